From an optimization exercise on the open Yosys and OpenROAD flow, aimed at small area and few clock cycles; shortcuts taken in it are not production practice.
At most, simulation tests tie the RTL to the original design; equivalence was not proved.
Order is by start time. A run may have started before the one above it ended, and the first run may already hold edits.
Some runs may be left out. An edit can pass the tests and still lose a function that they never use.
Only the layout flow was run in runs 3 and 4; the RTL was not checked for function there.

===== design/flow/run.sh =====
#!/bin/bash
# synth_recipe.tcl (not shown) runs the flow's synth.tcl, then flattens the netlist and writes it again
# the make line also repeats each setting of config.mk as NAME=value (left out here)
make -C /OpenROAD-flow-scripts/flow DESIGN_CONFIG=/design/flow/config.mk WORK_HOME=/design/flow/orfs CLKGATE_MAP_FILE= SYNTH_SCRIPT=/design/flow/synth_recipe.tcl finish

===== design/flow/config.mk =====
export PLATFORM = sky130hd
export DESIGN_NAME = gazmusino_top
export DESIGN_NICKNAME = gazmusino_top
export VERILOG_FILES = /design/flow/design.v
export SDC_FILE = /design/flow/constraint.sdc
export NUM_CORES = 4
export LEC_CHECK = 0
export CAP_MARGIN = 20
export CORE_MARGIN = 2
export CORE_UTILIZATION = 40
export SLEW_MARGIN = 20

===== design/flow/constraint.sdc =====
create_clock -name core_clock -period 18.0 [get_ports {clk}]
set_input_delay 3.6000 -clock core_clock [delete_from_list [all_inputs] [get_ports {clk}]]
set_output_delay 3.6000 -clock core_clock [all_outputs]
set_load 0.01 [all_outputs]

===== design/flow/design.v =====
localparam int NUM_MMIO = 1;
localparam int CORE_RF_NUM_READ = 3;
typedef logic[31:0] rv32_word;
typedef rv32_word [1:0] rv64_word;
typedef logic [4:0] rv_reg_id_t;
typedef logic [11:0] rv_csr_id_t;
typedef logic [6:0] opcode_t;
typedef struct packed {
    logic [6:0] funct7;      
    rv_reg_id_t rs2;         
    rv_reg_id_t rs1;         
    logic [2:0] funct3;      
    rv_reg_id_t rd;          
    opcode_t opcode;         
} rv_instr_t;
typedef struct packed {
    rv_reg_id_t rs3;
    logic [1:0] fmt;
    rv_reg_id_t rs2;
    rv_reg_id_t rs1;
    logic [2:0] rm;
    rv_reg_id_t rd;
    opcode_t opcode;
} rv_r4_instr_t;
localparam logic [31:0] RV_NOP = 32'h33;
typedef enum logic [6:0] {
    OPCODE_LUI = 7'b0110111,
    OPCODE_AUIPC = 7'b0010111,
    OPCODE_JAL = 7'b1101111,
    OPCODE_JALR = 7'b1100111,
    OPCODE_BRANCH = 7'b1100011,
    OPCODE_LOAD = 7'b0000011,
    OPCODE_STORE = 7'b0100011,
    OPCODE_INTEGER_IMM = 7'b0010011,
    OPCODE_INTEGER_REG = 7'b0110011,
    OPCODE_ZICSR = 7'b1110011,
    OPCODE_BARRIER = 7'b0001111,
    OPCODE_CUSTOM_0 = 7'b0001011,
    OPCODE_CUSTOM_1 = 7'b0101011,
    OPCODE_CUSTOM_2 = 7'b1011011,
    OPCODE_CUSTOM_3 = 7'b1111011
} valid_opcodes_t;
typedef enum logic [2:0] {
    INSTR_R_TYPE,
    INSTR_I_TYPE,
    INSTR_S_TYPE,
    INSTR_B_TYPE,
    INSTR_U_TYPE,
    INSTR_J_TYPE
} instr_type_t;
typedef enum logic [3:0] {
    ALU_OP_ADD  = 4'b0000,
    ALU_OP_SLL  = 4'b0001,
    ALU_OP_SLT  = 4'b0010,
    ALU_OP_SLTU = 4'b0011,
    ALU_OP_XOR  = 4'b0100,
    ALU_OP_SRL  = 4'b0101,
    ALU_OP_OR   = 4'b0110,
    ALU_OP_AND  = 4'b0111,
    ALU_OP_SUB  = 4'b1000,
    ALU_OP_SRA  = 4'b1101
} int_alu_op_t;
typedef enum logic [1:0] {
    MUL_OP_MUL    = 2'b00,
    MUL_OP_MULH   = 2'b01,
    MUL_OP_MULHSU = 2'b10,
    MUL_OP_MULHU  = 2'b11
} mul_op_t;
typedef enum logic [1:0] {
    CSR_NOP = 2'b00,
    CSR_RW = 2'b01,
    CSR_RS = 2'b10,
    CSR_RC = 2'b11
} zicsr_op_t;
typedef enum logic [3:0] {
    OP_BEQ = 4'b0000,
    OP_BNE = 4'b0001,
    OP_BLT = 4'b0100,
    OP_BGE = 4'b0101,
    OP_BLTU = 4'b0110,
    OP_BGEU = 4'b0111,
    OP_J = 4'b1000,
    OP_NOP = 4'b1111
} branch_op_t;
typedef enum logic [3:0] {
    MEM_LB = 4'b0000,
    MEM_LH = 4'b0001,
    MEM_LW = 4'b0010,
    MEM_LBU = 4'b0100,
    MEM_LHU = 4'b0101,
    MEM_SB = 4'b1000,
    MEM_SH = 4'b1001,
    MEM_SW = 4'b1010,
    MEM_NOP = 4'b1111
} mem_op_t;
typedef enum logic [2:0] {
    ALU_IN_ZERO,
    ALU_IN_REG_1,
    ALU_IN_REG_2,
    ALU_IN_PC,
    ALU_IN_IMM
} int_alu_xbar_t;
typedef enum logic [2:0] {
    WB_PC4,
    WB_INT_ALU,
    WB_MEM_DATA,
    WB_STORE,
    WB_MUL_UNIT,
    WB_CSR,
    WB_FXMADD
} wb_result_t;
typedef enum logic [2:0] {
    NO_BYPASS,
    BYPASS_EXEC_BUFF,
    BYPASS_MEM_BUFF
} bypass_t;
typedef struct packed {
    int_alu_op_t op;
    int_alu_xbar_t [1:0] xbar;
} int_alu_instr_t;
typedef struct packed {
    logic invalid;
    logic is_bubble;
    instr_type_t t;
    bypass_t [CORE_RF_NUM_READ - 1:0] bypass_rs;
    branch_op_t branch_op;
    int_alu_instr_t int_alu_instr;
    mem_op_t mem_op;
    wb_result_t wb_result_src;
    logic register_wb;
    logic csr_wb;
} rv_control_t;
localparam logic [36:0] NOP_CTRL =
    {1'b0, 1'b0, INSTR_R_TYPE, {CORE_RF_NUM_READ{NO_BYPASS}}, OP_NOP,
     ALU_OP_ADD, ALU_IN_ZERO, ALU_IN_ZERO, MEM_NOP, WB_INT_ALU, 1'b0, 1'b0};
localparam logic [36:0] BUBBLE_CTRL =
    {1'b0, 1'b1, INSTR_R_TYPE, {CORE_RF_NUM_READ{NO_BYPASS}}, OP_NOP,
     ALU_OP_ADD, ALU_IN_ZERO, ALU_IN_ZERO, MEM_NOP, WB_INT_ALU, 1'b0, 1'b0};
typedef struct packed {
    logic write;
    rv_reg_id_t id;
    rv32_word data;
} register_write_request_t;
typedef struct packed {
    rv_csr_id_t id;
    rv32_word value;
    logic write;
} csr_write_request_t;
typedef struct packed {
    rv32_word pc;
    logic generate_nop;
} fetch_decode_buffer_t;
typedef struct packed {
    rv_instr_t instr;
    rv32_word pc;
    rv_control_t control;
    rv32_word[CORE_RF_NUM_READ - 1:0] reg_data;
} decode_exec_buffer_t;
typedef struct packed {
    rv_instr_t instr;
    rv32_word pc;
    rv_control_t control;
    rv32_word [1:0] data_result;
} exec_mem_buffer_t;
typedef exec_mem_buffer_t mem_wb_buffer_t;
typedef struct packed {
    rv32_word addr;
    rv32_word data;
    mem_op_t op;
} memory_request_t;
/*verilator lint_off UNUSEDSIGNAL*/
module rv32_immediate_gen
(
    input instr_type_t instr_type,
    input rv32_word instruction,
    output rv32_word immediate
);
function automatic [31:0] decode_i_imm(input [31:0] instr);
    reg [31:0] imm;
    imm[31:11] = {21{instr[31]}};
    imm[10:0] = instr[30:20];
    decode_i_imm = imm;
endfunction
function automatic [31:0] decode_s_imm(input [31:0] instr);
    reg [31:0] imm;
    imm[31:11] = {21{instr[31]}};
    imm[10:5] = instr[30:25];
    imm[4:0] = instr[11:7];
    decode_s_imm = imm;
endfunction
function automatic [31:0] decode_b_imm(input [31:0] instr);
    reg [31:0] imm;
    imm[31:12] = {20{instr[31]}};
    imm[11] = instr[7];
    imm[10:5] = instr[30:25];
    imm[4:1] = instr[11:8];
    imm[0] = 0;
    decode_b_imm = imm;
endfunction
function automatic [31:0] decode_u_imm(input [31:0] instr);
    reg [31:0] imm;
    imm[31:12] = instr[31:12];
    imm[11:0] = 12'b0;
    decode_u_imm = imm;
endfunction
function automatic [31:0] decode_j_imm(input [31:0] instr);
    reg [31:0] imm;
    imm[31:20] = {12{instr[31]}};
    imm[19:12] = instr[19:12];
    imm[11] = instr[20];
    imm[10:1] = instr[30:21];
    imm[0] = 0;
    decode_j_imm = imm;
endfunction
always_comb begin
    case (instr_type)
        INSTR_I_TYPE: immediate = decode_i_imm(instruction);
        INSTR_S_TYPE: immediate = decode_s_imm(instruction);
        INSTR_B_TYPE: immediate = decode_b_imm(instruction);
        INSTR_U_TYPE: immediate = decode_u_imm(instruction);
        INSTR_J_TYPE: immediate = decode_j_imm(instruction);
        default: immediate = 0;
    endcase
end
endmodule
module rv32_int_alu
(
    input rv32_word op1, op2,
    input int_alu_op_t opsel,
    output rv32_word result
);
always_comb begin
    case (opsel)
        ALU_OP_ADD: begin
            result = op1 + op2;
        end
        ALU_OP_SLL: begin
            result = op1 << op2[4:0];
        end
        ALU_OP_SLT: begin
            result = {31'b0, $signed(op1) < $signed(op2)};
        end
        ALU_OP_SLTU: begin
            result = {31'b0, op1 < op2};
        end
        ALU_OP_XOR: begin
            result = op1 ^ op2;
        end
        ALU_OP_SRL: begin
            result = op1 >> op2[4:0];
        end
        ALU_OP_OR: begin
            result = op1 | op2;
        end
        ALU_OP_AND: begin
            result = op1 & op2;
        end
        ALU_OP_SRA: begin
            result = $signed(op1) >>> op2[4:0];
        end
        ALU_OP_SUB: begin
            result = $signed(op1) - $signed(op2);
        end
        default: result = 0;
    endcase
end
endmodule
module rv32_branch_unit
(
    input rv32_word op1, op2,
    input branch_op_t branch_op,
    output logic do_branch
);
logic eq, lt, ltu;
always_comb begin
    eq = (op1 == op2);
    lt = ($signed(op1) < $signed(op2));
    ltu = (op1 < op2);
end
always_comb begin
    case (branch_op)
        OP_BEQ: do_branch = eq;
        OP_BNE: do_branch = ~eq;
        OP_BLT: do_branch = lt;
        OP_BGE: do_branch = ~lt;
        OP_BLTU: do_branch = ltu;
        OP_BGEU: do_branch = ~ltu;
        OP_J: do_branch = 1;
        default: do_branch = 0;
    endcase
end
endmodule
/*verilator lint_off UNUSEDSIGNAL*/
module rv32_mul_unit
(
    input rv32_word op1, op2,
    input mul_op_t opsel,
    output rv32_word result
);
logic[63:0] smul, umul;
logic[32:0] sumul_op1, sumul_op2;
logic[65:0] sumul;
always_comb begin
    smul = $signed(op1) * $signed(op2);
    umul = op1 * op2;
    sumul_op1[31:0] = op1;
    sumul_op1[32] = op1[31];
    sumul_op2[31:0] = op2;
    sumul_op2[32] = 0;
    sumul = $signed(sumul_op1) * $signed(sumul_op2);
    case(opsel)
        MUL_OP_MUL: result = smul[31:0];
        MUL_OP_MULH: result = smul[63:32];
        MUL_OP_MULHSU: result = sumul[63:32];
        MUL_OP_MULHU: result = umul[63:32];
    endcase
end
endmodule
module rv32_zicsr_unit
(
    input rv32_word csr, operand,
    input zicsr_op_t opsel,
    output rv32_word reg_result,
    output rv32_word csr_result
);
always_comb begin
    reg_result = csr;
    case (opsel)
        CSR_RW: begin
            csr_result = operand;
        end
        CSR_RS: begin 
            csr_result = csr | operand;
        end
        CSR_RC: begin
            csr_result = csr & (~operand);
        end
        default: csr_result = csr; 
    endcase
end
endmodule
module rv32_fxmadd_unit
(
    input  rv32_word mul_op_1, mul_op_2, add_op,
    input logic[2:0] low_bits_selected_scale,
    input logic[1:0] high_bit_selected_scale,
    output rv32_word result 
);
logic[31:0] res_mul, res_mul_shifted;
logic[4:0] shift_value;
always_comb begin
    shift_value = {high_bit_selected_scale, low_bits_selected_scale};
    res_mul = $signed(mul_op_1) * $signed(mul_op_2);
    res_mul_shifted = $signed(res_mul) >>> shift_value;
    result = $signed(res_mul_shifted) + $signed(add_op);
end
endmodule
/*verilator lint_off UNUSEDSIGNAL*/
module rv32_load_fix
(
    input mem_op_t op,
    input rv32_word addr,
    output rv32_word fixed_load,
    input rv32_word raw_load
);
always_comb begin
    case (op)
        MEM_LW: begin
            fixed_load = raw_load;
        end
        MEM_LB: begin
            case(addr[1:0])
                0: fixed_load[7:0] = raw_load[7:0];
                1: fixed_load[7:0] = raw_load[15:8];
                2: fixed_load[7:0] = raw_load[23:16];
                3: fixed_load[7:0] = raw_load[31:24];
                default: fixed_load[7:0] = 0;
            endcase
            fixed_load[31:8] = {24{fixed_load[7]}};
        end
        MEM_LH: begin
            case(addr[1:0])
                0: fixed_load[15:0] = raw_load[15:0];
                2: fixed_load[15:0] = raw_load[31:16];
                default: fixed_load[15:0] = 0;
            endcase
            fixed_load[31:16] = {16{fixed_load[15]}};
        end
        MEM_LBU: begin
            case(addr[1:0])
                0: fixed_load[7:0] = raw_load[7:0];
                1: fixed_load[7:0] = raw_load[15:8];
                2: fixed_load[7:0] = raw_load[23:16];
                3: fixed_load[7:0] = raw_load[31:24];
                default: fixed_load[7:0] = 0;
            endcase
            fixed_load[31:8] = 0;
        end
        MEM_LHU: begin
            case(addr[1:0])
                0: fixed_load[15:0] = raw_load[15:0];
                2: fixed_load[15:0] = raw_load[31:16];
                default: fixed_load[15:0] = 0;
            endcase
            fixed_load[31:16] = 0;
        end
        default: begin
            fixed_load = 0;
        end
    endcase
end
endmodule
/*verilator lint_off UNUSEDSIGNAL*/
module rv32_decoder
(
    input rv_instr_t instr,
    output rv_control_t control,
    output logic [CORE_RF_NUM_READ-1:0] use_rs
);
logic is_srai;
always_comb begin
    is_srai = 0;
    control = NOP_CTRL;
    for (int idx = 0; idx < CORE_RF_NUM_READ; idx = idx + 1) begin
        use_rs[idx] = 0;  
    end
    case(instr.opcode)
        OPCODE_LUI: begin
            control.t = INSTR_U_TYPE;
            control.int_alu_instr.xbar[1] = ALU_IN_IMM;
            control.register_wb = 1;
        end
        OPCODE_AUIPC: begin
            control.t = INSTR_U_TYPE;
            control.int_alu_instr.xbar[0] = ALU_IN_PC;
            control.int_alu_instr.xbar[1] = ALU_IN_IMM;
            control.register_wb = 1;
        end
        OPCODE_JAL: begin
            control.t = INSTR_J_TYPE;
            control.branch_op = OP_J;
            control.int_alu_instr.xbar[0] = ALU_IN_PC;
            control.int_alu_instr.xbar[1] = ALU_IN_IMM;
            control.register_wb = 1;
            control.wb_result_src = WB_PC4;
        end
        OPCODE_JALR: begin
            control.t = INSTR_I_TYPE;
            control.branch_op = OP_J;
            control.int_alu_instr.xbar[0] = ALU_IN_REG_1;
            control.int_alu_instr.xbar[1] = ALU_IN_IMM;
            control.register_wb = 1;
            control.wb_result_src = WB_PC4;
            use_rs[0] = 1;
        end
        OPCODE_BRANCH: begin
            control.t = INSTR_B_TYPE;
            control.branch_op = branch_op_t'({1'b0, instr.funct3});
            control.int_alu_instr.xbar[0] = ALU_IN_PC;
            control.int_alu_instr.xbar[1] = ALU_IN_IMM;
            use_rs[0] = 1;
            use_rs[1] = 1;
        end
        OPCODE_INTEGER_IMM: begin
            if (instr.funct3 == 3'b101 && instr.funct7[5]) is_srai = 1;
            else is_srai = 0;
            control.t = INSTR_I_TYPE;
            control.int_alu_instr.op = int_alu_op_t'({is_srai, instr.funct3});
            control.int_alu_instr.xbar[0] = ALU_IN_REG_1;
            control.int_alu_instr.xbar[1] = ALU_IN_IMM;
            control.register_wb = 1;
            use_rs[0] = 1;
        end
        OPCODE_INTEGER_REG: begin
            control.t = INSTR_R_TYPE;
            control.register_wb = 1;
            use_rs[0] = 1;
            use_rs[1] = 1;
            case (instr.funct7)
                7'b0000001: begin  
                    control.wb_result_src = WB_MUL_UNIT;
                end
                default: begin  
                    control.int_alu_instr.op = int_alu_op_t'({instr.funct7[5], instr.funct3});
                    control.int_alu_instr.xbar[0] = ALU_IN_REG_1;
                    control.int_alu_instr.xbar[1] = ALU_IN_REG_2;
                end
            endcase
        end
        OPCODE_STORE: begin
            control.t = INSTR_S_TYPE;
            control.int_alu_instr.xbar[0] = ALU_IN_REG_1;
            control.int_alu_instr.xbar[1] = ALU_IN_IMM;
            control.mem_op = mem_op_t'({1'b1, instr.funct3});
            control.wb_result_src = WB_STORE;
            use_rs[0] = 1;
            use_rs[1] = 1;
        end
        OPCODE_LOAD: begin
            control.t = INSTR_I_TYPE;
            control.int_alu_instr.xbar[0] = ALU_IN_REG_1;
            control.int_alu_instr.xbar[1] = ALU_IN_IMM;
            control.mem_op = mem_op_t'({1'b0, instr.funct3});
            control.wb_result_src = WB_MEM_DATA;
            control.register_wb = 1;
            use_rs[0] = 1;
        end
        OPCODE_ZICSR: begin
            control.register_wb = 1;
            control.csr_wb = 1;
            control.wb_result_src = WB_CSR;
            use_rs[0] = 1;
        end
        OPCODE_CUSTOM_0: begin
            control.wb_result_src = WB_FXMADD;
            control.register_wb = 1;
            use_rs[0] = 1;
            use_rs[1] = 1;
            use_rs[2] = 1;
        end
        OPCODE_CUSTOM_1: begin
            control.invalid = 1;
        end
        OPCODE_CUSTOM_2: begin
            control.invalid = 1;
        end
        default: begin
            control.invalid = 1;
        end
    endcase
    if (instr.rd == 0) control.register_wb = 0;
end
endmodule
/*verilator lint_off UNUSEDSIGNAL*/
module rv32_hazzard_detection_unit
(
    input logic [CORE_RF_NUM_READ-1:0] use_rs,
    input rv_instr_t current_instr,
    input rv_control_t current_control,
    input decode_exec_buffer_t decode_exec_buff,
    input exec_mem_buffer_t exec_mem_buff,
    output logic stall,
    output bypass_t [CORE_RF_NUM_READ - 1:0] bypass_rs
);
logic [CORE_RF_NUM_READ-1:0] stall_vec;
rv_r4_instr_t r4_instr;
rv_reg_id_t rs;
always_comb begin
    stall_vec = '0;
    r4_instr = current_instr;
    rs = '0;
    for(int idx = 0; idx < CORE_RF_NUM_READ; idx = idx + 1) begin
        bypass_rs[idx] = NO_BYPASS;
        if (idx == 0) rs = current_instr.rs1;
        else if (idx == 1) rs = current_instr.rs2;
        else if (idx == 2) rs = r4_instr.rs3;
        else rs = current_instr.rd;
        if(rs == exec_mem_buff.instr.rd && exec_mem_buff.control.register_wb)
            bypass_rs[idx] = BYPASS_MEM_BUFF;
        if (rs == decode_exec_buff.instr.rd &&
            decode_exec_buff.control.register_wb) begin
            bypass_rs[idx] = BYPASS_EXEC_BUFF;
            if (decode_exec_buff.control.wb_result_src == WB_MEM_DATA)
                stall_vec[idx] = 1;
        end
        if (!use_rs[idx]) begin
            bypass_rs[idx] = NO_BYPASS;
            stall_vec[idx] = 0;
        end
    end
    stall = |stall_vec;
    if (current_control.wb_result_src == WB_CSR) begin
        stall = stall | (decode_exec_buff.control.wb_result_src == WB_CSR);
        stall = stall | (exec_mem_buff.control.wb_result_src == WB_CSR);
    end
end
endmodule
module rv32_register_file
#(
    parameter int NUM_READ_PORTS = 4
) (
    input logic clk,
    input rv_reg_id_t [NUM_READ_PORTS - 1:0] rs,
    output rv32_word [NUM_READ_PORTS - 1:0] o,
    input register_write_request_t write_request
);
rv32_word register_file [32];
always_ff @(posedge clk) begin
    if (write_request.write) begin
        register_file[write_request.id] <= write_request.data;
    end
end
always_comb begin
    for(int idx = 0; idx < NUM_READ_PORTS; idx = idx + 1) begin
        if (rs[idx] == 0) o[idx] = 0;
        else if (write_request.write && write_request.id == rs[idx]) o[idx] = write_request.data;
        else o[idx] = register_file[rs[idx]];
    end
end
endmodule
module rv32_csr
(
    input logic clk, resetn,
    input rv_csr_id_t read_id,
    output rv32_word read_value,
    input csr_write_request_t write_request
);
localparam logic [11:0] CSR_MSCRATCH = 12'h340;
rv32_word mscratch;
always_comb begin
    read_value = 0;
    if (read_id == CSR_MSCRATCH) read_value = mscratch;
end
always_ff @(posedge clk) begin
    if (resetn && write_request.write && write_request.id == CSR_MSCRATCH) begin
        mscratch <= write_request.value;
    end
end
endmodule
/*verilator lint_off UNUSEDSIGNAL*/
module rv32_fetch_stage
(
    input logic clk, resetn,
    input logic set_nop,
    input logic stop,
    input rv32_word set_nop_pc,
    input rv32_word pc,
    output logic stall,
    output fetch_decode_buffer_t fetch_decode_buff,
    output memory_request_t instr_request,
    input logic request_done
);
fetch_decode_buffer_t internal_data;
always_comb begin
    if (stop) instr_request.op = MEM_NOP;
    else instr_request.op = MEM_LW;
    instr_request.addr = pc;
    instr_request.data = 0;
    stall = ~request_done;
end
always_ff @(posedge clk) begin
    if (!resetn) begin
        fetch_decode_buff.pc <= 0;
        fetch_decode_buff.generate_nop <= 1;
    end
    else if (set_nop) begin
        fetch_decode_buff.pc <= set_nop_pc;
        fetch_decode_buff.generate_nop <= 1;
    end
    else if (!stop) begin
        if (request_done) begin
            fetch_decode_buff.pc <= pc;
            fetch_decode_buff.generate_nop <= 0;
        end
    end
end
endmodule
/*verilator lint_off UNUSEDSIGNAL*/
module rv32_decode_stage
(
    input logic clk, resetn,
    input logic set_nop, stop,
    input rv32_word set_nop_pc,
    input fetch_decode_buffer_t fetch_decode_buff,
    output decode_exec_buffer_t decode_exec_buff,
    output logic stall,
    input rv_instr_t instr,
    input rv32_word [CORE_RF_NUM_READ - 1:0] reg_data,
    input rv32_word csr_data,
    input exec_mem_buffer_t exec_mem_buff
);
decode_exec_buffer_t internal_data;
decode_exec_buffer_t output_internal_data;
rv_instr_t internal_instr;
always_comb begin
    if (fetch_decode_buff.generate_nop) internal_instr = RV_NOP;
    else internal_instr = instr;
end
logic [CORE_RF_NUM_READ-1:0] decoder_use_rs;
rv_control_t decoder_output;
rv32_decoder decoder(
    .instr(internal_instr),
    .use_rs(decoder_use_rs),
    .control(decoder_output)
);
logic [CORE_RF_NUM_READ-1:0] use_rs;
rv_control_t control_signals;
always_comb begin
    use_rs = decoder_use_rs;
    control_signals = decoder_output;
end
bypass_t [CORE_RF_NUM_READ - 1:0] bypass_rs;
logic hazzard_stall;
rv32_hazzard_detection_unit hazzard_detection(
    .use_rs(use_rs),
    .current_instr(internal_instr),
    .current_control(control_signals),
    .decode_exec_buff(decode_exec_buff),
    .exec_mem_buff(exec_mem_buff),
    .stall(hazzard_stall),
    .bypass_rs(bypass_rs)
);
always_comb begin
    internal_data.pc = fetch_decode_buff.pc;
    internal_data.instr = internal_instr;
    internal_data.reg_data = reg_data;
    internal_data.control = control_signals;
    internal_data.control.bypass_rs = bypass_rs;
    stall = hazzard_stall;
    if (internal_data.control.wb_result_src == WB_CSR) begin
        internal_data.reg_data[2] = csr_data;
    end
    if (fetch_decode_buff.generate_nop) begin
        internal_data.control = BUBBLE_CTRL;
    end
    output_internal_data = internal_data;
    if (stall | set_nop) begin
        output_internal_data.instr = RV_NOP;
        output_internal_data.control = BUBBLE_CTRL;
        if (set_nop) output_internal_data.pc = set_nop_pc;
    end
end
always_ff @(posedge clk) begin
    if (!resetn) begin
        decode_exec_buff.instr <= RV_NOP;
        decode_exec_buff.control <= BUBBLE_CTRL;
        decode_exec_buff.pc <= 0;
    end
    else if (!stop) begin
        decode_exec_buff <= output_internal_data;
    end
end
endmodule
/*verilator lint_off UNUSEDSIGNAL*/
module rv32_exec_stage
(
    input logic clk, resetn,
    input decode_exec_buffer_t decode_exec_buff,
    output exec_mem_buffer_t exec_mem_buff,
    input logic stop,
    output logic do_jump,
    output rv32_word jump_addr,
    input rv32_word wb_bypass
);
exec_mem_buffer_t internal_data;
rv32_word [CORE_RF_NUM_READ-1:0] reg_data;
always_comb begin
    for(int idx = 0; idx < CORE_RF_NUM_READ; idx = idx + 1) begin
        case (decode_exec_buff.control.bypass_rs[idx])
            BYPASS_EXEC_BUFF: reg_data[idx] = exec_mem_buff.data_result[0];
            BYPASS_MEM_BUFF: reg_data[idx] = wb_bypass;
            default: reg_data[idx] = decode_exec_buff.reg_data[idx];
        endcase
    end
end
rv32_word immediate;
rv32_immediate_gen immediate_gen(
    .instr_type(decode_exec_buff.control.t),
    .instruction(decode_exec_buff.instr),
    .immediate(immediate)
);
zicsr_op_t zicsr_unit_op;
rv32_word zicsr_operand_data, zicsr_reg_result, zicsr_csr_result;
always_comb begin
    zicsr_unit_op = zicsr_op_t'(decode_exec_buff.instr.funct3[1:0]);
    if (decode_exec_buff.instr.funct3[2] == 0) zicsr_operand_data = reg_data[0];
    else begin
        zicsr_operand_data[4:0] = decode_exec_buff.instr.rs1;
        zicsr_operand_data[31:5] = 0;
    end
end
rv32_zicsr_unit zicsr_unit (
    .csr(reg_data[2]), .operand(zicsr_operand_data),
    .opsel(zicsr_unit_op),
    .reg_result(zicsr_reg_result), .csr_result(zicsr_csr_result)
);
rv32_word [1:0] alu_op;
always_comb begin
    for(int idx = 0; idx < 2; idx = idx + 1) begin
        case (decode_exec_buff.control.int_alu_instr.xbar[idx])
            ALU_IN_REG_1: alu_op[idx] = reg_data[0];
            ALU_IN_REG_2: alu_op[idx] = reg_data[1];
            ALU_IN_PC: alu_op[idx] = decode_exec_buff.pc;
            ALU_IN_IMM: alu_op[idx] = immediate;
            default: alu_op[idx] = 0;
        endcase
    end
end
rv32_word int_alu_result;
rv32_int_alu int_alu (
    .op1(alu_op[0]), .op2(alu_op[1]),
    .opsel(decode_exec_buff.control.int_alu_instr.op),
    .result(int_alu_result)
);
logic branch_unit_out;
rv32_branch_unit branch_unit (
    .op1(reg_data[0]), .op2(reg_data[1]),
    .branch_op(decode_exec_buff.control.branch_op),
    .do_branch(branch_unit_out)
);
mul_op_t mul_unit_op;
rv32_word mul_unit_result;
always_comb begin 
    mul_unit_op = mul_op_t'(decode_exec_buff.instr.funct3[1:0]);
end
rv32_mul_unit mul_unit (
    .op1(reg_data[0]), .op2(reg_data[1]),
    .opsel(mul_unit_op),
    .result(mul_unit_result)
);
rv_r4_instr_t instr_r4;
assign instr_r4 = decode_exec_buff.instr;
rv32_word fxmadd_result;
rv32_fxmadd_unit fxmadd (
    .mul_op_1(reg_data[0]),
    .mul_op_2(reg_data[1]),
    .add_op(reg_data[2]),
    .low_bits_selected_scale(instr_r4.rm),
    .high_bit_selected_scale(instr_r4.fmt),
    .result(fxmadd_result)
);
always_comb begin
    internal_data.instr = decode_exec_buff.instr;
    internal_data.pc = decode_exec_buff.pc;
    jump_addr = int_alu_result;
    do_jump = branch_unit_out;
    begin
        internal_data.control = decode_exec_buff.control;
        internal_data.data_result[1] = int_alu_result;
        case(decode_exec_buff.control.wb_result_src)
            WB_PC4: internal_data.data_result[0] = decode_exec_buff.pc + 4;
            WB_INT_ALU: internal_data.data_result[0] = int_alu_result;
            WB_STORE: internal_data.data_result[0] = reg_data[1];
            WB_MUL_UNIT: internal_data.data_result[0] = mul_unit_result;
            WB_CSR: begin 
                internal_data.data_result[0] = zicsr_reg_result;
                internal_data.data_result[1] = zicsr_csr_result;
            end
            WB_FXMADD: internal_data.data_result[0] = fxmadd_result;
            default: internal_data.data_result[0] = 0;
        endcase
    end
end
always_ff @(posedge clk) begin
    if (!resetn) begin
        exec_mem_buff.instr <= RV_NOP;
        exec_mem_buff.pc <= 0;
        exec_mem_buff.control <= BUBBLE_CTRL;
    end
    else if (!stop) exec_mem_buff <= internal_data;
end
endmodule
/*verilator lint_off UNUSEDSIGNAL*/
module rv32_mem_stage
(
    input logic clk, resetn,
    input exec_mem_buffer_t exec_mem_buff,
    output mem_wb_buffer_t mem_wb_buff,
    output logic stall,
    output memory_request_t data_request,
    input logic request_done,
    output csr_write_request_t csr_write_request,
    output logic instr_retired
);
mem_wb_buffer_t internal_data;
always_comb begin 
    csr_write_request.id = exec_mem_buff.instr[31:20];
    csr_write_request.value = exec_mem_buff.data_result[1];
    csr_write_request.write = exec_mem_buff.control.csr_wb;
end
always_comb begin
    data_request.addr = exec_mem_buff.data_result[1];
    data_request.op = exec_mem_buff.control.mem_op;
    data_request.data = exec_mem_buff.data_result[0];
end
always_comb begin
    internal_data = exec_mem_buff;
    if (exec_mem_buff.control.mem_op == MEM_NOP) stall = 0;
    else stall = ~request_done;
    instr_retired = ~(internal_data.control.is_bubble | stall);
end
always_ff @(posedge clk) begin
    if(!resetn) begin
        mem_wb_buff.instr <= RV_NOP;
        mem_wb_buff.control <= BUBBLE_CTRL;
        mem_wb_buff.pc <= 0;
    end
    else if (!stall) mem_wb_buff <= internal_data;
    else begin 
        mem_wb_buff.control.is_bubble <= 1;
    end
end
endmodule
/*verilator lint_off UNUSEDSIGNAL*/
module rv32_wb_stage
(
    input mem_wb_buffer_t mem_wb_buff,
    input rv32_word mem_data,
    output register_write_request_t rf_write_request
);
rv32_word fixed_load;
rv32_load_fix load_fix(
    .op(mem_wb_buff.control.mem_op),
    .addr(mem_wb_buff.data_result[1]),
    .raw_load(mem_data),
    .fixed_load(fixed_load)
);
always_comb begin
    rf_write_request.write = mem_wb_buff.control.register_wb;
    rf_write_request.id = mem_wb_buff.instr.rd;
    case (mem_wb_buff.control.wb_result_src)
        WB_MEM_DATA: rf_write_request.data = fixed_load;
        default: rf_write_request.data = mem_wb_buff.data_result[0];
    endcase
end
endmodule
/*verilator lint_off UNUSEDSIGNAL*/
module rv32_core
(
    input logic clk, resetn,
    output memory_request_t instr_request,
    input logic instr_request_done,
    input rv_instr_t instr,
    output memory_request_t data_request,
    input logic data_request_done,
    input rv32_word data
);
fetch_decode_buffer_t fetch_decode_buff;
decode_exec_buffer_t decode_exec_buff;
exec_mem_buffer_t exec_mem_buff;
mem_wb_buffer_t mem_wb_buff;
rv32_word wb_bypass;
logic dec_stall;
logic mem_stall;
logic exec_jump;
logic jump_set_nop;
rv32_word exec_jump_addr, jump_nop_pc;
rv32_word pc; 
rv32_word next_pc;
always_comb begin
    jump_set_nop = 0;
    jump_nop_pc = decode_exec_buff.pc;
    next_pc = pc + 4;
    if(exec_jump) begin
        next_pc = exec_jump_addr;
        jump_set_nop = 1;
    end
    else if (dec_stall | mem_stall) next_pc = pc;
end
always_ff @(posedge clk) begin
    if (!resetn) pc <= 0;
    else pc <= next_pc;
end
rv_reg_id_t [CORE_RF_NUM_READ - 1:0] rs;
rv32_word [CORE_RF_NUM_READ - 1:0] reg_data;
rv_r4_instr_t r4_instr;
always_comb begin
    r4_instr = instr;  
    rs[0] = r4_instr.rs1;
    rs[1] = r4_instr.rs2;
    rs[2] = r4_instr.rs3;
end
register_write_request_t rf_write_request;
rv32_register_file #(.NUM_READ_PORTS(CORE_RF_NUM_READ)) rf(
    .clk(clk),
    .rs(rs), .o(reg_data),
    .write_request(rf_write_request)
);
rv32_word csr_read_data;
rv_csr_id_t csr_read_id;
csr_write_request_t csr_write_request;
logic instr_retired;
always_comb begin 
    csr_read_id = instr[31:20];
end
rv32_csr csr_file(
    .clk(clk), .resetn(resetn),
    .read_id(csr_read_id), .read_value(csr_read_data),
    .write_request(csr_write_request)
);
logic fetch_stall;
rv32_fetch_stage fetch_stage(
    .clk(clk), .resetn(resetn),
    .pc(pc),
    .fetch_decode_buff(fetch_decode_buff),
    .stall(fetch_stall),
    .stop(dec_stall | mem_stall),
    .set_nop(jump_set_nop),
    .set_nop_pc(jump_nop_pc),
    .instr_request(instr_request),
    .request_done(instr_request_done)
);
rv32_decode_stage decode_stage(
    .clk(clk), .resetn(resetn),
    .fetch_decode_buff(fetch_decode_buff),
    .instr(instr),
    .decode_exec_buff(decode_exec_buff),
    .stall(dec_stall),
    .stop(mem_stall),
    .set_nop(jump_set_nop),
    .set_nop_pc(jump_nop_pc),
    .reg_data(reg_data),
    .csr_data(csr_read_data),
    .exec_mem_buff(exec_mem_buff)
);
rv32_exec_stage exec_stage(
    .clk(clk), .resetn(resetn),
    .decode_exec_buff(decode_exec_buff),
    .exec_mem_buff(exec_mem_buff),
    .stop(mem_stall),
    .do_jump(exec_jump),
    .jump_addr(exec_jump_addr),
    .wb_bypass(rf_write_request.data)
);
rv32_mem_stage mem_stage(
    .clk(clk), .resetn(resetn),
    .exec_mem_buff(exec_mem_buff),
    .mem_wb_buff(mem_wb_buff),
    .stall(mem_stall),
    .data_request(data_request),
    .request_done(data_request_done),
    .csr_write_request(csr_write_request),
    .instr_retired(instr_retired)
);
rv32_wb_stage wb_stage(
    .mem_wb_buff(mem_wb_buff),
    .mem_data(data),
    .rf_write_request(rf_write_request)
);
endmodule
module gazmusino_top
(
    input  logic        clk,
    input  logic        resetn,
    output logic [31:0] imem_addr,
    output logic        imem_req,
    input  logic [31:0] imem_rdata,
    output logic [31:0] dmem_addr,
    output logic [31:0] dmem_wdata,
    output logic [3:0]  dmem_op,
    input  logic        dmem_ready,
    input  logic [31:0] dmem_rdata
);
memory_request_t instr_request, data_request;
rv32_core core (
    .clk(clk), .resetn(resetn),
    .instr_request(instr_request),
    .instr_request_done(1'b1),
    .instr(imem_rdata),
    .data_request(data_request),
    .data_request_done(dmem_ready),
    .data(dmem_rdata)
);
assign imem_addr  = instr_request.addr;
assign imem_req   = (instr_request.op == MEM_LW);
assign dmem_addr  = data_request.addr;
assign dmem_wdata = data_request.data;
assign dmem_op    = data_request.op;
endmodule

==> results.json, run 1 <==
{
  "synth.area.top_cells": "fa_1 (27%), edfxtp_1 (22%), mux4_2 (11%)",
  "cap_violations": 0,
  "clkLatencyLatePin_ns": 0.86,
  "crit_arrival_ns": 17.97,
  "cts_root_buf": "clkbuf_16",
  "cp.required_ns": 18.53,
  "finClkSkew_ns": 0.0906,
  "synth_adder_area_share": 0.330,
  "dpl_cell_area_um2": 182000,
  "fin_hold_ws_ns": 0.451,
  "io_pins": 168,
  "fin_crit_sh": 0.969,
  "die_w_um": 658,
  "core_area_um2": 426000,
  "slew_viol_final": 0,
  "finalNetCount": 19400,
  "cts_inserted_buffers": 160,
  "end_kind": "flip-flop",
  "syn2layout_area_growth_pct": 9.68,
  "dieArea_um2": 432000,
  "synth_top_area_frac": 0.267,
  "fmax_mhz": 57.3,
  "post_cts_buffers": 0,
  "dp.cells": 21700,
  "firstDrtPassIters": 12,
  "antenna_found_initial": 46,
  "ys.flop_type": "edfxtp_1",
  "stdcell_count": 22100,
  "drc": 0,
  "postCtsHoldBufs": 0,
  "final-hold-violation-count": 0,
  "slowest_stage": "a222oi_1",
  "die_h_um": 658,
  "vias": 136000,
  "synth_top_family_by_area": "adder cells",
  "synthesis.nets": 19400,
  "wl_met2_mm": 339,
  "fp-row-count": 240,
  "rsz0062_at_grt": "false",
  "cp_max_fo": 11,
  "globalRouteOverflowTotal": 0,
  "synthMuxAreaShare": 0.136,
  "cts_tree": "yes",
  "ctsResizeCount": 0,
  "routedLengthMet1_mm": 281,
  "synth_top_cell_by_area": "fa_1",
  "cts_max_level": 4,
  "setup_tns_ns": 0,
  "netlist_instances": 16200,
  "wl_per_cell_um": 35.0,
  "drive_gt1_frac": 0.126,
  "min_path_type": "flip-flop to flip-flop",
  "yosysUniqueCellTypes": 107,
  "gp_congestion": 1.06,
  "viasPerCell": 6.17,
  "layout_min_cycle_time_ns": 17.44,
  "start_kind": "input pin",
  "setup_viol": 0,
  "synth_simple_gate_area_frac": 0.0873,
  "track_usage": 0.354,
  "clockBufferDepth": 4,
  "synth_edf_count": 1250,
  "grt_pass1_wl_mm": 1080,
  "yosysSeqAreaShare": 0.242,
  "port_buffers": 167,
  "synth-compound-area-share": 0.0990,
  "drt-total-wl_mm": 772,
  "design_area_um2": 187000,
  "hold_path_depth": 2,
  "top_layer": "met5",
  "status": "no timing/DRC/antenna violations",
  "worstMarginPinSlew_ns": 1.29,
  "critPathKind": "input pin to flip-flop",
  "synthesis.area_um2": 171000,
  "start_util": 0.401,
  "synth_area_per_cell_um2": 10.6,
  "slowest_delay_ns": 0.80,
  "dp_hpwl_mm": 601,
  "wl_met3_mm": 89.4,
  "async_flop_share": 0,
  "grt_pass1_vias": 137000,
  "r2r_setup_slack_ns": 2.70,
  "cts_sinks": 1441,
  "yosysWarnings": 17,
  "grt_max_degree": 132,
  "relSlewSlack": 0.143,
  "drtIter0Drc": 18900,
  "crit_top_cell": "fa_1",
  "rr_worst_depth": 50,
  "synth_xor_area_frac": 0.0151,
  "antenna_left": 0,
  "ys_seq_elements": 1441,
  "cts.reportedPaths.clkPinSlew_ns": 0.06
}
==> through the flow <==
step | setup WS, ns | util
after floorplan | 1.91 | -
after global placement | -0.103 | 0.427
after detailed placement | -0.103 | 0.427
after CTS | 0.659 | 0.439
after global routing | 0.142 | 0.439
final | 0.555 | 0.439
==> cells by family after synthesis <==
kind of cell,after synthesis
buffers and inverters,4023
and+or+nand+nor,3426
adders and majority gates,3133
AOI/OAI and AO/OA,2573
DFF,1441
muxes,1276
xor gates and xnor gates,294
==> registers in the layout (all words and copies together) (netlist names) <==
register                            count
core.csr_file.mscratch                 32
core.pc                                32
core.fetch_stage.fetch_decode_buff     33
core.decode_stage.decode_exec_buff    183
core.mem_stage.mem_wb_buff             47
core.rf.register_file                1024
core.exec_stage.exec_mem_buff          90
==> final timing paths <==
kind | startpoint | to
setup reg to reg | core.mem_stage.mem_wb_buff[32] | core.exec_stage.exec_mem_buff[30]
hold reg to reg | core.fetch_stage.fetch_decode_buff[12] | core.decode_stage.decode_exec_buff[144]
hold / removal | core.fetch_stage.fetch_decode_buff[12] | core.decode_stage.decode_exec_buff[144]
setup / recovery | dmem_rdata[31] | core.exec_stage.exec_mem_buff[30]
==> layout make-up <==
cell class	instances	area, um2
diodes	37	92.6
clock buffers	189	4240
clock inverters	96	993
fillers	40700	239000
inverters	3048	11500
multi-input cells	10700	115000
flip-flops and latches	1441	41400
well taps	5687	7120
repair buffers	858	7140
==> layout by cell type (no fill, tap or decap), types with 32 or more instances in the layout <==
cell and count:
ha_1 849, xnor2_1 195, edfxtp_1 1250, a21o_1 165, a22o_1 66, a31oi_1 117, and2_1 60, nand2_1 1340
nor2_4 41, nand3_1 163, fa_1 2280, o22ai_1 96, nor2_1 1211, nand4_1 93, dfxtp_1 184, o211ai_1 89
o2111ai_1 36, clkinv_1 54, a221o_1 41, o21a_1 49, nor2b_1 64, a211oi_1 175, nor3_1 105, or3_1 39
mux4_2 837, o21bai_1 38, and3_1 51, clkbuf_16 163, o21ai_0 417, buf_4 675, inv_1 3005, a221oi_1 59
mux2i_1 411, a21oi_1 706, a22oi_1 95, xor2_1 99, o221ai_1 32, clkdlybuf4s50_1 151, nand2b_1 61, diode_2 37
==> worst max-delay path, delay by kind of cell <==
| family | cells | cell delay, ns |
|---|---|---|
| muxes | 4 | 1.12 |
| adders and majority gates | 10 | 4.59 |
| buffers and inverters | 14 | 2.46 |
| and+or+nand+nor | 4 | 0.83 |
| xor gates and xnor gates | 1 | 0.16 |
| AOI/OAI and AO/OA | 19 | 5.16 |
==> Yosys cell counts, types with 41 or more instances <==
cell	instances
clkbuf_1	680
a21oi_1	730
and2_1	63
mux4_2	837
o21ai_0	428
a22oi_1	95
and3_1	52
a221oi_1	60
a221o_1	41
edfxtp_1	1250
o211ai_1	89
xor2_1	99
nand2_1	1342
a31oi_1	127
buf_4	73
o22ai_1	96
a22o_1	67
nor2_1	1254
fa_1	2280
nor2b_1	67
inv_1	3007
nor3_1	111
nand2b_1	61
nand3_1	166
buf_1	183
ha_1	853
a211oi_1	181
a21o_1	166
o21a_1	51
mux2i_1	414
nand4_1	93
xnor2_1	195
dfxtp_1	191
==> metal layers <==
layer,GRT usage,vias to the layer above
li1,-,54900
met1,0.451,70100
met5,0,-
met4,0.225,18
met3,0.0905,2063
met2,0.539,9073
Testbench counts, summed over its fixed seeds: cycles 52,013.
Power of run 1 is left out: the tool's default activity adds up to more than one toggle a clock period on the data nets, which glitch-free logic cannot reach.
==> inputs of run 2 (changes only) <==
==> design/flow/design.v (replaced) <==
module gazmusino_top
(
    input  logic        clk,
    input  logic        resetn,
    output logic [31:0] imem_addr,
    output logic        imem_req,
    input  logic [31:0] imem_rdata,
    output logic [31:0] dmem_addr,
    output logic [31:0] dmem_wdata,
    output logic [3:0]  dmem_op,
    input  logic        dmem_ready,
    input  logic [31:0] dmem_rdata
);
logic [31:0] pc_q;       
logic        fx_q;       
logic        w_en;       
logic [4:0]  w_rd;
logic        w_ld;       
logic [2:0]  w_f3;       
logic [31:0] w_res;      
logic [31:0] mscratch;
logic [31:0] rf [1:31];
logic [31:0] ins;
assign ins = imem_rdata;
logic [2:0] f3;
logic [4:0] rd, ra, rb;
assign f3 = ins[14:12];
assign rd = ins[11:7];
assign ra = ins[19:15];
assign rb = fx_q ? ins[31:27] : ins[24:20];
logic op_lui, op_auipc, op_jal, op_jalr, op_br, op_ld, op_st, op_imm, op_reg, op_sys, op_fx;
assign op_lui   = ins[6:0] == 7'b0110111;
assign op_auipc = ins[6:0] == 7'b0010111;
assign op_jal   = ins[6:0] == 7'b1101111;
assign op_jalr  = ins[6:0] == 7'b1100111;
assign op_br    = ins[6:0] == 7'b1100011;
assign op_ld    = ins[6:0] == 7'b0000011;
assign op_st    = ins[6:0] == 7'b0100011;
assign op_imm   = ins[6:0] == 7'b0010011;
assign op_reg   = ins[6:0] == 7'b0110011;
assign op_sys   = ins[6:0] == 7'b1110011;
assign op_fx    = ins[6:0] == 7'b0001011;
logic is_mul, is_alu;
assign is_mul = op_reg && ins[31:25] == 7'b0000001;
assign is_alu = op_imm || (op_reg && !is_mul);
logic [31:0] imm_i, imm_s, imm_b, imm_u, imm_j;
assign imm_i = {{21{ins[31]}}, ins[30:20]};
assign imm_s = {{21{ins[31]}}, ins[30:25], ins[11:7]};
assign imm_b = {{20{ins[31]}}, ins[7], ins[30:25], ins[11:8], 1'b0};
assign imm_u = {ins[31:12], 12'b0};
assign imm_j = {{12{ins[31]}}, ins[19:12], ins[20], ins[30:21], 1'b0};
logic [31:0] ld_val, w_val;
always_comb begin
    logic [15:0] h;
    logic [7:0]  b;
    h = w_res[1] ? dmem_rdata[31:16] : dmem_rdata[15:0];
    b = w_res[0] ? h[15:8] : h[7:0];
    if (w_f3[1])      ld_val = dmem_rdata;
    else if (w_f3[0]) ld_val = {{16{h[15] & !w_f3[2]}}, h};
    else              ld_val = {{24{b[7] & !w_f3[2]}}, b};
end
assign w_val = w_ld ? ld_val : w_res;
always_ff @(posedge clk) begin
    for (int i = 1; i < 32; i++)
        if (w_en && w_rd == 5'(i)) rf[i] <= w_val;
end
logic [31:0] rfa, rfb, a, b;
always_comb begin
    rfa = '0;
    rfb = '0;
    for (int i = 1; i < 32; i++) begin
        if (ra == 5'(i)) rfa = rf[i];
        if (rb == 5'(i)) rfb = rf[i];
    end
    a = (w_en && w_rd == ra) ? w_val : rfa;
    b = (w_en && w_rd == rb) ? w_val : rfb;
end
logic        sub;
logic [31:0] opb, sum, x;
logic        cout, lt, ltu, eq;
assign sub = op_br || ((op_reg || op_imm) && f3[2:1] == 2'b01) ||
             (op_reg && f3 == 3'b000 && ins[30]);
assign opb = (op_reg || op_br || fx_q) ? b : (op_st ? imm_s : imm_i);
logic [31:0] sh_out, add_a;
assign add_a = fx_q ? sh_out : a;
assign {cout, sum} = {1'b0, add_a} + {1'b0, opb ^ {32{sub}}} + {32'b0, sub};
assign x   = a ^ opb;
assign eq  = x == 32'b0;
assign ltu = !cout;
assign lt  = (a[31] ^ opb[31]) ? a[31] : sum[31];
logic [31:0] sh_in, sh_rev, sh_r;
logic [4:0]  sh_amt;
logic        sh_left, sh_arith;
assign sh_in    = fx_q ? w_res : a;
assign sh_amt   = fx_q ? {ins[26:25], ins[14:12]} : opb[4:0];
assign sh_left  = !fx_q && f3 == 3'b001;
assign sh_arith = fx_q || ins[30];
always_comb begin
    for (int i = 0; i < 32; i++) sh_rev[i] = sh_left ? sh_in[31 - i] : sh_in[i];
    sh_r = 32'($signed({sh_arith & sh_rev[31] & !sh_left, sh_rev}) >>> sh_amt);
    for (int i = 0; i < 32; i++) sh_out[i] = sh_left ? sh_r[31 - i] : sh_r[i];
end
logic [31:0] alu;
always_comb begin
    case (f3)
        3'b000: alu = sum;
        3'b001: alu = sh_out;
        3'b010: alu = {31'b0, lt};
        3'b011: alu = {31'b0, ltu};
        3'b100: alu = x;
        3'b101: alu = sh_out;
        3'b110: alu = a | opb;
        default: alu = a & opb;
    endcase
end
logic        sa, sb;
logic [63:0] prod;
assign sa = !(f3[1] && f3[0]);      
assign sb = f3 == 3'b001;           
assign prod = 64'($signed({sa & a[31], a}) * $signed({sb & b[31], b}));
logic        csr_hit;
logic [31:0] csr_rd, csr_opnd, csr_new;
assign csr_hit  = ins[31:20] == 12'h340;
assign csr_rd   = csr_hit ? mscratch : 32'b0;
assign csr_opnd = f3[2] ? {27'b0, ins[19:15]} : a;
always_comb begin
    case (f3[1:0])
        2'b01:   csr_new = csr_opnd;
        2'b10:   csr_new = csr_rd | csr_opnd;
        2'b11:   csr_new = csr_rd & ~csr_opnd;
        default: csr_new = csr_rd;
    endcase
end
always_ff @(posedge clk) begin
    if (op_sys && csr_hit) mscratch <= csr_new;
end
logic [31:0] pc4, pc_sum, npc;
logic        br_cond, taken;
assign pc4    = pc_q + 32'd4;
assign pc_sum = pc_q + (op_jal ? imm_j : (op_br ? imm_b : imm_u));
always_comb begin
    case (f3)
        3'b000: br_cond = eq;
        3'b001: br_cond = !eq;
        3'b100: br_cond = lt;
        3'b101: br_cond = !lt;
        3'b110: br_cond = ltu;
        3'b111: br_cond = !ltu;
        default: br_cond = 1'b0;
    endcase
end
assign taken = op_jal || op_jalr || (op_br && br_cond);
assign npc   = taken ? (op_jalr ? sum : pc_sum) : pc4;
logic mem, stall;
assign mem   = op_ld || op_st;
assign stall = (mem && !dmem_ready) || (op_fx && !fx_q);
assign imem_req  = !resetn || !stall;
assign imem_addr = resetn ? npc : 32'b0;
assign dmem_addr  = sum;
assign dmem_wdata = b;
assign dmem_op    = op_ld ? {1'b0, f3} : (op_st ? {1'b1, f3} : 4'hF);
logic [31:0] res;
logic        wr;
always_comb begin
    if (op_lui)                     res = imm_u;
    else if (op_auipc)              res = pc_sum;
    else if (op_jal || op_jalr)     res = pc4;
    else if (op_sys)                res = csr_rd;
    else if (op_fx)                 res = fx_q ? sum : prod[31:0];
    else if (is_mul)                res = (f3 == 3'b000) ? prod[31:0] : prod[63:32];
    else if (is_alu)                res = alu;
    else                            res = sum;
end
assign wr = op_lui || op_auipc || op_jal || op_jalr || op_sys || op_fx ||
            op_reg || op_imm || op_ld;
always_ff @(posedge clk) begin
    if (!resetn) begin
        pc_q <= 32'b0;
        fx_q <= 1'b0;
        w_en <= 1'b0;
    end else begin
        if (!stall) pc_q <= npc;
        fx_q <= op_fx && !fx_q;
        w_en <= !stall && wr && rd != 5'b0;
    end
    w_rd  <= rd;
    w_ld  <= op_ld;
    w_f3  <= f3;
    w_res <= res;
end
endmodule
--- a/design/flow/config.mk
+++ b/design/flow/config.mk
@@ -6,4 +6,5 @@
 export NUM_CORES = 4
 export LEC_CHECK = 0
+export ABC_AREA = 1
 export CAP_MARGIN = 20
 export CORE_MARGIN = 2
==> run 2 against run 1 <==
  * Still clean on timing, DRC and antenna
  * Clock skew rose by 0.044 ns
  * First-iteration DRC count fell by 32%
  * Register-to-register slack improved by 0.22 ns
  * Core utilization increased by 5.0 points
  * Hold slack improved by 0.050 ns
  * Area after synthesis down 42%
  * Critical path type is now input pin to output port
  * Largest cell class unchanged
==> results.json, run 2 <==
{
  "start_kind": "input pin",
  "setup_viol": 0,
  "slowest_delay_ns": 0.45,
  "synthMostInstantiatedCell": "nand2_1",
  "drive_gt1_frac": 0.168,
  "crit_arrival_ns": 14.06,
  "synth_area_per_cell_um2": 8.54,
  "yosysUniqueCellTypes": 69,
  "dp.cells": 16100,
  "track_usage": 0.392,
  "synthesis.nets": 13200,
  "port_buffers": 167,
  "grt_pass1_wl_mm": 698,
  "drtIter0Drc": 12800,
  "yosysWarnings": 2,
  "cp_max_fo": 8,
  "final_common_cell": "nand2_1",
  "dpl_cell_area_um2": 116000,
  "synthesis.area_um2": 99400,
  "finalNetCount": 14500,
  "finClkSkew_ns": 0.135,
  "worstMarginPinSlew_ns": 1.32,
  "slowest_stage": "clkdlybuf4s50_1",
  "end_kind": "output port",
  "yosysSeqAreaShare": 0.324,
  "gp_congestion": 1.11,
  "drt-total-wl_mm": 498,
  "cts.reportedPaths.clkPinSlew_ns": 0.06,
  "fin_crit_sh": 0.981,
  "dp_hpwl_mm": 390,
  "grt_pass1_vias": 93400,
  "synth_top_area_frac": 0.309,
  "synth_edf_count": 1024,
  "postCtsHoldBufs": 0,
  "cts_sinks": 1099,
  "critPathKind": "input pin to output port",
  "die_h_um": 503,
  "cts_inserted_buffers": 116,
  "antenna_found_initial": 42,
  "num-fill-cells": 23800,
  "io_pins": 168,
  "fp-row-count": 183,
  "cts_tree": "yes",
  "final_cell_mix": "nand2_1 (2,816), inv_1 (1,879), buf_4 (1,454), fa_1 (1,127), nor2_1 (1,091)",
  "stdcell_count": 16400,
  "synth_top_cell_by_area": "edfxtp_1",
  "cts_root_buf": "clkbuf_16",
  "status": "no timing/DRC/antenna violations",
  "relSlewSlack": 0.119,
  "fmax_mhz": 56.6,
  "drc": 0,
  "final-hold-violation-count": 0,
  "clkLatencyLatePin_ns": 0.83,
  "cap_violations": 0,
  "netlist_instances": 11700,
  "cts_max_level": 3,
  "grt_max_degree": 57,
  "async_flop_share": 0,
  "globalRouteOverflowTotal": 0,
  "cp.required_ns": 14.40,
  "largest_register_ffs": 992,
  "syn2layout_area_growth_pct": 22.2,
  "antenna_left": 0,
  "slew_viol_final": 0,
  "layout_min_cycle_time_ns": 17.66,
  "core_area_um2": 248000,
  "top_register": "rf",
  "setup_tns_ns": 0,
  "start_util": 0.401,
  "firstDrtPassIters": 7,
  "die_w_um": 503,
  "ys.flop_type": "edfxtp_1",
  "wl_per_cell_um": 30.4,
  "viasPerCell": 5.75,
  "dieArea_um2": 253000,
  "crit_top_cell": "buf_4",
  "clockBufferDepth": 3,
  "vias": 94200,
  "synth_top_cells_by_count": "nand2_1 (2,849), inv_1 (1,886), nor2_1 (1,175)",
  "synth.area.top_cells": "edfxtp_1 (31%), fa_1 (23%), nand2_1 (11%)",
  "ys_seq_elements": 1099,
  "min_path_type": "flip-flop to flip-flop",
  "design_area_um2": 121000
}
run 2: path summary, 6_finish.rpt:
kind	cells after the start	endpoint	startpoint	slack (ns)
max reg2reg	70	w_res[25]	fx_q	2.92
min reg2reg	2	pc_q[23]	pc_q[23]	0.50
max	71	imem_addr[3]	imem_rdata[19]	0.34
min	2	pc_q[23]	pc_q[23]	0.50
run 2: worst max-delay path, delay by kind of cell:
kind / cells / cell delay (ns)
compound gates: 24 / 3.67
fa+ha+maj: 1 / 0.22
buf+inv: 20 / 2.88
simple gates: 26 / 3.62
run 2: what timing repair did:
item                                    4_1_cts  5_1_grt
endpoints found under the setup margin       32       53
gates cloned                                  0        2
setup buffers                                 6       12
resized for setup                            69      266
pin swaps                                    19      118
run 2: cells by family after synthesis:
kind of cell,share of synthesized area
simple gates,0.196
buf+inv,0.0961
compound gates,0.0975
fa+ha+maj,0.269
flops,0.324
xor+xnor,0.0160
mux,0.000604
run 2: per-stage QoR:
step,hold WS (ns),util,worst slack [ns]
global route,0.539,0.490,-0.116
CTS,0.497,0.486,0.00384
floorplan,0.455,-,2.54
global placement,0.487,0.469,-0.665
detailed placement,0.484,0.469,-0.647
finish,0.501,0.490,0.340
run 2: cell type report:
class	count	area [um2]	share of cell area
multi-input cells	8037	59100	0.487
flip-flops and latches	1099	32300	0.266
repair buffers	1731	14600	0.120
inverters	1959	7360	0.0606
well taps	3330	4170	0.0343
clock buffers	141	3070	0.0252
clock inverters	77	868	0.00715
diodes	9	22.5	0.000185
run 2: metal layers:
metal / track usage / up-vias / share of wire / wire length (um)
met3: 0.0942 / 1213 / 0.11 / 54800
met5: 0 / - / 0.00030 / 151
met4: 0.234 / 24 / 0.073 / 36600
li1: - / 40000 / - / -
met1: 0.519 / 47100 / 0.39 / 193000
met2: 0.582 / 5848 / 0.43 / 213000
Testbench counts for the RTL of run 2, summed over its fixed seeds: cycles 45,376.
Power of run 2 is left out for the same reason.
==> inputs of run 3 (changes only) <==
--- a/design/flow/design.v
+++ b/design/flow/design.v
@@ -1,2 +1,1210 @@
+module rv32_mul33 (
+    input  logic [31:0] a, b,
+    input  logic        sa, sb,
+    output logic [63:0] p
+);
+wire as = sa & a[31];
+wire bs = sb & b[31];
+wire [34:0] a3 = {as, as, a[31:0]} + {as, a[31:0], 1'b0};
+wire x1 = b[0] ^ 1'b0;
+wire x2 = b[0] & 1'b0;
+wire x3 = ~b[1] & ~x1 & ~x2;
+wire x4 = ~b[1] & x1;
+wire x5 = (~b[1] & x2) | (b[1] & ~x1 & ~x2);
+wire x6 = b[1] & x1;
+wire x7 = b[1] & x2;
+wire sel8 = b[2] ? x6 : x4;
+wire sel9 = x5;
+wire sel10 = b[2] ? x4 : x6;
+wire sel11 = b[2] ? x3 : x7;
+wire neg12 = b[2];
+wire p13 = ((sel8 & a[0]) | (sel10 & a3[0])) ^ neg12;
+wire p14 = ((sel8 & a[1]) | (sel10 & a3[1]) | (sel9 & a[0])) ^ neg12;
+wire p15 = ((sel8 & a[2]) | (sel10 & a3[2]) | (sel9 & a[1]) | (sel11 & a[0])) ^ neg12;
+wire p16 = ((sel8 & a[3]) | (sel10 & a3[3]) | (sel9 & a[2]) | (sel11 & a[1])) ^ neg12;
+wire p17 = ((sel8 & a[4]) | (sel10 & a3[4]) | (sel9 & a[3]) | (sel11 & a[2])) ^ neg12;
+wire p18 = ((sel8 & a[5]) | (sel10 & a3[5]) | (sel9 & a[4]) | (sel11 & a[3])) ^ neg12;
+wire p19 = ((sel8 & a[6]) | (sel10 & a3[6]) | (sel9 & a[5]) | (sel11 & a[4])) ^ neg12;
+wire p20 = ((sel8 & a[7]) | (sel10 & a3[7]) | (sel9 & a[6]) | (sel11 & a[5])) ^ neg12;
+wire p21 = ((sel8 & a[8]) | (sel10 & a3[8]) | (sel9 & a[7]) | (sel11 & a[6])) ^ neg12;
+wire p22 = ((sel8 & a[9]) | (sel10 & a3[9]) | (sel9 & a[8]) | (sel11 & a[7])) ^ neg12;
+wire p23 = ((sel8 & a[10]) | (sel10 & a3[10]) | (sel9 & a[9]) | (sel11 & a[8])) ^ neg12;
+wire p24 = ((sel8 & a[11]) | (sel10 & a3[11]) | (sel9 & a[10]) | (sel11 & a[9])) ^ neg12;
+wire p25 = ((sel8 & a[12]) | (sel10 & a3[12]) | (sel9 & a[11]) | (sel11 & a[10])) ^ neg12;
+wire p26 = ((sel8 & a[13]) | (sel10 & a3[13]) | (sel9 & a[12]) | (sel11 & a[11])) ^ neg12;
+wire p27 = ((sel8 & a[14]) | (sel10 & a3[14]) | (sel9 & a[13]) | (sel11 & a[12])) ^ neg12;
+wire p28 = ((sel8 & a[15]) | (sel10 & a3[15]) | (sel9 & a[14]) | (sel11 & a[13])) ^ neg12;
+wire p29 = ((sel8 & a[16]) | (sel10 & a3[16]) | (sel9 & a[15]) | (sel11 & a[14])) ^ neg12;
+wire p30 = ((sel8 & a[17]) | (sel10 & a3[17]) | (sel9 & a[16]) | (sel11 & a[15])) ^ neg12;
+wire p31 = ((sel8 & a[18]) | (sel10 & a3[18]) | (sel9 & a[17]) | (sel11 & a[16])) ^ neg12;
+wire p32 = ((sel8 & a[19]) | (sel10 & a3[19]) | (sel9 & a[18]) | (sel11 & a[17])) ^ neg12;
+wire p33 = ((sel8 & a[20]) | (sel10 & a3[20]) | (sel9 & a[19]) | (sel11 & a[18])) ^ neg12;
+wire p34 = ((sel8 & a[21]) | (sel10 & a3[21]) | (sel9 & a[20]) | (sel11 & a[19])) ^ neg12;
+wire p35 = ((sel8 & a[22]) | (sel10 & a3[22]) | (sel9 & a[21]) | (sel11 & a[20])) ^ neg12;
+wire p36 = ((sel8 & a[23]) | (sel10 & a3[23]) | (sel9 & a[22]) | (sel11 & a[21])) ^ neg12;
+wire p37 = ((sel8 & a[24]) | (sel10 & a3[24]) | (sel9 & a[23]) | (sel11 & a[22])) ^ neg12;
+wire p38 = ((sel8 & a[25]) | (sel10 & a3[25]) | (sel9 & a[24]) | (sel11 & a[23])) ^ neg12;
+wire p39 = ((sel8 & a[26]) | (sel10 & a3[26]) | (sel9 & a[25]) | (sel11 & a[24])) ^ neg12;
+wire p40 = ((sel8 & a[27]) | (sel10 & a3[27]) | (sel9 & a[26]) | (sel11 & a[25])) ^ neg12;
+wire p41 = ((sel8 & a[28]) | (sel10 & a3[28]) | (sel9 & a[27]) | (sel11 & a[26])) ^ neg12;
+wire p42 = ((sel8 & a[29]) | (sel10 & a3[29]) | (sel9 & a[28]) | (sel11 & a[27])) ^ neg12;
+wire p43 = ((sel8 & a[30]) | (sel10 & a3[30]) | (sel9 & a[29]) | (sel11 & a[28])) ^ neg12;
+wire p44 = ((sel8 & a[31]) | (sel10 & a3[31]) | (sel9 & a[30]) | (sel11 & a[29])) ^ neg12;
+wire p45 = ((sel8 & as) | (sel10 & a3[32]) | (sel9 & a[31]) | (sel11 & a[30])) ^ neg12;
+wire p46 = ((sel8 & as) | (sel10 & a3[33]) | (sel9 & as) | (sel11 & a[31])) ^ neg12;
+wire p47 = ~(((sel8 & as) | (sel10 & a3[34]) | (sel9 & as) | (sel11 & as)) ^ neg12);
+wire x48 = b[3] ^ b[2];
+wire x49 = b[3] & b[2];
+wire x50 = ~b[4] & ~x48 & ~x49;
+wire x51 = ~b[4] & x48;
+wire x52 = (~b[4] & x49) | (b[4] & ~x48 & ~x49);
+wire x53 = b[4] & x48;
+wire x54 = b[4] & x49;
+wire sel55 = b[5] ? x53 : x51;
+wire sel56 = x52;
+wire sel57 = b[5] ? x51 : x53;
+wire sel58 = b[5] ? x50 : x54;
+wire neg59 = b[5];
+wire p60 = ((sel55 & a[0]) | (sel57 & a3[0])) ^ neg59;
+wire p61 = ((sel55 & a[1]) | (sel57 & a3[1]) | (sel56 & a[0])) ^ neg59;
+wire p62 = ((sel55 & a[2]) | (sel57 & a3[2]) | (sel56 & a[1]) | (sel58 & a[0])) ^ neg59;
+wire p63 = ((sel55 & a[3]) | (sel57 & a3[3]) | (sel56 & a[2]) | (sel58 & a[1])) ^ neg59;
+wire p64 = ((sel55 & a[4]) | (sel57 & a3[4]) | (sel56 & a[3]) | (sel58 & a[2])) ^ neg59;
+wire p65 = ((sel55 & a[5]) | (sel57 & a3[5]) | (sel56 & a[4]) | (sel58 & a[3])) ^ neg59;
+wire p66 = ((sel55 & a[6]) | (sel57 & a3[6]) | (sel56 & a[5]) | (sel58 & a[4])) ^ neg59;
+wire p67 = ((sel55 & a[7]) | (sel57 & a3[7]) | (sel56 & a[6]) | (sel58 & a[5])) ^ neg59;
+wire p68 = ((sel55 & a[8]) | (sel57 & a3[8]) | (sel56 & a[7]) | (sel58 & a[6])) ^ neg59;
+wire p69 = ((sel55 & a[9]) | (sel57 & a3[9]) | (sel56 & a[8]) | (sel58 & a[7])) ^ neg59;
+wire p70 = ((sel55 & a[10]) | (sel57 & a3[10]) | (sel56 & a[9]) | (sel58 & a[8])) ^ neg59;
+wire p71 = ((sel55 & a[11]) | (sel57 & a3[11]) | (sel56 & a[10]) | (sel58 & a[9])) ^ neg59;
+wire p72 = ((sel55 & a[12]) | (sel57 & a3[12]) | (sel56 & a[11]) | (sel58 & a[10])) ^ neg59;
+wire p73 = ((sel55 & a[13]) | (sel57 & a3[13]) | (sel56 & a[12]) | (sel58 & a[11])) ^ neg59;
+wire p74 = ((sel55 & a[14]) | (sel57 & a3[14]) | (sel56 & a[13]) | (sel58 & a[12])) ^ neg59;
+wire p75 = ((sel55 & a[15]) | (sel57 & a3[15]) | (sel56 & a[14]) | (sel58 & a[13])) ^ neg59;
+wire p76 = ((sel55 & a[16]) | (sel57 & a3[16]) | (sel56 & a[15]) | (sel58 & a[14])) ^ neg59;
+wire p77 = ((sel55 & a[17]) | (sel57 & a3[17]) | (sel56 & a[16]) | (sel58 & a[15])) ^ neg59;
+wire p78 = ((sel55 & a[18]) | (sel57 & a3[18]) | (sel56 & a[17]) | (sel58 & a[16])) ^ neg59;
+wire p79 = ((sel55 & a[19]) | (sel57 & a3[19]) | (sel56 & a[18]) | (sel58 & a[17])) ^ neg59;
+wire p80 = ((sel55 & a[20]) | (sel57 & a3[20]) | (sel56 & a[19]) | (sel58 & a[18])) ^ neg59;
+wire p81 = ((sel55 & a[21]) | (sel57 & a3[21]) | (sel56 & a[20]) | (sel58 & a[19])) ^ neg59;
+wire p82 = ((sel55 & a[22]) | (sel57 & a3[22]) | (sel56 & a[21]) | (sel58 & a[20])) ^ neg59;
+wire p83 = ((sel55 & a[23]) | (sel57 & a3[23]) | (sel56 & a[22]) | (sel58 & a[21])) ^ neg59;
+wire p84 = ((sel55 & a[24]) | (sel57 & a3[24]) | (sel56 & a[23]) | (sel58 & a[22])) ^ neg59;
+wire p85 = ((sel55 & a[25]) | (sel57 & a3[25]) | (sel56 & a[24]) | (sel58 & a[23])) ^ neg59;
+wire p86 = ((sel55 & a[26]) | (sel57 & a3[26]) | (sel56 & a[25]) | (sel58 & a[24])) ^ neg59;
+wire p87 = ((sel55 & a[27]) | (sel57 & a3[27]) | (sel56 & a[26]) | (sel58 & a[25])) ^ neg59;
+wire p88 = ((sel55 & a[28]) | (sel57 & a3[28]) | (sel56 & a[27]) | (sel58 & a[26])) ^ neg59;
+wire p89 = ((sel55 & a[29]) | (sel57 & a3[29]) | (sel56 & a[28]) | (sel58 & a[27])) ^ neg59;
+wire p90 = ((sel55 & a[30]) | (sel57 & a3[30]) | (sel56 & a[29]) | (sel58 & a[28])) ^ neg59;
+wire p91 = ((sel55 & a[31]) | (sel57 & a3[31]) | (sel56 & a[30]) | (sel58 & a[29])) ^ neg59;
+wire p92 = ((sel55 & as) | (sel57 & a3[32]) | (sel56 & a[31]) | (sel58 & a[30])) ^ neg59;
+wire p93 = ((sel55 & as) | (sel57 & a3[33]) | (sel56 & as) | (sel58 & a[31])) ^ neg59;
+wire p94 = ~(((sel55 & as) | (sel57 & a3[34]) | (sel56 & as) | (sel58 & as)) ^ neg59);
+wire x95 = b[6] ^ b[5];
+wire x96 = b[6] & b[5];
+wire x97 = ~b[7] & ~x95 & ~x96;
+wire x98 = ~b[7] & x95;
+wire x99 = (~b[7] & x96) | (b[7] & ~x95 & ~x96);
+wire x100 = b[7] & x95;
+wire x101 = b[7] & x96;
+wire sel102 = b[8] ? x100 : x98;
+wire sel103 = x99;
+wire sel104 = b[8] ? x98 : x100;
+wire sel105 = b[8] ? x97 : x101;
+wire neg106 = b[8];
+wire p107 = ((sel102 & a[0]) | (sel104 & a3[0])) ^ neg106;
+wire p108 = ((sel102 & a[1]) | (sel104 & a3[1]) | (sel103 & a[0])) ^ neg106;
+wire p109 = ((sel102 & a[2]) | (sel104 & a3[2]) | (sel103 & a[1]) | (sel105 & a[0])) ^ neg106;
+wire p110 = ((sel102 & a[3]) | (sel104 & a3[3]) | (sel103 & a[2]) | (sel105 & a[1])) ^ neg106;
+wire p111 = ((sel102 & a[4]) | (sel104 & a3[4]) | (sel103 & a[3]) | (sel105 & a[2])) ^ neg106;
+wire p112 = ((sel102 & a[5]) | (sel104 & a3[5]) | (sel103 & a[4]) | (sel105 & a[3])) ^ neg106;
+wire p113 = ((sel102 & a[6]) | (sel104 & a3[6]) | (sel103 & a[5]) | (sel105 & a[4])) ^ neg106;
+wire p114 = ((sel102 & a[7]) | (sel104 & a3[7]) | (sel103 & a[6]) | (sel105 & a[5])) ^ neg106;
+wire p115 = ((sel102 & a[8]) | (sel104 & a3[8]) | (sel103 & a[7]) | (sel105 & a[6])) ^ neg106;
+wire p116 = ((sel102 & a[9]) | (sel104 & a3[9]) | (sel103 & a[8]) | (sel105 & a[7])) ^ neg106;
+wire p117 = ((sel102 & a[10]) | (sel104 & a3[10]) | (sel103 & a[9]) | (sel105 & a[8])) ^ neg106;
+wire p118 = ((sel102 & a[11]) | (sel104 & a3[11]) | (sel103 & a[10]) | (sel105 & a[9])) ^ neg106;
+wire p119 = ((sel102 & a[12]) | (sel104 & a3[12]) | (sel103 & a[11]) | (sel105 & a[10])) ^ neg106;
+wire p120 = ((sel102 & a[13]) | (sel104 & a3[13]) | (sel103 & a[12]) | (sel105 & a[11])) ^ neg106;
+wire p121 = ((sel102 & a[14]) | (sel104 & a3[14]) | (sel103 & a[13]) | (sel105 & a[12])) ^ neg106;
+wire p122 = ((sel102 & a[15]) | (sel104 & a3[15]) | (sel103 & a[14]) | (sel105 & a[13])) ^ neg106;
+wire p123 = ((sel102 & a[16]) | (sel104 & a3[16]) | (sel103 & a[15]) | (sel105 & a[14])) ^ neg106;
+wire p124 = ((sel102 & a[17]) | (sel104 & a3[17]) | (sel103 & a[16]) | (sel105 & a[15])) ^ neg106;
+wire p125 = ((sel102 & a[18]) | (sel104 & a3[18]) | (sel103 & a[17]) | (sel105 & a[16])) ^ neg106;
+wire p126 = ((sel102 & a[19]) | (sel104 & a3[19]) | (sel103 & a[18]) | (sel105 & a[17])) ^ neg106;
+wire p127 = ((sel102 & a[20]) | (sel104 & a3[20]) | (sel103 & a[19]) | (sel105 & a[18])) ^ neg106;
+wire p128 = ((sel102 & a[21]) | (sel104 & a3[21]) | (sel103 & a[20]) | (sel105 & a[19])) ^ neg106;
+wire p129 = ((sel102 & a[22]) | (sel104 & a3[22]) | (sel103 & a[21]) | (sel105 & a[20])) ^ neg106;
+wire p130 = ((sel102 & a[23]) | (sel104 & a3[23]) | (sel103 & a[22]) | (sel105 & a[21])) ^ neg106;
+wire p131 = ((sel102 & a[24]) | (sel104 & a3[24]) | (sel103 & a[23]) | (sel105 & a[22])) ^ neg106;
+wire p132 = ((sel102 & a[25]) | (sel104 & a3[25]) | (sel103 & a[24]) | (sel105 & a[23])) ^ neg106;
+wire p133 = ((sel102 & a[26]) | (sel104 & a3[26]) | (sel103 & a[25]) | (sel105 & a[24])) ^ neg106;
+wire p134 = ((sel102 & a[27]) | (sel104 & a3[27]) | (sel103 & a[26]) | (sel105 & a[25])) ^ neg106;
+wire p135 = ((sel102 & a[28]) | (sel104 & a3[28]) | (sel103 & a[27]) | (sel105 & a[26])) ^ neg106;
+wire p136 = ((sel102 & a[29]) | (sel104 & a3[29]) | (sel103 & a[28]) | (sel105 & a[27])) ^ neg106;
+wire p137 = ((sel102 & a[30]) | (sel104 & a3[30]) | (sel103 & a[29]) | (sel105 & a[28])) ^ neg106;
+wire p138 = ((sel102 & a[31]) | (sel104 & a3[31]) | (sel103 & a[30]) | (sel105 & a[29])) ^ neg106;
+wire p139 = ((sel102 & as) | (sel104 & a3[32]) | (sel103 & a[31]) | (sel105 & a[30])) ^ neg106;
+wire p140 = ((sel102 & as) | (sel104 & a3[33]) | (sel103 & as) | (sel105 & a[31])) ^ neg106;
+wire p141 = ~(((sel102 & as) | (sel104 & a3[34]) | (sel103 & as) | (sel105 & as)) ^ neg106);
+wire x142 = b[9] ^ b[8];
+wire x143 = b[9] & b[8];
+wire x144 = ~b[10] & ~x142 & ~x143;
+wire x145 = ~b[10] & x142;
+wire x146 = (~b[10] & x143) | (b[10] & ~x142 & ~x143);
+wire x147 = b[10] & x142;
+wire x148 = b[10] & x143;
+wire sel149 = b[11] ? x147 : x145;
+wire sel150 = x146;
+wire sel151 = b[11] ? x145 : x147;
+wire sel152 = b[11] ? x144 : x148;
+wire neg153 = b[11];
+wire p154 = ((sel149 & a[0]) | (sel151 & a3[0])) ^ neg153;
+wire p155 = ((sel149 & a[1]) | (sel151 & a3[1]) | (sel150 & a[0])) ^ neg153;
+wire p156 = ((sel149 & a[2]) | (sel151 & a3[2]) | (sel150 & a[1]) | (sel152 & a[0])) ^ neg153;
+wire p157 = ((sel149 & a[3]) | (sel151 & a3[3]) | (sel150 & a[2]) | (sel152 & a[1])) ^ neg153;
+wire p158 = ((sel149 & a[4]) | (sel151 & a3[4]) | (sel150 & a[3]) | (sel152 & a[2])) ^ neg153;
+wire p159 = ((sel149 & a[5]) | (sel151 & a3[5]) | (sel150 & a[4]) | (sel152 & a[3])) ^ neg153;
+wire p160 = ((sel149 & a[6]) | (sel151 & a3[6]) | (sel150 & a[5]) | (sel152 & a[4])) ^ neg153;
+wire p161 = ((sel149 & a[7]) | (sel151 & a3[7]) | (sel150 & a[6]) | (sel152 & a[5])) ^ neg153;
+wire p162 = ((sel149 & a[8]) | (sel151 & a3[8]) | (sel150 & a[7]) | (sel152 & a[6])) ^ neg153;
+wire p163 = ((sel149 & a[9]) | (sel151 & a3[9]) | (sel150 & a[8]) | (sel152 & a[7])) ^ neg153;
+wire p164 = ((sel149 & a[10]) | (sel151 & a3[10]) | (sel150 & a[9]) | (sel152 & a[8])) ^ neg153;
+wire p165 = ((sel149 & a[11]) | (sel151 & a3[11]) | (sel150 & a[10]) | (sel152 & a[9])) ^ neg153;
+wire p166 = ((sel149 & a[12]) | (sel151 & a3[12]) | (sel150 & a[11]) | (sel152 & a[10])) ^ neg153;
+wire p167 = ((sel149 & a[13]) | (sel151 & a3[13]) | (sel150 & a[12]) | (sel152 & a[11])) ^ neg153;
+wire p168 = ((sel149 & a[14]) | (sel151 & a3[14]) | (sel150 & a[13]) | (sel152 & a[12])) ^ neg153;
+wire p169 = ((sel149 & a[15]) | (sel151 & a3[15]) | (sel150 & a[14]) | (sel152 & a[13])) ^ neg153;
+wire p170 = ((sel149 & a[16]) | (sel151 & a3[16]) | (sel150 & a[15]) | (sel152 & a[14])) ^ neg153;
+wire p171 = ((sel149 & a[17]) | (sel151 & a3[17]) | (sel150 & a[16]) | (sel152 & a[15])) ^ neg153;
+wire p172 = ((sel149 & a[18]) | (sel151 & a3[18]) | (sel150 & a[17]) | (sel152 & a[16])) ^ neg153;
+wire p173 = ((sel149 & a[19]) | (sel151 & a3[19]) | (sel150 & a[18]) | (sel152 & a[17])) ^ neg153;
+wire p174 = ((sel149 & a[20]) | (sel151 & a3[20]) | (sel150 & a[19]) | (sel152 & a[18])) ^ neg153;
+wire p175 = ((sel149 & a[21]) | (sel151 & a3[21]) | (sel150 & a[20]) | (sel152 & a[19])) ^ neg153;
+wire p176 = ((sel149 & a[22]) | (sel151 & a3[22]) | (sel150 & a[21]) | (sel152 & a[20])) ^ neg153;
+wire p177 = ((sel149 & a[23]) | (sel151 & a3[23]) | (sel150 & a[22]) | (sel152 & a[21])) ^ neg153;
+wire p178 = ((sel149 & a[24]) | (sel151 & a3[24]) | (sel150 & a[23]) | (sel152 & a[22])) ^ neg153;
+wire p179 = ((sel149 & a[25]) | (sel151 & a3[25]) | (sel150 & a[24]) | (sel152 & a[23])) ^ neg153;
+wire p180 = ((sel149 & a[26]) | (sel151 & a3[26]) | (sel150 & a[25]) | (sel152 & a[24])) ^ neg153;
+wire p181 = ((sel149 & a[27]) | (sel151 & a3[27]) | (sel150 & a[26]) | (sel152 & a[25])) ^ neg153;
+wire p182 = ((sel149 & a[28]) | (sel151 & a3[28]) | (sel150 & a[27]) | (sel152 & a[26])) ^ neg153;
+wire p183 = ((sel149 & a[29]) | (sel151 & a3[29]) | (sel150 & a[28]) | (sel152 & a[27])) ^ neg153;
+wire p184 = ((sel149 & a[30]) | (sel151 & a3[30]) | (sel150 & a[29]) | (sel152 & a[28])) ^ neg153;
+wire p185 = ((sel149 & a[31]) | (sel151 & a3[31]) | (sel150 & a[30]) | (sel152 & a[29])) ^ neg153;
+wire p186 = ((sel149 & as) | (sel151 & a3[32]) | (sel150 & a[31]) | (sel152 & a[30])) ^ neg153;
+wire p187 = ((sel149 & as) | (sel151 & a3[33]) | (sel150 & as) | (sel152 & a[31])) ^ neg153;
+wire p188 = ~(((sel149 & as) | (sel151 & a3[34]) | (sel150 & as) | (sel152 & as)) ^ neg153);
+wire x189 = b[12] ^ b[11];
+wire x190 = b[12] & b[11];
+wire x191 = ~b[13] & ~x189 & ~x190;
+wire x192 = ~b[13] & x189;
+wire x193 = (~b[13] & x190) | (b[13] & ~x189 & ~x190);
+wire x194 = b[13] & x189;
+wire x195 = b[13] & x190;
+wire sel196 = b[14] ? x194 : x192;
+wire sel197 = x193;
+wire sel198 = b[14] ? x192 : x194;
+wire sel199 = b[14] ? x191 : x195;
+wire neg200 = b[14];
+wire p201 = ((sel196 & a[0]) | (sel198 & a3[0])) ^ neg200;
+wire p202 = ((sel196 & a[1]) | (sel198 & a3[1]) | (sel197 & a[0])) ^ neg200;
+wire p203 = ((sel196 & a[2]) | (sel198 & a3[2]) | (sel197 & a[1]) | (sel199 & a[0])) ^ neg200;
+wire p204 = ((sel196 & a[3]) | (sel198 & a3[3]) | (sel197 & a[2]) | (sel199 & a[1])) ^ neg200;
+wire p205 = ((sel196 & a[4]) | (sel198 & a3[4]) | (sel197 & a[3]) | (sel199 & a[2])) ^ neg200;
+wire p206 = ((sel196 & a[5]) | (sel198 & a3[5]) | (sel197 & a[4]) | (sel199 & a[3])) ^ neg200;
+wire p207 = ((sel196 & a[6]) | (sel198 & a3[6]) | (sel197 & a[5]) | (sel199 & a[4])) ^ neg200;
+wire p208 = ((sel196 & a[7]) | (sel198 & a3[7]) | (sel197 & a[6]) | (sel199 & a[5])) ^ neg200;
+wire p209 = ((sel196 & a[8]) | (sel198 & a3[8]) | (sel197 & a[7]) | (sel199 & a[6])) ^ neg200;
+wire p210 = ((sel196 & a[9]) | (sel198 & a3[9]) | (sel197 & a[8]) | (sel199 & a[7])) ^ neg200;
+wire p211 = ((sel196 & a[10]) | (sel198 & a3[10]) | (sel197 & a[9]) | (sel199 & a[8])) ^ neg200;
+wire p212 = ((sel196 & a[11]) | (sel198 & a3[11]) | (sel197 & a[10]) | (sel199 & a[9])) ^ neg200;
+wire p213 = ((sel196 & a[12]) | (sel198 & a3[12]) | (sel197 & a[11]) | (sel199 & a[10])) ^ neg200;
+wire p214 = ((sel196 & a[13]) | (sel198 & a3[13]) | (sel197 & a[12]) | (sel199 & a[11])) ^ neg200;
+wire p215 = ((sel196 & a[14]) | (sel198 & a3[14]) | (sel197 & a[13]) | (sel199 & a[12])) ^ neg200;
+wire p216 = ((sel196 & a[15]) | (sel198 & a3[15]) | (sel197 & a[14]) | (sel199 & a[13])) ^ neg200;
+wire p217 = ((sel196 & a[16]) | (sel198 & a3[16]) | (sel197 & a[15]) | (sel199 & a[14])) ^ neg200;
+wire p218 = ((sel196 & a[17]) | (sel198 & a3[17]) | (sel197 & a[16]) | (sel199 & a[15])) ^ neg200;
+wire p219 = ((sel196 & a[18]) | (sel198 & a3[18]) | (sel197 & a[17]) | (sel199 & a[16])) ^ neg200;
+wire p220 = ((sel196 & a[19]) | (sel198 & a3[19]) | (sel197 & a[18]) | (sel199 & a[17])) ^ neg200;
+wire p221 = ((sel196 & a[20]) | (sel198 & a3[20]) | (sel197 & a[19]) | (sel199 & a[18])) ^ neg200;
+wire p222 = ((sel196 & a[21]) | (sel198 & a3[21]) | (sel197 & a[20]) | (sel199 & a[19])) ^ neg200;
+wire p223 = ((sel196 & a[22]) | (sel198 & a3[22]) | (sel197 & a[21]) | (sel199 & a[20])) ^ neg200;
+wire p224 = ((sel196 & a[23]) | (sel198 & a3[23]) | (sel197 & a[22]) | (sel199 & a[21])) ^ neg200;
+wire p225 = ((sel196 & a[24]) | (sel198 & a3[24]) | (sel197 & a[23]) | (sel199 & a[22])) ^ neg200;
+wire p226 = ((sel196 & a[25]) | (sel198 & a3[25]) | (sel197 & a[24]) | (sel199 & a[23])) ^ neg200;
+wire p227 = ((sel196 & a[26]) | (sel198 & a3[26]) | (sel197 & a[25]) | (sel199 & a[24])) ^ neg200;
+wire p228 = ((sel196 & a[27]) | (sel198 & a3[27]) | (sel197 & a[26]) | (sel199 & a[25])) ^ neg200;
+wire p229 = ((sel196 & a[28]) | (sel198 & a3[28]) | (sel197 & a[27]) | (sel199 & a[26])) ^ neg200;
+wire p230 = ((sel196 & a[29]) | (sel198 & a3[29]) | (sel197 & a[28]) | (sel199 & a[27])) ^ neg200;
+wire p231 = ((sel196 & a[30]) | (sel198 & a3[30]) | (sel197 & a[29]) | (sel199 & a[28])) ^ neg200;
+wire p232 = ((sel196 & a[31]) | (sel198 & a3[31]) | (sel197 & a[30]) | (sel199 & a[29])) ^ neg200;
+wire p233 = ((sel196 & as) | (sel198 & a3[32]) | (sel197 & a[31]) | (sel199 & a[30])) ^ neg200;
+wire p234 = ((sel196 & as) | (sel198 & a3[33]) | (sel197 & as) | (sel199 & a[31])) ^ neg200;
+wire p235 = ~(((sel196 & as) | (sel198 & a3[34]) | (sel197 & as) | (sel199 & as)) ^ neg200);
+wire x236 = b[15] ^ b[14];
+wire x237 = b[15] & b[14];
+wire x238 = ~b[16] & ~x236 & ~x237;
+wire x239 = ~b[16] & x236;
+wire x240 = (~b[16] & x237) | (b[16] & ~x236 & ~x237);
+wire x241 = b[16] & x236;
+wire x242 = b[16] & x237;
+wire sel243 = b[17] ? x241 : x239;
+wire sel244 = x240;
+wire sel245 = b[17] ? x239 : x241;
+wire sel246 = b[17] ? x238 : x242;
+wire neg247 = b[17];
+wire p248 = ((sel243 & a[0]) | (sel245 & a3[0])) ^ neg247;
+wire p249 = ((sel243 & a[1]) | (sel245 & a3[1]) | (sel244 & a[0])) ^ neg247;
+wire p250 = ((sel243 & a[2]) | (sel245 & a3[2]) | (sel244 & a[1]) | (sel246 & a[0])) ^ neg247;
+wire p251 = ((sel243 & a[3]) | (sel245 & a3[3]) | (sel244 & a[2]) | (sel246 & a[1])) ^ neg247;
+wire p252 = ((sel243 & a[4]) | (sel245 & a3[4]) | (sel244 & a[3]) | (sel246 & a[2])) ^ neg247;
+wire p253 = ((sel243 & a[5]) | (sel245 & a3[5]) | (sel244 & a[4]) | (sel246 & a[3])) ^ neg247;
+wire p254 = ((sel243 & a[6]) | (sel245 & a3[6]) | (sel244 & a[5]) | (sel246 & a[4])) ^ neg247;
+wire p255 = ((sel243 & a[7]) | (sel245 & a3[7]) | (sel244 & a[6]) | (sel246 & a[5])) ^ neg247;
+wire p256 = ((sel243 & a[8]) | (sel245 & a3[8]) | (sel244 & a[7]) | (sel246 & a[6])) ^ neg247;
+wire p257 = ((sel243 & a[9]) | (sel245 & a3[9]) | (sel244 & a[8]) | (sel246 & a[7])) ^ neg247;
+wire p258 = ((sel243 & a[10]) | (sel245 & a3[10]) | (sel244 & a[9]) | (sel246 & a[8])) ^ neg247;
+wire p259 = ((sel243 & a[11]) | (sel245 & a3[11]) | (sel244 & a[10]) | (sel246 & a[9])) ^ neg247;
+wire p260 = ((sel243 & a[12]) | (sel245 & a3[12]) | (sel244 & a[11]) | (sel246 & a[10])) ^ neg247;
+wire p261 = ((sel243 & a[13]) | (sel245 & a3[13]) | (sel244 & a[12]) | (sel246 & a[11])) ^ neg247;
+wire p262 = ((sel243 & a[14]) | (sel245 & a3[14]) | (sel244 & a[13]) | (sel246 & a[12])) ^ neg247;
+wire p263 = ((sel243 & a[15]) | (sel245 & a3[15]) | (sel244 & a[14]) | (sel246 & a[13])) ^ neg247;
+wire p264 = ((sel243 & a[16]) | (sel245 & a3[16]) | (sel244 & a[15]) | (sel246 & a[14])) ^ neg247;
+wire p265 = ((sel243 & a[17]) | (sel245 & a3[17]) | (sel244 & a[16]) | (sel246 & a[15])) ^ neg247;
+wire p266 = ((sel243 & a[18]) | (sel245 & a3[18]) | (sel244 & a[17]) | (sel246 & a[16])) ^ neg247;
+wire p267 = ((sel243 & a[19]) | (sel245 & a3[19]) | (sel244 & a[18]) | (sel246 & a[17])) ^ neg247;
+wire p268 = ((sel243 & a[20]) | (sel245 & a3[20]) | (sel244 & a[19]) | (sel246 & a[18])) ^ neg247;
+wire p269 = ((sel243 & a[21]) | (sel245 & a3[21]) | (sel244 & a[20]) | (sel246 & a[19])) ^ neg247;
+wire p270 = ((sel243 & a[22]) | (sel245 & a3[22]) | (sel244 & a[21]) | (sel246 & a[20])) ^ neg247;
+wire p271 = ((sel243 & a[23]) | (sel245 & a3[23]) | (sel244 & a[22]) | (sel246 & a[21])) ^ neg247;
+wire p272 = ((sel243 & a[24]) | (sel245 & a3[24]) | (sel244 & a[23]) | (sel246 & a[22])) ^ neg247;
+wire p273 = ((sel243 & a[25]) | (sel245 & a3[25]) | (sel244 & a[24]) | (sel246 & a[23])) ^ neg247;
+wire p274 = ((sel243 & a[26]) | (sel245 & a3[26]) | (sel244 & a[25]) | (sel246 & a[24])) ^ neg247;
+wire p275 = ((sel243 & a[27]) | (sel245 & a3[27]) | (sel244 & a[26]) | (sel246 & a[25])) ^ neg247;
+wire p276 = ((sel243 & a[28]) | (sel245 & a3[28]) | (sel244 & a[27]) | (sel246 & a[26])) ^ neg247;
+wire p277 = ((sel243 & a[29]) | (sel245 & a3[29]) | (sel244 & a[28]) | (sel246 & a[27])) ^ neg247;
+wire p278 = ((sel243 & a[30]) | (sel245 & a3[30]) | (sel244 & a[29]) | (sel246 & a[28])) ^ neg247;
+wire p279 = ((sel243 & a[31]) | (sel245 & a3[31]) | (sel244 & a[30]) | (sel246 & a[29])) ^ neg247;
+wire p280 = ((sel243 & as) | (sel245 & a3[32]) | (sel244 & a[31]) | (sel246 & a[30])) ^ neg247;
+wire p281 = ((sel243 & as) | (sel245 & a3[33]) | (sel244 & as) | (sel246 & a[31])) ^ neg247;
+wire p282 = ~(((sel243 & as) | (sel245 & a3[34]) | (sel244 & as) | (sel246 & as)) ^ neg247);
+wire x283 = b[18] ^ b[17];
+wire x284 = b[18] & b[17];
+wire x285 = ~b[19] & ~x283 & ~x284;
+wire x286 = ~b[19] & x283;
+wire x287 = (~b[19] & x284) | (b[19] & ~x283 & ~x284);
+wire x288 = b[19] & x283;
+wire x289 = b[19] & x284;
+wire sel290 = b[20] ? x288 : x286;
+wire sel291 = x287;
+wire sel292 = b[20] ? x286 : x288;
+wire sel293 = b[20] ? x285 : x289;
+wire neg294 = b[20];
+wire p295 = ((sel290 & a[0]) | (sel292 & a3[0])) ^ neg294;
+wire p296 = ((sel290 & a[1]) | (sel292 & a3[1]) | (sel291 & a[0])) ^ neg294;
+wire p297 = ((sel290 & a[2]) | (sel292 & a3[2]) | (sel291 & a[1]) | (sel293 & a[0])) ^ neg294;
+wire p298 = ((sel290 & a[3]) | (sel292 & a3[3]) | (sel291 & a[2]) | (sel293 & a[1])) ^ neg294;
+wire p299 = ((sel290 & a[4]) | (sel292 & a3[4]) | (sel291 & a[3]) | (sel293 & a[2])) ^ neg294;
+wire p300 = ((sel290 & a[5]) | (sel292 & a3[5]) | (sel291 & a[4]) | (sel293 & a[3])) ^ neg294;
+wire p301 = ((sel290 & a[6]) | (sel292 & a3[6]) | (sel291 & a[5]) | (sel293 & a[4])) ^ neg294;
+wire p302 = ((sel290 & a[7]) | (sel292 & a3[7]) | (sel291 & a[6]) | (sel293 & a[5])) ^ neg294;
+wire p303 = ((sel290 & a[8]) | (sel292 & a3[8]) | (sel291 & a[7]) | (sel293 & a[6])) ^ neg294;
+wire p304 = ((sel290 & a[9]) | (sel292 & a3[9]) | (sel291 & a[8]) | (sel293 & a[7])) ^ neg294;
+wire p305 = ((sel290 & a[10]) | (sel292 & a3[10]) | (sel291 & a[9]) | (sel293 & a[8])) ^ neg294;
+wire p306 = ((sel290 & a[11]) | (sel292 & a3[11]) | (sel291 & a[10]) | (sel293 & a[9])) ^ neg294;
+wire p307 = ((sel290 & a[12]) | (sel292 & a3[12]) | (sel291 & a[11]) | (sel293 & a[10])) ^ neg294;
+wire p308 = ((sel290 & a[13]) | (sel292 & a3[13]) | (sel291 & a[12]) | (sel293 & a[11])) ^ neg294;
+wire p309 = ((sel290 & a[14]) | (sel292 & a3[14]) | (sel291 & a[13]) | (sel293 & a[12])) ^ neg294;
+wire p310 = ((sel290 & a[15]) | (sel292 & a3[15]) | (sel291 & a[14]) | (sel293 & a[13])) ^ neg294;
+wire p311 = ((sel290 & a[16]) | (sel292 & a3[16]) | (sel291 & a[15]) | (sel293 & a[14])) ^ neg294;
+wire p312 = ((sel290 & a[17]) | (sel292 & a3[17]) | (sel291 & a[16]) | (sel293 & a[15])) ^ neg294;
+wire p313 = ((sel290 & a[18]) | (sel292 & a3[18]) | (sel291 & a[17]) | (sel293 & a[16])) ^ neg294;
+wire p314 = ((sel290 & a[19]) | (sel292 & a3[19]) | (sel291 & a[18]) | (sel293 & a[17])) ^ neg294;
+wire p315 = ((sel290 & a[20]) | (sel292 & a3[20]) | (sel291 & a[19]) | (sel293 & a[18])) ^ neg294;
+wire p316 = ((sel290 & a[21]) | (sel292 & a3[21]) | (sel291 & a[20]) | (sel293 & a[19])) ^ neg294;
+wire p317 = ((sel290 & a[22]) | (sel292 & a3[22]) | (sel291 & a[21]) | (sel293 & a[20])) ^ neg294;
+wire p318 = ((sel290 & a[23]) | (sel292 & a3[23]) | (sel291 & a[22]) | (sel293 & a[21])) ^ neg294;
+wire p319 = ((sel290 & a[24]) | (sel292 & a3[24]) | (sel291 & a[23]) | (sel293 & a[22])) ^ neg294;
+wire p320 = ((sel290 & a[25]) | (sel292 & a3[25]) | (sel291 & a[24]) | (sel293 & a[23])) ^ neg294;
+wire p321 = ((sel290 & a[26]) | (sel292 & a3[26]) | (sel291 & a[25]) | (sel293 & a[24])) ^ neg294;
+wire p322 = ((sel290 & a[27]) | (sel292 & a3[27]) | (sel291 & a[26]) | (sel293 & a[25])) ^ neg294;
+wire p323 = ((sel290 & a[28]) | (sel292 & a3[28]) | (sel291 & a[27]) | (sel293 & a[26])) ^ neg294;
+wire p324 = ((sel290 & a[29]) | (sel292 & a3[29]) | (sel291 & a[28]) | (sel293 & a[27])) ^ neg294;
+wire p325 = ((sel290 & a[30]) | (sel292 & a3[30]) | (sel291 & a[29]) | (sel293 & a[28])) ^ neg294;
+wire p326 = ((sel290 & a[31]) | (sel292 & a3[31]) | (sel291 & a[30]) | (sel293 & a[29])) ^ neg294;
+wire p327 = ((sel290 & as) | (sel292 & a3[32]) | (sel291 & a[31]) | (sel293 & a[30])) ^ neg294;
+wire p328 = ((sel290 & as) | (sel292 & a3[33]) | (sel291 & as) | (sel293 & a[31])) ^ neg294;
+wire p329 = ~(((sel290 & as) | (sel292 & a3[34]) | (sel291 & as) | (sel293 & as)) ^ neg294);
+wire x330 = b[21] ^ b[20];
+wire x331 = b[21] & b[20];
+wire x332 = ~b[22] & ~x330 & ~x331;
+wire x333 = ~b[22] & x330;
+wire x334 = (~b[22] & x331) | (b[22] & ~x330 & ~x331);
+wire x335 = b[22] & x330;
+wire x336 = b[22] & x331;
+wire sel337 = b[23] ? x335 : x333;
+wire sel338 = x334;
+wire sel339 = b[23] ? x333 : x335;
+wire sel340 = b[23] ? x332 : x336;
+wire neg341 = b[23];
+wire p342 = ((sel337 & a[0]) | (sel339 & a3[0])) ^ neg341;
+wire p343 = ((sel337 & a[1]) | (sel339 & a3[1]) | (sel338 & a[0])) ^ neg341;
+wire p344 = ((sel337 & a[2]) | (sel339 & a3[2]) | (sel338 & a[1]) | (sel340 & a[0])) ^ neg341;
+wire p345 = ((sel337 & a[3]) | (sel339 & a3[3]) | (sel338 & a[2]) | (sel340 & a[1])) ^ neg341;
+wire p346 = ((sel337 & a[4]) | (sel339 & a3[4]) | (sel338 & a[3]) | (sel340 & a[2])) ^ neg341;
+wire p347 = ((sel337 & a[5]) | (sel339 & a3[5]) | (sel338 & a[4]) | (sel340 & a[3])) ^ neg341;
+wire p348 = ((sel337 & a[6]) | (sel339 & a3[6]) | (sel338 & a[5]) | (sel340 & a[4])) ^ neg341;
+wire p349 = ((sel337 & a[7]) | (sel339 & a3[7]) | (sel338 & a[6]) | (sel340 & a[5])) ^ neg341;
+wire p350 = ((sel337 & a[8]) | (sel339 & a3[8]) | (sel338 & a[7]) | (sel340 & a[6])) ^ neg341;
+wire p351 = ((sel337 & a[9]) | (sel339 & a3[9]) | (sel338 & a[8]) | (sel340 & a[7])) ^ neg341;
+wire p352 = ((sel337 & a[10]) | (sel339 & a3[10]) | (sel338 & a[9]) | (sel340 & a[8])) ^ neg341;
+wire p353 = ((sel337 & a[11]) | (sel339 & a3[11]) | (sel338 & a[10]) | (sel340 & a[9])) ^ neg341;
+wire p354 = ((sel337 & a[12]) | (sel339 & a3[12]) | (sel338 & a[11]) | (sel340 & a[10])) ^ neg341;
+wire p355 = ((sel337 & a[13]) | (sel339 & a3[13]) | (sel338 & a[12]) | (sel340 & a[11])) ^ neg341;
+wire p356 = ((sel337 & a[14]) | (sel339 & a3[14]) | (sel338 & a[13]) | (sel340 & a[12])) ^ neg341;
+wire p357 = ((sel337 & a[15]) | (sel339 & a3[15]) | (sel338 & a[14]) | (sel340 & a[13])) ^ neg341;
+wire p358 = ((sel337 & a[16]) | (sel339 & a3[16]) | (sel338 & a[15]) | (sel340 & a[14])) ^ neg341;
+wire p359 = ((sel337 & a[17]) | (sel339 & a3[17]) | (sel338 & a[16]) | (sel340 & a[15])) ^ neg341;
+wire p360 = ((sel337 & a[18]) | (sel339 & a3[18]) | (sel338 & a[17]) | (sel340 & a[16])) ^ neg341;
+wire p361 = ((sel337 & a[19]) | (sel339 & a3[19]) | (sel338 & a[18]) | (sel340 & a[17])) ^ neg341;
+wire p362 = ((sel337 & a[20]) | (sel339 & a3[20]) | (sel338 & a[19]) | (sel340 & a[18])) ^ neg341;
+wire p363 = ((sel337 & a[21]) | (sel339 & a3[21]) | (sel338 & a[20]) | (sel340 & a[19])) ^ neg341;
+wire p364 = ((sel337 & a[22]) | (sel339 & a3[22]) | (sel338 & a[21]) | (sel340 & a[20])) ^ neg341;
+wire p365 = ((sel337 & a[23]) | (sel339 & a3[23]) | (sel338 & a[22]) | (sel340 & a[21])) ^ neg341;
+wire p366 = ((sel337 & a[24]) | (sel339 & a3[24]) | (sel338 & a[23]) | (sel340 & a[22])) ^ neg341;
+wire p367 = ((sel337 & a[25]) | (sel339 & a3[25]) | (sel338 & a[24]) | (sel340 & a[23])) ^ neg341;
+wire p368 = ((sel337 & a[26]) | (sel339 & a3[26]) | (sel338 & a[25]) | (sel340 & a[24])) ^ neg341;
+wire p369 = ((sel337 & a[27]) | (sel339 & a3[27]) | (sel338 & a[26]) | (sel340 & a[25])) ^ neg341;
+wire p370 = ((sel337 & a[28]) | (sel339 & a3[28]) | (sel338 & a[27]) | (sel340 & a[26])) ^ neg341;
+wire p371 = ((sel337 & a[29]) | (sel339 & a3[29]) | (sel338 & a[28]) | (sel340 & a[27])) ^ neg341;
+wire p372 = ((sel337 & a[30]) | (sel339 & a3[30]) | (sel338 & a[29]) | (sel340 & a[28])) ^ neg341;
+wire p373 = ((sel337 & a[31]) | (sel339 & a3[31]) | (sel338 & a[30]) | (sel340 & a[29])) ^ neg341;
+wire p374 = ((sel337 & as) | (sel339 & a3[32]) | (sel338 & a[31]) | (sel340 & a[30])) ^ neg341;
+wire p375 = ((sel337 & as) | (sel339 & a3[33]) | (sel338 & as) | (sel340 & a[31])) ^ neg341;
+wire p376 = ~(((sel337 & as) | (sel339 & a3[34]) | (sel338 & as) | (sel340 & as)) ^ neg341);
+wire x377 = b[24] ^ b[23];
+wire x378 = b[24] & b[23];
+wire x379 = ~b[25] & ~x377 & ~x378;
+wire x380 = ~b[25] & x377;
+wire x381 = (~b[25] & x378) | (b[25] & ~x377 & ~x378);
+wire x382 = b[25] & x377;
+wire x383 = b[25] & x378;
+wire sel384 = b[26] ? x382 : x380;
+wire sel385 = x381;
+wire sel386 = b[26] ? x380 : x382;
+wire sel387 = b[26] ? x379 : x383;
+wire neg388 = b[26];
+wire p389 = ((sel384 & a[0]) | (sel386 & a3[0])) ^ neg388;
+wire p390 = ((sel384 & a[1]) | (sel386 & a3[1]) | (sel385 & a[0])) ^ neg388;
+wire p391 = ((sel384 & a[2]) | (sel386 & a3[2]) | (sel385 & a[1]) | (sel387 & a[0])) ^ neg388;
+wire p392 = ((sel384 & a[3]) | (sel386 & a3[3]) | (sel385 & a[2]) | (sel387 & a[1])) ^ neg388;
+wire p393 = ((sel384 & a[4]) | (sel386 & a3[4]) | (sel385 & a[3]) | (sel387 & a[2])) ^ neg388;
+wire p394 = ((sel384 & a[5]) | (sel386 & a3[5]) | (sel385 & a[4]) | (sel387 & a[3])) ^ neg388;
+wire p395 = ((sel384 & a[6]) | (sel386 & a3[6]) | (sel385 & a[5]) | (sel387 & a[4])) ^ neg388;
+wire p396 = ((sel384 & a[7]) | (sel386 & a3[7]) | (sel385 & a[6]) | (sel387 & a[5])) ^ neg388;
+wire p397 = ((sel384 & a[8]) | (sel386 & a3[8]) | (sel385 & a[7]) | (sel387 & a[6])) ^ neg388;
+wire p398 = ((sel384 & a[9]) | (sel386 & a3[9]) | (sel385 & a[8]) | (sel387 & a[7])) ^ neg388;
+wire p399 = ((sel384 & a[10]) | (sel386 & a3[10]) | (sel385 & a[9]) | (sel387 & a[8])) ^ neg388;
+wire p400 = ((sel384 & a[11]) | (sel386 & a3[11]) | (sel385 & a[10]) | (sel387 & a[9])) ^ neg388;
+wire p401 = ((sel384 & a[12]) | (sel386 & a3[12]) | (sel385 & a[11]) | (sel387 & a[10])) ^ neg388;
+wire p402 = ((sel384 & a[13]) | (sel386 & a3[13]) | (sel385 & a[12]) | (sel387 & a[11])) ^ neg388;
+wire p403 = ((sel384 & a[14]) | (sel386 & a3[14]) | (sel385 & a[13]) | (sel387 & a[12])) ^ neg388;
+wire p404 = ((sel384 & a[15]) | (sel386 & a3[15]) | (sel385 & a[14]) | (sel387 & a[13])) ^ neg388;
+wire p405 = ((sel384 & a[16]) | (sel386 & a3[16]) | (sel385 & a[15]) | (sel387 & a[14])) ^ neg388;
+wire p406 = ((sel384 & a[17]) | (sel386 & a3[17]) | (sel385 & a[16]) | (sel387 & a[15])) ^ neg388;
+wire p407 = ((sel384 & a[18]) | (sel386 & a3[18]) | (sel385 & a[17]) | (sel387 & a[16])) ^ neg388;
+wire p408 = ((sel384 & a[19]) | (sel386 & a3[19]) | (sel385 & a[18]) | (sel387 & a[17])) ^ neg388;
+wire p409 = ((sel384 & a[20]) | (sel386 & a3[20]) | (sel385 & a[19]) | (sel387 & a[18])) ^ neg388;
+wire p410 = ((sel384 & a[21]) | (sel386 & a3[21]) | (sel385 & a[20]) | (sel387 & a[19])) ^ neg388;
+wire p411 = ((sel384 & a[22]) | (sel386 & a3[22]) | (sel385 & a[21]) | (sel387 & a[20])) ^ neg388;
+wire p412 = ((sel384 & a[23]) | (sel386 & a3[23]) | (sel385 & a[22]) | (sel387 & a[21])) ^ neg388;
+wire p413 = ((sel384 & a[24]) | (sel386 & a3[24]) | (sel385 & a[23]) | (sel387 & a[22])) ^ neg388;
+wire p414 = ((sel384 & a[25]) | (sel386 & a3[25]) | (sel385 & a[24]) | (sel387 & a[23])) ^ neg388;
+wire p415 = ((sel384 & a[26]) | (sel386 & a3[26]) | (sel385 & a[25]) | (sel387 & a[24])) ^ neg388;
+wire p416 = ((sel384 & a[27]) | (sel386 & a3[27]) | (sel385 & a[26]) | (sel387 & a[25])) ^ neg388;
+wire p417 = ((sel384 & a[28]) | (sel386 & a3[28]) | (sel385 & a[27]) | (sel387 & a[26])) ^ neg388;
+wire p418 = ((sel384 & a[29]) | (sel386 & a3[29]) | (sel385 & a[28]) | (sel387 & a[27])) ^ neg388;
+wire p419 = ((sel384 & a[30]) | (sel386 & a3[30]) | (sel385 & a[29]) | (sel387 & a[28])) ^ neg388;
+wire p420 = ((sel384 & a[31]) | (sel386 & a3[31]) | (sel385 & a[30]) | (sel387 & a[29])) ^ neg388;
+wire p421 = ((sel384 & as) | (sel386 & a3[32]) | (sel385 & a[31]) | (sel387 & a[30])) ^ neg388;
+wire p422 = ((sel384 & as) | (sel386 & a3[33]) | (sel385 & as) | (sel387 & a[31])) ^ neg388;
+wire p423 = ~(((sel384 & as) | (sel386 & a3[34]) | (sel385 & as) | (sel387 & as)) ^ neg388);
+wire x424 = b[27] ^ b[26];
+wire x425 = b[27] & b[26];
+wire x426 = ~b[28] & ~x424 & ~x425;
+wire x427 = ~b[28] & x424;
+wire x428 = (~b[28] & x425) | (b[28] & ~x424 & ~x425);
+wire x429 = b[28] & x424;
+wire x430 = b[28] & x425;
+wire sel431 = b[29] ? x429 : x427;
+wire sel432 = x428;
+wire sel433 = b[29] ? x427 : x429;
+wire sel434 = b[29] ? x426 : x430;
+wire neg435 = b[29];
+wire p436 = ((sel431 & a[0]) | (sel433 & a3[0])) ^ neg435;
+wire p437 = ((sel431 & a[1]) | (sel433 & a3[1]) | (sel432 & a[0])) ^ neg435;
+wire p438 = ((sel431 & a[2]) | (sel433 & a3[2]) | (sel432 & a[1]) | (sel434 & a[0])) ^ neg435;
+wire p439 = ((sel431 & a[3]) | (sel433 & a3[3]) | (sel432 & a[2]) | (sel434 & a[1])) ^ neg435;
+wire p440 = ((sel431 & a[4]) | (sel433 & a3[4]) | (sel432 & a[3]) | (sel434 & a[2])) ^ neg435;
+wire p441 = ((sel431 & a[5]) | (sel433 & a3[5]) | (sel432 & a[4]) | (sel434 & a[3])) ^ neg435;
+wire p442 = ((sel431 & a[6]) | (sel433 & a3[6]) | (sel432 & a[5]) | (sel434 & a[4])) ^ neg435;
+wire p443 = ((sel431 & a[7]) | (sel433 & a3[7]) | (sel432 & a[6]) | (sel434 & a[5])) ^ neg435;
+wire p444 = ((sel431 & a[8]) | (sel433 & a3[8]) | (sel432 & a[7]) | (sel434 & a[6])) ^ neg435;
+wire p445 = ((sel431 & a[9]) | (sel433 & a3[9]) | (sel432 & a[8]) | (sel434 & a[7])) ^ neg435;
+wire p446 = ((sel431 & a[10]) | (sel433 & a3[10]) | (sel432 & a[9]) | (sel434 & a[8])) ^ neg435;
+wire p447 = ((sel431 & a[11]) | (sel433 & a3[11]) | (sel432 & a[10]) | (sel434 & a[9])) ^ neg435;
+wire p448 = ((sel431 & a[12]) | (sel433 & a3[12]) | (sel432 & a[11]) | (sel434 & a[10])) ^ neg435;
+wire p449 = ((sel431 & a[13]) | (sel433 & a3[13]) | (sel432 & a[12]) | (sel434 & a[11])) ^ neg435;
+wire p450 = ((sel431 & a[14]) | (sel433 & a3[14]) | (sel432 & a[13]) | (sel434 & a[12])) ^ neg435;
+wire p451 = ((sel431 & a[15]) | (sel433 & a3[15]) | (sel432 & a[14]) | (sel434 & a[13])) ^ neg435;
+wire p452 = ((sel431 & a[16]) | (sel433 & a3[16]) | (sel432 & a[15]) | (sel434 & a[14])) ^ neg435;
+wire p453 = ((sel431 & a[17]) | (sel433 & a3[17]) | (sel432 & a[16]) | (sel434 & a[15])) ^ neg435;
+wire p454 = ((sel431 & a[18]) | (sel433 & a3[18]) | (sel432 & a[17]) | (sel434 & a[16])) ^ neg435;
+wire p455 = ((sel431 & a[19]) | (sel433 & a3[19]) | (sel432 & a[18]) | (sel434 & a[17])) ^ neg435;
+wire p456 = ((sel431 & a[20]) | (sel433 & a3[20]) | (sel432 & a[19]) | (sel434 & a[18])) ^ neg435;
+wire p457 = ((sel431 & a[21]) | (sel433 & a3[21]) | (sel432 & a[20]) | (sel434 & a[19])) ^ neg435;
+wire p458 = ((sel431 & a[22]) | (sel433 & a3[22]) | (sel432 & a[21]) | (sel434 & a[20])) ^ neg435;
+wire p459 = ((sel431 & a[23]) | (sel433 & a3[23]) | (sel432 & a[22]) | (sel434 & a[21])) ^ neg435;
+wire p460 = ((sel431 & a[24]) | (sel433 & a3[24]) | (sel432 & a[23]) | (sel434 & a[22])) ^ neg435;
+wire p461 = ((sel431 & a[25]) | (sel433 & a3[25]) | (sel432 & a[24]) | (sel434 & a[23])) ^ neg435;
+wire p462 = ((sel431 & a[26]) | (sel433 & a3[26]) | (sel432 & a[25]) | (sel434 & a[24])) ^ neg435;
+wire p463 = ((sel431 & a[27]) | (sel433 & a3[27]) | (sel432 & a[26]) | (sel434 & a[25])) ^ neg435;
+wire p464 = ((sel431 & a[28]) | (sel433 & a3[28]) | (sel432 & a[27]) | (sel434 & a[26])) ^ neg435;
+wire p465 = ((sel431 & a[29]) | (sel433 & a3[29]) | (sel432 & a[28]) | (sel434 & a[27])) ^ neg435;
+wire p466 = ((sel431 & a[30]) | (sel433 & a3[30]) | (sel432 & a[29]) | (sel434 & a[28])) ^ neg435;
+wire p467 = ((sel431 & a[31]) | (sel433 & a3[31]) | (sel432 & a[30]) | (sel434 & a[29])) ^ neg435;
+wire p468 = ((sel431 & as) | (sel433 & a3[32]) | (sel432 & a[31]) | (sel434 & a[30])) ^ neg435;
+wire p469 = ((sel431 & as) | (sel433 & a3[33]) | (sel432 & as) | (sel434 & a[31])) ^ neg435;
+wire p470 = ~(((sel431 & as) | (sel433 & a3[34]) | (sel432 & as) | (sel434 & as)) ^ neg435);
+wire x471 = b[30] ^ b[29];
+wire x472 = b[30] & b[29];
+wire x473 = ~b[31] & ~x471 & ~x472;
+wire x474 = ~b[31] & x471;
+wire x475 = (~b[31] & x472) | (b[31] & ~x471 & ~x472);
+wire x476 = b[31] & x471;
+wire x477 = b[31] & x472;
+wire sel478 = bs ? x476 : x474;
+wire sel479 = x475;
+wire sel480 = bs ? x474 : x476;
+wire sel481 = bs ? x473 : x477;
+wire neg482 = bs;
+wire p483 = ((sel478 & a[0]) | (sel480 & a3[0])) ^ neg482;
+wire p484 = ((sel478 & a[1]) | (sel480 & a3[1]) | (sel479 & a[0])) ^ neg482;
+wire p485 = ((sel478 & a[2]) | (sel480 & a3[2]) | (sel479 & a[1]) | (sel481 & a[0])) ^ neg482;
+wire p486 = ((sel478 & a[3]) | (sel480 & a3[3]) | (sel479 & a[2]) | (sel481 & a[1])) ^ neg482;
+wire p487 = ((sel478 & a[4]) | (sel480 & a3[4]) | (sel479 & a[3]) | (sel481 & a[2])) ^ neg482;
+wire p488 = ((sel478 & a[5]) | (sel480 & a3[5]) | (sel479 & a[4]) | (sel481 & a[3])) ^ neg482;
+wire p489 = ((sel478 & a[6]) | (sel480 & a3[6]) | (sel479 & a[5]) | (sel481 & a[4])) ^ neg482;
+wire p490 = ((sel478 & a[7]) | (sel480 & a3[7]) | (sel479 & a[6]) | (sel481 & a[5])) ^ neg482;
+wire p491 = ((sel478 & a[8]) | (sel480 & a3[8]) | (sel479 & a[7]) | (sel481 & a[6])) ^ neg482;
+wire p492 = ((sel478 & a[9]) | (sel480 & a3[9]) | (sel479 & a[8]) | (sel481 & a[7])) ^ neg482;
+wire p493 = ((sel478 & a[10]) | (sel480 & a3[10]) | (sel479 & a[9]) | (sel481 & a[8])) ^ neg482;
+wire p494 = ((sel478 & a[11]) | (sel480 & a3[11]) | (sel479 & a[10]) | (sel481 & a[9])) ^ neg482;
+wire p495 = ((sel478 & a[12]) | (sel480 & a3[12]) | (sel479 & a[11]) | (sel481 & a[10])) ^ neg482;
+wire p496 = ((sel478 & a[13]) | (sel480 & a3[13]) | (sel479 & a[12]) | (sel481 & a[11])) ^ neg482;
+wire p497 = ((sel478 & a[14]) | (sel480 & a3[14]) | (sel479 & a[13]) | (sel481 & a[12])) ^ neg482;
+wire p498 = ((sel478 & a[15]) | (sel480 & a3[15]) | (sel479 & a[14]) | (sel481 & a[13])) ^ neg482;
+wire p499 = ((sel478 & a[16]) | (sel480 & a3[16]) | (sel479 & a[15]) | (sel481 & a[14])) ^ neg482;
+wire p500 = ((sel478 & a[17]) | (sel480 & a3[17]) | (sel479 & a[16]) | (sel481 & a[15])) ^ neg482;
+wire p501 = ((sel478 & a[18]) | (sel480 & a3[18]) | (sel479 & a[17]) | (sel481 & a[16])) ^ neg482;
+wire p502 = ((sel478 & a[19]) | (sel480 & a3[19]) | (sel479 & a[18]) | (sel481 & a[17])) ^ neg482;
+wire p503 = ((sel478 & a[20]) | (sel480 & a3[20]) | (sel479 & a[19]) | (sel481 & a[18])) ^ neg482;
+wire p504 = ((sel478 & a[21]) | (sel480 & a3[21]) | (sel479 & a[20]) | (sel481 & a[19])) ^ neg482;
+wire p505 = ((sel478 & a[22]) | (sel480 & a3[22]) | (sel479 & a[21]) | (sel481 & a[20])) ^ neg482;
+wire p506 = ((sel478 & a[23]) | (sel480 & a3[23]) | (sel479 & a[22]) | (sel481 & a[21])) ^ neg482;
+wire p507 = ((sel478 & a[24]) | (sel480 & a3[24]) | (sel479 & a[23]) | (sel481 & a[22])) ^ neg482;
+wire p508 = ((sel478 & a[25]) | (sel480 & a3[25]) | (sel479 & a[24]) | (sel481 & a[23])) ^ neg482;
+wire p509 = ((sel478 & a[26]) | (sel480 & a3[26]) | (sel479 & a[25]) | (sel481 & a[24])) ^ neg482;
+wire p510 = ((sel478 & a[27]) | (sel480 & a3[27]) | (sel479 & a[26]) | (sel481 & a[25])) ^ neg482;
+wire p511 = ((sel478 & a[28]) | (sel480 & a3[28]) | (sel479 & a[27]) | (sel481 & a[26])) ^ neg482;
+wire p512 = ((sel478 & a[29]) | (sel480 & a3[29]) | (sel479 & a[28]) | (sel481 & a[27])) ^ neg482;
+wire p513 = ((sel478 & a[30]) | (sel480 & a3[30]) | (sel479 & a[29]) | (sel481 & a[28])) ^ neg482;
+wire p514 = ((sel478 & a[31]) | (sel480 & a3[31]) | (sel479 & a[30]) | (sel481 & a[29])) ^ neg482;
+wire p515 = ((sel478 & as) | (sel480 & a3[32]) | (sel479 & a[31]) | (sel481 & a[30])) ^ neg482;
+wire p516 = ((sel478 & as) | (sel480 & a3[33]) | (sel479 & as) | (sel481 & a[31])) ^ neg482;
+wire s517 = p37 ^ p81;
+wire c518 = p37 & p81;
+wire s519 = p38 ^ p82;
+wire c520 = p38 & p82;
+wire s521 = p39 ^ p83;
+wire c522 = p39 & p83;
+wire s523 = p40 ^ p84 ^ p128;
+wire c524 = (p40 & p84) | (p128 & (p40 ^ p84));
+wire s525 = p172 ^ p216;
+wire c526 = p172 & p216;
+wire s527 = p41 ^ p85 ^ p129;
+wire c528 = (p41 & p85) | (p129 & (p41 ^ p85));
+wire s529 = p173 ^ p217;
+wire c530 = p173 & p217;
+wire s531 = p42 ^ p86 ^ p130;
+wire c532 = (p42 & p86) | (p130 & (p42 ^ p86));
+wire s533 = p174 ^ p218;
+wire c534 = p174 & p218;
+wire s535 = p43 ^ p87 ^ p131;
+wire c536 = (p43 & p87) | (p131 & (p43 ^ p87));
+wire s537 = p175 ^ p219 ^ p263;
+wire c538 = (p175 & p219) | (p263 & (p175 ^ p219));
+wire s539 = p307 ^ p351;
+wire c540 = p307 & p351;
+wire s541 = p44 ^ p88 ^ p132;
+wire c542 = (p44 & p88) | (p132 & (p44 ^ p88));
+wire s543 = p176 ^ p220 ^ p264;
+wire c544 = (p176 & p220) | (p264 & (p176 ^ p220));
+wire s545 = p308 ^ p352;
+wire c546 = p308 & p352;
+wire s547 = p45 ^ p89 ^ p133;
+wire c548 = (p45 & p89) | (p133 & (p45 ^ p89));
+wire s549 = p177 ^ p221 ^ p265;
+wire c550 = (p177 & p221) | (p265 & (p177 ^ p221));
+wire s551 = p309 ^ p353;
+wire c552 = p309 & p353;
+wire s553 = p46 ^ p90 ^ p134;
+wire c554 = (p46 & p90) | (p134 & (p46 ^ p90));
+wire s555 = p178 ^ p222 ^ p266;
+wire c556 = (p178 & p222) | (p266 & (p178 ^ p222));
+wire s557 = p310 ^ p354;
+wire c558 = p310 & p354;
+wire s559 = p47 ^ p91 ^ p135;
+wire c560 = (p47 & p91) | (p135 & (p47 ^ p91));
+wire s561 = p179 ^ p223 ^ p267;
+wire c562 = (p179 & p223) | (p267 & (p179 ^ p223));
+wire s563 = p311 ^ p355 ^ p399;
+wire c564 = (p311 & p355) | (p399 & (p311 ^ p355));
+wire s565 = p92 ^ p136 ^ p180;
+wire c566 = (p92 & p136) | (p180 & (p92 ^ p136));
+wire s567 = p224 ^ p268 ^ p312;
+wire c568 = (p224 & p268) | (p312 & (p224 ^ p268));
+wire s569 = p356 ^ p400;
+wire c570 = p356 & p400;
+wire s571 = p93 ^ p137 ^ p181;
+wire c572 = (p93 & p137) | (p181 & (p93 ^ p137));
+wire s573 = p225 ^ p269 ^ p313;
+wire c574 = (p225 & p269) | (p313 & (p225 ^ p269));
+wire s575 = p357 ^ p401;
+wire c576 = p357 & p401;
+wire s577 = p94 ^ p138 ^ p182;
+wire c578 = (p94 & p138) | (p182 & (p94 ^ p138));
+wire s579 = p226 ^ p270 ^ p314;
+wire c580 = (p226 & p270) | (p314 & (p226 ^ p270));
+wire s581 = p139 ^ p183 ^ p227;
+wire c582 = (p139 & p183) | (p227 & (p139 ^ p183));
+wire s583 = p271 ^ p315;
+wire c584 = p271 & p315;
+wire s585 = p140 ^ p184 ^ p228;
+wire c586 = (p140 & p184) | (p228 & (p140 ^ p184));
+wire s587 = p272 ^ p316;
+wire c588 = p272 & p316;
+wire s589 = p141 ^ p185 ^ p229;
+wire c590 = (p141 & p185) | (p229 & (p141 ^ p185));
+wire s591 = p186 ^ p230;
+wire c592 = p186 & p230;
+wire s593 = p187 ^ p231;
+wire c594 = p187 & p231;
+wire s595 = p28 ^ p72;
+wire c596 = p28 & p72;
+wire s597 = p29 ^ p73;
+wire c598 = p29 & p73;
+wire s599 = p30 ^ p74;
+wire c600 = p30 & p74;
+wire s601 = p31 ^ p75 ^ p119;
+wire c602 = (p31 & p75) | (p119 & (p31 ^ p75));
+wire s603 = p163 ^ p207;
+wire c604 = p163 & p207;
+wire s605 = p32 ^ p76 ^ p120;
+wire c606 = (p32 & p76) | (p120 & (p32 ^ p76));
+wire s607 = p164 ^ p208;
+wire c608 = p164 & p208;
+wire s609 = p33 ^ p77 ^ p121;
+wire c610 = (p33 & p77) | (p121 & (p33 ^ p77));
+wire s611 = p165 ^ p209;
+wire c612 = p165 & p209;
+wire s613 = p34 ^ p78 ^ p122;
+wire c614 = (p34 & p78) | (p122 & (p34 ^ p78));
+wire s615 = p166 ^ p210 ^ p254;
+wire c616 = (p166 & p210) | (p254 & (p166 ^ p210));
+wire s617 = p298 ^ p342;
+wire c618 = p298 & p342;
+wire s619 = p35 ^ p79 ^ p123;
+wire c620 = (p35 & p79) | (p123 & (p35 ^ p79));
+wire s621 = p167 ^ p211 ^ p255;
+wire c622 = (p167 & p211) | (p255 & (p167 ^ p211));
+wire s623 = p299 ^ p343;
+wire c624 = p299 & p343;
+wire s625 = p36 ^ p80 ^ p124;
+wire c626 = (p36 & p80) | (p124 & (p36 ^ p80));
+wire s627 = p168 ^ p212 ^ p256;
+wire c628 = (p168 & p212) | (p256 & (p168 ^ p212));
+wire s629 = p300 ^ p344;
+wire c630 = p300 & p344;
+wire s631 = s517 ^ p125 ^ p169;
+wire c632 = (s517 & p125) | (p169 & (s517 ^ p125));
+wire s633 = p213 ^ p257 ^ p301;
+wire c634 = (p213 & p257) | (p301 & (p213 ^ p257));
+wire s635 = p345 ^ p389 ^ neg388;
+wire c636 = (p345 & p389) | (neg388 & (p345 ^ p389));
+wire s637 = c518 ^ s519 ^ p126;
+wire c638 = (c518 & s519) | (p126 & (c518 ^ s519));
+wire s639 = p170 ^ p214 ^ p258;
+wire c640 = (p170 & p214) | (p258 & (p170 ^ p214));
+wire s641 = p302 ^ p346 ^ p390;
+wire c642 = (p302 & p346) | (p390 & (p302 ^ p346));
+wire s643 = c520 ^ s521 ^ p127;
+wire c644 = (c520 & s521) | (p127 & (c520 ^ s521));
+wire s645 = p171 ^ p215 ^ p259;
+wire c646 = (p171 & p215) | (p259 & (p171 ^ p215));
+wire s647 = p303 ^ p347 ^ p391;
+wire c648 = (p303 & p347) | (p391 & (p303 ^ p347));
+wire s649 = c522 ^ s523 ^ s525;
+wire c650 = (c522 & s523) | (s525 & (c522 ^ s523));
+wire s651 = p260 ^ p304 ^ p348;
+wire c652 = (p260 & p304) | (p348 & (p260 ^ p304));
+wire s653 = p392 ^ p436 ^ neg435;
+wire c654 = (p392 & p436) | (neg435 & (p392 ^ p436));
+wire s655 = c524 ^ c526 ^ s527;
+wire c656 = (c524 & c526) | (s527 & (c524 ^ c526));
+wire s657 = s529 ^ p261 ^ p305;
+wire c658 = (s529 & p261) | (p305 & (s529 ^ p261));
+wire s659 = p349 ^ p393 ^ p437;
+wire c660 = (p349 & p393) | (p437 & (p349 ^ p393));
+wire s661 = c528 ^ c530 ^ s531;
+wire c662 = (c528 & c530) | (s531 & (c528 ^ c530));
+wire s663 = s533 ^ p262 ^ p306;
+wire c664 = (s533 & p262) | (p306 & (s533 ^ p262));
+wire s665 = p350 ^ p394 ^ p438;
+wire c666 = (p350 & p394) | (p438 & (p350 ^ p394));
+wire s667 = c532 ^ c534 ^ s535;
+wire c668 = (c532 & c534) | (s535 & (c532 ^ c534));
+wire s669 = s537 ^ s539 ^ p395;
+wire c670 = (s537 & s539) | (p395 & (s537 ^ s539));
+wire s671 = p439 ^ p483 ^ neg482;
+wire c672 = (p439 & p483) | (neg482 & (p439 ^ p483));
+wire s673 = c536 ^ c538 ^ c540;
+wire c674 = (c536 & c538) | (c540 & (c536 ^ c538));
+wire s675 = s541 ^ s543 ^ s545;
+wire c676 = (s541 & s543) | (s545 & (s541 ^ s543));
+wire s677 = p396 ^ p440 ^ p484;
+wire c678 = (p396 & p440) | (p484 & (p396 ^ p440));
+wire s679 = c542 ^ c544 ^ c546;
+wire c680 = (c542 & c544) | (c546 & (c542 ^ c544));
+wire s681 = s547 ^ s549 ^ s551;
+wire c682 = (s547 & s549) | (s551 & (s547 ^ s549));
+wire s683 = p397 ^ p441 ^ p485;
+wire c684 = (p397 & p441) | (p485 & (p397 ^ p441));
+wire s685 = c548 ^ c550 ^ c552;
+wire c686 = (c548 & c550) | (c552 & (c548 ^ c550));
+wire s687 = s553 ^ s555 ^ s557;
+wire c688 = (s553 & s555) | (s557 & (s553 ^ s555));
+wire s689 = p398 ^ p442 ^ p486;
+wire c690 = (p398 & p442) | (p486 & (p398 ^ p442));
+wire s691 = c554 ^ c556 ^ c558;
+wire c692 = (c554 & c556) | (c558 & (c554 ^ c556));
+wire s693 = s559 ^ s561 ^ s563;
+wire c694 = (s559 & s561) | (s563 & (s559 ^ s561));
+wire s695 = p443 ^ p487 ^ 1'b1;
+wire c696 = (p443 & p487) | (1'b1 & (p443 ^ p487));
+wire s697 = c560 ^ c562 ^ c564;
+wire c698 = (c560 & c562) | (c564 & (c560 ^ c562));
+wire s699 = s565 ^ s567 ^ s569;
+wire c700 = (s565 & s567) | (s569 & (s565 ^ s567));
+wire s701 = p444 ^ p488 ^ 1'b1;
+wire c702 = (p444 & p488) | (1'b1 & (p444 ^ p488));
+wire s703 = c566 ^ c568 ^ c570;
+wire c704 = (c566 & c568) | (c570 & (c566 ^ c568));
+wire s705 = s571 ^ s573 ^ s575;
+wire c706 = (s571 & s573) | (s575 & (s571 ^ s573));
+wire s707 = p445 ^ p489 ^ 1'b1;
+wire c708 = (p445 & p489) | (1'b1 & (p445 ^ p489));
+wire s709 = c572 ^ c574 ^ c576;
+wire c710 = (c572 & c574) | (c576 & (c572 ^ c574));
+wire s711 = s577 ^ s579 ^ p358;
+wire c712 = (s577 & s579) | (p358 & (s577 ^ s579));
+wire s713 = p402 ^ p446 ^ p490;
+wire c714 = (p402 & p446) | (p490 & (p402 ^ p446));
+wire s715 = c578 ^ c580 ^ s581;
+wire c716 = (c578 & c580) | (s581 & (c578 ^ c580));
+wire s717 = s583 ^ p359 ^ p403;
+wire c718 = (s583 & p359) | (p403 & (s583 ^ p359));
+wire s719 = p447 ^ p491 ^ 1'b1;
+wire c720 = (p447 & p491) | (1'b1 & (p447 ^ p491));
+wire s721 = c582 ^ c584 ^ s585;
+wire c722 = (c582 & c584) | (s585 & (c582 ^ c584));
+wire s723 = s587 ^ p360 ^ p404;
+wire c724 = (s587 & p360) | (p404 & (s587 ^ p360));
+wire s725 = p448 ^ p492 ^ 1'b1;
+wire c726 = (p448 & p492) | (1'b1 & (p448 ^ p492));
+wire s727 = c586 ^ c588 ^ s589;
+wire c728 = (c586 & c588) | (s589 & (c586 ^ c588));
+wire s729 = p273 ^ p317 ^ p361;
+wire c730 = (p273 & p317) | (p361 & (p273 ^ p317));
+wire s731 = p405 ^ p449 ^ p493;
+wire c732 = (p405 & p449) | (p493 & (p405 ^ p449));
+wire s733 = c590 ^ s591 ^ p274;
+wire c734 = (c590 & s591) | (p274 & (c590 ^ s591));
+wire s735 = p318 ^ p362 ^ p406;
+wire c736 = (p318 & p362) | (p406 & (p318 ^ p362));
+wire s737 = p450 ^ p494 ^ 1'b1;
+wire c738 = (p450 & p494) | (1'b1 & (p450 ^ p494));
+wire s739 = c592 ^ s593 ^ p275;
+wire c740 = (c592 & s593) | (p275 & (c592 ^ s593));
+wire s741 = p319 ^ p363 ^ p407;
+wire c742 = (p319 & p363) | (p407 & (p319 ^ p363));
+wire s743 = p451 ^ p495 ^ 1'b1;
+wire c744 = (p451 & p495) | (1'b1 & (p451 ^ p495));
+wire s745 = c594 ^ p188 ^ p232;
+wire c746 = (c594 & p188) | (p232 & (c594 ^ p188));
+wire s747 = p276 ^ p320 ^ p364;
+wire c748 = (p276 & p320) | (p364 & (p276 ^ p320));
+wire s749 = p408 ^ p452 ^ p496;
+wire c750 = (p408 & p452) | (p496 & (p408 ^ p452));
+wire s751 = p233 ^ p277 ^ p321;
+wire c752 = (p233 & p277) | (p321 & (p233 ^ p277));
+wire s753 = p365 ^ p409 ^ p453;
+wire c754 = (p365 & p409) | (p453 & (p365 ^ p409));
+wire s755 = p497 ^ 1'b1;
+wire c756 = p497 & 1'b1;
+wire s757 = p234 ^ p278 ^ p322;
+wire c758 = (p234 & p278) | (p322 & (p234 ^ p278));
+wire s759 = p366 ^ p410 ^ p454;
+wire c760 = (p366 & p410) | (p454 & (p366 ^ p410));
+wire s761 = p498 ^ 1'b1;
+wire c762 = p498 & 1'b1;
+wire s763 = p235 ^ p279 ^ p323;
+wire c764 = (p235 & p279) | (p323 & (p235 ^ p279));
+wire s765 = p367 ^ p411 ^ p455;
+wire c766 = (p367 & p411) | (p455 & (p367 ^ p411));
+wire s767 = p280 ^ p324 ^ p368;
+wire c768 = (p280 & p324) | (p368 & (p280 ^ p324));
+wire s769 = p412 ^ p456;
+wire c770 = p412 & p456;
+wire s771 = p281 ^ p325 ^ p369;
+wire c772 = (p281 & p325) | (p369 & (p281 ^ p325));
+wire s773 = p413 ^ p457;
+wire c774 = p413 & p457;
+wire s775 = p282 ^ p326 ^ p370;
+wire c776 = (p282 & p326) | (p370 & (p282 ^ p326));
+wire s777 = p327 ^ p371;
+wire c778 = p327 & p371;
+wire s779 = p328 ^ p372;
+wire c780 = p328 & p372;
+wire s781 = p22 ^ p66;
+wire c782 = p22 & p66;
+wire s783 = p23 ^ p67;
+wire c784 = p23 & p67;
+wire s785 = p24 ^ p68;
+wire c786 = p24 & p68;
+wire s787 = p25 ^ p69 ^ p113;
+wire c788 = (p25 & p69) | (p113 & (p25 ^ p69));
+wire s789 = p157 ^ p201;
+wire c790 = p157 & p201;
+wire s791 = p26 ^ p70 ^ p114;
+wire c792 = (p26 & p70) | (p114 & (p26 ^ p70));
+wire s793 = p158 ^ p202;
+wire c794 = p158 & p202;
+wire s795 = p27 ^ p71 ^ p115;
+wire c796 = (p27 & p71) | (p115 & (p27 ^ p71));
+wire s797 = p159 ^ p203;
+wire c798 = p159 & p203;
+wire s799 = s595 ^ p116 ^ p160;
+wire c800 = (s595 & p116) | (p160 & (s595 ^ p116));
+wire s801 = p204 ^ p248 ^ neg247;
+wire c802 = (p204 & p248) | (neg247 & (p204 ^ p248));
+wire s803 = c596 ^ s597 ^ p117;
+wire c804 = (c596 & s597) | (p117 & (c596 ^ s597));
+wire s805 = p161 ^ p205 ^ p249;
+wire c806 = (p161 & p205) | (p249 & (p161 ^ p205));
+wire s807 = c598 ^ s599 ^ p118;
+wire c808 = (c598 & s599) | (p118 & (c598 ^ s599));
+wire s809 = p162 ^ p206 ^ p250;
+wire c810 = (p162 & p206) | (p250 & (p162 ^ p206));
+wire s811 = c600 ^ s601 ^ s603;
+wire c812 = (c600 & s601) | (s603 & (c600 ^ s601));
+wire s813 = p251 ^ p295 ^ neg294;
+wire c814 = (p251 & p295) | (neg294 & (p251 ^ p295));
+wire s815 = c602 ^ c604 ^ s605;
+wire c816 = (c602 & c604) | (s605 & (c602 ^ c604));
+wire s817 = s607 ^ p252 ^ p296;
+wire c818 = (s607 & p252) | (p296 & (s607 ^ p252));
+wire s819 = c606 ^ c608 ^ s609;
+wire c820 = (c606 & c608) | (s609 & (c606 ^ c608));
+wire s821 = s611 ^ p253 ^ p297;
+wire c822 = (s611 & p253) | (p297 & (s611 ^ p253));
+wire s823 = c610 ^ c612 ^ s613;
+wire c824 = (c610 & c612) | (s613 & (c610 ^ c612));
+wire s825 = s615 ^ s617 ^ neg341;
+wire c826 = (s615 & s617) | (neg341 & (s615 ^ s617));
+wire s827 = c614 ^ c616 ^ c618;
+wire c828 = (c614 & c616) | (c618 & (c614 ^ c616));
+wire s829 = s619 ^ s621 ^ s623;
+wire c830 = (s619 & s621) | (s623 & (s619 ^ s621));
+wire s831 = c620 ^ c622 ^ c624;
+wire c832 = (c620 & c622) | (c624 & (c620 ^ c622));
+wire s833 = s625 ^ s627 ^ s629;
+wire c834 = (s625 & s627) | (s629 & (s625 ^ s627));
+wire s835 = c626 ^ c628 ^ c630;
+wire c836 = (c626 & c628) | (c630 & (c626 ^ c628));
+wire s837 = s631 ^ s633 ^ s635;
+wire c838 = (s631 & s633) | (s635 & (s631 ^ s633));
+wire s839 = c632 ^ c634 ^ c636;
+wire c840 = (c632 & c634) | (c636 & (c632 ^ c634));
+wire s841 = s637 ^ s639 ^ s641;
+wire c842 = (s637 & s639) | (s641 & (s637 ^ s639));
+wire s843 = c638 ^ c640 ^ c642;
+wire c844 = (c638 & c640) | (c642 & (c638 ^ c640));
+wire s845 = s643 ^ s645 ^ s647;
+wire c846 = (s643 & s645) | (s647 & (s643 ^ s645));
+wire s847 = c644 ^ c646 ^ c648;
+wire c848 = (c644 & c646) | (c648 & (c644 ^ c646));
+wire s849 = s649 ^ s651 ^ s653;
+wire c850 = (s649 & s651) | (s653 & (s649 ^ s651));
+wire s851 = c650 ^ c652 ^ c654;
+wire c852 = (c650 & c652) | (c654 & (c650 ^ c652));
+wire s853 = s655 ^ s657 ^ s659;
+wire c854 = (s655 & s657) | (s659 & (s655 ^ s657));
+wire s855 = c656 ^ c658 ^ c660;
+wire c856 = (c656 & c658) | (c660 & (c656 ^ c658));
+wire s857 = s661 ^ s663 ^ s665;
+wire c858 = (s661 & s663) | (s665 & (s661 ^ s663));
+wire s859 = c662 ^ c664 ^ c666;
+wire c860 = (c662 & c664) | (c666 & (c662 ^ c664));
+wire s861 = s667 ^ s669 ^ s671;
+wire c862 = (s667 & s669) | (s671 & (s667 ^ s669));
+wire s863 = c668 ^ c670 ^ c672;
+wire c864 = (c668 & c670) | (c672 & (c668 ^ c670));
+wire s865 = s673 ^ s675 ^ s677;
+wire c866 = (s673 & s675) | (s677 & (s673 ^ s675));
+wire s867 = c674 ^ c676 ^ c678;
+wire c868 = (c674 & c676) | (c678 & (c674 ^ c676));
+wire s869 = s679 ^ s681 ^ s683;
+wire c870 = (s679 & s681) | (s683 & (s679 ^ s681));
+wire s871 = c680 ^ c682 ^ c684;
+wire c872 = (c680 & c682) | (c684 & (c680 ^ c682));
+wire s873 = s685 ^ s687 ^ s689;
+wire c874 = (s685 & s687) | (s689 & (s685 ^ s687));
+wire s875 = c686 ^ c688 ^ c690;
+wire c876 = (c686 & c688) | (c690 & (c686 ^ c688));
+wire s877 = s691 ^ s693 ^ s695;
+wire c878 = (s691 & s693) | (s695 & (s691 ^ s693));
+wire s879 = c692 ^ c694 ^ c696;
+wire c880 = (c692 & c694) | (c696 & (c692 ^ c694));
+wire s881 = s697 ^ s699 ^ s701;
+wire c882 = (s697 & s699) | (s701 & (s697 ^ s699));
+wire s883 = c698 ^ c700 ^ c702;
+wire c884 = (c698 & c700) | (c702 & (c698 ^ c700));
+wire s885 = s703 ^ s705 ^ s707;
+wire c886 = (s703 & s705) | (s707 & (s703 ^ s705));
+wire s887 = c704 ^ c706 ^ c708;
+wire c888 = (c704 & c706) | (c708 & (c704 ^ c706));
+wire s889 = s709 ^ s711 ^ s713;
+wire c890 = (s709 & s711) | (s713 & (s709 ^ s711));
+wire s891 = c710 ^ c712 ^ c714;
+wire c892 = (c710 & c712) | (c714 & (c710 ^ c712));
+wire s893 = s715 ^ s717 ^ s719;
+wire c894 = (s715 & s717) | (s719 & (s715 ^ s717));
+wire s895 = c716 ^ c718 ^ c720;
+wire c896 = (c716 & c718) | (c720 & (c716 ^ c718));
+wire s897 = s721 ^ s723 ^ s725;
+wire c898 = (s721 & s723) | (s725 & (s721 ^ s723));
+wire s899 = c722 ^ c724 ^ c726;
+wire c900 = (c722 & c724) | (c726 & (c722 ^ c724));
+wire s901 = s727 ^ s729 ^ s731;
+wire c902 = (s727 & s729) | (s731 & (s727 ^ s729));
+wire s903 = c728 ^ c730 ^ c732;
+wire c904 = (c728 & c730) | (c732 & (c728 ^ c730));
+wire s905 = s733 ^ s735 ^ s737;
+wire c906 = (s733 & s735) | (s737 & (s733 ^ s735));
+wire s907 = c734 ^ c736 ^ c738;
+wire c908 = (c734 & c736) | (c738 & (c734 ^ c736));
+wire s909 = s739 ^ s741 ^ s743;
+wire c910 = (s739 & s741) | (s743 & (s739 ^ s741));
+wire s911 = c740 ^ c742 ^ c744;
+wire c912 = (c740 & c742) | (c744 & (c740 ^ c742));
+wire s913 = s745 ^ s747 ^ s749;
+wire c914 = (s745 & s747) | (s749 & (s745 ^ s747));
+wire s915 = c746 ^ c748 ^ c750;
+wire c916 = (c746 & c748) | (c750 & (c746 ^ c748));
+wire s917 = s751 ^ s753 ^ s755;
+wire c918 = (s751 & s753) | (s755 & (s751 ^ s753));
+wire s919 = c752 ^ c754 ^ c756;
+wire c920 = (c752 & c754) | (c756 & (c752 ^ c754));
+wire s921 = s757 ^ s759 ^ s761;
+wire c922 = (s757 & s759) | (s761 & (s757 ^ s759));
+wire s923 = c758 ^ c760 ^ c762;
+wire c924 = (c758 & c760) | (c762 & (c758 ^ c760));
+wire s925 = s763 ^ s765 ^ p499;
+wire c926 = (s763 & s765) | (p499 & (s763 ^ s765));
+wire s927 = c764 ^ c766 ^ s767;
+wire c928 = (c764 & c766) | (s767 & (c764 ^ c766));
+wire s929 = s769 ^ p500 ^ 1'b1;
+wire c930 = (s769 & p500) | (1'b1 & (s769 ^ p500));
+wire s931 = c768 ^ c770 ^ s771;
+wire c932 = (c768 & c770) | (s771 & (c768 ^ c770));
+wire s933 = s773 ^ p501 ^ 1'b1;
+wire c934 = (s773 & p501) | (1'b1 & (s773 ^ p501));
+wire s935 = c772 ^ c774 ^ s775;
+wire c936 = (c772 & c774) | (s775 & (c772 ^ c774));
+wire s937 = p414 ^ p458 ^ p502;
+wire c938 = (p414 & p458) | (p502 & (p414 ^ p458));
+wire s939 = c776 ^ s777 ^ p415;
+wire c940 = (c776 & s777) | (p415 & (c776 ^ s777));
+wire s941 = p459 ^ p503 ^ 1'b1;
+wire c942 = (p459 & p503) | (1'b1 & (p459 ^ p503));
+wire s943 = c778 ^ s779 ^ p416;
+wire c944 = (c778 & s779) | (p416 & (c778 ^ s779));
+wire s945 = p460 ^ p504 ^ 1'b1;
+wire c946 = (p460 & p504) | (1'b1 & (p460 ^ p504));
+wire s947 = c780 ^ p329 ^ p373;
+wire c948 = (c780 & p329) | (p373 & (c780 ^ p329));
+wire s949 = p417 ^ p461 ^ p505;
+wire c950 = (p417 & p461) | (p505 & (p417 ^ p461));
+wire s951 = p374 ^ p418 ^ p462;
+wire c952 = (p374 & p418) | (p462 & (p374 ^ p418));
+wire s953 = p506 ^ 1'b1;
+wire c954 = p506 & 1'b1;
+wire s955 = p375 ^ p419 ^ p463;
+wire c956 = (p375 & p419) | (p463 & (p375 ^ p419));
+wire s957 = p507 ^ 1'b1;
+wire c958 = p507 & 1'b1;
+wire s959 = p376 ^ p420 ^ p464;
+wire c960 = (p376 & p420) | (p464 & (p376 ^ p420));
+wire s961 = p421 ^ p465;
+wire c962 = p421 & p465;
+wire s963 = p422 ^ p466;
+wire c964 = p422 & p466;
+wire s965 = p19 ^ p63;
+wire c966 = p19 & p63;
+wire s967 = p20 ^ p64;
+wire c968 = p20 & p64;
+wire s969 = p21 ^ p65;
+wire c970 = p21 & p65;
+wire s971 = s781 ^ p110 ^ p154;
+wire c972 = (s781 & p110) | (p154 & (s781 ^ p110));
+wire s973 = c782 ^ s783 ^ p111;
+wire c974 = (c782 & s783) | (p111 & (c782 ^ s783));
+wire s975 = c784 ^ s785 ^ p112;
+wire c976 = (c784 & s785) | (p112 & (c784 ^ s785));
+wire s977 = c786 ^ s787 ^ s789;
+wire c978 = (c786 & s787) | (s789 & (c786 ^ s787));
+wire s979 = c788 ^ c790 ^ s791;
+wire c980 = (c788 & c790) | (s791 & (c788 ^ c790));
+wire s981 = c792 ^ c794 ^ s795;
+wire c982 = (c792 & c794) | (s795 & (c792 ^ c794));
+wire s983 = c796 ^ c798 ^ s799;
+wire c984 = (c796 & c798) | (s799 & (c796 ^ c798));
+wire s985 = c800 ^ c802 ^ s803;
+wire c986 = (c800 & c802) | (s803 & (c800 ^ c802));
+wire s987 = c804 ^ c806 ^ s807;
+wire c988 = (c804 & c806) | (s807 & (c804 ^ c806));
+wire s989 = c808 ^ c810 ^ s811;
+wire c990 = (c808 & c810) | (s811 & (c808 ^ c810));
+wire s991 = c812 ^ c814 ^ s815;
+wire c992 = (c812 & c814) | (s815 & (c812 ^ c814));
+wire s993 = c816 ^ c818 ^ s819;
+wire c994 = (c816 & c818) | (s819 & (c816 ^ c818));
+wire s995 = c820 ^ c822 ^ s823;
+wire c996 = (c820 & c822) | (s823 & (c820 ^ c822));
+wire s997 = c824 ^ c826 ^ s827;
+wire c998 = (c824 & c826) | (s827 & (c824 ^ c826));
+wire s999 = c828 ^ c830 ^ s831;
+wire c1000 = (c828 & c830) | (s831 & (c828 ^ c830));
+wire s1001 = c832 ^ c834 ^ s835;
+wire c1002 = (c832 & c834) | (s835 & (c832 ^ c834));
+wire s1003 = c836 ^ c838 ^ s839;
+wire c1004 = (c836 & c838) | (s839 & (c836 ^ c838));
+wire s1005 = c840 ^ c842 ^ s843;
+wire c1006 = (c840 & c842) | (s843 & (c840 ^ c842));
+wire s1007 = c844 ^ c846 ^ s847;
+wire c1008 = (c844 & c846) | (s847 & (c844 ^ c846));
+wire s1009 = c848 ^ c850 ^ s851;
+wire c1010 = (c848 & c850) | (s851 & (c848 ^ c850));
+wire s1011 = c852 ^ c854 ^ s855;
+wire c1012 = (c852 & c854) | (s855 & (c852 ^ c854));
+wire s1013 = c856 ^ c858 ^ s859;
+wire c1014 = (c856 & c858) | (s859 & (c856 ^ c858));
+wire s1015 = c860 ^ c862 ^ s863;
+wire c1016 = (c860 & c862) | (s863 & (c860 ^ c862));
+wire s1017 = c864 ^ c866 ^ s867;
+wire c1018 = (c864 & c866) | (s867 & (c864 ^ c866));
+wire s1019 = c868 ^ c870 ^ s871;
+wire c1020 = (c868 & c870) | (s871 & (c868 ^ c870));
+wire s1021 = c872 ^ c874 ^ s875;
+wire c1022 = (c872 & c874) | (s875 & (c872 ^ c874));
+wire s1023 = c876 ^ c878 ^ s879;
+wire c1024 = (c876 & c878) | (s879 & (c876 ^ c878));
+wire s1025 = c880 ^ c882 ^ s883;
+wire c1026 = (c880 & c882) | (s883 & (c880 ^ c882));
+wire s1027 = c884 ^ c886 ^ s887;
+wire c1028 = (c884 & c886) | (s887 & (c884 ^ c886));
+wire s1029 = c888 ^ c890 ^ s891;
+wire c1030 = (c888 & c890) | (s891 & (c888 ^ c890));
+wire s1031 = c892 ^ c894 ^ s895;
+wire c1032 = (c892 & c894) | (s895 & (c892 ^ c894));
+wire s1033 = c896 ^ c898 ^ s899;
+wire c1034 = (c896 & c898) | (s899 & (c896 ^ c898));
+wire s1035 = c900 ^ c902 ^ s903;
+wire c1036 = (c900 & c902) | (s903 & (c900 ^ c902));
+wire s1037 = c904 ^ c906 ^ s907;
+wire c1038 = (c904 & c906) | (s907 & (c904 ^ c906));
+wire s1039 = c908 ^ c910 ^ s911;
+wire c1040 = (c908 & c910) | (s911 & (c908 ^ c910));
+wire s1041 = c912 ^ c914 ^ s915;
+wire c1042 = (c912 & c914) | (s915 & (c912 ^ c914));
+wire s1043 = c916 ^ c918 ^ s919;
+wire c1044 = (c916 & c918) | (s919 & (c916 ^ c918));
+wire s1045 = c920 ^ c922 ^ s923;
+wire c1046 = (c920 & c922) | (s923 & (c920 ^ c922));
+wire s1047 = c924 ^ c926 ^ s927;
+wire c1048 = (c924 & c926) | (s927 & (c924 ^ c926));
+wire s1049 = c928 ^ c930 ^ s931;
+wire c1050 = (c928 & c930) | (s931 & (c928 ^ c930));
+wire s1051 = c932 ^ c934 ^ s935;
+wire c1052 = (c932 & c934) | (s935 & (c932 ^ c934));
+wire s1053 = c936 ^ c938 ^ s939;
+wire c1054 = (c936 & c938) | (s939 & (c936 ^ c938));
+wire s1055 = c940 ^ c942 ^ s943;
+wire c1056 = (c940 & c942) | (s943 & (c940 ^ c942));
+wire s1057 = c944 ^ c946 ^ s947;
+wire c1058 = (c944 & c946) | (s947 & (c944 ^ c946));
+wire s1059 = c948 ^ c950 ^ s951;
+wire c1060 = (c948 & c950) | (s951 & (c948 ^ c950));
+wire s1061 = c952 ^ c954 ^ s955;
+wire c1062 = (c952 & c954) | (s955 & (c952 ^ c954));
+wire s1063 = c956 ^ c958 ^ s959;
+wire c1064 = (c956 & c958) | (s959 & (c956 ^ c958));
+wire s1065 = c960 ^ s961 ^ p509;
+wire c1066 = (c960 & s961) | (p509 & (c960 ^ s961));
+wire s1067 = c962 ^ s963 ^ p510;
+wire c1068 = (c962 & s963) | (p510 & (c962 ^ s963));
+wire s1069 = c964 ^ p423 ^ p467;
+wire c1070 = (c964 & p423) | (p467 & (c964 ^ p423));
+wire s1071 = p468 ^ p512;
+wire c1072 = p468 & p512;
+wire s1073 = p469 ^ p513;
+wire c1074 = p469 & p513;
+wire s1075 = p16 ^ p60;
+wire c1076 = p16 & p60;
+wire s1077 = p17 ^ p61;
+wire c1078 = p17 & p61;
+wire s1079 = p18 ^ p62;
+wire c1080 = p18 & p62;
+wire s1081 = s965 ^ p107 ^ neg106;
+wire c1082 = (s965 & p107) | (neg106 & (s965 ^ p107));
+wire s1083 = c966 ^ s967 ^ p108;
+wire c1084 = (c966 & s967) | (p108 & (c966 ^ s967));
+wire s1085 = c968 ^ s969 ^ p109;
+wire c1086 = (c968 & s969) | (p109 & (c968 ^ s969));
+wire s1087 = c970 ^ s971 ^ neg153;
+wire c1088 = (c970 & s971) | (neg153 & (c970 ^ s971));
+wire s1089 = c972 ^ s973 ^ p155;
+wire c1090 = (c972 & s973) | (p155 & (c972 ^ s973));
+wire s1091 = c974 ^ s975 ^ p156;
+wire c1092 = (c974 & s975) | (p156 & (c974 ^ s975));
+wire s1093 = c976 ^ s977 ^ neg200;
+wire c1094 = (c976 & s977) | (neg200 & (c976 ^ s977));
+wire s1095 = c978 ^ s979 ^ s793;
+wire c1096 = (c978 & s979) | (s793 & (c978 ^ s979));
+wire s1097 = c980 ^ s981 ^ s797;
+wire c1098 = (c980 & s981) | (s797 & (c980 ^ s981));
+wire s1099 = c982 ^ s983 ^ s801;
+wire c1100 = (c982 & s983) | (s801 & (c982 ^ s983));
+wire s1101 = c984 ^ s985 ^ s805;
+wire c1102 = (c984 & s985) | (s805 & (c984 ^ s985));
+wire s1103 = c986 ^ s987 ^ s809;
+wire c1104 = (c986 & s987) | (s809 & (c986 ^ s987));
+wire s1105 = c988 ^ s989 ^ s813;
+wire c1106 = (c988 & s989) | (s813 & (c988 ^ s989));
+wire s1107 = c990 ^ s991 ^ s817;
+wire c1108 = (c990 & s991) | (s817 & (c990 ^ s991));
+wire s1109 = c992 ^ s993 ^ s821;
+wire c1110 = (c992 & s993) | (s821 & (c992 ^ s993));
+wire s1111 = c994 ^ s995 ^ s825;
+wire c1112 = (c994 & s995) | (s825 & (c994 ^ s995));
+wire s1113 = c996 ^ s997 ^ s829;
+wire c1114 = (c996 & s997) | (s829 & (c996 ^ s997));
+wire s1115 = c998 ^ s999 ^ s833;
+wire c1116 = (c998 & s999) | (s833 & (c998 ^ s999));
+wire s1117 = c1000 ^ s1001 ^ s837;
+wire c1118 = (c1000 & s1001) | (s837 & (c1000 ^ s1001));
+wire s1119 = c1002 ^ s1003 ^ s841;
+wire c1120 = (c1002 & s1003) | (s841 & (c1002 ^ s1003));
+wire s1121 = c1004 ^ s1005 ^ s845;
+wire c1122 = (c1004 & s1005) | (s845 & (c1004 ^ s1005));
+wire s1123 = c1006 ^ s1007 ^ s849;
+wire c1124 = (c1006 & s1007) | (s849 & (c1006 ^ s1007));
+wire s1125 = c1008 ^ s1009 ^ s853;
+wire c1126 = (c1008 & s1009) | (s853 & (c1008 ^ s1009));
+wire s1127 = c1010 ^ s1011 ^ s857;
+wire c1128 = (c1010 & s1011) | (s857 & (c1010 ^ s1011));
+wire s1129 = c1012 ^ s1013 ^ s861;
+wire c1130 = (c1012 & s1013) | (s861 & (c1012 ^ s1013));
+wire s1131 = c1014 ^ s1015 ^ s865;
+wire c1132 = (c1014 & s1015) | (s865 & (c1014 ^ s1015));
+wire s1133 = c1016 ^ s1017 ^ s869;
+wire c1134 = (c1016 & s1017) | (s869 & (c1016 ^ s1017));
+wire s1135 = c1018 ^ s1019 ^ s873;
+wire c1136 = (c1018 & s1019) | (s873 & (c1018 ^ s1019));
+wire s1137 = c1020 ^ s1021 ^ s877;
+wire c1138 = (c1020 & s1021) | (s877 & (c1020 ^ s1021));
+wire s1139 = c1022 ^ s1023 ^ s881;
+wire c1140 = (c1022 & s1023) | (s881 & (c1022 ^ s1023));
+wire s1141 = c1024 ^ s1025 ^ s885;
+wire c1142 = (c1024 & s1025) | (s885 & (c1024 ^ s1025));
+wire s1143 = c1026 ^ s1027 ^ s889;
+wire c1144 = (c1026 & s1027) | (s889 & (c1026 ^ s1027));
+wire s1145 = c1028 ^ s1029 ^ s893;
+wire c1146 = (c1028 & s1029) | (s893 & (c1028 ^ s1029));
+wire s1147 = c1030 ^ s1031 ^ s897;
+wire c1148 = (c1030 & s1031) | (s897 & (c1030 ^ s1031));
+wire s1149 = c1032 ^ s1033 ^ s901;
+wire c1150 = (c1032 & s1033) | (s901 & (c1032 ^ s1033));
+wire s1151 = c1034 ^ s1035 ^ s905;
+wire c1152 = (c1034 & s1035) | (s905 & (c1034 ^ s1035));
+wire s1153 = c1036 ^ s1037 ^ s909;
+wire c1154 = (c1036 & s1037) | (s909 & (c1036 ^ s1037));
+wire s1155 = c1038 ^ s1039 ^ s913;
+wire c1156 = (c1038 & s1039) | (s913 & (c1038 ^ s1039));
+wire s1157 = c1040 ^ s1041 ^ s917;
+wire c1158 = (c1040 & s1041) | (s917 & (c1040 ^ s1041));
+wire s1159 = c1042 ^ s1043 ^ s921;
+wire c1160 = (c1042 & s1043) | (s921 & (c1042 ^ s1043));
+wire s1161 = c1044 ^ s1045 ^ s925;
+wire c1162 = (c1044 & s1045) | (s925 & (c1044 ^ s1045));
+wire s1163 = c1046 ^ s1047 ^ s929;
+wire c1164 = (c1046 & s1047) | (s929 & (c1046 ^ s1047));
+wire s1165 = c1048 ^ s1049 ^ s933;
+wire c1166 = (c1048 & s1049) | (s933 & (c1048 ^ s1049));
+wire s1167 = c1050 ^ s1051 ^ s937;
+wire c1168 = (c1050 & s1051) | (s937 & (c1050 ^ s1051));
+wire s1169 = c1052 ^ s1053 ^ s941;
+wire c1170 = (c1052 & s1053) | (s941 & (c1052 ^ s1053));
+wire s1171 = c1054 ^ s1055 ^ s945;
+wire c1172 = (c1054 & s1055) | (s945 & (c1054 ^ s1055));
+wire s1173 = c1056 ^ s1057 ^ s949;
+wire c1174 = (c1056 & s1057) | (s949 & (c1056 ^ s1057));
+wire s1175 = c1058 ^ s1059 ^ s953;
+wire c1176 = (c1058 & s1059) | (s953 & (c1058 ^ s1059));
+wire s1177 = c1060 ^ s1061 ^ s957;
+wire c1178 = (c1060 & s1061) | (s957 & (c1060 ^ s1061));
+wire s1179 = c1062 ^ s1063 ^ p508;
+wire c1180 = (c1062 & s1063) | (p508 & (c1062 ^ s1063));
+wire s1181 = c1064 ^ s1065 ^ 1'b1;
+wire c1182 = (c1064 & s1065) | (1'b1 & (c1064 ^ s1065));
+wire s1183 = c1066 ^ s1067 ^ 1'b1;
+wire c1184 = (c1066 & s1067) | (1'b1 & (c1066 ^ s1067));
+wire s1185 = c1068 ^ s1069 ^ p511;
+wire c1186 = (c1068 & s1069) | (p511 & (c1068 ^ s1069));
+wire s1187 = c1070 ^ s1071 ^ 1'b1;
+wire c1188 = (c1070 & s1071) | (1'b1 & (c1070 ^ s1071));
+wire s1189 = c1072 ^ s1073 ^ 1'b1;
+wire c1190 = (c1072 & s1073) | (1'b1 & (c1072 ^ s1073));
+wire s1191 = c1074 ^ p470 ^ p514;
+wire c1192 = (c1074 & p470) | (p514 & (c1074 ^ p470));
+wire s1193 = p515 ^ 1'b1;
+wire c1194 = p515 & 1'b1;
+wire s1195 = p516 ^ 1'b1;
+wire c1196 = p516 & 1'b1;
+wire [63:0] r0 = {c1194, c1192, c1190, c1188, c1186, c1184, c1182, c1180, c1178, c1176, c1174, c1172, c1170, c1168, c1166, c1164, c1162, c1160, c1158, c1156, c1154, c1152, c1150, c1148, c1146, c1144, c1142, c1140, c1138, c1136, c1134, c1132, c1130, c1128, c1126, c1124, c1122, c1120, c1118, c1116, c1114, c1112, c1110, c1108, c1106, c1104, c1102, c1100, c1098, c1096, c1094, c1092, c1090, c1088, c1086, c1084, c1082, c1080, c1078, c1076, s1075, p15, p14, p13};
+wire [63:0] r1 = {s1195, s1193, s1191, s1189, s1187, s1185, s1183, s1181, s1179, s1177, s1175, s1173, s1171, s1169, s1167, s1165, s1163, s1161, s1159, s1157, s1155, s1153, s1151, s1149, s1147, s1145, s1143, s1141, s1139, s1137, s1135, s1133, s1131, s1129, s1127, s1125, s1123, s1121, s1119, s1117, s1115, s1113, s1111, s1109, s1107, s1105, s1103, s1101, s1099, s1097, s1095, s1093, s1091, s1089, s1087, s1085, s1083, s1081, s1079, s1077, neg59, 1'b0, 1'b0, neg12};
+assign p = r0 + r1;
+endmodule
 module gazmusino_top
 (
@@ -70,6 +1278,6 @@
     rfb = '0;
     for (int i = 1; i < 32; i++) begin
-        if (ra == 5'(i)) rfa = rf[i];
-        if (rb == 5'(i)) rfb = rf[i];
+        rfa = rfa | (rf[i] & {32{ra == 5'(i)}});
+        rfb = rfb | (rf[i] & {32{rb == 5'(i)}});
     end
     a = (w_en && w_rd == ra) ? w_val : rfa;
@@ -84,5 +1292,6 @@
 logic [31:0] sh_out, add_a;
 assign add_a = fx_q ? sh_out : a;
-assign {cout, sum} = {1'b0, add_a} + {1'b0, opb ^ {32{sub}}} + {32'b0, sub};
+logic        add_lsb;
+assign {cout, sum, add_lsb} = {1'b0, add_a, 1'b1} + {1'b0, opb ^ {32{sub}}, sub};
 assign x   = a ^ opb;
 assign eq  = x == 32'b0;
@@ -118,5 +1327,5 @@
 assign sa = !(f3[1] && f3[0]);      
 assign sb = f3 == 3'b001;           
-assign prod = 64'($signed({sa & a[31], a}) * $signed({sb & b[31], b}));
+rv32_mul33 mul (.a(a), .b(b), .sa(sa), .sb(sb), .p(prod));
 logic        csr_hit;
 logic [31:0] csr_rd, csr_opnd, csr_new;
--- a/design/flow/config.mk
+++ b/design/flow/config.mk
@@ -6,7 +6,8 @@
 export NUM_CORES = 4
 export LEC_CHECK = 0
-export ABC_AREA = 1
-export CAP_MARGIN = 20
+export CAP_MARGIN = 10
 export CORE_MARGIN = 2
-export CORE_UTILIZATION = 40
-export SLEW_MARGIN = 20
+export CORE_UTILIZATION = 55
+export GPL_TIMING_DRIVEN = 0
+export PLACE_DENSITY = 0.7
+export SLEW_MARGIN = 10
==> run 3 against run 2 <==
  * The run now fails in global routing (5_1_grt)
  * Synthesized cell count shrank 18%
  * Area after synthesis shrank 10%
==> results.json, run 3 <==
{
  "yosysUniqueCellTypes": 108,
  "die_h_um": 407,
  "synth_edf_count": 1024,
  "ys.flop_type": "edfxtp_1",
  "status": "did not finish",
  "cts_root_buf": "clkbuf_16",
  "cts_inserted_buffers": 112,
  "stop_stage": "global routing (5_1_grt)",
  "synth.area.top_cells": "edfxtp_1 (34%), fa_1 (6.0%), ha_1 (4.1%)",
  "dpl_cell_area_um2": 96700,
  "synthesis.nets": 10200,
  "synthesis.area_um2": 89400,
  "port_buffers": 162,
  "track_usage": 0.814,
  "clockBufferDepth": 3,
  "ys_seq_elements": 1099,
  "grt_pass1_vias": 107000,
  "cts_max_level": 3,
  "synth_top_area_frac": 0.344,
  "die_w_um": 407,
  "synthMostInstantiatedCell": "edfxtp_1",
  "gp_congestion": 1.29,
  "start_util": 0.556,
  "grt_max_degree": 35,
  "first-error": "[ERROR GRT-0116] Global routing finished with congestion. Check the congestion regions in the DRC Viewer.",
  "synth_top_cells_by_count": "edfxtp_1 (1,024), clkbuf_1 (733), a21oi_1 (581)",
  "netlist_instances": 9584,
  "yosysWarnings": 2,
  "cts_sinks": 1099,
  "dp_hpwl_mm": 458,
  "globalRouteOverflowTotal": 37,
  "async_flop_share": 0,
  "synth_area_per_cell_um2": 9.33,
  "fp-row-count": 147,
  "grt_pass1_wl_mm": 943,
  "yosysSeqAreaShare": 0.361,
  "dp.cells": 12000,
  "synth_top_cell_by_area": "edfxtp_1",
  "io_pins": 168
}
[run 3: changes by cell type after synthesis, moves of 368 or more]
cell     change
a22oi_1    +437
and3_1     +368
fa_1       -857
inv_1     -1415
nand2_1   -2292
nor2_1     -674
[run 3: per-layer routing]
metal,GRT usage,GRT overflow
met5,0.482,0
met4,0.790,17
met3,0.732,1
met2,0.919,18
met1,0.815,1
[run 3: kinds of logic after synthesis]
group,after synthesis,share of synthesized area
and+or+nand+nor,2502,0.142
adders and majority gates,560,0.101
xor gates and xnor gates,504,0.0494
buffers and inverters,1393,0.0603
DFF,1099,0.361
muxes,266,0.0305
AOI/OAI and AO/OA,3260,0.256
[run 3: what timing repair did]
| action | in CTS |
|---|---|
| setup endpoints to repair | 76 |
| pin swaps | 16 |
| resized for setup | 482 |
| hold buffers | 0 |
| setup buffers | 27 |
[run 3: worst max-delay path by stage]
stage	start	endpoint	slack, ns
CTS	imem_rdata[19]	w_res[19]	0.003
detailed placement	imem_rdata[16]	w_res[26]	-4.78
global placement	imem_rdata[18]	w_res[26]	-5.84
floorplan	imem_rdata[15]	w_res[31]	2.97
[run 3: through the flow]
stage | util | TNS, ns | setup WS (ns)
after floorplan | - | 0 | 2.97
after global placement | 0.582 | -299.32 | -5.84
after detailed placement | 0.601 | -187.00 | -4.78
after CTS | 0.633 | 0 | 0.00256
==> inputs of run 4 (changes only) <==
--- a/design/flow/config.mk
+++ b/design/flow/config.mk
@@ -9,4 +9,6 @@
 export CORE_MARGIN = 2
 export CORE_UTILIZATION = 55
+export CTS_BUF_LIST = sky130_fd_sc_hd__clkbuf_8
+export CTS_CLUSTER_SIZE = 24
 export GPL_TIMING_DRIVEN = 0
 export PLACE_DENSITY = 0.7
==> run 4 against run 3 <==
  * The run again fails in global routing (5_1_grt)
  * Synthesized cell count is the same
  * Area after synthesis did not move
==> results.json, run 4 <==
{
  "status": "did not finish",
  "stop_stage": "global routing (5_1_grt)",
  "first-error": "[ERROR GRT-0116] Global routing finished with congestion. Check the congestion regions in the DRC Viewer.",
  "grt_pass1_vias": 107000,
  "synthesis.nets": 10200,
  "ys.flop_type": "edfxtp_1",
  "io_pins": 168,
  "grt_pass1_wl_mm": 940,
  "postCtsHoldBufs": 0,
  "cts_inserted_buffers": 178,
  "pre_cts_slack_ns": -4.78,
  "synth_edf_count": 1024,
  "yosysUniqueCellTypes": 108,
  "synth_top_cells_by_count": "edfxtp_1 (1,024), clkbuf_1 (733), a21oi_1 (581)",
  "die_w_um": 407,
  "start_util": 0.556,
  "async_flop_share": 0,
  "fp-row-count": 147,
  "synth_xor_area_frac": 0.0494,
  "synth.area.top_cells": "edfxtp_1 (34%), fa_1 (6.0%), ha_1 (4.1%)",
  "clockBufferDepth": 3,
  "port_buffers": 162,
  "synth_adder_area_share": 0.101,
  "synth_top_area_frac": 0.344,
  "globalRouteOverflowTotal": 42,
  "cts_sinks": 1099,
  "dp_hpwl_mm": 458,
  "synth_simple_gate_area_frac": 0.142,
  "dp.cells": 12000,
  "synth_top_family_by_area": "compound AO/OA/AOI/OAI gates",
  "synth_top_cell_by_area": "edfxtp_1",
  "netlist_instances": 9584,
  "ys_seq_elements": 1099,
  "synthMuxAreaShare": 0.0305,
  "cts_root_buf": "clkbuf_8",
  "gp_congestion": 1.29,
  "track_usage": 0.812,
  "synthMostInstantiatedCell": "edfxtp_1",
  "synth_area_per_cell_um2": 9.33,
  "grt_max_degree": 35,
  "cts_max_level": 4,
  "die_h_um": 407,
  "synth-compound-area-share": 0.256,
  "synthesis.area_um2": 89400,
  "dpl_cell_area_um2": 96700,
  "yosysSeqAreaShare": 0.361,
  "yosysWarnings": 2
}
## run 4: cell counts after synthesis
Identical to the previous run, type by type.
## run 4: through the flow
step / utilization / hold WS [ns]
after floorplan: - / 0.476
after global placement: 0.582 / 0.506
after detailed placement: 0.601 / 0.509
after CTS: 0.630 / 0.520
## run 4: routing by layer
metal / GRT overflow / global-route usage
met1: 1 / 0.814
met2: 23 / 0.916
met3: 2 / 0.724
met4: 16 / 0.791
met5: 0 / 0.499
## run 4: what timing repair did
action / in CTS
pin swaps: 11
gates resized for setup: 441
buffers inserted: 26
endpoints found under the setup margin: 77
## run 4: cells by family after synthesis
family / Yosys count
buffers and inverters: 1393
xor gates and xnor gates: 504
AOI/OAI and AO/OA: 3260
DFF: 1099
adders and majority gates: 560
and+or+nand+nor: 2502
muxes: 266
## run 4: worst max-delay path by stage
stage,to,cells past startpoint,slack (ns),start
after floorplan,w_res[31],61,2.97,imem_rdata[15]
after global placement,w_res[26],58,-5.84,imem_rdata[18]
after detailed placement,w_res[26],59,-4.78,imem_rdata[16]
after CTS,w_res[19],48,0.02,imem_rdata[30]
==> inputs of run 5 (changes only) <==
--- a/design/flow/design.v
+++ b/design/flow/design.v
@@ -1290,6 +1290,6 @@
              (op_reg && f3 == 3'b000 && ins[30]);
 assign opb = (op_reg || op_br || fx_q) ? b : (op_st ? imm_s : imm_i);
-logic [31:0] sh_out, add_a;
-assign add_a = fx_q ? sh_out : a;
+logic [31:0] add_a;
+assign add_a = fx_q ? sh_r : a;
 logic        add_lsb;
 assign {cout, sum, add_lsb} = {1'b0, add_a, 1'b1} + {1'b0, opb ^ {32{sub}}, sub};
@@ -1298,5 +1298,5 @@
 assign ltu = !cout;
 assign lt  = (a[31] ^ opb[31]) ? a[31] : sum[31];
-logic [31:0] sh_in, sh_rev, sh_r;
+logic [31:0] sh_in, sh_rev, sh_r, sh_lout;
 logic [4:0]  sh_amt;
 logic        sh_left, sh_arith;
@@ -1308,5 +1308,5 @@
     for (int i = 0; i < 32; i++) sh_rev[i] = sh_left ? sh_in[31 - i] : sh_in[i];
     sh_r = 32'($signed({sh_arith & sh_rev[31] & !sh_left, sh_rev}) >>> sh_amt);
-    for (int i = 0; i < 32; i++) sh_out[i] = sh_left ? sh_r[31 - i] : sh_r[i];
+    for (int i = 0; i < 32; i++) sh_lout[i] = sh_r[31 - i];
 end
 logic [31:0] alu;
@@ -1314,9 +1314,9 @@
     case (f3)
         3'b000: alu = sum;
-        3'b001: alu = sh_out;
+        3'b001: alu = sh_lout;
         3'b010: alu = {31'b0, lt};
         3'b011: alu = {31'b0, ltu};
         3'b100: alu = x;
-        3'b101: alu = sh_out;
+        3'b101: alu = sh_r;
         3'b110: alu = a | opb;
         default: alu = a & opb;
==> design/flow/config.mk (replaced) <==
export PLATFORM = sky130hd
export DESIGN_NAME = gazmusino_top
export DESIGN_NICKNAME = gazmusino_top
export VERILOG_FILES = /design/flow/design.v
export SDC_FILE = /design/flow/constraint.sdc
export NUM_CORES = 4
export LEC_CHECK = 0
export CAP_MARGIN = 20
export CELL_PAD_IN_SITES_DETAIL_PLACEMENT = 1
export CORE_MARGIN = 2
export CORE_UTILIZATION = 40
export PLACE_DENSITY = 0.5
export SLEW_MARGIN = 20
==> run 5 against run 4 <==
  * Synthesized cell count shrank 5.5%
  * Now clean on timing, DRC and antenna
  * Area after synthesis down 2.8%
==> results.json, run 5 <==
{
  "final-hold-violation-count": 0,
  "synthMostInstantiatedCell": "edfxtp_1",
  "slowest_stage": "clkdlybuf4s50_1",
  "drive_gt1_frac": 0.128,
  "yosysUniqueCellTypes": 115,
  "cts_root_buf": "clkbuf_16",
  "status": "no timing/DRC/antenna violations",
  "rr_worst_depth": 50,
  "min_path_type": "flip-flop to flip-flop",
  "hold_path_depth": 2,
  "async_flop_share": 0,
  "start_kind": "input pin",
  "synth_area_per_cell_um2": 9.59,
  "largest_register_ffs": 992,
  "core_area_um2": 217000,
  "slew_viol_final": 0,
  "viasPerCell": 7.61,
  "critPathKind": "input pin to output port",
  "cp.required_ns": 14.40,
  "min_from": "pc_q[7]",
  "gp_congestion": 1.08,
  "io_pins": 168,
  "end_kind": "output port",
  "antenna_found_initial": 46,
  "antenna_left": 0,
  "finClkSkew_ns": 0.0672,
  "ys.flop_type": "edfxtp_1",
  "crit_top_cell": "mux2i_1",
  "r2r_setup_slack_ns": 3.32,
  "top_register": "rf",
  "drtIter0Drc": 16500,
  "die_w_um": 470,
  "clockBufferDepth": 3,
  "synthesis.nets": 9684,
  "cts.reportedPaths.clkPinSlew_ns": 0.06,
  "drt-total-wl_mm": 574,
  "cts_inserted_buffers": 131,
  "final_cell_mix": "edfxtp_1 (1,024), buf_4 (633), nand2_1 (556), inv_1 (468), xnor2_1 (436)",
  "die_h_um": 470,
  "syn2layout_area_growth_pct": 14.8,
  "synth_edf_count": 1024,
  "synth.area.top_cells": "edfxtp_1 (35%), fa_1 (6.2%), xnor2_1 (4.5%)",
  "cts_sinks": 1099,
  "worstMarginPinSlew_ns": 1.28,
  "layout_min_cycle_time_ns": 17.69,
  "synth_top_cell_by_area": "edfxtp_1",
  "port_buffers": 167,
  "finalNetCount": 9833,
  "yosysWarnings": 2,
  "fmax_mhz": 56.5,
  "wl_per_cell_um": 47.1,
  "relSlewSlack": 0.138,
  "grt_pass1_wl_mm": 769,
  "worst_r2r_endpoint": "w_res[30]",
  "slowest_delay_ns": 0.61,
  "grt_pass1_vias": 90300,
  "cts_tree": "yes",
  "fp-row-count": 171,
  "final_common_cell": "edfxtp_1",
  "synth_top_area_frac": 0.354,
  "start_util": 0.401,
  "fin_hold_ws_ns": 0.528,
  "grt_max_degree": 80,
  "design_area_um2": 99800,
  "r2r-start": "w_ld",
  "dpl_cell_area_um2": 95000,
  "clkLatencyLatePin_ns": 0.85,
  "ys_seq_elements": 1099,
  "synth_top_cells_by_count": "edfxtp_1 (1,024), clkbuf_1 (668), nand2_1 (559)",
  "track_usage": 0.500,
  "setup_viol": 0,
  "postCtsHoldBufs": 0,
  "drc": 0,
  "cap_violations": 0,
  "cts_max_level": 4,
  "firstDrtPassIters": 10,
  "dieArea_um2": 221000,
  "dp_hpwl_mm": 398,
  "cp_max_fo": 39,
  "hold_end": "pc_q[7]",
  "vias": 92900,
  "netlist_instances": 9057,
  "yosysSeqAreaShare": 0.371,
  "synthesis.area_um2": 86900,
  "fin_crit_sh": 0.983,
  "crit_arrival_ns": 14.09,
  "globalRouteOverflowTotal": 0
}
run 5: cell type report:
class,instances,area (um2)
clock inverters,80,875
clock buffers,158,3380
diodes,36,90.1
repair buffers,826,6890
multi-input cells,6658,50900
fillers,24000,117000
inverters,490,1840
well taps,2854,3570
flip-flops and latches,1099,32300
run 5: how the worst max path moves through the flow:
stage | start | to | cells after the start
floorplan | imem_rdata[18] | w_res[30] | 54
global placement | imem_rdata[17] | w_res[30] | 51
detailed placement | imem_rdata[17] | w_res[26] | 52
CTS | imem_rdata[27] | imem_addr[20] | 41
global route | imem_rdata[17] | w_res[30] | 51
finish | imem_rdata[15] | imem_addr[31] | 37
run 5: timing repair:
action | 4_1_cts | 5_1_grt
setup buffers | 0 | 13
gates cloned | 0 | 2
pin swaps | 0 | 5
setup endpoints to repair | 31 | 56
gates resized for setup | 8 | 41
run 5: per-layer routing:
layer  share of wire  global-route usage  vias to the layer above
met5         0.00030                   0                        -
met4            0.11               0.445                       26
met3            0.13               0.164                     2789
met2            0.42               0.729                     8340
met1            0.34               0.587                    46500
li1                -                   -                    35300
run 5: critical path: cells and delay by family:
| kind | cells | cell delay [ns] |
|---|---|---|
| fa+ha+maj | 1 | 0.36 |
| compound gates | 18 | 4.97 |
| mux | 3 | 0.48 |
| buf+inv | 5 | 1.99 |
| simple gates | 10 | 2.33 |
run 5: kinds of logic (layout without fill, tap and decap cells):
| family | Yosys count | in the layout | synth area share |
|---|---|---|---|
| buffers and inverters | 1302 | 1554 | 0.0582 |
| adders and majority gates | 560 | 560 | 0.104 |
| xor gates and xnor gates | 563 | 563 | 0.0569 |
| DFF | 1099 | 1099 | 0.371 |
| muxes | 203 | 203 | 0.0247 |
| and+or+nand+nor | 2354 | 2355 | 0.136 |
| other | 0 | 36 | 0 |
| AOI/OAI and AO/OA | 2976 | 2977 | 0.249 |
run 5: metrics by stage:
step	instances	util	worst slack (ns)	setup TNS, ns
after global placement	11900	0.439	-0.749	-14.94
final	12200	0.461	0.307	0
after floorplan	9057	-	2.52	0
after global routing	12200	0.460	-0.0105	-0.0105
after detailed placement	11900	0.439	-0.724	-14.80
after CTS	12100	0.459	0.0643	0
Testbench counts for the RTL of run 5, summed over its fixed seeds: cycles 45,376.
Power of run 5 is left out for the same reason.

-- port drivers added, routing unchanged --
The results above use ideal ports. As a check the final layouts listed here were re-extracted and re-timed, cells and wires unchanged.
Step 1 assumes that a clkbuf_16 drives the clock port and a buf_2 every other input.
Step 2 adds t to the input delays and takes it off the output delays; t is the mean of the earliest and latest rising clock arrival at the registers after step 1. Input paths then give back, and output paths get back, about the clock's delay inside the block.
Slacks: no drivers / after step 1 / after step 2; pairs: no drivers / after step 1.
run	t, ns	setup WS [ns]	latest minus earliest clock arrival (ns)	worst slew at a driven data input, ns	cell pins on the clock port's net
run 1	0.903	0.555 / 0.615 / -0.288	0.095 / 0.094	0.05	1
run 2	0.833	0.340 / 0.310 / -0.115	0.141 / 0.141	0.09	1
run 5	0.917	0.307 / 0.283 / -0.365	0.068 / 0.068	0.12	1
Met with ideal ports but missed after step 2: setup timing in every run listed. For run 1, which loses most, drivers alone change the setup slack by +0.060 ns; drivers and shift together by -0.843 ns.
